Source: an optimization exercise on an open RTL-to-GDS flow (aim: small area). Production flows keep margins and buffers that such runs may drop. At most, simulation tests tie the RTL to the original design; equivalence was not proved. Order is by start time. A run may have started before the one above it ended, and the first run may already hold edits. The series may have gaps, and a smaller design here may also do less where the tests do not look. The RTL of runs 1 and 3 to 7 was laid out without a check of its function. The clock cells of runs 19 and 20 come from the design's own scripts or RTL, not from TritonCTS. The clock input has no modelled driver; a real chip could not lean on it and would need a root buffer or a full tree. Power is estimated from default activity; no workload was simulated.

==> flow/design.v <==
`timescale 1ns / 1ps
module clockDiv(
    input clk,
    input rst,
    output out,
    output rise,
    output fall
    );
parameter scale = 5;  
reg [scale:0] r;
assign out = r[scale];
assign rise = ~r[scale] & (&r[scale-1:0]);
assign fall = &r;
always @ (posedge clk) begin
    if (rst) r <= 0;
    else     r <= r + 1;
end
endmodule
`timescale 1ns / 1ps
module counter(
    clk,
    rst,    
    en,     
    reset,  
    out,
    overflow
);
input clk, rst, en, reset;
parameter bitSize = 8;
output reg [bitSize-1:0] out;
output wire overflow;
parameter [bitSize-1:0] clearVal = {bitSize{1'b1}};
assign overflow = &out;
always @ (posedge clk) begin
    if (rst) out <= 0;
    else if (en) begin
        if (reset) out <= 0;
        else if (out == clearVal) out <= 0;
        else out <= out + 1;
    end
end
endmodule
`timescale 1ns / 1ps
module crcGenerator 
#(parameter LEN = 7)(
    input inputBit,
    input clk,
    input clear,                
    input enable,                
    input [LEN:0] generator,
    output reg [LEN - 1:0] crc
    );
wire invert;
assign invert = inputBit ^ crc[LEN - 1];
always @ (posedge clk) begin
    if (clear) begin
        crc <= 0;    
        end
    else if (enable) begin
        crc <= {crc[LEN - 2:0] ^ ({(LEN - 1){invert}} & generator[LEN - 1:1]), invert};
    end
end
endmodule
`timescale 1ns / 1ps
module crcGenMaster # (
parameter bitLength = 40,
parameter crcLength = 7
)(
    clk,             
    rst,             
    useModule,       
    instream,        
    generator,       
    crc,             
    finish,          
    state            
    );
input clk;
input rst;
input useModule;
input [bitLength - 1:0] instream;
input [crcLength:0] generator;
output wire [crcLength - 1:0] crc;
output reg finish;
output [2:0] state;
wire [crcLength - 1:0] _crc; 
reg _enable, _clear, _sync_enable; 
reg _start, _running, _waiting;
reg [9:0] _i;  
wire _datain;
assign _datain = _enable ? instream[_i] : 1'b0;
reg [1:0] _edge_useModule;
assign crc = _crc;
crcGenerator #(.LEN(crcLength)) c0 (_datain, clk, _clear, _sync_enable, generator, _crc);
always @ (posedge clk) begin
    if (rst) begin
        finish  <= 0;
        _clear  <= 1;
        _enable <= 0;
        _start  <= 0;
    end else if (_edge_useModule == 2'b01 && ~_start && ~_running && ~_waiting) begin
        finish  <= 0;
        _clear  <= 0;
        _enable <= 1;
        _start  <= 1;  
    end else if (_edge_useModule == 2'b11 && _start &&  _waiting) begin
        _start <= 0;   
        _enable <= 0;
    end else if (_edge_useModule == 2'b11 && ~_start && _waiting) begin
        finish <= 1;
    end else if (_edge_useModule == 2'b10)  begin
        finish  <= 0;
        _clear  <= 1;
        _enable <= 0;
    end
end
always @ (posedge clk) begin 
    if (rst) begin
        _running <= 0;
        _waiting <= 0;
        _i       <= 0;
    end else if (_start && ~_running && ~_waiting) begin
        _running <= 1;
        _i <= bitLength - 2;         
    end else if (_start && _running & ~_waiting) begin
        _i <= _i - 1;
        if (_i == 2) begin           
            _running <= 0;
            _waiting <= 1;
        end
    end else if (_start && _waiting) begin
    end else begin
        _running <= 0;
        _waiting <= 0;
    end
end
assign state = {_start, _running, _waiting};
always @ (posedge clk) begin
    if (rst) begin
        _sync_enable    <= 0;
        _edge_useModule <= 2'b00;
    end else begin
        _sync_enable <= _enable;
        _edge_useModule[1] <= _edge_useModule[0];
        _edge_useModule[0] <= useModule;
    end
end
endmodule
`timescale 1ns / 1ps
module spiRead(
    clk,
    rst,
    spiEn,
    start,
    bitIn,
    finish,
    byteOut, 
    waitForBitIn
);
parameter outByteSize = 1;
input clk;
input rst;
input spiEn;
input start;
input bitIn;
output [(outByteSize * 8) - 1:0] byteOut;
output reg finish;
input waitForBitIn;
wire _start;
assign _start = start;
reg _running, _waiting;
reg [(outByteSize * 8) - 1:0] inputBuffer;
reg [outByteSize + 3:0] _i;
assign byteOut = inputBuffer;
always @ (posedge clk) begin
    if (rst) begin
        inputBuffer <= 0;
        finish      <= 0;
        _running    <= 0;
        _waiting    <= 0;
        _i          <= 0;
    end else if (spiEn) begin
        if (_start && ~_running && ~_waiting) begin
            if (~waitForBitIn || ~bitIn) begin
                inputBuffer <= {{(outByteSize * 8 - 1){1'b0}}, bitIn};
                finish   <= 0;
                _running <= 1;
                _i <= (outByteSize * 8) - 1;                                     
            end
        end else if (_start && _running && ~_waiting) begin
            _i <= _i - 1;
            inputBuffer <= {inputBuffer[(outByteSize * 8) - 2:0], bitIn};
            if (_i == 1) begin
                finish   <= 1;
                _running <= 0;
                _waiting <= 1;
            end
        end else if (_start && _waiting) begin
        end else if (~_start) begin
            finish   <= 0;
            _waiting <= 0;
        end
    end
end
endmodule
`timescale 1ns / 1ps
module spiSend(
    clk,
    rst,
    spiEn,
    start,
    cmd,
    bitout,
    finish
);
parameter byteSize = 6;
input clk;
input rst;
input spiEn;
input start;
input [(byteSize * 8) - 1:0] cmd;
output bitout;
output reg finish;
wire _start;
assign _start = start;
reg _running, _waiting;
reg [(byteSize * 8) - 1:0] _cmdBuffer;
reg [byteSize - 1:0]       _i;
assign bitout = _running ? _cmdBuffer[47] : 1'b1;    
always @ (posedge clk) begin
    if (rst) begin
        finish     <= 0;
        _running   <= 0;
        _waiting   <= 0;
        _cmdBuffer <= 0;
        _i         <= 0;
    end else if (spiEn) begin
        if (_start && ~_running && ~_waiting) begin
            finish   <= 0;
            _cmdBuffer <= cmd;  
            _running <= 1;
            _i <= 47;  
        end else if (_start && _running && ~_waiting) begin
            _i <= _i - 1;
            _cmdBuffer <= _cmdBuffer << 1;
            if (_i == 1) begin
                _running <= 0;
                _waiting <= 1;
            end
        end else if (_start && _waiting) begin
            finish   <= 1;
        end else if (~_start) begin
            finish   <= 0;
            _waiting <= 0;
        end
    end
end
endmodule
`timescale 1ns / 1ps
module spiCommMaster(
    input cpuClock,              
    input enable,                
    input reset,                 
    input spiClockEn,            
    input spiClockBS,            
    output errorInterrupt,       
    output [3:0] errorType,      
    output [3:0] errorState,     
    input cmdTransmitBit,        
    input [5:0] cmdIndex,        
    input [31:0] cmdArgument,    
    input [1:0] readMode,        
    output [39:0] readResponse,  
    input commStart,             
    output commFinish,           
    input SD_MISO,               
    input SD_CD,                 
    input SD_WP,                 
    output SD_SCLK,              
    output SD_MOSI,              
    output SD_CS                 
);
localparam ST_IDLE       = 4'b0000;   
localparam ST_GEN_CRC    = 4'b0010;   
localparam ST_SEND       = 4'b0100;   
localparam ST_READ       = 4'b0110;   
localparam ST_INPUT      = 4'b1000;   
localparam ST_COOLDOWN   = 4'b1010;   
localparam ST_FINISH     = 4'b1100;   
localparam ST_ERROR      = 4'b1111;   
localparam ER_UNKN       = 4'b0000;   
localparam ER_IVST       = 4'b0001;   
localparam ER_TMOT       = 4'b0010;   
localparam ER_RESP       = 4'b0100;   
localparam ER_UDEV       = 4'b0110;   
reg [3:0] CST;             
reg EINT;                  
reg [3:0] EST;             
reg [3:0] ETYPE;           
assign errorInterrupt = EINT;
assign errorType = ETYPE;
assign errorState = EST;
wire [39:0] readData;                                         
assign readResponse = readData;
wire MOSI;                                                    
reg MOSI_EN;                                                  
assign SD_MOSI = MOSI_EN ? MOSI : 1'b1;
reg CS;                                                       
assign SD_CS = CS;
assign commFinish = (CST == 4'b1100);
wire _spiClock;                                
wire SPI_RISE, SPI_FALL;                       
clockDiv #(8) SPICLKM (cpuClock, reset, _spiClock, SPI_RISE, SPI_FALL);        
wire byte_sync;
wire spiGate;                                  
assign spiGate = spiClockEn && enable && byte_sync;
assign SD_SCLK = (spiClockEn ? byte_sync & _spiClock : 1);
localparam TMTO_bitSize = 16;
reg TMTO_RST;
wire [TMTO_bitSize-1 :0] TMTO_OUT;
wire TMTO_OV;
wire [TMTO_bitSize-1 :0] TMTO_VAL;    
wire TMTO_TOI;                        
assign TMTO_TOI = (TMTO_OUT >= TMTO_VAL);
counter #(TMTO_bitSize) TMTOM (cpuClock, reset, SPI_RISE, TMTO_RST, TMTO_OUT, TMTO_OV);
localparam TMWC_bitSize = 4;
reg TMWC_RST;
wire [TMWC_bitSize-1 :0] TMWC_OUT;
wire TMWC_OV;           
wire TMWC_MSB;          
assign TMWC_MSB = TMWC_OUT[TMWC_bitSize - 1];
counter #(TMWC_bitSize) TMWCM (cpuClock, reset, SPI_RISE, TMWC_RST, TMWC_OUT, TMWC_OV);
localparam TMBS_bitSize = 4;
reg TMBS_RST;
wire [TMBS_bitSize-1 :0] TMBS_OUT;
wire TMBS_OV;           
counter #(TMBS_bitSize, 8) TMBSM (cpuClock, reset, SPI_RISE, TMBS_RST, TMBS_OUT, TMBS_OV);
wire TMBS_TOGGLE;
assign TMBS_TOGGLE = TMBS_OUT[3];
assign byte_sync = spiClockBS ? ~TMBS_TOGGLE : 1'b1;
reg [1:0] spiClockBS_BUFF;
wire [5:0] CMD_INDEX;       
wire [31:0] CMD_ARG;        
wire [6:0] CMD_CRC;         
wire CMD_TRANSMIT;          
wire [47:0] CMD;            
assign CMD_INDEX = cmdIndex;
assign CMD_ARG = cmdArgument;
assign CMD_TRANSMIT = cmdTransmitBit;
assign CMD = {1'b0, CMD_TRANSMIT, CMD_INDEX, CMD_ARG, CMD_CRC, 1'b1};
reg SPS_STA;
reg [47:0] SPS_BUFF;
wire SPS_FIN;
spiSend SPSM (cpuClock, reset, SPI_FALL & spiGate, SPS_STA, SPS_BUFF, MOSI, SPS_FIN);
reg SPRS_STA;                             
wire [7:0] SPRS_OUT;                      
wire SPRS_FIN;                            
spiRead SPRSM (cpuClock, reset, SPI_RISE & spiGate, SPRS_STA, SD_MISO, SPRS_FIN, SPRS_OUT, 1'b1);
reg SPRD_STA;   
wire [15:0] SPRD_OUT;         
wire SPRD_FIN;
spiRead #(2) SPRDM (cpuClock, reset, SPI_RISE & spiGate, SPRD_STA, SD_MISO, SPRD_FIN, SPRD_OUT, 1'b1);
reg SPRW_STA;
wire [39:0] SPRW_OUT;
wire SPRW_FIN;
spiRead #(5) SPRWM (cpuClock, reset, SPI_RISE & spiGate, SPRW_STA, SD_MISO, SPRW_FIN, SPRW_OUT, 1'b1);
wire SPR_FIN;
assign SPR_FIN = (readMode == 2'b00 ? SPRS_FIN : (readMode == 2'b01 ?  SPRD_FIN : SPRW_FIN));
reg [39:0] SPR_BUFF;
assign readData = SPR_BUFF;
assign TMTO_VAL = (readMode == 2'b00 ? 100 : (readMode == 2'b01 ? 200 : 500));
wire [39:0] CRCR_IN;
reg CRCR_EN;
wire CRCR_FIN;
wire [6:0] CRCR_OUT;
wire [2:0] CRCR_ST;
crcGenMaster CRCRM (cpuClock, reset, CRCR_EN, CRCR_IN, 8'b10001001, CRCR_OUT, CRCR_FIN, CRCR_ST);
assign CRCR_IN = {1'b0, CMD_TRANSMIT, CMD_INDEX, CMD_ARG};
assign CMD_CRC = CRCR_OUT;
always @ (posedge cpuClock) begin
    if (reset) begin
        CST <= ST_IDLE;      
        EINT <= 0;           
        ETYPE <= 0;          
        EST <= 0;            
        MOSI_EN <= 0;        
        CS <= 1;             
        TMTO_RST <= 1;       
        TMWC_RST <= 1;       
        SPS_STA  <= 0;       
        SPS_BUFF <= 0;       
        SPRS_STA <= 0;       
        SPRD_STA <= 0;       
        SPRW_STA <= 0;       
        SPR_BUFF <= 0;       
        CRCR_EN  <= 0;       
        TMBS_RST <= 1;       
        spiClockBS_BUFF <= 0;
    end else begin
        if (SPI_FALL) begin  
            if ({spiClockBS_BUFF, spiClockBS} == 2'b01) begin  
                TMBS_RST <= 0;
            end else if ({spiClockBS_BUFF, spiClockBS} == 2'b10) begin  
                TMBS_RST <= 1;
            end
            spiClockBS_BUFF <= {spiClockBS_BUFF[0], spiClockBS};
        end
        case (CST)
            ST_IDLE: begin
                if (commStart) begin
                    CST <= ST_GEN_CRC;
                end
            end
            ST_GEN_CRC: begin  
                if (!TMWC_OV) begin
                    CS       <= 1;        
                    TMWC_RST <= 0;        
                    CRCR_EN  <= 1;        
                    CST      <= ST_SEND;  
                end
            end
            ST_SEND: begin   
                if (CRCR_FIN && TMWC_OV) begin
                    TMWC_RST <= 1;        
                    CS       <= 0;        
                    SPS_STA  <= 1;        
                    SPS_BUFF <= CMD;      
                    MOSI_EN  <= 1;        
                    CRCR_EN  <= 0;        
                    CST      <= ST_READ;  
                end else begin
                    CS <= ~TMWC_MSB;      
                end
            end
            ST_READ: begin   
                if (SPS_FIN) begin
                    SPS_STA   <= 0;      
                    MOSI_EN   <= 0;      
                    TMTO_RST  <= 0;      
                    case (readMode)      
                        2'b00:   SPRS_STA <= 1;
                        2'b01:   SPRD_STA <= 1;
                        default: SPRW_STA <= 1;
                    endcase
                    CST <= ST_INPUT;
                end
            end
            ST_INPUT: begin  
                if (TMTO_TOI) begin
                    CST <= ST_ERROR;
                    ETYPE <= ER_TMOT;     
                    EINT  <= 1;           
                    EST   <= CST;         
                end else if (SPR_FIN) begin
                    TMTO_RST <= 1;        
                    TMWC_RST <= 0;        
                    case (readMode)       
                        2'b00:   SPR_BUFF <= {32'b0, SPRS_OUT};
                        2'b01:   SPR_BUFF <= {24'b0, SPRD_OUT};
                        default: SPR_BUFF <= SPRW_OUT;
                    endcase
                    case (readMode)       
                        2'b00:   SPRS_STA <= 0;
                        2'b01:   SPRD_STA <= 0;
                        default: SPRW_STA <= 0;
                    endcase
                    CST <= ST_COOLDOWN;   
                end
            end
            ST_COOLDOWN: begin
                if (TMWC_OV) begin
                    TMWC_RST <= 1;       
                    CS <= 1;             
                    CST <= ST_FINISH;    
                end else begin
                    CS <= TMWC_MSB;      
                end
            end
            ST_FINISH: begin     
                if (!commStart) begin
                    CST <= ST_IDLE;
                end
            end
            ST_ERROR: begin      
            end
            default: begin
                CST   <= ST_ERROR;
                ETYPE <= ER_IVST;
                EST   <= 0;
            end
        endcase
    end
end  
endmodule
==> flow/run.sh <==
#!/bin/bash
# synth_recipe.tcl (not shown) runs the flow's synth.tcl, then flattens the netlist and writes it again
# the make line also repeats each setting of config.mk as NAME=value (left out here)
make -C /OpenROAD-flow-scripts/flow DESIGN_CONFIG=/design/flow/config.mk WORK_HOME=/design/flow/orfs CLKGATE_MAP_FILE= SYNTH_SCRIPT=/design/flow/synth_recipe.tcl finish
==> flow/config.mk <==
export PLATFORM = sky130hd
export DESIGN_NAME = spiCommMaster
export DESIGN_NICKNAME = spiCommMaster
export VERILOG_FILES = /design/flow/design.v
export SDC_FILE = /design/flow/constraint.sdc
export NUM_CORES = 4
export LEC_CHECK = 0
export CAP_MARGIN = 20
export CORE_MARGIN = 2
export CORE_UTILIZATION = 40
export SLEW_MARGIN = 20
==> flow/constraint.sdc <==
create_clock -name core_clock -period 10.0 [get_ports {cpuClock}]
set_input_delay 2.0000 -clock core_clock [delete_from_list [all_inputs] [get_ports {cpuClock}]]
set_output_delay 2.0000 -clock core_clock [all_outputs]
set_load 0.01 [all_outputs]
==> results of run 1 <==
final cells by class:
class                   instances  area (um^2)  area share [%]
repair buffers                115         1110            6.97
multi-input cells            1125         6620            41.5
well taps                     448          561            3.51
clock inverters                13          134           0.839
flip-flops and latches        318         6370            39.9
clock buffers                  50         1030            6.49
inverters                      35          131           0.823
power by group:
group	internal [uW]	switching, uW
Clock	777	526
Combinational	91.2	117
Sequential	1290	45.3
Total	2160	688
how the worst min path moves through the flow:
| stage | from | end | slack (ns) | cells after the start |
|---|---|---|---|---|
| floorplan | SPICLKM.r[0] | SPICLKM.r[0] | 0.41 | 1 |
| global placement | EST[0] | EST[0] | 0.42 | 2 |
| detailed placement | EST[1] | EST[1] | 0.42 | 2 |
| CTS | EST[1] | EST[1] | 0.43 | 2 |
| global route | EST[1] | EST[1] | 0.45 | 2 |
| finish | EST[1] | EST[1] | 0.42 | 2 |
registers in the layout, indices dropped and copies added, names as in the netlist, 10 cells and up:
name / flops
CRCRM._i: 10
SPRDM.inputBuffer: 16
SPRWM.inputBuffer: 40
SPR_BUFF: 40
SPSM._cmdBuffer: 48
SPS_BUFF: 47
TMTOM.out: 16
worst max-delay path, stage by stage:
cell             delay [ns]
clkdlybuf4s50_1        0.45
buf_4                  0.37
inv_2                  0.32
nand2_1                0.26
ha_1                   0.26
a21bo_1                0.19
a21o_1                 0.17
a21o_1                 0.20
a2111oi_4              0.56
o211ai_4               0.09
buf_4                  0.31
a211oi_1               0.36
nor3_1                 0.10
through the flow:
stage,setup WS [ns],total power [uW],instance area (um^2),std cells
floorplan,5.50,1500,13600,1592
global placement,4.14,1560,14800,2041
detailed placement,4.12,1570,14800,2041
CTS,4.65,2880,16000,2104
global route,4.39,2970,16000,2104
finish,4.66,2840,16000,2104
cell families (layout without fill, tap and decap cells):
group | after synthesis | in the layout | synth area share (%)
simple gates | 627 | 627 | 20.7
compound gates | 334 | 334 | 15.4
flops | 318 | 318 | 46.9
buf+inv | 149 | 213 | 4.52
mux | 91 | 91 | 7.19
xor+xnor | 47 | 47 | 3.03
fa+ha+maj | 24 | 24 | 2.21
other cells | 1 | 2 | 0.0276
cells in the mapped netlist, types with 8 or more instances:
cell type and n:
a211oi_1 61, nor2_1 179, and3_1 18, xnor2_1 26, o21ai_0 18, o211ai_1 9
a22oi_1 27, a21oi_1 175, dfxtp_1 318, nor4_1 15, nor3_1 43, clkbuf_1 88
mux2i_1 84, nand2_1 224, ha_1 24, buf_2 10, buf_1 8, xor2_1 21
inv_1 33, nand3_1 82, nor2b_1 11, nand4_1 9
routing by layer:
metal / global-route usage, % / share of wire, % / up-vias
met1: 23.6 / 48 / 5200
met4: 4.45 / 1.4 / 0
met5: 0 / 0 / -
met2: 28.7 / 46 / 171
li1: - / - / 5614
met3: 3.80 / 4.6 / 34
==> qor.yml, run 1 <==
run_status:
  status: "no timing/DRC/antenna violations"
sta:
  skew_ns: 0.0256
  post-route-period-util_pct: 53.4
  timing.slew.headroom_pct: 36.0
  setup_violations: 0
  finalHoldViolCount: 0
  slew_viol_final: 0
  min_period_ns: 5.34
  setup_tns_ns: 0
  worstMarginPinSlew_ns: 0.960
  holdWs_ns: 0.424
  max_freq_mhz: 187
  rsz0062_at_grt: "no"
critical_path:
  r2r_end: "SPRSM.inputBuffer[7]"
  critPathCaptureType: "flop"
  crit_type: "primary input to flop"
  rr_worst_depth: 9
  startpoint_type: "primary input"
  worstReg2RegStart: "SPICLKM.r[0]"
  crit_path_end: "SPR_BUFF[9]"
  critPathLaunch: "readMode[1]"
  cp_max_fo: 43
  worstPathArrival_ns: 5.69
  critPathRequiredTime_ns: 10.36
  regToRegSetupSlack_ns: 6.05
detailed_routing:
  ant_nets: 0
  vias_per_cell: 5.24
  wire_per_inst_um: 14.8
  first_pass_iters: 5
  drt_iter0_markers: 617
  drt-total-wl_um: 31100
  drc: 0
  vias: 11019
final_layout:
  fin_util_pct: 47.7
  final_cell_mix: "dfxtp_1, nand2_1, nor2_1"
  drive_gt1_share_pct: 5.92
  nFillCells: 3233
  syn_to_final_growth_pct: 17.6
  final_common_cell: "dfxtp_1"
  fin_nets: 1705
  num_antenna_cells: 0
placed_design:
  dp_hpwl_um: 19000
  io_buffers: 98
  gp_congestion: 0.782
global_routing:
  grt_usage_pct: 17.6
  grt_max_degree: 114
  grt_pass1_vias: 10542
  grt_pass1_wl_um: 52500
  antenna_found_initial: 0
  grt_overflow: 0
synthesis:
  ys.flop_type: "dfxtp_1"
  netlist_instances: 1591
  netlist_area_mm2: 0.0136
  yosysWarnings: 11
  yosysSeqAreaShare_pct: 46.9
  avgSynthCellArea_um2: 8.53
  synth_largest_area_cell: "dfxtp_1"
  synth-edff-count: 0
  yosys-top-cells-area: "dfxtp_1, a21oi_1, mux2i_1"
  async_reset_ff_share_pct: 0
  ys_types: 67
  synth-seq-cells: 318
  synth.top_cell.area_share_pct: 46.9
floorplan:
  die_height_um: 188
  core_area_mm2: 0.0334
  start_util_pct: 40.6
  die-area_mm2: 0.0354
  fp-row-count: 67
  die_x_um: 188
  pin_count: 103
hold_path:
  hold_path.class: "flop to flop"
power:
  power_density_mw_per_mm2: 178
  vdd_drop_max_uv: 146
  p_leak_uw: 0.00525
clock_tree:
  cts_tree: "built"
  root_buffer: "clkbuf_16"
  clockBufferDepth: 3
  clkSinkCount: 318
  holdBufCountCts: 0
  clock_latency_ns: 0.53
  post_cts_buffers: 0
  htreeDepth: 2
  clk_pin_slew_worst_paths_ns: 0.06
  cts_resized: 0
  cts_buffers: 36
run:
  cap_violations: 0
==> run 2: changes to the inputs <==
==> flow/design.v (replaced) <==
`timescale 1ns / 1ps
module spiCommMaster(
    input cpuClock,
    input enable,
    input reset,
    input spiClockEn,
    input spiClockBS,
    output errorInterrupt,
    output [3:0] errorType,
    output [3:0] errorState,
    input cmdTransmitBit,
    input [5:0] cmdIndex,
    input [31:0] cmdArgument,
    input [1:0] readMode,
    output [39:0] readResponse,
    input commStart,
    output commFinish,
    input SD_MISO,
    input SD_CD,
    input SD_WP,
    output SD_SCLK,
    output SD_MOSI,
    output SD_CS
);
localparam ST_IDLE  = 3'b000;
localparam ST_GEN   = 3'b001;   
localparam ST_SEND  = 3'b010;   
localparam ST_READ  = 3'b101;   
localparam ST_INPUT = 3'b011;   
localparam ST_COOL  = 3'b110;   
localparam ST_FIN   = 3'b100;
localparam ST_ERR   = 3'b111;
reg [2:0] st;
wire isErr  = (st == ST_ERR);
wire isRead = (st == ST_READ);
wire rdAct  = (st == ST_INPUT) | isErr;      
wire wcAct  = (st == ST_SEND) | (st == ST_COOL);
assign errorInterrupt = isErr;
assign errorType  = {2'b00, isErr, 1'b0};
assign errorState = {isErr, 3'b000};
assign commFinish = (st == ST_FIN);
reg [8:0] div;
wire spiRise = ~div[8] & (&div[7:0]);
wire spiFall = &div;
reg [3:0] bsCnt;
reg       bsStop;
reg [1:0] bsBuf;
wire byteSync = spiClockBS ? ~bsCnt[3] : 1'b1;
wire spiGate  = spiClockEn & enable & byteSync;
wire gFall    = spiFall & spiGate;
wire gRise    = spiRise & spiGate;
assign SD_SCLK = spiClockEn ? (byteSync & div[8]) : 1'b1;
reg [3:0] wc;           
reg [8:0] to;           
wire wcOv = &wc;
wire [8:0] toVal = (readMode == 2'b00) ? 9'd100 : (readMode == 2'b01) ? 9'd200 : 9'd500;
wire toI = (to >= toVal);
reg [5:0]  idx;         
reg        run;         
reg        sDone;       
reg [1:0]  rDone;       
reg [6:0]  crc;
reg [38:0] sh;          
reg [38:0] resp;
reg        cs;
assign readResponse = {1'b0, resp};
assign SD_CS = cs;
wire [1:0] sel = {readMode[1] | readMode[0], readMode[1] | ~readMode[0]};
wire rFin = (rDone == sel);
wire [5:0] rLen = readMode[1] ? 6'd39 : readMode[0] ? 6'd15 : 6'd7;
wire [47:0] cmd = {1'b0, cmdTransmitBit, cmdIndex, cmdArgument, 8'b0};
wire idxHi = |idx[5:3];
wire sBit  = idxHi ? cmd[idx] : crc[6];
wire sRun  = isRead & run & (|idx);
assign SD_MOSI = sRun ? sBit : 1'b1;
wire crcIn  = (idx == 6'd8) ? 1'b0 : sBit;    
wire crcInv = crcIn ^ crc[6];
always @(posedge cpuClock) begin
    if (reset) div <= 0;
    else       div <= div + 1'b1;
end
always @(posedge cpuClock) begin
    if (reset) begin
        bsStop <= 1'b1;
        bsBuf  <= 2'b00;
        bsCnt  <= 4'd0;
    end else begin
        if (spiFall) begin
            if ({bsBuf, spiClockBS} == 3'b001)      bsStop <= 1'b0;
            else if ({bsBuf, spiClockBS} == 3'b010) bsStop <= 1'b1;
            bsBuf <= {bsBuf[0], spiClockBS};
        end
        if (spiRise) begin
            if (bsStop | bsCnt[3]) bsCnt <= 4'd0;
            else                   bsCnt <= bsCnt + 1'b1;
        end
    end
end
always @(posedge cpuClock) begin
    if (reset) begin
        wc <= 4'd0;
        to <= 9'd0;
    end else if (spiRise) begin
        wc <= wcAct ? wc + 1'b1 : 4'd0;
        to <= rdAct ? to + 1'b1 : 9'd0;
    end
end
always @(posedge cpuClock) begin
    if (gFall & isRead) begin
        if (~run & ~sDone) begin
            idx <= 6'd47;
            crc <= 7'd0;
        end else if (sRun) begin
            idx <= idx - 1'b1;
            crc <= {crc[5:3], crc[2] ^ crcInv, crc[1:0], crcInv};
        end
    end else if (gRise & rdAct & ~rFin) begin
        if (~run) idx <= rLen;
        else      idx <= idx - 1'b1;
    end
end
always @(posedge cpuClock) begin
    if (gRise & rdAct & ~rFin & (run | ~SD_MISO))
        sh <= {sh[37:0], SD_MISO};
end
always @(posedge cpuClock) begin
    if (reset) begin
        run   <= 1'b0;
        sDone <= 1'b0;
        rDone <= 2'd0;
    end else begin
        if (gFall) begin
            if (isRead) begin
                if (~run & ~sDone)             run <= 1'b1;
                else if (run & ~(|idx)) begin  run <= 1'b0; sDone <= 1'b1; end
            end else begin
                sDone <= 1'b0;
            end
        end
        if (gRise) begin
            if (rdAct & ~rFin) begin
                if (~run) begin
                    rDone <= 2'd0;
                    if (~SD_MISO) run <= 1'b1;
                end else if (idx == 6'd1) begin
                    run   <= 1'b0;
                    rDone <= sel;
                end
            end else if (~rdAct) begin
                rDone <= 2'd0;
            end
        end
    end
end
always @(posedge cpuClock) begin
    if (reset) begin
        st   <= ST_IDLE;
        cs   <= 1'b1;
        resp <= 39'd0;
    end else begin
        case (st)
            ST_IDLE:  if (commStart) st <= ST_GEN;
            ST_GEN:   if (~wcOv) st <= ST_SEND;
            ST_SEND:  if (wcOv) begin
                          cs <= 1'b0;
                          st <= ST_READ;
                      end else cs <= ~wc[3];
            ST_READ:  if (sDone) st <= ST_INPUT;
            ST_INPUT: if (toI) st <= ST_ERR;
                      else if (rFin) begin
                          resp <= {sh[38:15] & {24{readMode[1]}},
                                   sh[14:8] & {7{readMode[1] | readMode[0]}},
                                   sh[7:0]};
                          st <= ST_COOL;
                      end
            ST_COOL:  if (wcOv) begin
                          cs <= 1'b1;
                          st <= ST_FIN;
                      end else cs <= wc[3];
            ST_FIN:   if (~commStart) st <= ST_IDLE;
            default:  ;
        endcase
    end
end
endmodule
==> run 2 against run 1 <==
  * Maximum frequency is 19% lower
  * Largest cell class is now registers
  * Clock skew fell by 0.015 ns
  * Cell count down 61%
  * Sequential share of layout area rose by 0.66 points
  * Clock power shrank about 50%
==> qor.yml, run 2 <==
final_layout:
  multi_input_area_mm2: 0.00266  # -60%
  final_common_cell: "clkdlybuf4s50_1"
  nFillCells: 1247  # -61%
  final_cell_mix: "clkdlybuf4s50_1, dfxtp_1, nand2b_1, edfxtp_1, mux2i_1"
  final_cell_count_no_fill: 821  # -61%
  regArea_mm2: 0.00308  # -52%
  fin_nets: 689  # -60%
  drive_gt1_share_pct: 6.28  # +0.36 points
  num_antenna_cells: 0  # unchanged
  syn_to_final_growth_pct: 27.0
  reg_top3: "resp (39), sh (39)"
synthesis:
  netlist_instances: 544  # -66%
  synthAdderAreaFrac_pct: 3.30  # +1.1 points
  ys_types: 53  # -21%
  synth-simple-area-share_pct: 19.9  # -0.80 points
  synth_largest_area_cell: "edfxtp_1"
  synthTopCellsByCount: "dfxtp_1, edfxtp_1, nand2b_1"
  synth-xor-area-share_pct: 2.78  # -0.25 points
  yosysWarnings: 1  # -10
  async_reset_ff_share_pct: 0  # unchanged
  synth_compound_area_share_pct: 6.02  # -9.4 points
  yosysSeqAreaShare_pct: 51.5  # +4.6 points
  ys.flop_type: "dfxtp_1"
  synth-edff-count: 52  # +52
  synth-seq-cells: 128  # -60%
  synth_most_common_cell: "dfxtp_1"
  netlist_area_mm2: 0.00598  # -56%
  yosys-mux-area-fraction_pct: 11.7  # +4.5 points
  synth.top_cell.area_share_pct: 26.1  # -21 points
  avgSynthCellArea_um2: 11.0  # +29%
  synth_top_family_by_area: "simple AND/OR/NAND/NOR gates"
  yosys-top-cells-area: "edfxtp_1, dfxtp_1, mux2i_1"
detailed_routing:
  drc: 0  # unchanged
  vias_per_cell: 5.09  # -2.8%
  drt_iter0_markers: 290  # -53%
  vias: 4180  # -62%
  wire_per_inst_um: 14.0  # -5.1%
  first_pass_iters: 4  # -1
  ant_nets: 0  # unchanged
  drt-total-wl_um: 11500  # -63%
placed_design:
  io_buffers: 93  # -5.1%
  gp_congestion: 0.809  # +3.4%
  dp_slack_ns: 3.43  # -0.691 ns
  dp_hpwl_um: 7630  # -60%
  place_inst: 789  # -61%
clock_tree:
  clockBufferDepth: 2  # -1
  root_buffer: "clkbuf_16"
  holdBufCountCts: 0  # unchanged
  cts_resized: 0  # unchanged
  clk_pin_slew_worst_paths_ns: 0.06  # about the same
  htreeDepth: 4  # +2
  clock_latency_ns: 0.41  # -0.12 ns
  cts_tree: "built"
  cts_buffers: 17  # -53%
  post_cts_buffers: 0  # unchanged
  clkSinkCount: 128  # -60%
power:
  p_leak_uw: 0.00258  # -51%
  combPwrFrac_pct: 4.5  # -2.8 points
  switching_share_pct: 20.5  # -3.7 points
  power.share.sequential_pct: 43.9  # -3.0 points
  power.internal_uw: 993  # -54%
  power_density_mw_per_mm2: 164  # -7.7%
  pwr-share-clk_pct: 51.5  # +5.7 points
  vdd_drop_max_uv: 123  # -16%
  power_switching_uw: 257  # -63%
critical_path:
  crit_chain: "clkdlybuf4s50_1, mux4_1, mux2i_1, a2111oi_0, and4bb_1, or4b_1, clkdlybuf4s50_1"
  cp_slowest_stage_delay_ns: 0.52  # -0.04 ns
  critPathCaptureType: "output port"
  worstPathArrival_ns: 4.58  # -1.11 ns
  rr_worst_depth: 9  # unchanged
  critPathRequiredTime_ns: 8.00  # -2.36 ns
  regToRegSetupSlack_ns: 6.70  # +0.65 ns
  critPathBufInv: 2  # -2
  critPathLaunch: "cmdArgument[4]"
  cp_max_fo: 5  # -88%
  crit_type: "primary input to output port"
  critical_path.top_delay_family: "buffers and inverters"
  cp_common_cell: "clkdlybuf4s50_1"
  r2r_end: "sh[33]"
  crit_slowest_cell: "clkdlybuf4s50_1"
  worstReg2RegStart: "div[0]"
  startpoint_type: "primary input"
floorplan:
  fp-row-count: 44  # -34%
  die_x_um: 126  # -33%
  core_area_mm2: 0.0146  # -56%
  die_height_um: 126  # -33%
  die-area_mm2: 0.0159  # -55%
  start_util_pct: 41.0  # +0.43 points
  pin_count: 103  # unchanged
global_routing:
  antenna_found_initial: 0  # unchanged
  grt_max_degree: 108  # -5.3%
  grt_pass1_vias: 4000  # -62%
  grt_overflow: 0  # unchanged
  grt_pass1_wl_um: 19500  # -63%
  grt_usage_pct: 15.1  # -2.5 points
sta:
  rsz0062_at_grt: "no"
  max_freq_mhz: 152  # -19%
  worstMarginPinSlew_ns: 0.839  # -0.122 ns
  setup_tns_ns: 0  # unchanged
  min_period_ns: 6.58  # +1.24 ns
  skew_ns: 0.0103  # -0.0153 ns
  finalHoldViolCount: 0  # unchanged
  post-route-period-util_pct: 65.8  # +12 points
  holdWs_ns: 0.446  # +0.0220 ns
  setup_ws_ns: 3.42  # -1.24 ns
  timing.slew.headroom_pct: 44.1  # +8.1 points
  slew_viol_final: 0  # unchanged
  setup_violations: 0  # unchanged
hold_path:
  holdCritStartpoint: "div[0]"
  hold_end: "div[0]"
  hold_path.class: "flop to flop"
  worstHoldPathCells: 1  # -1
run:
  cap_violations: 0  # unchanged
run_status:
  status: "no timing/DRC/antenna violations"
## run 2: cell types whose count changed after synthesis, moves of 68 or more
cell / delta
dfxtp_1: -242
nand3_1: -72
a21oi_1: -157
nand2_1: -201
nor2_1: -134
clkbuf_1: -68
## run 2: metal layers
layer	part of all wire [%]	vias up	track usage, %
met5	0	-	0
met4	0.42	0	3.49
met3	4.9	8	5.15
met2	46	92	23.9
met1	49	2003	20.2
li1	-	2077	-
## run 2: worst max path at each step
stage	end	slack (ns)	cells past startpoint
2_1_floorplan	SD_MOSI	4.49	5
3_3_place_gp	SD_MOSI	3.43	7
3_5_place_dp	SD_MOSI	3.43	7
4_1_cts	SD_MOSI	3.40	7
5_1_grt	SD_MOSI	3.29	7
6_report	SD_MOSI	3.42	7
## run 2: stage by stage
step | util, % | instance area [um^2] | power, uW
floorplan | - | 6000 | 592
global placement | 47.9 | 6990 | 616
detailed placement | 47.9 | 6980 | 617
CTS | 52.1 | 7600 | 1270
global route | 52.1 | 7600 | 1290
finish | 52.1 | 7600 | 1250
## run 2: area by class of cell
cell class / instances / area share (%)
multi-input combinational: 364 / 35.0
sequential: 128 / 40.6
clock buffer: 19 / 5.70
tap: 184 / 3.03
timing repair buffer: 96 / 12.4
clock inverter: 13 / 2.44
inverter: 17 / 0.840
## run 2: logic make-up after synthesis
kind of cell / after synthesis
xor gates and xnor gates: 19
other: 1
adders and majority gates: 16
buffers and inverters: 58
and+or+nand+nor: 210
muxes: 56
DFF: 128
AOI/OAI and AO/OA: 56
## run 2: worst reg2reg max path: stages (launching register included)
cell and delay (ns):
dfxtp_1 0.35, ha_1 0.21, nand2_1 0.08, nor2_1 0.16, and3_1 0.22, ha_1 0.67, nand4_1 0.36, nand2b_1 0.32
a21oi_4 0.12, buf_4 0.44
## run 2: power groups by stage
stage	combinational (uW)	sequential [uW]	clock, uW
2_1_floorplan	36.1	556	0
3_3_place_gp	56.5	560	0
3_5_place_dp	57.2	560	0
4_1_cts	57.3	549	660
5_1_grt	62.3	550	681
6_report	56.6	549	644
==> run 3: changes to the inputs <==
--- a/flow/design.v
+++ b/flow/design.v
@@ -40,8 +40,9 @@
 assign errorState = {isErr, 3'b000};
 assign commFinish = (st == ST_FIN);
 reg [8:0] div;
-wire spiRise = ~div[8] & (&div[7:0]);
-wire spiFall = &div;
+wire divWrap = (div[7:0] == 8'h80);
+wire spiRise = ~div[8] & divWrap;
+wire spiFall =  div[8] & divWrap;
 reg [3:0] bsCnt;
 reg       bsStop;
 reg [1:0] bsBuf;
@@ -53,8 +54,8 @@
 reg [3:0] wc;           
 reg [8:0] to;           
 wire wcOv = &wc;
-wire [8:0] toVal = (readMode == 2'b00) ? 9'd100 : (readMode == 2'b01) ? 9'd200 : 9'd500;
-wire toI = (to >= toVal);
+wire [8:0] toVal = (readMode == 2'b00) ? 9'h16f : (readMode == 2'b01) ? 9'h07d : 9'h0c4;
+wire toI = (to == toVal);
 reg [5:0]  idx;         
 reg        run;         
 reg        sDone;       
@@ -63,6 +64,7 @@
 reg [38:0] sh;          
 reg [38:0] resp;
 reg        cs;
+reg        fresh;       
 assign readResponse = {1'b0, resp};
 assign SD_CS = cs;
 wire [1:0] sel = {readMode[1] | readMode[0], readMode[1] | ~readMode[0]};
@@ -77,7 +79,8 @@
 wire crcInv = crcIn ^ crc[6];
 always @(posedge cpuClock) begin
     if (reset) div <= 0;
-    else       div <= div + 1'b1;
+    else       div <= {div[8] ^ divWrap, div[6:0],
+                       div[7] ^ div[5] ^ div[4] ^ div[3] ^ (div[6:0] == 7'd0)};
 end
 always @(posedge cpuClock) begin
     if (reset) begin
@@ -99,10 +102,10 @@
 always @(posedge cpuClock) begin
     if (reset) begin
         wc <= 4'd0;
-        to <= 9'd0;
+        to <= 9'd1;
     end else if (spiRise) begin
         wc <= wcAct ? wc + 1'b1 : 4'd0;
-        to <= rdAct ? to + 1'b1 : 9'd0;
+        to <= rdAct ? {to[7:0], to[8] ^ to[4]} : 9'd1;
     end
 end
 always @(posedge cpuClock) begin
@@ -120,15 +123,17 @@
     end
 end
 always @(posedge cpuClock) begin
-    if (gRise & rdAct & ~rFin & (run | ~SD_MISO))
-        sh <= {sh[37:0], SD_MISO};
+    if (~rdAct | (gRise & ~rFin & (run | ~SD_MISO)))
+        sh <= {sh[37:0], rdAct & SD_MISO};
 end
 always @(posedge cpuClock) begin
     if (reset) begin
         run   <= 1'b0;
         sDone <= 1'b0;
         rDone <= 2'd0;
+        fresh <= 1'b0;
     end else begin
+        fresh <= (st == ST_INPUT) & (fresh | (gRise & ~rFin & run & (idx == 6'd1)));
         if (gFall) begin
             if (isRead) begin
                 if (~run & ~sDone)             run <= 1'b1;
@@ -168,9 +173,7 @@
             ST_READ:  if (sDone) st <= ST_INPUT;
             ST_INPUT: if (toI) st <= ST_ERR;
                       else if (rFin) begin
-                          resp <= {sh[38:15] & {24{readMode[1]}},
-                                   sh[14:8] & {7{readMode[1] | readMode[0]}},
-                                   sh[7:0]};
+                          if (fresh) resp <= sh;
                           st <= ST_COOL;
                       end
             ST_COOL:  if (wcOv) begin
==> flow/flow/run.sh (new file) <==
#!/bin/bash
# Standard ORFS layout, with the port buffers made from the smallest buffer
# cell and a clock tree of small buffers without dummy loads.
set -euo pipefail
export BUFFER_PORTS_ARGS="-buffer_cell sky130_fd_sc_hd__buf_1"
export CTS_ARGS="-sink_clustering_enable -repair_clock_nets -dont_use_dummy_load -buf_list sky130_fd_sc_hd__clkbuf_8 -root_buf sky130_fd_sc_hd__clkbuf_8 -sink_clustering_size 24"
bash standard.sh "BUFFER_PORTS_ARGS=$BUFFER_PORTS_ARGS" "CTS_ARGS=$CTS_ARGS" finish > flow.log 2>&1
==> flow/standard.sh (new file) <==
#!/bin/bash
# synth_recipe.tcl (not shown) runs the flow's synth.tcl, then flattens the netlist and writes it again
# the make line also repeats each setting of config.mk as NAME=value (left out here)
make -C /OpenROAD-flow-scripts/flow DESIGN_CONFIG=/design/flow/config.mk WORK_HOME=/design/flow/orfs CLKGATE_MAP_FILE= SYNTH_SCRIPT=/design/flow/synth_recipe.tcl "${@:-finish}"
--- a/flow/config.mk
+++ b/flow/config.mk
@@ -5,7 +5,8 @@
 export SDC_FILE = /design/flow/constraint.sdc
 export NUM_CORES = 4
 export LEC_CHECK = 0
+export ABC_AREA = 1
 export CAP_MARGIN = 20
 export CORE_MARGIN = 2
-export CORE_UTILIZATION = 40
+export CORE_UTILIZATION = 70
 export SLEW_MARGIN = 20
removed: flow/run.sh
==> run 3 against run 2 <==
  * Register-to-register slack worse by 0.35 ns
  * Maximum frequency grew 31%
  * Combinational power up 58%
  * First-iteration DRC count fell by 15%
  * Area after synthesis fell by 6.9%
  * Die area fell by 46%
==> qor.yml, run 3 <==
hold_path:
  holdCritStartpoint: "sh[11]"
  hold_path.class: "flop to flop"
placed_design:
  place_inst: 828  # +4.9%
  dp_hpwl_um: 7370  # -3.4%
  gp_congestion: 0.859  # +6.3%
  io_buffers: 93  # unchanged
floorplan:
  die-area_mm2: 0.00869  # -46%
  die_x_um: 93.2  # -26%
  pin_count: 103  # unchanged
  die_height_um: 93.2  # -26%
  start_util_pct: 72.1  # +31 points
  core_area_mm2: 0.00773  # -47%
  fp-row-count: 32  # -27%
clock_tree:
  clockBufferDepth: 2  # unchanged
  clock_latency_ns: 0.43  # +0.02 ns
  clk_pin_slew_worst_paths_ns: 0.08  # +0.02 ns
  htreeDepth: 4  # unchanged
  holdBufCountCts: 0  # unchanged
  cts_buffers: 17  # unchanged
  cts_resized: 0  # unchanged
  post_cts_buffers: 0  # unchanged
  clkSinkCount: 129  # +0.78%
  root_buffer: "clkbuf_8"
  cts_tree: "built"
synthesis:
  async_reset_ff_share_pct: 0  # unchanged
  synthTopCellsByCount: "nor2_1, nand2_1, dfxtp_1"
  ys.flop_type: "dfxtp_1"
  yosysSeqAreaShare_pct: 55.7  # +4.2 points
  synth_top_family_by_area: "simple AND/OR/NAND/NOR gates"
  yosysWarnings: 1  # unchanged
  netlist_instances: 658  # +21%
  synth.top_cell.area_share_pct: 28.0  # +1.9 points
  avgSynthCellArea_um2: 8.47  # -23%
  synth_compound_area_share_pct: 9.19  # +3.2 points
  synth-xor-area-share_pct: 1.86  # -0.92 points
  synth_most_common_cell: "nor2_1"
  ys_types: 38  # -28%
  synth-simple-area-share_pct: 23.1  # +3.3 points
  synth-edff-count: 52  # unchanged
  synth_largest_area_cell: "edfxtp_1"
  synth-seq-cells: 129  # +0.78%
  synthAdderAreaFrac_pct: 1.57  # -1.7 points
  netlist_area_mm2: 0.00557  # -6.9%
  yosys-top-cells-area: "edfxtp_1, dfxtp_1, nor2_1"
  yosys-mux-area-fraction_pct: 0  # -12 points
detailed_routing:
  first_pass_iters: 5  # +1
  drc: 0  # unchanged
  wl_met3_um: 511  # -10%
  drt_iter0_markers: 247  # -15%
  highest_layer: "met4"
  wire_per_inst_um: 12.6  # -9.9%
  vias: 4476  # +7.1%
  vias_per_cell: 5.30  # +4.0%
  drt-total-wl_um: 10700  # -7.2%
  wl_met1_um: 4800  # -14%
  routed-wl-met2_um: 5200  # -2.0%
  ant_nets: 0  # unchanged
critical_path:
  cp_slowest_stage_delay_ns: 0.17  # -0.35 ns
  regToRegSetupSlack_ns: 6.35  # -0.35 ns
  crit_slowest_cell: "a21oi_1"
  cp_common_cell: "nand2_1"
  worstReg2RegStart: "div[0]"
  startpoint_type: "primary input"
  cp_max_fo: 3  # -2
  critPathRequiredTime_ns: 8.00  # about the same
  critPathCaptureType: "output port"
  critPathLaunch: "cmdArgument[15]"
  worstPathArrival_ns: 3.01  # -1.57 ns
  crit_chain: "buf_1, nand2_1, nand3_1, nand2_1, nand2_1, a21oi_1, nand2_1, a21oi_1, nand3_1, buf_1"
  crit_type: "primary input to output port"
power:
  finalPower_uw: 1110  # -11%
  power_density_mw_per_mm2: 181  # +9.7%
  p_leak_uw: 0.00250  # -2.9%
  vdd_drop_max_uv: 98.0  # -20%
sta:
  slew_viol_final: 0  # unchanged
  setup_tns_ns: 0  # unchanged
  worstMarginPinSlew_ns: 0.817  # -0.0217 ns
  post-route-period-util_pct: 50.1  # -16 points
  timing.slew.headroom_pct: 45.5  # +1.4 points
  rsz0062_at_grt: "no"
  finalHoldViolCount: 0  # unchanged
  min_period_ns: 5.01  # -1.56 ns
  max_freq_mhz: 199  # +31%
  skew_ns: 0.0303  # +0.0199 ns
  setup_violations: 0  # unchanged
global_routing:
  grt_usage_pct: 26.5  # +11 points
  grt_max_degree: 41  # -62%
  antenna_found_initial: 0  # unchanged
  grt_pass1_wl_um: 18100  # -7.3%
  grt_pass1_vias: 4188  # +4.7%
  grt_overflow: 0  # unchanged
final_layout:
  num_antenna_cells: 0  # unchanged
  final_common_cell: "nor2_1"
  final_cell_count_no_fill: 845  # +2.9%
  final_cell_mix: "nor2_1, nand2_1, buf_1"
  reg_top3: "resp (39), sh (39)"
  nFillCells: 552  # -56%
  drive_gt1_share_pct: 4.58  # -1.7 points
  syn_to_final_growth_pct: 10.0
  fin_nets: 802  # +16%
run_status:
  status: "no timing/DRC/antenna violations"
run:
  cap_violations: 0  # unchanged
run 3: changes by cell type after synthesis, sizes merged, moves of 9 or more:
cell	previous run	this run
nand3b	34	0
o21ai	12	59
mux4	9	0
inv	17	71
nor2	45	137
nand3	10	37
nor2b	9	0
nand2	23	109
nand2b	52	0
mux2i	47	0
run 3: cell type report:
cell class              count  area (um^2)  area share (%)
flip-flops and latches    129         3100            50.6
clock buffers              17          234            3.82
inverters                  72          270            4.41
well taps                 102          128            2.08
repair buffers             96          372            6.06
multi-input cells         429         2020            33.0
run 3: metrics by stage:
step / setup slack (ns) / area, um^2 / hold slack (ns) / utilization (%)
after floorplan: 4.88 / 5590 / 0.403 / -
after global placement: 5.00 / 5900 / 0.416 / 76.3
after detailed placement: 4.97 / 5900 / 0.424 / 76.3
after CTS: 4.97 / 6130 / 0.422 / 79.3
after global routing: 4.79 / 6130 / 0.430 / 79.3
final: 4.99 / 6130 / 0.417 / 79.3
run 3: routing by layer:
layer  vias up  GRT usage, %
li1       2291             -
met2       135          44.8
met1      2028          33.1
met4         0          10.2
met5         -             0
met3        22          6.12
run 3: kinds of logic (layout without fill, tap and decap cells):
kind of cell / Yosys count / in the layout
xor+xnor: 11 / 11
buf+inv: 106 / 185
compound gates: 96 / 96
other cells: 1 / 7
simple gates: 308 / 308
flops: 129 / 129
fa+ha+maj: 7 / 7
run 3: worst paths after layout:
path         depth (start not counted)      end
min                                  0   sh[12]
min reg2reg                          0   sh[12]
max                                 10  SD_MOSI
max reg2reg                         11    sh[5]
run 3: worst max-delay path: cells and delay by family:
kind | cells | cell delay, ns
compound gates | 2 | 0.32
simple gates | 6 | 0.47
buf+inv | 2 | 0.22
run 3: power by group:
group	switching (uW)	internal, uW
registers	48.8	661
clock network	158	149
logic	59.6	30.1
total	266	840
==> run 4: changes to the inputs <==
==> flow/flow/run.sh (replaced) <==
#!/bin/bash
# Standard ORFS layout, with the port buffers made from the smallest buffer
# cell and a clock tree of small buffers without dummy loads.
set -euo pipefail
export BUFFER_PORTS_ARGS="-buffer_cell sky130_fd_sc_hd__buf_1"
export CTS_ARGS="-sink_clustering_enable -repair_clock_nets -dont_use_dummy_load -buf_list sky130_fd_sc_hd__clkbuf_4 -root_buf sky130_fd_sc_hd__clkbuf_8"
bash standard.sh "BUFFER_PORTS_ARGS=$BUFFER_PORTS_ARGS" "CTS_ARGS=$CTS_ARGS" finish > flow.log 2>&1
--- a/flow/config.mk
+++ b/flow/config.mk
@@ -8,5 +8,5 @@
 export ABC_AREA = 1
 export CAP_MARGIN = 20
 export CORE_MARGIN = 2
-export CORE_UTILIZATION = 70
+export CORE_UTILIZATION = 60
 export SLEW_MARGIN = 20
==> run 4 against run 3 <==
  * Non-clock buffer count rose by 1
  * Cell count rose by 1.2%
  * Cell area decreased by 1.3%
  * Critical endpoint unchanged
  * Critical path type unchanged
  * Largest power group unchanged
==> qor.yml, run 4 <==
power:
  switching_share_pct: 24.7  # +0.65 points
  power.internal_uw: 774  # -7.9%
  combPwrFrac_pct: 8.7  # +0.6 points
  power_density_mw_per_mm2: 170  # -5.9%
  pwr-share-clk_pct: 22.5  # -5.2 points
  vdd_drop_max_uv: 80.8  # -17%
  power.share.sequential_pct: 68.9  # +4.7 points
  p_leak_uw: 0.00246  # -1.5%
  power_switching_uw: 254  # -4.6%
clock_tree:
  cts_buffers: 17  # unchanged
  post_cts_buffers: 0  # unchanged
  clockBufferDepth: 2  # unchanged
  htreeDepth: 4  # unchanged
  root_buffer: "clkbuf_8"
  clk_pin_slew_worst_paths_ns: 0.08  # about the same
  cts_resized: 0  # unchanged
  cts_tree: "built"
  clkSinkCount: 129  # unchanged
  holdBufCountCts: 0  # unchanged
  clock_latency_ns: 0.40  # -0.03 ns
global_routing:
  grt_max_degree: 56  # +37%
  grt_usage_pct: 21.9  # -4.6 points
  grt_overflow: 0  # unchanged
  grt_pass1_wl_um: 17500  # -3.5%
  antenna_found_initial: 0  # unchanged
  use_met1_pct: 27.4  # -5.7 points
  top_usage_layer: "met2"
  grt_pass1_vias: 3990  # -4.7%
  met3_usage_pct: 5.08  # -1.0 points
  gr-usage-met2_pct: 36.9  # -7.9 points
synthesis:
  ys_types: 38  # unchanged
  synth_most_common_cell: "nor2_1"
  async_reset_ff_share_pct: 0  # unchanged
  synth.top_cell.area_share_pct: 28.0  # unchanged
  synth_largest_area_cell: "edfxtp_1"
  synth-edff-count: 52  # unchanged
  netlist_area_mm2: 0.00557  # unchanged
  synth-seq-cells: 129  # unchanged
  yosysSeqAreaShare_pct: 55.7  # unchanged
  yosysWarnings: 1  # unchanged
  synthTopCellsByCount: "nor2_1, nand2_1, dfxtp_1"
  ys.flop_type: "dfxtp_1"
  netlist_instances: 658  # unchanged
  yosys-top-cells-area: "edfxtp_1, dfxtp_1, nor2_1"
  avgSynthCellArea_um2: 8.47  # unchanged
critical_path:
  crit_chain: "buf_1, nand2_1, nand3_1, nand2_1, nand2_1, a21oi_1, nand2_1, a21oi_1, nand3_1, buf_1"
  critical_path.top_delay_family: "simple AND/OR/NAND/NOR gates"
  crit_slowest_cell: "a21oi_1"
  critPathBufInv: 2  # unchanged
  cp_slowest_stage_delay_ns: 0.16  # about the same
  rr_worst_depth: 11  # unchanged
  cp_common_cell: "nand2_1"
  worstPathArrival_ns: 3.02  # about the same
  cp.depth: 10  # unchanged
  critPathCaptureType: "output port"
  critPathRequiredTime_ns: 8.00  # about the same
  regToRegSetupSlack_ns: 6.62  # +0.27 ns
  crit_type: "primary input to output port"
  cp_max_fo: 3  # unchanged
  startpoint_type: "primary input"
placed_design:
  gp_congestion: 0.856  # -0.40%
  dp_hpwl_um: 7150  # -2.9%
  place_inst: 838  # +1.2%
  io_buffers: 93  # unchanged
final_layout:
  multi_input_area_mm2: 0.00202  # unchanged
  final_common_cell: "nor2_1"
  nFillCells: 825  # +49%
  fin_nets: 803  # +0.12%
  reg_top3: "resp (39), sh (39)"
  syn_to_final_growth_pct: 8.58
  final_cell_mix: "nor2_1, nand2_1, buf_1"
  drive_gt1_share_pct: 4.70  # +0.13 points
  regArea_mm2: 0.00310  # unchanged
  num_antenna_cells: 0  # unchanged
  final_cell_count_no_fill: 855  # +1.2%
detailed_routing:
  drc: 0  # unchanged
  drt_iter0_markers: 219  # -11%
  vias_per_cell: 5.13  # -3.2%
  vias: 4384  # -2.1%
  ant_nets: 0  # unchanged
  first_pass_iters: 4  # -1
  drt-total-wl_um: 10400  # -2.3%
  wire_per_inst_um: 12.2  # -3.4%
sta:
  max_freq_mhz: 199  # -0.14%
  skew_ns: 0.0427  # +0.0125 ns
  slew_viol_final: 0  # unchanged
  post-route-period-util_pct: 50.2  # +0.068 points
  finalHoldViolCount: 0  # unchanged
  setup_tns_ns: 0  # unchanged
  rsz0062_at_grt: "no"
  setup_violations: 0  # unchanged
  min_period_ns: 5.02  # +0.00684 ns
  worstMarginPinSlew_ns: 0.827  # +0.0102 ns
  timing.slew.headroom_pct: 44.8  # -0.68 points
floorplan:
  pin_count: 103  # unchanged
  fp-row-count: 35  # +9.4%
  die_x_um: 100  # +7.7%
  core_area_mm2: 0.00911  # +18%
  die-area_mm2: 0.0101  # +16%
  die_height_um: 100  # +7.7%
  start_util_pct: 61.2  # -11 points
run_status:
  status: "no timing/DRC/antenna violations"
hold_path:
  hold_path.class: "flop to flop"
  worstHoldPathCells: 2  # +2
run:
  cap_violations: 0  # unchanged
## run 4: changes by cell type in the layout (fill, tap and decap cells not counted)
| cell | delta |
|---|---|
| clkbuf_8 | -16 |
| buf_4 | +1 |
| clkbuf_4 | +16 |
## run 4: worst reg2reg max path, delay by kind of cell, from the launching register on
family,cells,cell delay (ns)
fa+ha+maj,1,0.72
flops,1,0.33
buf+inv,4,0.85
simple gates,5,0.96
compound gates,1,0.12
## run 4: path summary, 6_finish.rpt
path,from,to
worst max-delay path,cmdArgument[13],SD_MOSI
worst min-delay path,div[2],div[3]
worst max register to register,div[0],sh[8]
worst min register to register,div[2],div[3]
## run 4: cells by family after synthesis
kind of cell | share of synthesized area (%)
AOI/OAI and AO/OA | 9.19
xor gates and xnor gates | 1.86
adders and majority gates | 1.57
buffers and inverters | 8.47
DFF | 55.7
other | 0.0673
and+or+nand+nor | 23.1
## run 4: power by group through the flow
| stage | Combinational, uW | Sequential [uW] | Clock (uW) |
|---|---|---|---|
| detailed placement | 89.5 | 716 | 0 |
| floorplan | 66.2 | 701 | 0 |
| global route | 103 | 718 | 260 |
| CTS | 89.6 | 706 | 240 |
| finish | 88.9 | 708 | 231 |
| global placement | 87.0 | 715 | 0 |
## run 4: area by class of cell
class / count / area share [%]
clock buffer: 17 / 2.21
tap: 111 / 2.30
inverter: 72 / 4.47
timing repair buffer: 97 / 6.27
sequential: 129 / 51.3
multi-input combinational: 429 / 33.5
## run 4: metal layers
| layer | up-vias | part of all wire (%) |
|---|---|---|
| li1 | 2283 | - |
| met1 | 2014 | 48 |
| met2 | 82 | 48 |
| met3 | 5 | 3.6 |
| met4 | 0 | 0.69 |
| met5 | - | 0 |
## run 4: metrics by stage
step | hold slack [ns] | util [%] | setup WS, ns | cell area, um^2 | power [uW]
after detailed placement | 0.417 | 64.9 | 4.98 | 5910 | 805
after global placement | 0.413 | 64.9 | 4.99 | 5910 | 802
after global routing | 0.442 | 66.4 | 4.81 | 6050 | 1080
after floorplan | 0.403 | - | 4.88 | 5590 | 767
final | 0.426 | 66.4 | 4.98 | 6050 | 1030
after CTS | 0.431 | 66.4 | 4.98 | 6050 | 1040
==> run 5: changes to the inputs <==
==> flow/flow/run.sh (replaced) <==
#!/bin/bash
# The standard ORFS layout (standard.sh), with three changes:
#  - ABC maps the logic with an area-oriented script (flow/area.abc); the rest of
#    the standard synthesis, and so every register, is unchanged;
#  - the port buffers are the smallest buffer cell (buf_1);
#  - the clock tree uses clkbuf_8 at the root and clkbuf_4 at the leaves, with
#    no dummy loads.
set -euo pipefail
W=$PWD
{
  echo "proc abc {args} {"
  echo "  foreach opt {-script -constr -D} {"
  echo "    set i [lsearch -exact \$args \$opt]"
  echo "    if {\$i >= 0} { set args [lreplace \$args \$i [expr {\$i + 1}]] }"
  echo "  }"
  echo "  yosys abc -script $W/flow/area.abc {*}\$args"
  echo "}"
  cat "$W/synth_recipe.tcl"
} > "$W/flow_synth.tcl"
BUF="-buffer_cell sky130_fd_sc_hd__buf_1"
CTS="-sink_clustering_enable -repair_clock_nets -dont_use_dummy_load -buf_list \"sky130_fd_sc_hd__clkbuf_4 sky130_fd_sc_hd__clkbuf_8\" -root_buf sky130_fd_sc_hd__clkbuf_16"
export BUFFER_PORTS_ARGS="$BUF" CTS_ARGS="$CTS"
bash standard.sh "SYNTH_SCRIPT=$W/flow_synth.tcl" "BUFFER_PORTS_ARGS=$BUF" "CTS_ARGS=$CTS" finish > "$W/flow.log" 2>&1
==> flow/flow/area.abc (new file) <==
strash
ifraig
scorr
dc2
strash
dch -f
amap
==> run 5 against run 4 <==
  * Synthesized cell count shrank 30%
  * Area after synthesis shrank 7.9%
  * The flow now stops in clock tree synthesis
==> qor.yml, run 5 <==
synthesis:
  async_reset_ff_share_pct: 0  # unchanged
  yosysWarnings: 1  # unchanged
  synthAdderAreaFrac_pct: 1.71  # +0.13 points
  synth_largest_area_cell: "edfxtp_1"
  avgSynthCellArea_um2: 11.2  # +32%
  yosys-mux-area-fraction_pct: 0  # unchanged
  synth-xor-area-share_pct: 0  # -1.9 points
  synth_top_family_by_area: "compound AO/OA/AOI/OAI gates"
  synth.top_cell.area_share_pct: 30.4  # +2.4 points
  synth-simple-area-share_pct: 11.5  # -12 points
  synth_compound_area_share_pct: 21.7  # +13 points
  synth_most_common_cell: "dfxtp_1"
  netlist_instances: 460  # -30%
  ys_types: 34  # -11%
  yosys-top-cells-area: "edfxtp_1, dfxtp_1, o221a_1"
  synth-edff-count: 52  # unchanged
  netlist_area_mm2: 0.00513  # -7.9%
  yosysSeqAreaShare_pct: 60.5  # +4.8 points
  synth-seq-cells: 129  # unchanged
  ys.flop_type: "dfxtp_1"
  synthTopCellsByCount: "dfxtp_1, nor2_1, edfxtp_1"
floorplan:
  die_x_um: 96.5  # -3.9%
  pin_count: 103  # unchanged
  die_height_um: 96.5  # -3.9%
  fp-row-count: 33  # -5.7%
  start_util_pct: 62.2  # +1.0 points
run_status:
  status: "stopped before the end"
  tool.error: "[ERROR STA-0564] clock_tree_synthesis positional arguments not supported."
  haltStage: "clock tree synthesis"
placed_design:
  gp_congestion: 0.827  # -3.4%
  dp_hpwl_um: 7070  # -1.2%
  io_buffers: 93  # unchanged
[run 5: cell types whose count changed after synthesis, moves of 33 or more]
cell	previous run	this run
clkinv_1	1	44
nand3_1	37	4
nand2_1	106	23
o221a_1	0	40
nor2_1	134	60
inv_1	69	0
[run 5: through the flow]
stage | cell area, um^2 | setup slack, ns | std cells
floorplan | 5150 | 3.07 | 466
global placement | 5610 | 4.69 | 659
detailed placement | 5640 | 4.68 | 660
[run 5: cell families after synthesis]
family	count (synthesis)
compound gates	138
fa+ha+maj	7
buf+inv	53
flops	129
other cells	1
simple gates	132
[run 5: worst max path at each step]
stage	from	to	cells past startpoint
3_5_place_dp	cmdIndex[5]	SD_MOSI	9
3_3_place_gp	readMode[1]	resp[36]	11
2_1_floorplan	readMode[1]	resp[0]	8
[run 5: power groups by stage]
stage | combinational (uW) | sequential, uW | clock [uW]
after floorplan | 82.9 | 713 | 0
after global placement | 115 | 725 | 0
after detailed placement | 116 | 729 | 0
==> run 6: changes to the inputs <==
--- a/flow/flow/run.sh
+++ b/flow/flow/run.sh
@@ -18,6 +18,6 @@
   cat "$W/synth_recipe.tcl"
 } > "$W/flow_synth.tcl"
 BUF="-buffer_cell sky130_fd_sc_hd__buf_1"
-CTS="-sink_clustering_enable -repair_clock_nets -dont_use_dummy_load -buf_list \"sky130_fd_sc_hd__clkbuf_4 sky130_fd_sc_hd__clkbuf_8\" -root_buf sky130_fd_sc_hd__clkbuf_16"
+CTS="-sink_clustering_enable -repair_clock_nets -dont_use_dummy_load -buf_list {sky130_fd_sc_hd__clkbuf_4 sky130_fd_sc_hd__clkbuf_8} -root_buf sky130_fd_sc_hd__clkbuf_16"
 export BUFFER_PORTS_ARGS="$BUF" CTS_ARGS="$CTS"
 bash standard.sh "SYNTH_SCRIPT=$W/flow_synth.tcl" "BUFFER_PORTS_ARGS=$BUF" "CTS_ARGS=$CTS" finish > "$W/flow.log" 2>&1
==> run 6 against run 5 <==
  * The run now finishes clean
  * Synthesized cell count stayed put
  * Area after synthesis stayed put
==> qor.yml, run 6 <==
synthesis:
  yosysSeqAreaShare_pct: 60.5  # unchanged
  synth-edff-count: 52  # unchanged
  synth.top_cell.area_share_pct: 30.4  # unchanged
  synth_most_common_cell: "dfxtp_1"
  yosysWarnings: 1  # unchanged
  netlist_area_mm2: 0.00513  # unchanged
  synthTopCellsByCount: "dfxtp_1, nor2_1, edfxtp_1"
  ys.flop_type: "dfxtp_1"
  yosys-top-cells-area: "edfxtp_1, dfxtp_1, o221a_1"
  avgSynthCellArea_um2: 11.2  # unchanged
  synth_largest_area_cell: "edfxtp_1"
  netlist_instances: 460  # unchanged
  synth-seq-cells: 129  # unchanged
  async_reset_ff_share_pct: 0  # unchanged
  ys_types: 34  # unchanged
final_layout:
  final_cell_mix: "buf_1, dfxtp_1, nor2_1"
  reg_top3: "resp (39), sh (39)"
  drive_gt1_share_pct: 4.20
  final_common_cell: "buf_1"
  num_antenna_cells: 0
  nFillCells: 646
  fin_nets: 631
  syn_to_final_growth_pct: 14.6
sta:
  timing.slew.headroom_pct: 42.7
  post-route-period-util_pct: 53.2
  min_period_ns: 5.32
  finalHoldViolCount: 0
  setup_ws_ns: 4.68
  max_freq_mhz: 188
  skew_ns: 0.0469
  rsz0062_at_grt: "no"
  setup_tns_ns: 0
  worstMarginPinSlew_ns: 0.857
  slew_viol_final: 0
  setup_violations: 0
critical_path:
  startpoint_type: "primary input"
  cp_max_fo: 2
  r2r_end: "resp[1]"
  crit_chain: "buf_1, o221a_1, a31oi_1, nor3_1, o41ai_1, a31oi_1, nor2_1, nand2_1, buf_1"
  critPathCaptureType: "output port"
  cp_slowest_stage_delay_ns: 0.34
  regToRegSetupSlack_ns: 6.17
  crit_path_end: "SD_MOSI"
  crit_slowest_cell: "o41ai_1"
  cp.depth: 9
  rr_worst_depth: 10
  critPathBufInv: 2
  worstReg2RegStart: "st[0]"
  critPathRequiredTime_ns: 8.00
  critical_path.top_delay_family: "compound AO/OA/AOI/OAI gates"
  critPathLaunch: "cmdIndex[5]"
  worstPathArrival_ns: 3.32
  crit_type: "primary input to output port"
power:
  power.share.sequential_pct: 62.3
  p_leak_uw: 0.00201
  combPwrFrac_pct: 10.0
  switching_share_pct: 25.2
  power_switching_uw: 291
  power.internal_uw: 867
  finalPower_uw: 1160
  power_density_mw_per_mm2: 197
  vdd_drop_max_uv: 115
  pwr-share-clk_pct: 27.6
floorplan:
  die-area_mm2: 0.00931
  pin_count: 103  # unchanged
  die_height_um: 96.5  # unchanged
  start_util_pct: 62.2  # unchanged
  core_area_mm2: 0.00826
  fp-row-count: 33  # unchanged
  die_x_um: 96.5  # unchanged
detailed_routing:
  drt-total-wl_um: 10400
  vias: 3951
  drt_iter0_markers: 177
  vias_per_cell: 5.84
  first_pass_iters: 5
  wire_per_inst_um: 15.4
  drc: 0
  ant_nets: 0
clock_tree:
  clkSinkCount: 129
  cts_buffers: 17
  clock_latency_ns: 0.36
  cts_resized: 0
  root_buffer: "clkbuf_16"
  clockBufferDepth: 2
  htreeDepth: 4
  clk_pin_slew_worst_paths_ns: 0.07
  cts_tree: "built"
  holdBufCountCts: 0
  post_cts_buffers: 0
global_routing:
  grt_overflow: 0
  grt_max_degree: 41
  grt_pass1_wl_um: 16400
  antenna_found_initial: 0
  grt_pass1_vias: 3624
  grt_usage_pct: 23.0
placed_design:
  dp_slack_ns: 4.68  # unchanged
  dp_hpwl_um: 7070  # unchanged
  gp_congestion: 0.827  # unchanged
  io_buffers: 93  # unchanged
hold_path:
  hold_path.class: "flop to flop"
run:
  cap_violations: 0
run_status:
  status: "no timing/DRC/antenna violations"
-- run 6: cell counts after synthesis --
Identical to the previous run, type by type.
-- run 6: power groups by stage --
stage	logic (uW)	clock network (uW)	registers, uW
finish	116	320	722
CTS	116	329	721
global placement	115	0	725
detailed placement	116	0	729
global route	134	349	730
floorplan	82.9	0	713
-- run 6: per-stage QoR --
stage	hold WS, ns	instances	util, %	area (um^2)
final	0.429	677	71.2	5880
after global placement	0.414	659	67.9	5610
after CTS	0.427	677	71.2	5880
after detailed placement	0.416	660	68.2	5640
after floorplan	0.400	466	-	5150
after global routing	0.444	677	71.2	5880
-- run 6: cells by family after synthesis --
logic type / count (synthesis) / synth area share [%]
other: 1 / 0.0731
buffers and inverters: 53 / 4.53
AO/OA/AOI/OAI: 138 / 21.7
flip-flops: 129 / 60.5
adder cells (fa/ha/maj): 7 / 1.71
AND/OR/NAND/NOR: 132 / 11.5
-- run 6: cell type report --
type | instances | area (um^2) | share of cell area (%)
Multi-Input combinational cell | 284 | 1830 | 31.1
Tap cell | 105 | 131 | 2.23
Inverter | 44 | 165 | 2.81
Clock buffer | 17 | 245 | 4.17
Timing Repair Buffer | 98 | 407 | 6.91
Sequential cell | 129 | 3100 | 52.8
-- run 6: worst min path at each step --
stage | slack [ns] | startpoint | depth (start not counted) | to
after floorplan | 0.40 | div[2] | 2 | div[3]
after global placement | 0.41 | div[6] | 2 | div[7]
after detailed placement | 0.42 | div[6] | 2 | div[7]
after CTS | 0.43 | div[6] | 2 | div[7]
after global routing | 0.44 | sh[0] | 0 | sh[1]
final | 0.43 | div[6] | 2 | div[7]
-- run 6: per-layer routing --
layer / wire length, um / up-vias / GRT usage, %
li1: - / 1960 / -
met1: 4880 / 1886 / 29.8
met2: 4910 / 94 / 37.2
met3: 491 / 11 / 5.66
met4: 131 / 0 / 9.15
met5: 0 / - / 0
-- run 6: worst min-delay path, cell delays in order (launching register included) --
cell and delay (ns):
dfxtp_1 0.30, clkinv_1 0.05, nor2_1 0.04
==> run 7: changes to the inputs <==
--- a/flow/flow/run.sh
+++ b/flow/flow/run.sh
@@ -4,7 +4,8 @@
 #    the standard synthesis, and so every register, is unchanged;
 #  - the port buffers are the smallest buffer cell (buf_1);
 #  - the clock tree uses clkbuf_8 at the root and clkbuf_4 at the leaves, with
-#    no dummy loads.
+#    no dummy loads; after CTS, flow/clkfix.tcl sizes each leaf buffer to the
+#    smallest clkbuf whose estimated slew at the flip-flops is under 115 ps.
 set -euo pipefail
 W=$PWD
 {
@@ -18,6 +19,10 @@
   cat "$W/synth_recipe.tcl"
 } > "$W/flow_synth.tcl"
 BUF="-buffer_cell sky130_fd_sc_hd__buf_1"
-CTS="-sink_clustering_enable -repair_clock_nets -dont_use_dummy_load -buf_list {sky130_fd_sc_hd__clkbuf_4 sky130_fd_sc_hd__clkbuf_8} -root_buf sky130_fd_sc_hd__clkbuf_16"
+CTS="-sink_clustering_enable -repair_clock_nets -dont_use_dummy_load -buf_list sky130_fd_sc_hd__clkbuf_4 -root_buf sky130_fd_sc_hd__clkbuf_8"
 export BUFFER_PORTS_ARGS="$BUF" CTS_ARGS="$CTS"
-bash standard.sh "SYNTH_SCRIPT=$W/flow_synth.tcl" "BUFFER_PORTS_ARGS=$BUF" "CTS_ARGS=$CTS" finish > "$W/flow.log" 2>&1
+ARGS=("SYNTH_SCRIPT=$W/flow_synth.tcl" "BUFFER_PORTS_ARGS=$BUF" "CTS_ARGS=$CTS")
+bash standard.sh "${ARGS[@]}" cts > "$W/flow_to_cts.log" 2>&1
+RES="$W/orfs/results/$FLOW_PLATFORM/spiCommMaster/base" CLK_SLEW_TARGET=0.115 \
+  openroad -no_init -exit "$W/flow/clkfix.tcl" > "$W/clkfix.log" 2>&1
+bash standard.sh "${ARGS[@]}" finish > "$W/flow.log" 2>&1
==> flow/flow/clkfix.tcl (new file) <==
# Size each clock-tree buffer that drives flip-flops to the smallest clkbuf
# whose estimated output slew is under the target, then re-legalize.
set lib $::env(FLOW_HOME)/platforms/sky130hd/lib/sky130_fd_sc_hd__tt_025C_1v80.lib
set R $::env(RES)
read_liberty $lib
read_db $R/4_cts.odb
read_sdc $R/4_cts.sdc
source $::env(FLOW_HOME)/platforms/sky130hd/setRC.tcl
set_propagated_clock [all_clocks]
estimate_parasitics -placement
set target $::env(CLK_SLEW_TARGET)
proc outslew {inst} {
  set out [get_pins -of_objects $inst -filter "direction == output"]
  return [get_property $out slew_max_rise]
}
foreach inst [get_cells -filter "ref_name =~ sky130_fd_sc_hd__clkbuf_*"] {
  set out [get_pins -of_objects $inst -filter "direction == output"]
  set loads [get_pins -of_objects [get_nets -of_objects $out] -filter "direction == input"]
  set ff 0
  foreach l $loads { if {[get_property $l is_clock]} { incr ff } }
  if {$ff == 0} { continue }
  set name [get_full_name $inst]
  set orig [get_property $inst ref_name]
  set s0 [outslew $inst]
  foreach size {1 2 4 8 16} {
    replace_cell $inst sky130_fd_sc_hd__clkbuf_$size
    estimate_parasitics -placement
    set s [outslew $inst]
    if {$s <= $target} { break }
  }
  puts "clkfix: $name $orig -> sky130_fd_sc_hd__clkbuf_$size fanout $ff slew [format %.1f [expr $s * 1e3]] ps (was [format %.1f [expr $s0 * 1e3]])"
}
# second pass: the later changes move the earlier estimates a little
foreach inst [get_cells -filter "ref_name =~ sky130_fd_sc_hd__clkbuf_*"] {
  set out [get_pins -of_objects $inst -filter "direction == output"]
  set ff 0
  foreach l [get_pins -of_objects [get_nets -of_objects $out] -filter "direction == input"] {
    if {[get_property $l is_clock]} { incr ff }
  }
  if {$ff == 0} { continue }
  regexp {clkbuf_([0-9]+)$} [get_property $inst ref_name] -> size
  while {[outslew $inst] > $target && $size < 16} {
    set size [expr {$size * 2}]
    replace_cell $inst sky130_fd_sc_hd__clkbuf_$size
    estimate_parasitics -placement
    puts "clkfix: second pass [get_full_name $inst] -> sky130_fd_sc_hd__clkbuf_$size"
  }
}
detailed_placement
check_placement -verbose
estimate_parasitics -placement
write_db $R/4_cts.odb
==> run 7 against run 6 <==
  * Highest routed layer unchanged
  * Largest cell class unchanged
  * Worst setup slack worse by 0.040 ns
  * Non-clock buffer count did not move
  * Register-to-register slack better by 0.04 ns
==> qor.yml, run 7 <==
synthesis:
  ys_types: 34  # unchanged
  yosys-top-cells-area: "edfxtp_1, dfxtp_1, o221a_1"
  synthTopCellsByCount: "dfxtp_1, nor2_1, edfxtp_1"
  synth-seq-cells: 129  # unchanged
  async_reset_ff_share_pct: 0  # unchanged
  yosysWarnings: 1  # unchanged
  avgSynthCellArea_um2: 11.2  # unchanged
  netlist_instances: 460  # unchanged
  synth-edff-count: 52  # unchanged
  netlist_area_mm2: 0.00513  # unchanged
  synth_largest_area_cell: "edfxtp_1"
  yosysSeqAreaShare_pct: 60.5  # unchanged
  ys.flop_type: "dfxtp_1"
  synth.top_cell.area_share_pct: 30.4  # unchanged
  synth_most_common_cell: "dfxtp_1"
sta:
  post-route-period-util_pct: 53.6  # +0.40 points
  worstMarginPinSlew_ns: 0.848  # -0.00850 ns
  skew_ns: 0.0621  # +0.0152 ns
  setup_ws_ns: 4.64  # -0.0403 ns
  setup_tns_ns: 0  # unchanged
  finalHoldViolCount: 0  # unchanged
  timing.slew.headroom_pct: 43.3  # +0.57 points
  min_period_ns: 5.36  # +0.0403 ns
  slew_viol_final: 0  # unchanged
  setup_violations: 0  # unchanged
  max_freq_mhz: 186  # -0.75%
  rsz0062_at_grt: "no"
  holdWs_ns: 0.428  # -0.00143 ns
critical_path:
  cp_max_fo: 23  # +21
  worstReg2RegStart: "st[0]"
  startpoint_type: "flop"
  critPathLaunch: "idx[0]"
  worstPathArrival_ns: 3.36  # +0.04 ns
  critPathRequiredTime_ns: 8.00  # about the same
  critPathCaptureType: "output port"
  crit_type: "flop to output port"
detailed_routing:
  drt_iter0_markers: 222  # +25%
  drt-total-wl_um: 10300  # -1.2%
  vias: 4010  # +1.5%
  drc: 0  # unchanged
  first_pass_iters: 5  # unchanged
  wl_met1_um: 4830  # -1.0%
  vias_per_cell: 5.92  # +1.5%
  wl_met3_um: 453  # -7.7%
  routed-wl-met2_um: 4840  # -1.4%
  highest_layer: "met4"
  wire_per_inst_um: 15.2  # -1.2%
  ant_nets: 0  # unchanged
clock_tree:
  root_buffer: "clkbuf_8"
  clk_pin_slew_worst_paths_ns: 0.09  # +0.02 ns
  clockBufferDepth: 2  # unchanged
  post_cts_buffers: 0  # unchanged
  cts_resized: 0  # unchanged
  clkSinkCount: 129  # unchanged
  cts_buffers: 17  # unchanged
  cts_tree: "built"
  htreeDepth: 4  # unchanged
  clock_latency_ns: 0.39  # +0.03 ns
  holdBufCountCts: 0  # unchanged
floorplan:
  pin_count: 103  # unchanged
  core_area_mm2: 0.00826  # unchanged
  die_x_um: 96.5  # unchanged
  fp-row-count: 33  # unchanged
  die_height_um: 96.5  # unchanged
  die-area_mm2: 0.00931  # unchanged
  start_util_pct: 62.2  # unchanged
global_routing:
  antenna_found_initial: 0  # unchanged
  grt_pass1_vias: 3652  # +0.77%
  grt_max_degree: 41  # unchanged
  grt_usage_pct: 22.7  # -0.27 points
  grt_pass1_wl_um: 16300  # -0.92%
  grt_overflow: 0  # unchanged
final_layout:
  final_cell_count_no_fill: 677  # unchanged
  syn_to_final_growth_pct: 12.3
  drive_gt1_share_pct: 4.20  # unchanged
  final_cell_mix: "buf_1, dfxtp_1, nor2_1"
  final_common_cell: "buf_1"
  fin_nets: 631  # unchanged
  num_antenna_cells: 0  # unchanged
  reg_top3: "resp (39), sh (39)"
  design_area_mm2: 0.00577  # -2.0%
placed_design:
  place_inst: 660  # unchanged
  dp_hpwl_um: 7070  # unchanged
  dp_slack_ns: 4.68  # unchanged
  placed_area_mm2: 0.00564  # unchanged
  io_buffers: 93  # unchanged
  gp_congestion: 0.827  # unchanged
power:
  power_density_mw_per_mm2: 185  # -6.0%
  p_leak_uw: 0.00197  # -2.3%
  vdd_drop_max_uv: 91.8  # -20%
run:
  cap_violations: 0  # unchanged
run_status:
  status: "no timing/DRC/antenna violations"
hold_path:
  holdCritStartpoint: "sh[0]"
  hold_path.class: "flop to flop"
-- run 7: cell counts after synthesis --
Identical to the previous run, type by type.
-- run 7: layout make-up --
class	count	area, um^2
Sequential cell	129	3100
Timing Repair Buffer	98	407
Inverter	44	165
Fill cell	656	2490
Multi-Input combinational cell	284	1830
Clock buffer	17	130
Tap cell	105	131
-- run 7: path summary, 6_finish.rpt --
kind	endpoint	slack, ns	cells after the start
max reg2reg	resp[1]	6.21	10
min reg2reg	sh[1]	0.43	0
max	SD_MOSI	4.64	9
min	sh[1]	0.43	0
-- run 7: cells by family (layout without fill, tap and decap cells) --
logic type	count (synthesis)	after routing	synth area share, %
AO/OA/AOI/OAI	138	138	21.7
adder cells (fa/ha/maj)	7	7	1.71
buffers and inverters	53	159	4.53
flip-flops	129	129	60.5
other	1	7	0.0731
AND/OR/NAND/NOR	132	132	11.5
-- run 7: routing by layer --
| layer | up-vias | GRT usage (%) |
|---|---|---|
| li1 | 1964 | - |
| met1 | 1929 | 29.6 |
| met2 | 102 | 36.9 |
| met3 | 15 | 5.59 |
| met4 | 0 | 8.45 |
| met5 | - | 0 |
-- run 7: metrics by stage --
stage	power, uW	utilization (%)
after floorplan	796	-
after global placement	840	67.9
after detailed placement	845	68.2
after CTS	1080	69.9
after global routing	1120	69.8
final	1070	69.8
-- run 7: where the power goes --
| group | leakage [uW] | internal, uW | switching [uW] | total [uW] |
|---|---|---|---|---|
| sequential | 0.00118 | 669 | 50.7 | 720 |
| clock | 0.0000816 | 79.9 | 151 | 231 |
| combinational | 0.000711 | 36.7 | 79.4 | 116 |
| total | 0.00197 | 786 | 281 | 1070 |
-- run 7: critical path, cell delays in order (launching register included) --
cell and delay, ns:
edfxtp_1 0.82, clkinv_1 0.68, o221a_1 0.45, a31oi_1 0.14, nor3_1 0.06, o41ai_1 0.35, a31oi_1 0.16, nor2_1 0.11
nand2_1 0.06, buf_1 0.14
==> run 8: changes to the inputs <==
--- a/flow/design.v
+++ b/flow/design.v
@@ -100,27 +100,23 @@
     end
 end
 always @(posedge cpuClock) begin
-    if (reset) begin
-        wc <= 4'd0;
-        to <= 9'd1;
-    end else if (spiRise) begin
-        wc <= wcAct ? wc + 1'b1 : 4'd0;
-        to <= rdAct ? {to[7:0], to[8] ^ to[4]} : 9'd1;
-    end
+    if (~rdAct)       to <= 9'd1;
+    else if (spiRise) to <= {to[7:0], to[8] ^ to[4]};
 end
 always @(posedge cpuClock) begin
-    if (gFall & isRead) begin
-        if (~run & ~sDone) begin
-            idx <= 6'd47;
-            crc <= 7'd0;
-        end else if (sRun) begin
-            idx <= idx - 1'b1;
-            crc <= {crc[5:3], crc[2] ^ crcInv, crc[1:0], crcInv};
-        end
-    end else if (gRise & rdAct & ~rFin) begin
-        if (~run) idx <= rLen;
-        else      idx <= idx - 1'b1;
-    end
+    if (reset)        wc <= 4'd0;
+    else if (wcAct)   wc <= wc + spiRise;
+    else if (spiRise) wc <= 4'd0;
+end
+wire sLoad = gFall & isRead & ~run & ~sDone;     
+wire sStep = gFall & sRun;                       
+wire rAct  = gRise & rdAct & ~rFin;              
+always @(posedge cpuClock) begin
+    idx <= sLoad ? 6'd47 : (rAct & ~run) ? rLen : idx - ((sStep | rAct) & run);
+end
+always @(posedge cpuClock) begin
+    if (sLoad)      crc <= 7'd0;
+    else if (sStep) crc <= {crc[5:3], crc[2] ^ crcInv, crc[1:0], crcInv};
 end
 always @(posedge cpuClock) begin
     if (~rdAct | (gRise & ~rFin & (run | ~SD_MISO)))
==> run 8 against run 7 <==
  * Largest cell class unchanged
  * Worst setup slack worse by 0.30 ns
  * Cell area decreased by 2.8%
  * Critical path depth fell by 1
  * Largest power group unchanged
  * Critical path type is now primary input to output port
==> qor.yml, run 8 <==
final_layout:
  multi_input_area_mm2: 0.00184  # +0.62%
  final_cell_count_no_fill: 658  # -2.8%
  final_common_cell: "buf_1"
  fin_nets: 612  # -3.0%
  regArea_mm2: 0.00297  # -4.2%
  final_cell_mix: "buf_1, dfxtp_1, o221a_1"
  reg_top3: "resp (39), sh (39)"
  drive_gt1_share_pct: 4.34  # +0.14 points
  design_area_mm2: 0.00561  # -2.8%
  nFillCells: 659  # +0.46%
  syn_to_final_growth_pct: 12.2
  num_antenna_cells: 0  # unchanged
clock_tree:
  root_buffer: "clkbuf_8"
  post_cts_buffers: 0  # unchanged
  clkSinkCount: 129  # unchanged
  htreeDepth: 4  # unchanged
  clockBufferDepth: 2  # unchanged
  cts_tree: "built"
  cts_buffers: 17  # unchanged
  clock_latency_ns: 0.39  # about the same
  clk_pin_slew_worst_paths_ns: 0.11  # +0.02 ns
  holdBufCountCts: 0  # unchanged
  cts_resized: 0  # unchanged
floorplan:
  start_util_pct: 61.5  # -0.70 points
  die_x_um: 95.3  # -1.3%
  die_height_um: 95.3  # -1.3%
  die-area_mm2: 0.00908  # -2.5%
  core_area_mm2: 0.00813  # -1.5%
  pin_count: 103  # unchanged
  fp-row-count: 33  # unchanged
critical_path:
  cp_slowest_stage_delay_ns: 0.38  # -0.44 ns
  crit_slowest_cell: "a2111oi_0"
  crit_type: "primary input to output port"
  startpoint_type: "primary input"
  critPathRequiredTime_ns: 8.00  # about the same
  crit_chain: "buf_1, o221a_1, a2111oi_0, o32ai_1, a221oi_1, o32ai_1, or2_0, buf_1"
  worstPathArrival_ns: 3.66  # +0.30 ns
  critPathCaptureType: "output port"
  cp_max_fo: 2  # -91%
global_routing:
  grt_overflow: 0  # unchanged
  grt_max_degree: 42  # +2.4%
  antenna_found_initial: 0  # unchanged
  grt_pass1_vias: 3467  # -5.1%
  grt_pass1_wl_um: 16000  # -1.9%
  grt_usage_pct: 22.5  # -0.18 points
synthesis:
  synth-edff-count: 39  # -25%
  synthTopCellsByCount: "dfxtp_1, o221a_1, nor2_1"
  synth-seq-cells: 129  # unchanged
  ys.flop_type: "dfxtp_1"
  synth_largest_area_cell: "dfxtp_1"
  yosysSeqAreaShare_pct: 59.5  # -0.98 points
  yosys-top-cells-area: "dfxtp_1, edfxtp_1, o221a_1"
  yosysWarnings: 1  # unchanged
  netlist_instances: 441  # -4.1%
  async_reset_ff_share_pct: 0  # unchanged
  ys_types: 37  # +8.8%
  netlist_area_mm2: 0.00500  # -2.6%
  synth_most_common_cell: "dfxtp_1"
  avgSynthCellArea_um2: 11.3  # +1.6%
  synth.top_cell.area_share_pct: 36.0  # +5.6 points
sta:
  setup_tns_ns: 0  # unchanged
  slew_viol_final: 0  # unchanged
  max_freq_mhz: 177  # -5.2%
  skew_ns: 0.0536  # -0.00853 ns
  setup_ws_ns: 4.34  # -0.296 ns
  min_period_ns: 5.66  # +0.296 ns
  setup_violations: 0  # unchanged
  post-route-period-util_pct: 56.6  # +3.0 points
  rsz0062_at_grt: "no"
  timing.slew.headroom_pct: 40.0  # -3.3 points
  worstMarginPinSlew_ns: 0.897  # +0.0489 ns
  holdWs_ns: 0.414  # -0.0135 ns
  finalHoldViolCount: 0  # unchanged
detailed_routing:
  vias: 3873  # -3.4%
  drc: 0  # unchanged
  first_pass_iters: 4  # -1
  wl_met1_um: 4670  # -3.3%
  wl_met3_um: 454  # +0.22%
  wire_per_inst_um: 15.1  # -0.82%
  drt_iter0_markers: 206  # -7.2%
  routed-wl-met2_um: 4680  # -3.2%
  highest_layer: "met4"
  ant_nets: 0  # unchanged
  drt-total-wl_um: 9910  # -3.6%
  vias_per_cell: 5.89  # -0.63%
placed_design:
  dp_hpwl_um: 6500  # -8.0%
  place_inst: 641  # -2.9%
  placed_area_mm2: 0.00548  # -2.7%
  io_buffers: 93  # unchanged
  gp_congestion: 0.839  # +1.5%
  dp_slack_ns: 4.34  # -0.335 ns
power:
  p_leak_uw: 0.00194  # -1.6%
  vdd_drop_max_uv: 79.8  # -13%
  power_density_mw_per_mm2: 183  # -1.3%
hold_path:
  hold_path.class: "flop to flop"
run:
  cap_violations: 0  # unchanged
run_status:
  status: "no timing/DRC/antenna violations"
## run 8: cell types whose count changed after synthesis, moves of 8 or more
cell      before  now
dfxtp_1       77   90
edfxtp_1      52   39
nor2b_1       15    7
o221a_1       40   57
o22a_1         9    1
o22ai_1       13    5
## run 8: power breakdown
group | total (uW) | leakage [uW] | internal [uW] | switching, uW
clock network | 225 | 0.0000807 | 76.0 | 149
logic | 88.1 | 0.000703 | 29.2 | 58.9
registers | 710 | 0.00115 | 659 | 51.3
## run 8: cells by family after synthesis
family,synth area share [%]
xor+xnor,0.175
buf+inv,4.36
fa+ha+maj,1.75
other cells,0.0750
flops,59.5
compound gates,24.0
simple gates,10.2
## run 8: worst paths after layout
kind                         from  endpoint  slack (ns)  cells after the start
setup / recovery  cmdArgument[18]   SD_MOSI        4.34                      8
hold / removal             sh[16]    sh[17]        0.41                      0
setup reg to reg           div[5]    idx[4]        5.93                     17
hold reg to reg            sh[16]    sh[17]        0.41                      0
## run 8: worst max-delay path: cells and delay by family
kind	cells	cell delay, ns
AO/OA/AOI/OAI	5	1.20
buffers and inverters	2	0.21
AND/OR/NAND/NOR	1	0.24
## run 8: per-stage QoR
step	utilization, %	total power (uW)
after global routing	68.9	1080
after floorplan	-	767
after CTS	69.0	1040
after global placement	67.4	806
final	68.9	1020
after detailed placement	67.4	808
## run 8: layer usage
layer,global-route usage [%],up-vias
met1,31.3,1831
met5,0,-
met4,6.04,0
met3,6.32,10
li1,-,1924
met2,34.9,108
## run 8: layout make-up
| type | instances | area share [%] |
|---|---|---|
| clock buffer | 17 | 2.23 |
| multi-input combinational | 269 | 32.8 |
| inverter | 40 | 2.68 |
| timing repair buffer | 98 | 6.90 |
| tap | 105 | 2.34 |
| sequential | 129 | 53.0 |
==> run 9: changes to the inputs <==
--- a/flow/design.v
+++ b/flow/design.v
@@ -51,16 +51,17 @@
 wire gFall    = spiFall & spiGate;
 wire gRise    = spiRise & spiGate;
 assign SD_SCLK = spiClockEn ? (byteSync & div[8]) : 1'b1;
-reg [3:0] wc;           
-reg [8:0] to;           
-wire wcOv = &wc;
-wire [8:0] toVal = (readMode == 2'b00) ? 9'h16f : (readMode == 2'b01) ? 9'h07d : 9'h0c4;
-wire toI = (to == toVal);
-reg [5:0]  idx;         
+reg [1:0] toHi;
+wire [8:0] to = {toHi, crc};
+wire [8:0] toInit = {1'b0, readMode[1], 2'b00, readMode[1] | ~readMode[0],
+                     readMode[1] | readMode[0], 2'b00, 1'b1};
+wire toI = (to == 9'h193);
+reg [6:0]  crc;
+reg [5:0]  idx;
+wire wcOv = (idx == 6'd15);
 reg        run;         
 reg        sDone;       
 reg [1:0]  rDone;       
-reg [6:0]  crc;
 reg [38:0] sh;          
 reg [38:0] resp;
 reg        cs;
@@ -69,13 +70,21 @@
 assign SD_CS = cs;
 wire [1:0] sel = {readMode[1] | readMode[0], readMode[1] | ~readMode[0]};
 wire rFin = (rDone == sel);
-wire [5:0] rLen = readMode[1] ? 6'd39 : readMode[0] ? 6'd15 : 6'd7;
+wire [5:0] rLoad = readMode[1] ? 6'd25 : readMode[0] ? 6'd49 : 6'd57;
 wire [47:0] cmd = {1'b0, cmdTransmitBit, cmdIndex, cmdArgument, 8'b0};
-wire idxHi = |idx[5:3];
-wire sBit  = idxHi ? cmd[idx] : crc[6];
+wire [63:0] cmdU;       
+genvar gi;
+generate
+    for (gi = 0; gi < 64; gi = gi + 1) begin : g_cmd
+        if (gi >= 17 && gi <= 56) assign cmdU[gi] = cmd[64 - gi];
+        else                      assign cmdU[gi] = 1'b0;
+    end
+endgenerate
+wire crcPh = (&idx[5:3]) & (|idx[2:0]);       
+wire sBit  = crcPh ? crc[6] : cmdU[idx];
 wire sRun  = isRead & run & (|idx);
 assign SD_MOSI = sRun ? sBit : 1'b1;
-wire crcIn  = (idx == 6'd8) ? 1'b0 : sBit;    
+wire crcIn  = (idx == 6'd56) ? 1'b0 : sBit;   
 wire crcInv = crcIn ^ crc[6];
 always @(posedge cpuClock) begin
     if (reset) div <= 0;
@@ -99,24 +108,22 @@
         end
     end
 end
-always @(posedge cpuClock) begin
-    if (~rdAct)       to <= 9'd1;
-    else if (spiRise) to <= {to[7:0], to[8] ^ to[4]};
-end
-always @(posedge cpuClock) begin
-    if (reset)        wc <= 4'd0;
-    else if (wcAct)   wc <= wc + spiRise;
-    else if (spiRise) wc <= 4'd0;
-end
 wire sLoad = gFall & isRead & ~run & ~sDone;     
 wire sStep = gFall & sRun;                       
 wire rAct  = gRise & rdAct & ~rFin;              
 always @(posedge cpuClock) begin
-    idx <= sLoad ? 6'd47 : (rAct & ~run) ? rLen : idx - ((sStep | rAct) & run);
+    if (reset)                       idx <= 6'd0;
+    else if (sLoad)                  idx <= 6'd17;
+    else if (rAct & ~run)            idx <= rLoad;
+    else if (spiRise & ~wcAct & ~run) idx <= 6'd0;
+    else idx <= idx + (sStep | (rAct & run) | (spiRise & wcAct));
 end
 always @(posedge cpuClock) begin
-    if (sLoad)      crc <= 7'd0;
-    else if (sStep) crc <= {crc[5:3], crc[2] ^ crcInv, crc[1:0], crcInv};
+    if (isRead & sDone)       {toHi, crc} <= toInit;
+    else if (rdAct) begin
+        if (spiRise)          {toHi, crc} <= {to[7:0], to[8] ^ to[4]};
+    end else if (sLoad)       crc <= 7'd0;
+    else if (sStep)           crc <= {crc[5:3], crc[2] ^ crcInv, crc[1:0], crcInv};
 end
 always @(posedge cpuClock) begin
     if (~rdAct | (gRise & ~rFin & (run | ~SD_MISO)))
@@ -129,7 +136,7 @@
         rDone <= 2'd0;
         fresh <= 1'b0;
     end else begin
-        fresh <= (st == ST_INPUT) & (fresh | (gRise & ~rFin & run & (idx == 6'd1)));
+        fresh <= (st == ST_INPUT) & (fresh | (gRise & ~rFin & run & (&idx)));
         if (gFall) begin
             if (isRead) begin
                 if (~run & ~sDone)             run <= 1'b1;
@@ -143,7 +150,7 @@
                 if (~run) begin
                     rDone <= 2'd0;
                     if (~SD_MISO) run <= 1'b1;
-                end else if (idx == 6'd1) begin
+                end else if (&idx) begin
                     run   <= 1'b0;
                     rDone <= sel;
                 end
@@ -165,7 +172,7 @@
             ST_SEND:  if (wcOv) begin
                           cs <= 1'b0;
                           st <= ST_READ;
-                      end else cs <= ~wc[3];
+                      end else cs <= ~idx[3];
             ST_READ:  if (sDone) st <= ST_INPUT;
             ST_INPUT: if (toI) st <= ST_ERR;
                       else if (rFin) begin
@@ -175,7 +182,7 @@
             ST_COOL:  if (wcOv) begin
                           cs <= 1'b1;
                           st <= ST_FIN;
-                      end else cs <= wc[3];
+                      end else cs <= idx[3];
             ST_FIN:   if (~commStart) st <= ST_IDLE;
             default:  ;
         endcase
==> run 9 against run 8 <==
  * Worst setup slack better by 0.040 ns
  * Critical endpoint unchanged
  * Clock power is 5% lower
  * Worst hold slack worse by 0.0079 ns
  * Highest routed layer unchanged
  * Combinational power is about 70% higher
  * Clock skew is 0.00072 ns lower
  * Largest cell class unchanged
  * Power is 3.3% higher
  * Critical path depth is 1 higher
  * Global-route usage is 2.3 points higher
  * Clock-buffer cell count stayed put
  * Die area is 5.8% lower
  * Still clean on timing, DRC and antenna
  * Register-to-register slack better by 0.17 ns
  * Sequential cell count is 11 lower
  * Critical path type unchanged
==> qor.yml, run 9 <==
synthesis:
  ys.flop_type: "dfxtp_1"
  yosys-mux-area-fraction_pct: 0  # unchanged
  synth_most_common_cell: "dfxtp_1"
  avgSynthCellArea_um2: 10.9  # -3.8%
  synthTopCellsByCount: "dfxtp_1, nor2_1, clkinv_1"
  synth_top_family_by_area: "compound AO/OA/AOI/OAI gates"
  synthAdderAreaFrac_pct: 1.33  # -0.42 points
  yosysWarnings: 1  # unchanged
  synth-xor-area-share_pct: 0.186  # +0.011 points
  synth-seq-cells: 118  # -8.5%
  yosysSeqAreaShare_pct: 59.2  # -0.25 points
  yosys-top-cells-area: "dfxtp_1, edfxtp_1, o221a_1"
  synth_compound_area_share_pct: 22.7  # -1.3 points
  synth-edff-count: 42  # +7.7%
  synth.top_cell.area_share_pct: 32.4  # -3.7 points
  netlist_area_mm2: 0.00470  # -6.0%
  async_reset_ff_share_pct: 0  # unchanged
  synth_largest_area_cell: "dfxtp_1"
  netlist_instances: 431  # -2.3%
  ys_types: 36  # -2.7%
  synth-simple-area-share_pct: 11.3  # +1.1 points
sta:
  setup_tns_ns: 0  # unchanged
  rsz0062_at_grt: "no"
  max_freq_mhz: 178  # +0.72%
  post-route-period-util_pct: 56.2  # -0.40 points
  min_period_ns: 5.62  # -0.0404 ns
  slew_viol_final: 0  # unchanged
  finalHoldViolCount: 0  # unchanged
  timing.slew.headroom_pct: 32.5  # -7.5 points
  skew_ns: 0.0529  # -0.000719 ns
  worstMarginPinSlew_ns: 1.01  # +0.116 ns
  setup_violations: 0  # unchanged
floorplan:
  die_height_um: 92.5  # -2.9%
  core_area_mm2: 0.00765  # -6.0%
  die_x_um: 92.5  # -2.9%
  pin_count: 103  # unchanged
  fp-row-count: 32  # -3.0%
  die-area_mm2: 0.00855  # -5.8%
  start_util_pct: 61.4  # about the same
final_layout:
  drive_gt1_share_pct: 4.43  # +0.088 points
  regArea_mm2: 0.00278  # -6.4%
  nFillCells: 636  # -3.5%
  fin_util_pct: 69.5  # +0.59 points
  design_area_mm2: 0.00532  # -5.2%
  fin_nets: 599  # -2.1%
  final_common_cell: "buf_1"
  reg_top3: "resp (39), sh (39), div (9)"
  final_cell_mix: "buf_1, dfxtp_1, nor2_1"
  syn_to_final_growth_pct: 13.2
  num_antenna_cells: 0  # unchanged
  multi_input_area_mm2: 0.00172  # -6.7%
clock_tree:
  clockBufferDepth: 2  # unchanged
  cts_buffers: 17  # unchanged
  clkSinkCount: 118  # -8.5%
  cts_tree: "built"
  root_buffer: "clkbuf_8"
  htreeDepth: 4  # unchanged
  cts_resized: 0  # unchanged
  holdBufCountCts: 0  # unchanged
  clock_latency_ns: 0.40  # about the same
  post_cts_buffers: 0  # unchanged
  clk_pin_slew_worst_paths_ns: 0.10  # about the same
global_routing:
  grt_pass1_wl_um: 16800  # +4.8%
  grt_usage_pct: 24.8  # +2.3 points
  grt_overflow: 0  # unchanged
  grt_max_degree: 41  # -2.4%
  grt_pass1_vias: 3651  # +5.3%
  antenna_found_initial: 0  # unchanged
critical_path:
  worstPathArrival_ns: 3.62  # -0.04 ns
  rr_worst_depth: 10  # -7
  critical_path.top_delay_family: "compound AO/OA/AOI/OAI gates"
  cp_common_cell: "buf_1"
  critPathBufInv: 3  # +1
  startpoint_type: "primary input"
  crit_type: "primary input to output port"
  cp_max_fo: 2  # unchanged
  r2r_end: "resp[5]"
  worstReg2RegStart: "st[0]"
  crit_slowest_cell: "a221oi_1"
  cp.depth: 9  # +1
  crit_chain: "buf_1, a22o_1, a222oi_1, clkinv_1, a221oi_1, or3_1, o2111ai_1, or2_0, buf_1"
  regToRegSetupSlack_ns: 6.10  # +0.17 ns
  critPathCaptureType: "output port"
  critPathRequiredTime_ns: 8.00  # about the same
  cp_slowest_stage_delay_ns: 0.29  # -0.09 ns
detailed_routing:
  vias_per_cell: 5.87  # -0.31%
  wire_per_inst_um: 15.5  # +3.2%
  ant_nets: 0  # unchanged
  first_pass_iters: 5  # +1
  drt_iter0_markers: 190  # -7.8%
  vias: 3779  # -2.4%
  drc: 0  # unchanged
  drt-total-wl_um: 10000  # +0.97%
hold_path:
  holdCritStartpoint: "div[5]"
  hold_end: "div[6]"
  worstHoldPathCells: 2  # +2
  hold_path.class: "flop to flop"
placed_design:
  io_buffers: 93  # unchanged
  dp_hpwl_um: 6870  # +5.8%
  placed_area_mm2: 0.00518  # -5.4%
  gp_congestion: 0.895  # +6.7%
run_status:
  status: "no timing/DRC/antenna violations"
run:
  cap_violations: 0  # unchanged
power:
  finalPower_uw: 1060  # +3.3%
  vdd_drop_max_uv: 112  # +40%
  p_leak_uw: 0.00186  # -4.2%
  power_density_mw_per_mm2: 199  # +9.0%
-- run 9: report_power, final --
part | switching, uW | total [uW] | internal [uW]
combinational | 101 | 150 | 49.7
sequential | 58.1 | 693 | 635
clock | 138 | 214 | 75.8
-- run 9: metal layers --
metal,global-route usage [%],up-vias,part of all wire [%]
met3,5.45,13,5.2
met4,9.20,0,1.0
met1,31.8,1787,45
li1,-,1858,-
met2,41.4,121,49
met5,0,-,0
-- run 9: cell type report --
| class | count | share of cell area, % |
|---|---|---|
| sequential | 118 | 52.3 |
| multi-input combinational | 263 | 32.3 |
| timing repair buffer | 97 | 7.27 |
| inverter | 47 | 3.32 |
| tap | 102 | 2.40 |
| clock buffer | 17 | 2.35 |
-- run 9: stage by stage --
step,hold slack (ns),worst slack [ns],cells
final,0.407,4.38,644
after global routing,0.412,4.28,644
after CTS,0.404,4.43,644
after detailed placement,0.420,4.44,627
after global placement,0.418,4.43,626
after floorplan,0.400,3.11,437
-- run 9: worst min-delay path: cells and delay by family (launching register included) --
family | cells | cell delay (ns)
AND/OR/NAND/NOR | 1 | 0.04
buffers and inverters | 1 | 0.06
flip-flops | 1 | 0.31
-- run 9: how the worst max path moves through the flow --
stage	end	slack [ns]	from
after floorplan	resp[0]	3.11	readMode[0]
after global placement	SD_MOSI	4.43	cmdArgument[31]
after detailed placement	SD_MOSI	4.44	cmdArgument[31]
after CTS	SD_MOSI	4.43	cmdArgument[31]
after global routing	SD_MOSI	4.28	cmdArgument[20]
final	SD_MOSI	4.38	cmdArgument[31]
-- run 9: kinds of logic after synthesis --
logic type               count (synthesis)
buffers and inverters                   56
AND/OR/NAND/NOR                        120
XOR/XNOR                                 1
other                                    1
AO/OA/AOI/OAI                          130
flip-flops                             118
adder cells (fa/ha/maj)                  5
==> run 10: changes to the inputs <==
--- a/flow/flow/run.sh
+++ b/flow/flow/run.sh
@@ -21,7 +21,7 @@
 BUF="-buffer_cell sky130_fd_sc_hd__buf_1"
 CTS="-sink_clustering_enable -repair_clock_nets -dont_use_dummy_load -buf_list sky130_fd_sc_hd__clkbuf_4 -root_buf sky130_fd_sc_hd__clkbuf_8"
 export BUFFER_PORTS_ARGS="$BUF" CTS_ARGS="$CTS"
-ARGS=("SYNTH_SCRIPT=$W/flow_synth.tcl" "BUFFER_PORTS_ARGS=$BUF" "CTS_ARGS=$CTS")
+ARGS=("SKIP_REPAIR_TIE_FANOUT=1" "SYNTH_SCRIPT=$W/flow_synth.tcl" "BUFFER_PORTS_ARGS=$BUF" "CTS_ARGS=$CTS")
 bash standard.sh "${ARGS[@]}" cts > "$W/flow_to_cts.log" 2>&1
 RES="$W/orfs/results/$FLOW_PLATFORM/spiCommMaster/base" CLK_SLEW_TARGET=0.115 \
   openroad -no_init -exit "$W/flow/clkfix.tcl" > "$W/clkfix.log" 2>&1
--- a/flow/config.mk
+++ b/flow/config.mk
@@ -6,7 +6,7 @@
 export NUM_CORES = 4
 export LEC_CHECK = 0
 export ABC_AREA = 1
-export CAP_MARGIN = 20
+export CAP_MARGIN = 10
 export CORE_MARGIN = 2
 export CORE_UTILIZATION = 60
-export SLEW_MARGIN = 20
+export SLEW_MARGIN = 10
==> run 10 against run 9 <==
  * Still clean
  * Cell area fell by 0.87%
  * Clock-buffer cell count did not move
  * Sequential cell count did not move
  * Critical path depth did not move
  * Sequential share of layout area rose by 0.46 points
  * Global-route usage fell by 0.43 points
  * Core utilization fell by 0.61 points
  * First-iteration DRC count rose by 61%
  * Clock power fell by 5%
  * Synthesized cell count did not move
  * Register-to-register slack improved by 0.35 ns
  * Power fell by 1.4%
  * Critical path type unchanged
  * Critical endpoint unchanged
  * Largest power group unchanged
==> qor.yml, run 10 <==
floorplan:
  die_x_um: 92.5  # unchanged
  start_util_pct: 61.4  # unchanged
  die-area_mm2: 0.00855  # unchanged
  pin_count: 103  # unchanged
  core_area_mm2: 0.00765  # unchanged
  fp-row-count: 32  # unchanged
  die_height_um: 92.5  # unchanged
sta:
  finalHoldViolCount: 0  # unchanged
  skew_ns: 0.0541  # +0.00121 ns
  setup_violations: 0  # unchanged
  setup_tns_ns: 0  # unchanged
  timing.slew.headroom_pct: 23.3  # -9.2 points
  worstMarginPinSlew_ns: 1.15  # +0.135 ns
  slew_viol_final: 0  # unchanged
  max_freq_mhz: 179  # +0.69%
  rsz0062_at_grt: "no"
  post-route-period-util_pct: 55.8  # -0.38 points
  min_period_ns: 5.58  # -0.0382 ns
global_routing:
  grt_overflow: 0  # unchanged
  antenna_found_initial: 0  # unchanged
  grt_max_degree: 48  # +17%
  grt_usage_pct: 24.4  # -0.43 points
  grt_pass1_vias: 3555  # -2.6%
  grt_pass1_wl_um: 16500  # -1.4%
synthesis:
  ys.flop_type: "dfxtp_1"
  yosysSeqAreaShare_pct: 59.2  # unchanged
  avgSynthCellArea_um2: 10.9  # unchanged
  netlist_area_mm2: 0.00470  # unchanged
  yosysWarnings: 1  # unchanged
  netlist_instances: 431  # unchanged
  async_reset_ff_share_pct: 0  # unchanged
  synthTopCellsByCount: "dfxtp_1, nor2_1, clkinv_1"
  synth-seq-cells: 118  # unchanged
  synth.top_cell.area_share_pct: 32.4  # unchanged
  synth_largest_area_cell: "dfxtp_1"
  synth-edff-count: 42  # unchanged
  synth_most_common_cell: "dfxtp_1"
  yosys-top-cells-area: "dfxtp_1, edfxtp_1, o221a_1"
  ys_types: 36  # unchanged
clock_tree:
  clock_latency_ns: 0.38  # -0.02 ns
  clkSinkCount: 118  # unchanged
  clockBufferDepth: 2  # unchanged
  post_cts_buffers: 0  # unchanged
  holdBufCountCts: 0  # unchanged
  cts_tree: "built"
  clk_pin_slew_worst_paths_ns: 0.10  # about the same
  root_buffer: "clkbuf_8"
  cts_buffers: 17  # unchanged
  cts_resized: 0  # unchanged
  htreeDepth: 4  # unchanged
detailed_routing:
  vias_per_cell: 5.92  # +0.94%
  drc: 0  # unchanged
  drt-total-wl_um: 9830  # -1.8%
  vias: 3779  # unchanged
  ant_nets: 0  # unchanged
  wire_per_inst_um: 15.4  # -0.87%
  drt_iter0_markers: 305  # +61%
  first_pass_iters: 4  # -1
final_layout:
  nFillCells: 634  # -0.31%
  regArea_mm2: 0.00278  # unchanged
  drive_gt1_share_pct: 4.29  # -0.14 points
  fin_nets: 593  # -1.0%
  reg_top3: "resp (39), sh (39), div (9)"
  num_antenna_cells: 0  # unchanged
  multi_input_area_mm2: 0.00169  # -1.7%
  syn_to_final_growth_pct: 12.2
  final_cell_mix: "buf_1, dfxtp_1, nor2_1"
  final_common_cell: "buf_1"
  final_cell_count_no_fill: 638  # -0.93%
placed_design:
  gp_congestion: 0.925  # +3.4%
  io_buffers: 93  # unchanged
  dp_hpwl_um: 6690  # -2.6%
  place_inst: 621  # -0.96%
critical_path:
  critPathLaunch: "cmdArgument[31]"
  r2r_end: "crc[2]"
  crit_type: "primary input to output port"
  rr_worst_depth: 14  # +4
  startpoint_type: "primary input"
  critPathCaptureType: "output port"
  cp_max_fo: 2  # unchanged
  crit_path_end: "SD_MOSI"
  worstReg2RegStart: "div[5]"
  critPathRequiredTime_ns: 8.00  # about the same
  regToRegSetupSlack_ns: 6.45  # +0.35 ns
  worstPathArrival_ns: 3.58  # -0.04 ns
power:
  p_leak_uw: 0.00183  # -1.5%
  vdd_drop_max_uv: 93.3  # -17%
  pwr-share-clk_pct: 19.5  # -0.8 points
  switching_share_pct: 27.8  # -0.36 points
  power_switching_uw: 289  # -2.6%
  power.internal_uw: 753  # -0.91%
  power.share.sequential_pct: 66.3  # +0.8 points
  combPwrFrac_pct: 14.2  # about the same
  power_density_mw_per_mm2: 198  # -0.53%
run:
  cap_violations: 0  # unchanged
run_status:
  status: "no timing/DRC/antenna violations"
hold_path:
  hold_path.class: "flop to flop"
==> run 10: layout make-up <==
| class | count | area share [%] |
|---|---|---|
| Clock buffer | 17 | 2.21 |
| Inverter | 47 | 3.35 |
| Multi-Input combinational cell | 257 | 32.0 |
| Sequential cell | 118 | 52.8 |
| Tap cell | 102 | 2.42 |
| Timing Repair Buffer | 97 | 7.19 |
==> run 10: routing by layer <==
layer  GRT usage [%]  part of all wire (%)  vias to the layer above  routed length, um
li1                -                     -                     1847                  -
met1            33.0                    45                     1794               4380
met2            39.4                    48                      122               4750
met3            6.18                   6.1                       16                595
met4            6.47                   1.1                        0                108
met5               0                     0                        -                  0
==> run 10: how the worst min path moves through the flow <==
stage	from	endpoint	slack [ns]	cells past startpoint
2_1_floorplan	div[2]	div[3]	0.40	2
3_3_place_gp	div[6]	div[7]	0.41	2
3_5_place_dp	div[6]	div[7]	0.41	2
4_1_cts	sh[29]	sh[30]	0.42	0
5_1_grt	sh[0]	sh[1]	0.45	0
6_report	sh[29]	sh[30]	0.42	0
==> run 10: power by group through the flow <==
stage / combinational (uW) / sequential [uW] / clock, uW
2_1_floorplan: 109 / 683 / 0
3_3_place_gp: 144 / 698 / 0
3_5_place_dp: 149 / 699 / 0
4_1_cts: 149 / 691 / 227
5_1_grt: 170 / 703 / 233
6_report: 148 / 692 / 203
==> run 10: cell families after synthesis <==
kind of cell / Yosys count / synth area share (%)
flops: 118 / 59.2
compound gates: 130 / 22.7
fa+ha+maj: 5 / 1.33
xor+xnor: 1 / 0.186
simple gates: 120 / 11.3
buf+inv: 56 / 5.19
other cells: 1 / 0.0798
==> run 10: worst max-delay path, stage by stage <==
cell	delay (ns)
buf_1	0.07
a22o_1	0.21
a222oi_1	0.27
clkinv_1	0.11
a221oi_1	0.29
or3_1	0.14
o2111ai_1	0.10
or2_0	0.24
buf_1	0.14
==> run 10: per-stage QoR <==
step / total power [uW] / hold slack [ns] / area (um^2) / utilization, % / setup WS [ns]
floorplan: 791 / 0.400 / 4700 / - / 3.11
global placement: 842 / 0.414 / 5150 / 67.4 / 4.42
detailed placement: 848 / 0.414 / 5150 / 67.4 / 4.45
CTS: 1070 / 0.419 / 5290 / 69.1 / 4.44
global route: 1110 / 0.448 / 5270 / 68.9 / 4.20
finish: 1040 / 0.425 / 5270 / 68.9 / 4.42
==> run 11: changes to the inputs <==
--- a/flow/design.v
+++ b/flow/design.v
@@ -59,13 +59,13 @@
 reg [6:0]  crc;
 reg [5:0]  idx;
 wire wcOv = (idx == 6'd15);
-reg        run;         
+wire run  = idx[5] | idx[4];    
 reg        sDone;       
 reg [1:0]  rDone;       
 reg [38:0] sh;          
 reg [38:0] resp;
 reg        cs;
-reg        fresh;       
+wire afterRise = (div == 9'h100);
 assign readResponse = {1'b0, resp};
 assign SD_CS = cs;
 wire [1:0] sel = {readMode[1] | readMode[0], readMode[1] | ~readMode[0]};
@@ -76,15 +76,15 @@
 genvar gi;
 generate
     for (gi = 0; gi < 64; gi = gi + 1) begin : g_cmd
-        if (gi >= 17 && gi <= 56) assign cmdU[gi] = cmd[64 - gi];
+        if (gi >= 16 && gi <= 55) assign cmdU[gi] = cmd[63 - gi];
         else                      assign cmdU[gi] = 1'b0;
     end
 endgenerate
-wire crcPh = (&idx[5:3]) & (|idx[2:0]);       
+wire crcPh = &idx[5:3];                       
 wire sBit  = crcPh ? crc[6] : cmdU[idx];
-wire sRun  = isRead & run & (|idx);
+wire sRun  = isRead & run & ~(&idx);
 assign SD_MOSI = sRun ? sBit : 1'b1;
-wire crcIn  = (idx == 6'd56) ? 1'b0 : sBit;   
+wire crcIn  = (idx == 6'd55) ? 1'b0 : sBit;   
 wire crcInv = crcIn ^ crc[6];
 always @(posedge cpuClock) begin
     if (reset) div <= 0;
@@ -108,15 +108,16 @@
         end
     end
 end
-wire sLoad = gFall & isRead & ~run & ~sDone;     
+wire sAct  = gFall & isRead & ~sDone;            
+wire sLoad = sAct & ~run;                        
 wire sStep = gFall & sRun;                       
 wire rAct  = gRise & rdAct & ~rFin;              
 always @(posedge cpuClock) begin
-    if (reset)                       idx <= 6'd0;
-    else if (sLoad)                  idx <= 6'd17;
-    else if (rAct & ~run)            idx <= rLoad;
-    else if (spiRise & ~wcAct & ~run) idx <= 6'd0;
-    else idx <= idx + (sStep | (rAct & run) | (spiRise & wcAct));
+    if (reset)                          idx <= 6'd0;
+    else if (sLoad)                     idx <= 6'd16;
+    else if (rAct & ~run & ~SD_MISO)    idx <= rLoad;
+    else if (spiRise & ~wcAct & ~run)   idx <= 6'd0;
+    else idx <= idx + (((sAct | rAct) & run) | (spiRise & wcAct));
 end
 always @(posedge cpuClock) begin
     if (isRead & sDone)       {toHi, crc} <= toInit;
@@ -126,34 +127,25 @@
     else if (sStep)           crc <= {crc[5:3], crc[2] ^ crcInv, crc[1:0], crcInv};
 end
 always @(posedge cpuClock) begin
-    if (~rdAct | (gRise & ~rFin & (run | ~SD_MISO)))
+    if (~rdAct | (rAct & (run | ~SD_MISO)))
         sh <= {sh[37:0], rdAct & SD_MISO};
 end
 always @(posedge cpuClock) begin
     if (reset) begin
-        run   <= 1'b0;
         sDone <= 1'b0;
         rDone <= 2'd0;
-        fresh <= 1'b0;
     end else begin
-        fresh <= (st == ST_INPUT) & (fresh | (gRise & ~rFin & run & (&idx)));
         if (gFall) begin
             if (isRead) begin
-                if (~run & ~sDone)             run <= 1'b1;
-                else if (run & ~(|idx)) begin  run <= 1'b0; sDone <= 1'b1; end
+                if (&idx) sDone <= 1'b1;
             end else begin
                 sDone <= 1'b0;
             end
         end
         if (gRise) begin
             if (rdAct & ~rFin) begin
-                if (~run) begin
-                    rDone <= 2'd0;
-                    if (~SD_MISO) run <= 1'b1;
-                end else if (&idx) begin
-                    run   <= 1'b0;
-                    rDone <= sel;
-                end
+                if (~run)       rDone <= 2'd0;
+                else if (&idx)  rDone <= sel;
             end else if (~rdAct) begin
                 rDone <= 2'd0;
             end
@@ -176,7 +168,7 @@
             ST_READ:  if (sDone) st <= ST_INPUT;
             ST_INPUT: if (toI) st <= ST_ERR;
                       else if (rFin) begin
-                          if (fresh) resp <= sh;
+                          if (afterRise) resp <= sh;
                           st <= ST_COOL;
                       end
             ST_COOL:  if (wcOv) begin
--- a/flow/config.mk
+++ b/flow/config.mk
@@ -9,4 +9,5 @@
 export CAP_MARGIN = 10
 export CORE_MARGIN = 2
 export CORE_UTILIZATION = 60
+export GPL_TIMING_DRIVEN = 0
 export SLEW_MARGIN = 10
==> run 11 against run 10 <==
  * Still clean on timing, DRC and antenna
  * Global-route usage increased by 0.17 points
  * Die area shrank 1.6%
  * Sequential share of layout area is 1.3 points lower
  * Cell area grew 0.97%
  * Synthesized cell count decreased by 1.6%
  * First-iteration DRC count shrank 40%
  * Routed wire length is essentially flat
  * Clock-buffer cell count stayed put
  * Core utilization grew 1.0 points
  * Critical path type unchanged
  * Critical endpoint unchanged
  * Largest cell class unchanged
  * Highest routed layer unchanged
==> qor.yml, run 11 <==
run_status:
  status: "no timing/DRC/antenna violations"
clock_tree:
  cts_resized: 0  # unchanged
  clockBufferDepth: 2  # unchanged
  post_cts_buffers: 0  # unchanged
  cts_tree: "built"
  clk_pin_slew_worst_paths_ns: 0.10  # about the same
  cts_buffers: 17  # unchanged
  holdBufCountCts: 0  # unchanged
  root_buffer: "clkbuf_8"
  clkSinkCount: 116  # -1.7%
  clock_latency_ns: 0.40  # +0.02 ns
  htreeDepth: 4  # unchanged
synthesis:
  ys.flop_type: "dfxtp_1"
  avgSynthCellArea_um2: 10.9  # about the same
  yosysSeqAreaShare_pct: 59.3  # +0.11 points
  synth_largest_area_cell: "dfxtp_1"
  synth.top_cell.area_share_pct: 32.1  # -0.33 points
  ys_types: 39  # +8.3%
  yosysWarnings: 1  # unchanged
  yosys-top-cells-area: "dfxtp_1, edfxtp_1, o221a_1"
  synth-edff-count: 42  # unchanged
  netlist_instances: 424  # -1.6%
  synthTopCellsByCount: "dfxtp_1, clkinv_1, nor2_1"
  synth_most_common_cell: "dfxtp_1"
  netlist_area_mm2: 0.00462  # -1.6%
  async_reset_ff_share_pct: 0  # unchanged
  synth-seq-cells: 116  # -1.7%
critical_path:
  startpoint_type: "primary input"
  cp_slowest_stage_delay_ns: 0.43  # +0.14 ns
  worstPathArrival_ns: 3.74  # +0.16 ns
  cp_common_cell: "a31oi_1"
  cp_max_fo: 2  # unchanged
  crit_slowest_cell: "or4_1"
  critPathRequiredTime_ns: 8.00  # about the same
  critPathCaptureType: "output port"
  crit_type: "primary input to output port"
  crit_chain: "buf_1, a221oi_1, a31oi_1, or4_1, a31oi_1, a31oi_1, a31o_1, or3_1, buf_1"
power:
  power_density_mw_per_mm2: 198  # +0.17%
  finalPower_uw: 1050  # +1.1%
  power_switching_uw: 298  # +2.9%
  p_leak_uw: 0.00192  # +5.2%
  vdd_drop_max_uv: 104  # +11%
  power.internal_uw: 757  # +0.47%
  combPwrFrac_pct: 14.9  # +0.7 points
  switching_share_pct: 28.2  # +0.48 points
  power.share.sequential_pct: 64.8  # -1.5 points
  pwr-share-clk_pct: 20.2  # +0.7 points
final_layout:
  reg_top3: "resp (39), sh (39), div (9)"
  fin_nets: 599  # +1.0%
  num_antenna_cells: 0  # unchanged
  final_cell_mix: "buf_1, dfxtp_1, clkinv_1, nor2_1"
  final_common_cell: "buf_1"
  drive_gt1_share_pct: 6.83  # +2.5 points
  syn_to_final_growth_pct: 15.1
sta:
  rsz0062_at_grt: "no"
  finalHoldViolCount: 0  # unchanged
  worstMarginPinSlew_ns: 1.12  # -0.0244 ns
  slew_viol_final: 0  # unchanged
  min_period_ns: 5.74  # +0.156 ns
  skew_ns: 0.0495  # -0.00458 ns
  max_freq_mhz: 174  # -2.7%
  post-route-period-util_pct: 57.4  # +1.6 points
  setup_violations: 0  # unchanged
  timing.slew.headroom_pct: 24.9  # +1.6 points
  setup_ws_ns: 4.26  # -0.156 ns
floorplan:
  die_height_um: 91.8  # -0.78%
  die-area_mm2: 0.00842  # -1.6%
  pin_count: 103  # unchanged
  core_area_mm2: 0.00761  # -0.52%
  start_util_pct: 60.8  # -0.68 points
  fp-row-count: 32  # unchanged
  die_x_um: 91.8  # -0.78%
hold_path:
  hold_path.class: "flop to flop"
run:
  cap_violations: 0  # unchanged
global_routing:
  grt_usage_pct: 24.5  # +0.17 points
  grt_max_degree: 43  # -10%
  grt_pass1_vias: 3547  # -0.23%
  grt_overflow: 0  # unchanged
  antenna_found_initial: 0  # unchanged
  grt_pass1_wl_um: 16400  # -0.62%
placed_design:
  io_buffers: 93  # unchanged
  dp_hpwl_um: 6800  # +1.6%
  gp_congestion: 0.901  # -2.6%
  dp_slack_ns: 4.26  # -0.183 ns
detailed_routing:
  vias: 3782  # +0.079%
  first_pass_iters: 5  # +1
  wire_per_inst_um: 15.3  # -0.95%
  drt_iter0_markers: 184  # -40%
  drt-total-wl_um: 9830  # about the same
  ant_nets: 0  # unchanged
  drc: 0  # unchanged
  vias_per_cell: 5.87  # -0.85%
## run 11: cell count changes in the layout (fill, tap and decap cells not counted), moves of 3 or more
cell      change
a21oi_1       -3
buf_4         +9
a22o_1        +3
nor2_1        -5
a221oi_1      -4
nand2_1       +6
or2_0         -4
o221ai_1      -4
## run 11: cell families after synthesis
group / synth area share (%)
fa+ha+maj: 1.35
other cells: 0.0811
simple gates: 10.8
xor+xnor: 0.190
compound gates: 22.8
flops: 59.3
buf+inv: 5.44
## run 11: worst paths after layout
check                   start       to  slack, ns  depth (start not counted)
setup / recovery  cmdIndex[5]  SD_MOSI       4.26                          9
hold / removal         div[2]   div[3]       0.41                          2
setup reg to reg       div[3]   sh[14]       6.27                         13
hold reg to reg        div[2]   div[3]       0.41                          2
## run 11: metrics by stage
| step | cell area, um^2 | cells | util, % | hold slack [ns] | TNS, ns |
|---|---|---|---|---|---|
| final | 5320 | 644 | 70.0 | 0.409 | 0 |
| after global routing | 5320 | 644 | 70.0 | 0.442 | 0 |
| after CTS | 5310 | 643 | 69.7 | 0.406 | 0 |
| after detailed placement | 5170 | 626 | 68.0 | 0.423 | 0 |
| after global placement | 5100 | 619 | 67.0 | 0.417 | -59.02 |
| after floorplan | 4620 | 424 | - | 0.400 | 0 |
## run 11: worst max-delay path, delay by kind of cell
kind	cells	cell delay, ns
AO/OA/AOI/OAI	5	0.78
AND/OR/NAND/NOR	2	0.75
buffers and inverters	2	0.21
## run 11: power groups by stage
stage / Clock (uW) / Combinational, uW / Sequential, uW
6_report: 213 / 158 / 684
5_1_grt: 241 / 180 / 697
4_1_cts: 230 / 157 / 683
3_5_place_dp: 0 / 155 / 691
3_3_place_gp: 0 / 143 / 695
2_1_floorplan: 0 / 109 / 675
## run 11: layout make-up
type | count | area [um^2]
buffer | 9 | 67.6
clock buffer | 17 | 123
fill | 628 | 2290
inverter | 49 | 184
multi-input combinational | 250 | 1640
sequential | 116 | 2740
tap | 102 | 128
timing repair buffer | 101 | 438
## run 11: per-layer routing
metal / track usage [%] / part of all wire, % / vias up
met2: 37.7 / 47 / 130
met1: 33.2 / 45 / 1788
met3: 7.07 / 6.0 / 17
met5: 0 / 0 / -
li1: - / - / 1847
met4: 9.33 / 1.6 / 0
==> run 12: changes to the inputs <==
--- a/flow/config.mk
+++ b/flow/config.mk
@@ -9,5 +9,4 @@
 export CAP_MARGIN = 10
 export CORE_MARGIN = 2
 export CORE_UTILIZATION = 60
-export GPL_TIMING_DRIVEN = 0
 export SLEW_MARGIN = 10
==> run 12 against run 11 <==
  * Still clean on timing, DRC and antenna
  * First-iteration DRC count grew 3.3%
  * Maximum frequency shrank 0.22%
  * Combinational power shrank 6%
  * Global-route usage grew 0.080 points
  * Cell count shrank 1.9%
  * Clock power is essentially flat
  * Sequential power is essentially flat
  * Cell area shrank 2.2%
  * Critical path depth is the same
  * Highest routed layer unchanged
==> qor.yml, run 12 <==
run_status:
  status: "no timing/DRC/antenna violations"
power:
  power.share.sequential_pct: 65.3  # +0.5 points
  switching_share_pct: 28.2  # about the same
  power.internal_uw: 753  # -0.53%
  power_density_mw_per_mm2: 202  # +1.7%
  power_switching_uw: 296  # -0.55%
  p_leak_uw: 0.00184  # -4.3%
  pwr-share-clk_pct: 20.6  # +0.4 points
  vdd_drop_max_uv: 122  # +18%
  combPwrFrac_pct: 14.1  # -0.8 points
detailed_routing:
  ant_nets: 0  # unchanged
  drt-total-wl_um: 9830  # about the same
  vias_per_cell: 5.86  # -0.23%
  first_pass_iters: 7  # +2
  drt_iter0_markers: 190  # +3.3%
  drc: 0  # unchanged
  wire_per_inst_um: 15.6  # +1.9%
  vias: 3703  # -2.1%
clock_tree:
  htreeDepth: 4  # unchanged
  cts_tree: "built"
  cts_resized: 0  # unchanged
  clockBufferDepth: 2  # unchanged
  holdBufCountCts: 0  # unchanged
  clock_latency_ns: 0.40  # about the same
  clk_pin_slew_worst_paths_ns: 0.07  # -0.03 ns
  post_cts_buffers: 0  # unchanged
  cts_buffers: 17  # unchanged
  root_buffer: "clkbuf_8"
  clkSinkCount: 116  # unchanged
synthesis:
  yosysWarnings: 1  # unchanged
  yosysSeqAreaShare_pct: 59.3  # unchanged
  synth_most_common_cell: "dfxtp_1"
  synth-seq-cells: 116  # unchanged
  yosys-top-cells-area: "dfxtp_1, edfxtp_1, o221a_1"
  avgSynthCellArea_um2: 10.9  # unchanged
  synth_largest_area_cell: "dfxtp_1"
  ys_types: 39  # unchanged
  netlist_instances: 424  # unchanged
  synthTopCellsByCount: "dfxtp_1, clkinv_1, nor2_1"
  netlist_area_mm2: 0.00462  # unchanged
  ys.flop_type: "dfxtp_1"
  synth-edff-count: 42  # unchanged
  async_reset_ff_share_pct: 0  # unchanged
  synth.top_cell.area_share_pct: 32.1  # unchanged
sta:
  timing.slew.headroom_pct: 26.4  # +1.5 points
  post-route-period-util_pct: 57.5  # +0.13 points
  rsz0062_at_grt: "no"
  max_freq_mhz: 174  # -0.22%
  finalHoldViolCount: 0  # unchanged
  setup_violations: 0  # unchanged
  min_period_ns: 5.75  # +0.0126 ns
  setup_tns_ns: 0  # unchanged
  slew_viol_final: 0  # unchanged
  worstMarginPinSlew_ns: 1.10  # -0.0227 ns
  skew_ns: 0.0548  # +0.00530 ns
final_layout:
  final_cell_mix: "buf_1, dfxtp_1, clkinv_1"
  fin_nets: 587  # -2.0%
  num_antenna_cells: 0  # unchanged
  drive_gt1_share_pct: 4.53  # -2.3 points
  final_common_cell: "buf_1"
  fin_util_pct: 68.4  # -1.5 points
  reg_top3: "resp (39), sh (39), div (9)"
  syn_to_final_growth_pct: 12.6
critical_path:
  rr_worst_depth: 12  # -1
  cp_max_fo: 2  # unchanged
  worstPathArrival_ns: 3.75  # about the same
  critPathCaptureType: "output port"
  critPathRequiredTime_ns: 8.00  # about the same
  crit_type: "primary input to output port"
  startpoint_type: "primary input"
placed_design:
  gp_congestion: 0.860  # -4.6%
  dp_hpwl_um: 6600  # -3.0%
  io_buffers: 93  # unchanged
global_routing:
  grt_max_degree: 41  # -4.7%
  grt_pass1_wl_um: 16500  # +0.76%
  antenna_found_initial: 0  # unchanged
  grt_pass1_vias: 3645  # +2.8%
  grt_overflow: 0  # unchanged
  grt_usage_pct: 24.6  # +0.080 points
floorplan:
  die_height_um: 91.8  # unchanged
  die_x_um: 91.8  # unchanged
  start_util_pct: 60.8  # unchanged
  fp-row-count: 32  # unchanged
  die-area_mm2: 0.00842  # unchanged
  core_area_mm2: 0.00761  # unchanged
  pin_count: 103  # unchanged
run:
  cap_violations: 0  # unchanged
hold_path:
  worstHoldPathCells: 2  # unchanged
  hold_path.class: "flop to flop"
==> run 12: cell counts after synthesis <==
No cell type changed its count.
==> run 12: through the flow <==
stage	instances	area, um^2	setup slack, ns	total power [uW]	hold slack, ns
detailed placement	615	5080	4.26	839	0.421
finish	632	5200	4.25	1050	0.435
CTS	632	5210	4.24	1060	0.426
global placement	615	5080	4.29	834	0.414
global route	632	5200	4.16	1110	0.434
floorplan	424	4620	1.85	784	0.400
==> run 12: kinds of logic (layout without fill, tap and decap cells) <==
group,Yosys count,after routing,share of synthesized area (%)
AOI/OAI and AO/OA,128,128,22.8
xor gates and xnor gates,1,1,0.190
adders and majority gates,5,5,1.35
buffers and inverters,58,164,5.44
DFF,116,116,59.3
other,1,1,0.0811
and+or+nand+nor,115,115,10.8
==> run 12: per-layer routing <==
metal,global-route usage [%],wire [um]
met1,32.4,4620
met4,9.45,68
met2,39.5,4640
met5,0,0
met3,6.08,501
==> run 12: critical path: stages <==
cell      delay (ns)
buf_1           0.07
a221oi_1        0.28
a31oi_1         0.07
or4_1           0.42
a31oi_1         0.17
a31oi_1         0.07
a31o_1          0.21
or3_1           0.31
buf_1           0.13
==> run 12: layout make-up <==
cell class / count / area (um^2)
flip-flops and latches: 116 / 2740
fillers: 626 / 2400
multi-input cells: 250 / 1640
repair buffers: 98 / 387
inverters: 49 / 184
well taps: 102 / 128
clock buffers: 17 / 125
==> run 12: power groups by stage <==
stage	registers (uW)	clock network, uW	logic, uW
floorplan	675	0	109
global placement	691	0	144
detailed placement	691	0	148
CTS	685	231	148
global route	697	240	172
finish	685	216	148
==> run 12: final timing paths <==
path	slack, ns	end	from
max	4.25	SD_MOSI	cmdIndex[5]
min	0.43	div[4]	div[3]
max reg2reg	6.37	crc[3]	idx[0]
min reg2reg	0.43	div[4]	div[3]
==> run 13: changes to the inputs <==
--- a/flow/config.mk
+++ b/flow/config.mk
@@ -8,5 +8,5 @@
 export ABC_AREA = 1
 export CAP_MARGIN = 10
 export CORE_MARGIN = 2
-export CORE_UTILIZATION = 60
+export CORE_UTILIZATION = 70
 export SLEW_MARGIN = 10
==> run 13 against run 12 <==
  * Still clean
  * Sequential share of layout area grew 0.46 points
  * Global-route usage grew 4.1 points
  * Cell count shrank 4.1%
  * Cell area shrank 0.87%
  * Clock skew shrank 0.0016 ns
  * Clock power shrank 3%
  * Critical path depth is the same
  * Non-clock buffer count shrank 1
  * Via count grew 3.2%
  * Critical endpoint unchanged
  * Largest power group unchanged
  * Highest routed layer unchanged
==> qor.yml, run 13 <==
clock_tree:
  cts_tree: "built"
  clockBufferDepth: 2  # unchanged
  clock_latency_ns: 0.40  # about the same
  clk_pin_slew_worst_paths_ns: 0.09  # +0.02 ns
  holdBufCountCts: 0  # unchanged
  cts_resized: 0  # unchanged
  root_buffer: "clkbuf_8"
  cts_buffers: 17  # unchanged
  htreeDepth: 4  # unchanged
  post_cts_buffers: 0  # unchanged
  clkSinkCount: 116  # unchanged
global_routing:
  grt_max_degree: 41  # unchanged
  grt_pass1_wl_um: 16300  # -1.7%
  grt_pass1_vias: 3481  # -4.5%
  antenna_found_initial: 0  # unchanged
  grt_usage_pct: 28.7  # +4.1 points
  grt_overflow: 0  # unchanged
floorplan:
  pin_count: 103  # unchanged
  fp-row-count: 29  # -9.4%
  die-area_mm2: 0.00727  # -14%
  core_area_mm2: 0.00635  # -17%
  die_x_um: 85.3  # -7.1%
  start_util_pct: 72.8  # +12 points
  die_height_um: 85.3  # -7.1%
final_layout:
  fin_nets: 586  # -0.17%
  design_area_mm2: 0.00516  # -0.87%
  drive_gt1_share_pct: 4.35  # -0.18 points
  final_common_cell: "buf_1"
  reg_top3: "resp (39), sh (39), div (9)"
  final_cell_count_no_fill: 606  # -4.1%
  final_cell_mix: "buf_1, dfxtp_1, clkinv_1"
  syn_to_final_growth_pct: 11.6
  num_antenna_cells: 0  # unchanged
synthesis:
  netlist_instances: 424  # unchanged
  yosysSeqAreaShare_pct: 59.3  # unchanged
  avgSynthCellArea_um2: 10.9  # unchanged
  async_reset_ff_share_pct: 0  # unchanged
  ys_types: 39  # unchanged
  synthTopCellsByCount: "dfxtp_1, clkinv_1, nor2_1"
  netlist_area_mm2: 0.00462  # unchanged
  synth_most_common_cell: "dfxtp_1"
  synth.top_cell.area_share_pct: 32.1  # unchanged
  synth-seq-cells: 116  # unchanged
  yosysWarnings: 1  # unchanged
  synth-edff-count: 42  # unchanged
  yosys-top-cells-area: "dfxtp_1, edfxtp_1, o221a_1"
  synth_largest_area_cell: "dfxtp_1"
  ys.flop_type: "dfxtp_1"
critical_path:
  crit_type: "primary input to output port"
  worstPathArrival_ns: 3.75  # about the same
  startpoint_type: "primary input"
  regToRegSetupSlack_ns: 5.81  # -0.56 ns
  critPathCaptureType: "output port"
  cp_max_fo: 2  # unchanged
  critPathRequiredTime_ns: 8.00  # about the same
detailed_routing:
  ant_nets: 0  # unchanged
  wire_per_inst_um: 16.7  # +7.7%
  first_pass_iters: 5  # -2
  drc: 0  # unchanged
  drt-total-wl_um: 10100  # +3.2%
  vias: 3820  # +3.2%
  vias_per_cell: 6.30  # +7.6%
  drt_iter0_markers: 225  # +18%
sta:
  min_period_ns: 5.75  # +0.00644 ns
  skew_ns: 0.0532  # -0.00162 ns
  rsz0062_at_grt: "no"
  worstMarginPinSlew_ns: 1.13  # +0.0310 ns
  max_freq_mhz: 174  # -0.11%
  setup_tns_ns: 0  # unchanged
  setup_ws_ns: 4.25  # -0.00644 ns
  timing.slew.headroom_pct: 24.3  # -2.1 points
  setup_violations: 0  # unchanged
  slew_viol_final: 0  # unchanged
  post-route-period-util_pct: 57.5  # +0.064 points
  finalHoldViolCount: 0  # unchanged
placed_design:
  gp_congestion: 0.966  # +12%
  place_inst: 589  # -4.2%
  dp_slack_ns: 4.25  # -0.00618 ns
  dp_hpwl_um: 6920  # +4.8%
  io_buffers: 93  # unchanged
  placed_area_mm2: 0.00504  # -0.76%
power:
  vdd_drop_max_uv: 176  # +45%
  finalPower_uw: 1050  # +0.26%
  p_leak_uw: 0.00183  # -0.37%
  power_density_mw_per_mm2: 204  # +1.1%
run:
  cap_violations: 0  # unchanged
hold_path:
  hold_path.class: "flop to flop"
run_status:
  status: "no timing/DRC/antenna violations"
-- run 13: per-stage QoR --
stage	utilization (%)	hold slack, ns
after floorplan	-	0.400
after global placement	79.4	0.411
after detailed placement	79.4	0.424
after CTS	81.5	0.421
after global routing	81.3	0.442
final	81.3	0.430
-- run 13: kinds of logic (layout without fill, tap and decap cells) --
kind of cell               count (synthesis)  in the layout  share of synthesized area [%]
AOI/OAI and AO/OA                        128            128                           22.8
xor gates and xnor gates                   1              1                          0.190
adders and majority gates                  5              5                           1.35
buffers and inverters                     58            163                           5.44
DFF                                      116            116                           59.3
other                                      1              1                         0.0811
and+or+nand+nor                          115            115                           10.8
-- run 13: where the power goes --
part           leakage [uW]  switching, uW  total, uW  internal, uW
Sequential          0.00105           62.9        690           627
Combinational      0.000706            101        151          50.3
Clock             0.0000781            139        210          71.6
Total               0.00183            303       1050           749
-- run 13: layer usage --
layer | global-route usage [%] | share of wire [%] | up-vias
met5 | 0 | 0 | -
met4 | 14.6 | 2.4 | 0
met3 | 7.00 | 6.8 | 25
met2 | 44.2 | 48 | 171
met1 | 38.1 | 43 | 1804
li1 | - | - | 1820
-- run 13: final cells by class --
cell class / count / area, um^2
inverters: 49 / 184
fillers: 426 / 1190
clock buffers: 17 / 119
multi-input cells: 250 / 1640
well taps: 77 / 96.3
flip-flops and latches: 116 / 2740
repair buffers: 97 / 379
-- run 13: path summary, 6_finish.rpt --
check,startpoint,depth (start not counted),to
max reg2reg,st[0],9,resp[18]
max,cmdIndex[5],9,SD_MOSI
min reg2reg,div[6],2,div[7]
min,div[6],2,div[7]
-- run 13: worst max-delay path, stage by stage --
cell	delay [ns]
buf_1	0.07
a221oi_1	0.25
a31oi_1	0.07
or4_1	0.43
a31oi_1	0.18
a31oi_1	0.07
a31o_1	0.21
or3_1	0.33
buf_1	0.14
==> run 14: changes to the inputs <==
==> flow/flow/area.abc (replaced) <==
strash
ifraig
scorr
dc2
balance
rewrite
refactor
balance
rewrite
rewrite -z
balance
refactor -z
rewrite -z
balance
dch -f
amap -F 3 -A 8
strash
dch -f
amap -F 3 -A 8
==> run 14 against run 13 <==
  * Sequential cell count is the same
  * Synthesized cell count grew 1.9%
  * Via count shrank 1.9%
  * Largest cell class unchanged
  * First-iteration DRC count grew 59%
  * Still clean
  * Routed wire length shrank 5.7%
  * Worst setup slack gained 0.26 ns
  * Area after synthesis shrank 3.2%
  * Clock power grew 2%
  * Combinational power shrank 44%
  * Global-route usage shrank 0.71 points
  * Critical path depth is the same
  * Largest power group unchanged
  * Worst hold slack lost 0.015 ns
==> qor.yml, run 14 <==
placed_design:
  dp_hpwl_um: 6510  # -5.9%
  place_inst: 596  # +1.2%
  gp_congestion: 0.894  # -7.4%
  dp_slack_ns: 4.51  # +0.260 ns
  io_buffers: 93  # unchanged
clock_tree:
  clk_pin_slew_worst_paths_ns: 0.10  # about the same
  clkSinkCount: 116  # unchanged
  root_buffer: "clkbuf_8"
  clockBufferDepth: 2  # unchanged
  cts_tree: "built"
  clock_latency_ns: 0.40  # about the same
  cts_buffers: 17  # unchanged
  cts_resized: 0  # unchanged
  post_cts_buffers: 0  # unchanged
  htreeDepth: 4  # unchanged
  holdBufCountCts: 0  # unchanged
sta:
  worstMarginPinSlew_ns: 1.12  # -0.0109 ns
  rsz0062_at_grt: "no"
  finalHoldViolCount: 0  # unchanged
  max_freq_mhz: 182  # +4.8%
  setup_ws_ns: 4.51  # +0.262 ns
  min_period_ns: 5.49  # -0.262 ns
  slew_viol_final: 0  # unchanged
  setup_violations: 0  # unchanged
  post-route-period-util_pct: 54.9  # -2.6 points
  skew_ns: 0.0450  # -0.00821 ns
  setup_tns_ns: 0  # unchanged
  timing.slew.headroom_pct: 24.3  # about the same
synthesis:
  yosysSeqAreaShare_pct: 61.3  # +2.0 points
  async_reset_ff_share_pct: 0  # unchanged
  synth.top_cell.area_share_pct: 33.1  # +1.1 points
  synth_largest_area_cell: "dfxtp_1"
  yosysWarnings: 1  # unchanged
  synth_most_common_cell: "nor2_1"
  netlist_instances: 432  # +1.9%
  synth-seq-cells: 116  # unchanged
  yosys-top-cells-area: "dfxtp_1, edfxtp_1, o22ai_1"
  synth-edff-count: 42  # unchanged
  synthTopCellsByCount: "nor2_1, dfxtp_1, o22ai_1"
  avgSynthCellArea_um2: 10.4  # -5.0%
  ys.flop_type: "dfxtp_1"
  ys_types: 36  # -7.7%
  netlist_area_mm2: 0.00447  # -3.2%
final_layout:
  final_cell_mix: "buf_1, nor2_1, dfxtp_1"
  fin_nets: 593  # +1.2%
  final_common_cell: "buf_1"
  num_antenna_cells: 0  # unchanged
  fin_util_pct: 79.8  # -1.4 points
  drive_gt1_share_pct: 4.29  # -0.057 points
  syn_to_final_growth_pct: 12.0
  reg_top3: "resp (39), sh (39), div (9)"
  final_cell_count_no_fill: 613  # +1.2%
run:
  cap_violations: 0  # unchanged
global_routing:
  grt_usage_pct: 28.0  # -0.71 points
  grt_pass1_wl_um: 15800  # -3.1%
  grt_max_degree: 65  # +59%
  grt_overflow: 0  # unchanged
  grt_pass1_vias: 3457  # -0.69%
  antenna_found_initial: 0  # unchanged
floorplan:
  die-area_mm2: 0.00705  # -3.1%
  fp-row-count: 29  # unchanged
  start_util_pct: 71.3  # -1.5 points
  die_x_um: 83.9  # -1.5%
  core_area_mm2: 0.00628  # -1.1%
  pin_count: 103  # unchanged
  die_height_um: 83.9  # -1.5%
power:
  power_density_mw_per_mm2: 191  # -6.1%
  p_leak_uw: 0.00173  # -5.7%
  vdd_drop_max_uv: 143  # -19%
detailed_routing:
  first_pass_iters: 5  # unchanged
  drc: 0  # unchanged
  drt-total-wl_um: 9570  # -5.7%
  wire_per_inst_um: 15.6  # -6.8%
  ant_nets: 0  # unchanged
  vias_per_cell: 6.11  # -3.0%
  drt_iter0_markers: 357  # +59%
  vias: 3748  # -1.9%
critical_path:
  worstPathArrival_ns: 3.49  # -0.26 ns
  startpoint_type: "primary input"
  cp_max_fo: 2  # unchanged
  crit_type: "primary input to output port"
  critPathCaptureType: "output port"
  critPathRequiredTime_ns: 8.00  # about the same
run_status:
  status: "no timing/DRC/antenna violations"
hold_path:
  hold_path.class: "flop to flop"
run 14: cell types whose count changed in the layout (fill, tap and decap cells not counted), sizes merged, moves of 4 or more:
cell	delta
a21oi	-8
a22o	-6
a22oi	+8
clkinv	-6
nand2	-21
nand3	-4
nor2	+32
o221a	-40
o22ai	+46
run 14: area by class of cell:
type | count | area [um^2]
repair buffers | 96 | 373
clock buffers | 17 | 125
well taps | 77 | 96.3
fillers | 436 | 1270
multi-input cells | 264 | 1510
inverters | 43 | 161
flip-flops and latches | 116 | 2740
run 14: logic make-up (layout without fill, tap and decap cells):
group	Yosys count	count (layout)	synth area share (%)
flops	116	116	61.3
fa+ha+maj	5	5	1.40
simple gates	127	127	12.3
buf+inv	52	156	5.12
compound gates	130	130	19.6
other cells	1	1	0.0838
xor+xnor	1	1	0.196
run 14: path summary, 6_finish.rpt:
kind                                 startpoint  endpoint  slack, ns  cells past startpoint
worst min-delay path                     div[1]    div[2]       0.41                      2
worst max-delay path            cmdArgument[18]   SD_MOSI       4.51                      9
worst max register to register           div[5]    crc[4]       6.20                     11
worst min register to register           div[1]    div[2]       0.41                      2
run 14: stage by stage:
stage / instance area [um^2] / hold WS, ns / total power, uW
after global placement: 4890 / 0.409 / 745
after detailed placement: 4890 / 0.424 / 750
final: 5010 / 0.415 / 959
after CTS: 5020 / 0.409 / 968
after floorplan: 4470 / 0.401 / 708
after global routing: 5010 / 0.426 / 996
run 14: where the power goes:
| group | switching [uW] | internal [uW] |
|---|---|---|
| clock network | 139 | 75.8 |
| logic | 54.9 | 30.1 |
| registers | 51.6 | 608 |
| total | 245 | 714 |
run 14: metal layers:
layer  up-vias  share of wire, %  GRT usage, %
li1       1835                 -             -
met2       166                49          46.0
met3        18               6.8          7.22
met1      1729                43          36.6
met5         -                 0             0
met4         0               1.5          9.09
run 14: worst max-delay path, stage by stage:
cell and delay [ns]:
buf_1 0.07, a222oi_1 0.35, a32oi_1 0.15, nor2_1 0.12, nor4_1 0.05, a41oi_1 0.15, o21ai_0 0.13, or3_1 0.33
buf_1 0.14
==> run 15: changes to the inputs <==
--- a/flow/config.mk
+++ b/flow/config.mk
@@ -8,5 +8,5 @@
 export ABC_AREA = 1
 export CAP_MARGIN = 10
 export CORE_MARGIN = 2
-export CORE_UTILIZATION = 70
+export CORE_UTILIZATION = 80
 export SLEW_MARGIN = 10
==> run 15 against run 14 <==
  * Clock power is 2% higher
  * Via count rose by 11%
  * Largest cell class unchanged
  * Clock-buffer cell count did not move
  * Critical path type unchanged
  * Worst hold slack better by 0.027 ns
==> qor.yml, run 15 <==
synthesis:
  netlist_instances: 432  # unchanged
  ys.flop_type: "dfxtp_1"
  synth-edff-count: 42  # unchanged
  avgSynthCellArea_um2: 10.4  # unchanged
  synth_most_common_cell: "nor2_1"
  yosysWarnings: 1  # unchanged
  async_reset_ff_share_pct: 0  # unchanged
  synth.top_cell.area_share_pct: 33.1  # unchanged
  synth_largest_area_cell: "dfxtp_1"
  yosysSeqAreaShare_pct: 61.3  # unchanged
  ys_types: 36  # unchanged
  yosys-top-cells-area: "dfxtp_1, edfxtp_1, o22ai_1"
  synthTopCellsByCount: "nor2_1, dfxtp_1, o22ai_1"
  synth-seq-cells: 116  # unchanged
  netlist_area_mm2: 0.00447  # unchanged
detailed_routing:
  vias: 4155  # +11%
  drc: 0  # unchanged
  wire_per_inst_um: 19.9  # +28%
  first_pass_iters: 9  # +4
  vias_per_cell: 6.83  # +12%
  ant_nets: 0  # unchanged
  drt_iter0_markers: 465  # +30%
  drt-total-wl_um: 12100  # +27%
critical_path:
  critPathBufInv: 2  # unchanged
  critPathCaptureType: "output port"
  critical_path.top_delay_family: "compound AO/OA/AOI/OAI gates"
  cp_max_fo: 2  # unchanged
  critPathRequiredTime_ns: 8.00  # about the same
  worstPathArrival_ns: 3.54  # +0.05 ns
  cp_slowest_stage_delay_ns: 0.35  # about the same
  cp.depth: 9  # unchanged
  startpoint_type: "primary input"
  crit_chain: "buf_1, a222oi_1, a32oi_1, nor2_1, nor4_1, a41oi_1, o21ai_0, or3_1, buf_1"
  cp_common_cell: "buf_1"
  crit_slowest_cell: "or3_1"
  rr_worst_depth: 14  # +3
  crit_type: "primary input to output port"
placed_design:
  placed_area_mm2: 0.00488  # -0.13%
  place_inst: 591  # -0.84%
  dp_hpwl_um: 7580  # +16%
  gp_congestion: 0.908  # +1.6%
  io_buffers: 93  # unchanged
hold_path:
  worstHoldPathCells: 2  # unchanged
  hold_path.class: "flop to flop"
sta:
  max_freq_mhz: 180  # -0.88%
  finalHoldViolCount: 0  # unchanged
  setup_tns_ns: 0  # unchanged
  min_period_ns: 5.54  # +0.0487 ns
  worstMarginPinSlew_ns: 1.09  # -0.0321 ns
  skew_ns: 0.0397  # -0.00532 ns
  setup_violations: 0  # unchanged
  timing.slew.headroom_pct: 27.0  # +2.6 points
  post-route-period-util_pct: 55.4  # +0.49 points
  rsz0062_at_grt: "no"
  slew_viol_final: 0  # unchanged
clock_tree:
  clkSinkCount: 116  # unchanged
  clock_latency_ns: 0.40  # about the same
  cts_tree: "built"
  root_buffer: "clkbuf_8"
  clk_pin_slew_worst_paths_ns: 0.11  # about the same
  holdBufCountCts: 0  # unchanged
  htreeDepth: 4  # unchanged
  cts_resized: 0  # unchanged
  clockBufferDepth: 2  # unchanged
  post_cts_buffers: 0  # unchanged
  cts_buffers: 17  # unchanged
floorplan:
  die-area_mm2: 0.00621  # -12%
  start_util_pct: 82.2  # +11 points
  fp-row-count: 27  # -6.9%
  die_x_um: 78.8  # -6.1%
  pin_count: 103  # unchanged
  die_height_um: 78.8  # -6.1%
  core_area_mm2: 0.00544  # -13%
final_layout:
  syn_to_final_growth_pct: 11.8
  regArea_mm2: 0.00274  # unchanged
  fin_nets: 593  # unchanged
  reg_top3: "resp (39), sh (39), div (9)"
  final_cell_mix: "buf_1, nor2_1, dfxtp_1"
  nFillCells: 227  # -48%
  final_common_cell: "buf_1"
  drive_gt1_share_pct: 4.29  # unchanged
  multi_input_area_mm2: 0.00151  # unchanged
  final_cell_count_no_fill: 608  # -0.82%
  num_antenna_cells: 0  # unchanged
  design_area_mm2: 0.00500  # -0.17%
power:
  power_density_mw_per_mm2: 195  # +2.1%
  vdd_drop_max_uv: 143  # -0.23%
  finalPower_uw: 977  # +1.9%
  p_leak_uw: 0.00173  # about the same
global_routing:
  grt_overflow: 0  # unchanged
  grt_pass1_wl_um: 18500  # +18%
  grt_max_degree: 65  # unchanged
  grt_usage_pct: 39.8  # +12 points
  grt_pass1_vias: 3862  # +12%
  antenna_found_initial: 0  # unchanged
run_status:
  status: "no timing/DRC/antenna violations"
run:
  cap_violations: 0  # unchanged
[run 15: cell types whose count changed in the layout (fill, tap and decap cells not counted)]
| cell | previous run | this run |
|---|---|---|
| clkbuf_2 | 7 | 8 |
| clkbuf_4 | 9 | 8 |
| o311ai_0 | 1 | 0 |
| o311ai_1 | 0 | 1 |
[run 15: cell type report]
type,instances,share of cell area (%)
clock buffers,17,2.45
inverters,43,3.23
multi-input cells,264,30.2
flip-flops and latches,116,54.8
well taps,72,1.80
repair buffers,96,7.45
[run 15: worst paths after layout]
check,from,to,slack [ns]
setup / recovery,cmdArgument[18],SD_MOSI,4.46
hold / removal,div[0],div[1],0.44
setup reg to reg,div[5],crc[5],6.06
hold reg to reg,div[0],div[1],0.44
[run 15: report_power, final]
| part | leakage, uW | switching (uW) | internal (uW) |
|---|---|---|---|
| clock | 0.0000803 | 144 | 73.8 |
| combinational | 0.000601 | 56.0 | 30.2 |
| sequential | 0.00105 | 64.0 | 609 |
[run 15: worst min-delay path: cells and delay by family (launching register included)]
| family | cells | cell delay [ns] |
|---|---|---|
| simple gates | 1 | 0.04 |
| buf+inv | 1 | 0.05 |
| flops | 1 | 0.32 |
[run 15: per-stage QoR]
stage	hold slack (ns)	setup slack [ns]	util [%]
floorplan	0.401	2.12	-
global placement	0.408	4.56	89.7
detailed placement	0.426	4.56	89.7
CTS	0.422	4.51	92.2
global route	0.451	4.29	92.0
finish	0.442	4.46	92.0
[run 15: kinds of logic after synthesis]
kind of cell / Yosys count / share of synthesized area [%]
AOI/OAI and AO/OA: 130 / 19.6
and+or+nand+nor: 127 / 12.3
DFF: 116 / 61.3
buffers and inverters: 52 / 5.12
adders and majority gates: 5 / 1.40
xor gates and xnor gates: 1 / 0.196
other: 1 / 0.0838
[run 15: routing by layer]
layer  GRT usage, %  part of all wire, %  up-vias  wire (um)
met4           19.5                  4.4        0        534
met5              0                    0        -          0
li1               -                    -     1831          -
met1           46.9                   36     1921       4360
met2           67.4                   50      329       6070
met3           11.0                  9.5       74       1150
==> run 16: changes to the inputs <==
--- a/flow/flow/run.sh
+++ b/flow/flow/run.sh
@@ -1,11 +1,12 @@
 #!/bin/bash
-# The standard ORFS layout (standard.sh), with three changes:
+# The standard ORFS layout (standard.sh), with these changes:
 #  - ABC maps the logic with an area-oriented script (flow/area.abc); the rest of
 #    the standard synthesis, and so every register, is unchanged;
 #  - the port buffers are the smallest buffer cell (buf_1);
+#  - one tie cell drives all constant outputs (SKIP_REPAIR_TIE_FANOUT);
 #  - the clock tree uses clkbuf_8 at the root and clkbuf_4 at the leaves, with
 #    no dummy loads; after CTS, flow/clkfix.tcl sizes each leaf buffer to the
-#    smallest clkbuf whose estimated slew at the flip-flops is under 115 ps.
+#    smallest clkbuf whose estimated slew at the flip-flops is under 100 ps.
 set -euo pipefail
 W=$PWD
 {
@@ -23,6 +24,6 @@
 export BUFFER_PORTS_ARGS="$BUF" CTS_ARGS="$CTS"
 ARGS=("SKIP_REPAIR_TIE_FANOUT=1" "SYNTH_SCRIPT=$W/flow_synth.tcl" "BUFFER_PORTS_ARGS=$BUF" "CTS_ARGS=$CTS")
 bash standard.sh "${ARGS[@]}" cts > "$W/flow_to_cts.log" 2>&1
-RES="$W/orfs/results/$FLOW_PLATFORM/spiCommMaster/base" CLK_SLEW_TARGET=0.115 \
+RES="$W/orfs/results/$FLOW_PLATFORM/spiCommMaster/base" CLK_SLEW_TARGET=0.100 \
   openroad -no_init -exit "$W/flow/clkfix.tcl" > "$W/clkfix.log" 2>&1
 bash standard.sh "${ARGS[@]}" finish > "$W/flow.log" 2>&1
--- a/flow/config.mk
+++ b/flow/config.mk
@@ -8,5 +8,5 @@
 export ABC_AREA = 1
 export CAP_MARGIN = 10
 export CORE_MARGIN = 2
-export CORE_UTILIZATION = 80
+export CORE_UTILIZATION = 70
 export SLEW_MARGIN = 10
==> run 16 against run 15 <==
  * Die area increased by 14%
  * Cell area increased by 0.50%
  * Worst setup slack gained 0.049 ns
  * Routed wire length down 21%
  * Cell count increased by 0.82%
  * Largest power group unchanged
==> qor.yml, run 16 <==
clock_tree:
  clock_latency_ns: 0.40  # about the same
  cts_buffers: 17  # unchanged
  root_buffer: "clkbuf_8"
  cts_resized: 0  # unchanged
  post_cts_buffers: 0  # unchanged
  clkSinkCount: 116  # unchanged
  clk_pin_slew_worst_paths_ns: 0.09  # -0.02 ns
  clockBufferDepth: 2  # unchanged
  htreeDepth: 4  # unchanged
  cts_tree: "built"
  holdBufCountCts: 0  # unchanged
placed_design:
  dp_hpwl_um: 6510  # -14%
  io_buffers: 93  # unchanged
  placed_area_mm2: 0.00489  # +0.13%
  gp_congestion: 0.894  # -1.5%
  dp_slack_ns: 4.51  # -0.0482 ns
detailed_routing:
  drc: 0  # unchanged
  first_pass_iters: 5  # -4
  drt_iter0_markers: 315  # -32%
  drt-total-wl_um: 9600  # -21%
  ant_nets: 0  # unchanged
  vias_per_cell: 6.13  # -10%
  vias: 3756  # -9.6%
  wire_per_inst_um: 15.7  # -21%
critical_path:
  rr_worst_depth: 11  # -3
  worstReg2RegStart: "div[5]"
  crit_slowest_cell: "a222oi_1"
  critPathRequiredTime_ns: 8.00  # about the same
  cp_common_cell: "buf_1"
  r2r_end: "crc[4]"
  startpoint_type: "primary input"
  regToRegSetupSlack_ns: 6.20  # +0.14 ns
  critPathCaptureType: "output port"
  critical_path.top_delay_family: "compound AO/OA/AOI/OAI gates"
  cp_max_fo: 2  # unchanged
  critPathBufInv: 2  # unchanged
  cp_slowest_stage_delay_ns: 0.35  # about the same
  crit_chain: "buf_1, a222oi_1, a32oi_1, nor2_1, nor4_1, a41oi_1, o21ai_0, or3_1, buf_1"
  worstPathArrival_ns: 3.49  # -0.05 ns
  crit_type: "primary input to output port"
power:
  vdd_drop_max_uv: 142  # -0.81%
  power_density_mw_per_mm2: 194  # -0.92%
  p_leak_uw: 0.00173  # +0.22%
final_layout:
  syn_to_final_growth_pct: 12.4
  design_area_mm2: 0.00503  # +0.50%
  nFillCells: 430  # +89%
  num_antenna_cells: 0  # unchanged
  final_cell_mix: "buf_1, nor2_1, dfxtp_1"
  fin_nets: 593  # unchanged
  reg_top3: "resp (39), sh (39), div (9)"
  final_common_cell: "buf_1"
  fin_util_pct: 80.1  # -12 points
  drive_gt1_share_pct: 4.29  # unchanged
floorplan:
  pin_count: 103  # unchanged
  die_x_um: 83.9  # +6.6%
  start_util_pct: 71.3  # -11 points
  die_height_um: 83.9  # +6.6%
  core_area_mm2: 0.00628  # +15%
  die-area_mm2: 0.00705  # +14%
  fp-row-count: 29  # +7.4%
sta:
  min_period_ns: 5.49  # -0.0493 ns
  post-route-period-util_pct: 54.9  # -0.49 points
  worstMarginPinSlew_ns: 1.12  # +0.0320 ns
  finalHoldViolCount: 0  # unchanged
  slew_viol_final: 0  # unchanged
  timing.slew.headroom_pct: 24.3  # -2.6 points
  rsz0062_at_grt: "no"
  setup_tns_ns: 0  # unchanged
  setup_violations: 0  # unchanged
  holdWs_ns: 0.408  # -0.0340 ns
  setup_ws_ns: 4.51  # +0.0493 ns
  max_freq_mhz: 182  # +0.90%
  skew_ns: 0.0354  # -0.00432 ns
synthesis:
  yosysWarnings: 1  # unchanged
  synth.top_cell.area_share_pct: 33.1  # unchanged
  ys.flop_type: "dfxtp_1"
  ys_types: 36  # unchanged
  async_reset_ff_share_pct: 0  # unchanged
  netlist_instances: 432  # unchanged
  synth-edff-count: 42  # unchanged
  yosys-top-cells-area: "dfxtp_1, edfxtp_1, o22ai_1"
  yosysSeqAreaShare_pct: 61.3  # unchanged
  synth_most_common_cell: "nor2_1"
  synthTopCellsByCount: "nor2_1, dfxtp_1, o22ai_1"
  avgSynthCellArea_um2: 10.4  # unchanged
  synth_largest_area_cell: "dfxtp_1"
  synth-seq-cells: 116  # unchanged
  netlist_area_mm2: 0.00447  # unchanged
hold_path:
  worstHoldPathCells: 2  # unchanged
  hold_end: "div[2]"
  holdCritStartpoint: "div[1]"
  hold_path.class: "flop to flop"
run:
  cap_violations: 0  # unchanged
global_routing:
  grt_pass1_wl_um: 15800  # -15%
  grt_usage_pct: 28.0  # -12 points
  antenna_found_initial: 0  # unchanged
  grt_overflow: 0  # unchanged
  grt_pass1_vias: 3461  # -10%
  grt_max_degree: 65  # unchanged
run_status:
  status: "no timing/DRC/antenna violations"
run 16: layer usage:
layer  up-vias  global-route usage (%)  wire length (um)
li1       1835                       -                 -
met1      1714                    37.1              4030
met2       185                    45.5              4700
met3        22                    7.22               682
met4         0                    9.09               182
met5         -                       0                 0
run 16: cell families (layout without fill, tap and decap cells):
logic type / Yosys count / in the layout / synth area share, %
AND/OR/NAND/NOR: 127 / 127 / 12.3
AO/OA/AOI/OAI: 130 / 130 / 19.6
adder cells (fa/ha/maj): 5 / 5 / 1.40
flip-flops: 116 / 116 / 61.3
XOR/XNOR: 1 / 1 / 0.196
other: 1 / 1 / 0.0838
buffers and inverters: 52 / 156 / 5.12
run 16: metrics by stage:
stage,instances,power (uW)
floorplan,432,708
global placement,596,745
detailed placement,596,750
CTS,613,968
global route,613,1010
finish,613,973
run 16: layout make-up:
cell class              count  area [um^2]  share of cell area [%]
clock buffers              17          141                    2.81
flip-flops and latches    116         2740                    54.6
well taps                  77         96.3                    1.92
repair buffers             96          373                    7.42
multi-input cells         264         1510                    30.1
inverters                  43          161                    3.21
run 16: report_power, final:
group / switching (uW) / internal (uW) / leakage (uW)
Clock: 141 / 87.8 / 0.0000851
Sequential: 51.6 / 608 / 0.00105
Combinational: 54.7 / 30.1 / 0.000600
run 16: worst reg2reg max path: stages (launching register included):
cell	delay (ns)
dfxtp_1	0.33
clkinv_1	0.07
nand4_1	0.07
or4_1	0.47
nor2_1	0.21
ha_1	0.25
clkinv_1	0.16
nor2_1	0.28
clkinv_1	0.13
o311ai_0	0.93
clkinv_1	0.38
nand2_1	0.22
run 16: worst max path at each step:
stage,startpoint,endpoint,slack (ns),cells past startpoint
after floorplan,readMode[1],resp[0],2.12,9
after detailed placement,cmdArgument[18],SD_MOSI,4.51,9
after global routing,cmdArgument[18],SD_MOSI,4.29,9
after CTS,cmdArgument[18],SD_MOSI,4.50,9
final,cmdArgument[18],SD_MOSI,4.51,9
after global placement,cmdArgument[18],SD_MOSI,4.51,9
==> run 17: changes to the inputs <==
==> flow/flow/area.abc (replaced) <==
strash
ifraig
scorr
dc2
balance
rewrite
refactor
balance
rewrite
rewrite -z
balance
refactor -z
rewrite -z
balance
dch -f
amap -F 3 -A 8 -E 0.01
strash
dch -f
amap -F 3 -A 8 -E 0.01
--- a/flow/config.mk
+++ b/flow/config.mk
@@ -6,7 +6,7 @@
 export NUM_CORES = 4
 export LEC_CHECK = 0
 export ABC_AREA = 1
-export CAP_MARGIN = 10
+export CAP_MARGIN = 0
 export CORE_MARGIN = 2
 export CORE_UTILIZATION = 70
-export SLEW_MARGIN = 10
+export SLEW_MARGIN = 0
==> run 17 against run 16 <==
  * Worst setup slack got worse by 0.055 ns
  * Clock-buffer cell count unchanged
  * Die area decreased by 0.48%
  * Non-clock buffer count unchanged
  * Area after synthesis decreased by 0.50%
  * Cell area decreased by 0.55%
  * Sequential power about the same
  * Critical path type unchanged
==> qor.yml, run 17 <==
critical_path:
  r2r_end: "crc[4]"
  worstReg2RegStart: "div[5]"
  crit_slowest_cell: "a222oi_1"
  critPathBufInv: 2  # unchanged
  cp_slowest_stage_delay_ns: 0.33  # -0.02 ns
  critPathLaunch: "cmdArgument[27]"
  regToRegSetupSlack_ns: 6.28  # +0.08 ns
  rr_worst_depth: 12  # +1
  critPathCaptureType: "output port"
  worstPathArrival_ns: 3.55  # +0.06 ns
  cp.depth: 9  # unchanged
  crit_chain: "buf_1, a222oi_1, a22oi_1, o22ai_1, nor2_1, a31oi_1, o221ai_1, or3_1, buf_1"
  critPathRequiredTime_ns: 8.00  # about the same
  crit_type: "primary input to output port"
  cp_common_cell: "buf_1"
  critical_path.top_delay_family: "compound AO/OA/AOI/OAI gates"
  startpoint_type: "primary input"
  cp_max_fo: 2  # unchanged
  crit_path_end: "SD_MOSI"
floorplan:
  core_area_mm2: 0.00624  # -0.58%
  die_x_um: 83.7  # -0.24%
  start_util_pct: 71.3  # about the same
  die-area_mm2: 0.00701  # -0.48%
  fp-row-count: 29  # unchanged
  die_height_um: 83.7  # -0.24%
  pin_count: 103  # unchanged
global_routing:
  grt_pass1_vias: 3276  # -5.3%
  grt_overflow: 0  # unchanged
  antenna_found_initial: 0  # unchanged
  grt_usage_pct: 27.6  # -0.39 points
  grt_pass1_wl_um: 15400  # -2.2%
  grt_max_degree: 65  # unchanged
final_layout:
  final_cell_mix: "buf_1, nor2_1, dfxtp_1"
  drive_gt1_share_pct: 4.36  # +0.073 points
  fin_util_pct: 80.1  # about the same
  syn_to_final_growth_pct: 12.3  # about the same
  reg_top3: "resp (39), sh (39), div (9)"
  nFillCells: 446  # +3.7%
  fin_nets: 584  # -1.5%
  final_common_cell: "buf_1"
  num_antenna_cells: 0  # unchanged
placed_design:
  gp_congestion: 0.865  # -3.2%
  io_buffers: 93  # unchanged
  dp_hpwl_um: 6330  # -2.7%
sta:
  max_freq_mhz: 180  # -0.99%
  setup_tns_ns: 0  # unchanged
  min_period_ns: 5.55  # +0.0547 ns
  worstMarginPinSlew_ns: 1.12  # -0.000454 ns
  slew_viol_final: 0  # unchanged
  finalHoldViolCount: 0  # unchanged
  post-route-period-util_pct: 55.5  # +0.55 points
  setup_violations: 0  # unchanged
  rsz0062_at_grt: "no"
  timing.slew.headroom_pct: 24.4  # +0.031 points
  holdWs_ns: 0.429  # +0.0207 ns
  skew_ns: 0.0420  # +0.00661 ns
synthesis:
  yosys-top-cells-area: "dfxtp_1, edfxtp_1, o22ai_1"
  netlist_area_mm2: 0.00445  # -0.50%
  synth_most_common_cell: "nor2_1"
  synthTopCellsByCount: "nor2_1, dfxtp_1, o22ai_1"
  synth-seq-cells: 116  # unchanged
  avgSynthCellArea_um2: 10.5  # +1.6%
  yosysWarnings: 1  # unchanged
  yosysSeqAreaShare_pct: 61.6  # +0.31 points
  synth.top_cell.area_share_pct: 33.3  # +0.17 points
  synth_largest_area_cell: "dfxtp_1"
  ys_types: 38  # +5.6%
  synth-edff-count: 42  # unchanged
  netlist_instances: 423  # -2.1%
  async_reset_ff_share_pct: 0  # unchanged
  ys.flop_type: "dfxtp_1"
power:
  finalPower_uw: 960  # -1.3%
  pwr-share-clk_pct: 22.8  # -0.7 points
  p_leak_uw: 0.00174  # +0.33%
  power.internal_uw: 722  # -0.60%
  vdd_drop_max_uv: 142  # -0.28%
  power_density_mw_per_mm2: 192  # -0.80%
  combPwrFrac_pct: 8.7  # about the same
  power_switching_uw: 238  # -3.5%
  switching_share_pct: 24.8  # -0.56 points
  power.share.sequential_pct: 68.6  # +0.8 points
hold_path:
  holdCritStartpoint: "div[1]"
  hold_path.class: "flop to flop"
clock_tree:
  clk_pin_slew_worst_paths_ns: 0.06  # -0.03 ns
  cts_resized: 0  # unchanged
  cts_buffers: 17  # unchanged
  holdBufCountCts: 0  # unchanged
  htreeDepth: 4  # unchanged
  clock_latency_ns: 0.39  # about the same
  cts_tree: "built"
  clockBufferDepth: 2  # unchanged
  root_buffer: "clkbuf_8"
  clkSinkCount: 116  # unchanged
  post_cts_buffers: 0  # unchanged
detailed_routing:
  drt_iter0_markers: 403  # +28%
  first_pass_iters: 5  # unchanged
  drc: 0  # unchanged
  ant_nets: 0  # unchanged
  vias_per_cell: 6.13  # about the same
  vias: 3702  # -1.4%
  wire_per_inst_um: 15.5  # -1.2%
  drt-total-wl_um: 9340  # -2.7%
run:
  cap_violations: 0  # unchanged
run_status:
  status: "no timing/DRC/antenna violations"
run 17: changes by cell type after synthesis, sizes merged, moves of 3 or more:
cell	before	now
nor3	14	8
a222oi	3	6
a22oi	12	9
a31oi	3	6
o21ai	20	11
run 17: cells by family (layout without fill, tap and decap cells):
logic type | Yosys count | in the layout | share of synthesized area (%)
AND/OR/NAND/NOR | 124 | 124 | 12.1
buffers and inverters | 51 | 155 | 5.06
flip-flops | 116 | 116 | 61.6
adder cells (fa/ha/maj) | 5 | 5 | 1.41
XOR/XNOR | 1 | 1 | 0.197
AO/OA/AOI/OAI | 125 | 125 | 19.5
other | 1 | 1 | 0.0843
run 17: cell type report:
class	instances	area [um^2]	area share, %
Clock buffer	17	136	2.73
Inverter	42	158	3.15
Multi-Input combinational cell	256	1490	29.9
Sequential cell	116	2740	54.9
Tap cell	77	96.3	1.93
Timing Repair Buffer	96	373	7.46
run 17: routing by layer:
| metal | track usage [%] | vias up | share of wire, % |
|---|---|---|---|
| met3 | 8.21 | 12 | 6.8 |
| met2 | 43.2 | 145 | 49 |
| met1 | 38.3 | 1742 | 43 |
| met4 | 7.33 | 0 | 0.99 |
| li1 | - | 1803 | - |
| met5 | 0 | - | 0 |
run 17: how the worst min path moves through the flow:
| stage | end | slack, ns | cells after the start |
|---|---|---|---|
| after global routing | sh[21] | 0.44 | 0 |
| after detailed placement | div[2] | 0.42 | 2 |
| after global placement | div[2] | 0.41 | 2 |
| after floorplan | div[1] | 0.40 | 2 |
| after CTS | sh[5] | 0.42 | 0 |
| final | div[2] | 0.43 | 2 |
run 17: through the flow:
| step | instances | setup slack (ns) | cell area, um^2 |
|---|---|---|---|
| 2_1_floorplan | 423 | 2.02 | 4450 |
| 6_report | 604 | 4.45 | 5000 |
| 4_1_cts | 604 | 4.49 | 5000 |
| 5_1_grt | 604 | 4.35 | 5000 |
| 3_5_place_dp | 587 | 4.49 | 4860 |
| 3_3_place_gp | 587 | 4.53 | 4860 |
run 17: worst min-delay path: cells and delay by family (launching register included):
kind	cells	cell delay [ns]
buf+inv	1	0.05
simple gates	1	0.04
flops	1	0.30
run 17: power by group through the flow:
stage	clock (uW)	combinational (uW)	sequential (uW)
finish	219	83.2	658
detailed placement	0	82.0	667
CTS	224	82.1	659
global placement	0	80.0	664
floorplan	0	56.3	651
global route	242	89.8	668
==> run 18: changes to the inputs <==
--- a/flow/config.mk
+++ b/flow/config.mk
@@ -6,7 +6,7 @@
 export NUM_CORES = 4
 export LEC_CHECK = 0
 export ABC_AREA = 1
-export CAP_MARGIN = 0
+export CAP_MARGIN = 10
 export CORE_MARGIN = 2
 export CORE_UTILIZATION = 70
-export SLEW_MARGIN = 0
+export SLEW_MARGIN = 10
==> run 18 against run 17 <==
  * Area after synthesis unchanged
  * Worst hold slack unchanged
  * Critical path type unchanged
  * First-iteration DRC count unchanged
  * Worst setup slack is the same
  * Synthesized cell count unchanged
  * Still clean
  * Largest power group unchanged
  * Largest cell class unchanged
  * Core utilization is the same
  * Sequential power about the same
  * Clock-buffer cell count is the same
==> qor.yml, run 18 <==
clock_tree:
  clkSinkCount: 116  # unchanged
  cts_tree: "built"
  clk_pin_slew_worst_paths_ns: 0.06  # about the same
  holdBufCountCts: 0  # unchanged
  htreeDepth: 4  # unchanged
  clock_latency_ns: 0.39  # about the same
  root_buffer: "clkbuf_8"
  cts_resized: 0  # unchanged
  post_cts_buffers: 0  # unchanged
  clockBufferDepth: 2  # unchanged
  cts_buffers: 17  # unchanged
sta:
  worstMarginPinSlew_ns: 1.12  # unchanged
  finalHoldViolCount: 0  # unchanged
  min_period_ns: 5.55  # unchanged
  max_freq_mhz: 180  # unchanged
  setup_violations: 0  # unchanged
  rsz0062_at_grt: "no"
  timing.slew.headroom_pct: 24.4  # unchanged
  setup_tns_ns: 0  # unchanged
  post-route-period-util_pct: 55.5  # unchanged
  skew_ns: 0.0420  # unchanged
  slew_viol_final: 0  # unchanged
  holdWs_ns: 0.429  # unchanged
detailed_routing:
  wl_met3_um: 631  # unchanged
  wire_per_inst_um: 15.5  # unchanged
  vias: 3702  # unchanged
  drt-total-wl_um: 9340  # unchanged
  wl_met1_um: 4030  # unchanged
  routed-wl-met2_um: 4590  # unchanged
  ant_nets: 0  # unchanged
  drt_iter0_markers: 403  # unchanged
  first_pass_iters: 5  # unchanged
  vias_per_cell: 6.13  # unchanged
  highest_layer: "met4"
  drc: 0  # unchanged
floorplan:
  die_height_um: 83.7  # unchanged
  fp-row-count: 29  # unchanged
  core_area_mm2: 0.00624  # unchanged
  die-area_mm2: 0.00701  # unchanged
  start_util_pct: 71.3  # unchanged
  pin_count: 103  # unchanged
  die_x_um: 83.7  # unchanged
global_routing:
  grt_pass1_vias: 3276  # unchanged
  antenna_found_initial: 0  # unchanged
  grt_usage_pct: 27.6  # unchanged
  grt_overflow: 0  # unchanged
  grt_pass1_wl_um: 15400  # unchanged
  grt_max_degree: 65  # unchanged
critical_path:
  critical_path.top_delay_family: "compound AO/OA/AOI/OAI gates"
  crit_chain: "buf_1, a222oi_1, a22oi_1, o22ai_1, nor2_1, a31oi_1, o221ai_1, or3_1, buf_1"
  critPathRequiredTime_ns: 8.00  # about the same
  critPathCaptureType: "output port"
  cp_slowest_stage_delay_ns: 0.33  # about the same
  crit_type: "primary input to output port"
  critPathBufInv: 2  # unchanged
  worstPathArrival_ns: 3.55  # about the same
  startpoint_type: "primary input"
  cp_max_fo: 2  # unchanged
  cp_common_cell: "buf_1"
  crit_slowest_cell: "a222oi_1"
power:
  power_density_mw_per_mm2: 192  # unchanged
  vdd_drop_max_uv: 142  # unchanged
  p_leak_uw: 0.00174  # unchanged
  finalPower_uw: 960  # unchanged
synthesis:
  synth-seq-cells: 116  # unchanged
  synth_compound_area_share_pct: 19.5  # unchanged
  synth.top_cell.area_share_pct: 33.3  # unchanged
  netlist_instances: 423  # unchanged
  async_reset_ff_share_pct: 0  # unchanged
  yosysSeqAreaShare_pct: 61.6  # unchanged
  avgSynthCellArea_um2: 10.5  # unchanged
  synth-xor-area-share_pct: 0.197  # unchanged
  ys.flop_type: "dfxtp_1"
  synthAdderAreaFrac_pct: 1.41  # unchanged
  ys_types: 38  # unchanged
  netlist_area_mm2: 0.00445  # unchanged
  synth_largest_area_cell: "dfxtp_1"
  synthTopCellsByCount: "nor2_1, dfxtp_1, o22ai_1"
  synth_top_family_by_area: "compound AO/OA/AOI/OAI gates"
  yosys-top-cells-area: "dfxtp_1, edfxtp_1, o22ai_1"
  synth-edff-count: 42  # unchanged
  synth-simple-area-share_pct: 12.1  # unchanged
  yosys-mux-area-fraction_pct: 0  # unchanged
  synth_most_common_cell: "nor2_1"
  yosysWarnings: 1  # unchanged
placed_design:
  gp_congestion: 0.865  # unchanged
  dp_hpwl_um: 6330  # unchanged
  place_inst: 587  # unchanged
  io_buffers: 93  # unchanged
final_layout:
  reg_top3: "resp (39), sh (39), div (9)"
  nFillCells: 446  # unchanged
  syn_to_final_growth_pct: 12.3  # unchanged
  final_cell_count_no_fill: 604  # unchanged
  fin_nets: 584  # unchanged
  final_cell_mix: "buf_1, nor2_1, dfxtp_1"
  drive_gt1_share_pct: 4.36  # unchanged
  final_common_cell: "buf_1"
  num_antenna_cells: 0  # unchanged
run_status:
  status: "no timing/DRC/antenna violations"
run:
  cap_violations: 0  # unchanged
hold_path:
  hold_path.class: "flop to flop"
-- run 18: cell counts in the layout (fill, tap and decap cells not counted) --
Identical to the previous run, type by type.
-- run 18: final timing paths --
| kind | startpoint | end | slack, ns | cells after the start |
|---|---|---|---|---|
| hold / removal | div[1] | div[2] | 0.43 | 2 |
| setup / recovery | cmdArgument[27] | SD_MOSI | 4.45 | 9 |
| setup reg to reg | div[5] | crc[4] | 6.28 | 12 |
| hold reg to reg | div[1] | div[2] | 0.43 | 2 |
-- run 18: cell type report --
type,count,area [um^2],area share (%)
flip-flops and latches,116,2740,54.9
multi-input cells,256,1490,29.9
repair buffers,96,373,7.46
inverters,42,158,3.15
clock buffers,17,136,2.73
well taps,77,96.3,1.93
-- run 18: routing by layer --
| layer | global-route usage, % | up-vias |
|---|---|---|
| met5 | 0 | - |
| met4 | 7.33 | 0 |
| met3 | 8.21 | 12 |
| met2 | 43.2 | 145 |
| met1 | 38.3 | 1742 |
| li1 | - | 1803 |
-- run 18: tightest hold or removal path, delay by kind of cell, from the launching register on --
kind                   cells  cell delay, ns
flip-flops                 1            0.30
AND/OR/NAND/NOR            1            0.04
buffers and inverters      1            0.05
-- run 18: cells by family after synthesis --
family | count (synthesis)
AOI/OAI and AO/OA | 125
and+or+nand+nor | 124
DFF | 116
buffers and inverters | 51
adders and majority gates | 5
xor gates and xnor gates | 1
other | 1
-- run 18: power breakdown --
part           internal [uW]  switching (uW)
clock network           83.8             135
registers                608            50.3
logic                   30.0            53.2
-- run 18: metrics by stage --
step                worst slack (ns)  area, um^2  util [%]
global route                    4.35        5000      80.1
CTS                             4.49        5000      80.1
global placement                4.53        4860      77.9
finish                          4.45        5000      80.1
floorplan                       2.02        4450         -
detailed placement              4.49        4860      77.9
==> run 19: changes to the inputs <==
--- a/flow/flow/run.sh
+++ b/flow/flow/run.sh
@@ -4,9 +4,11 @@
 #    the standard synthesis, and so every register, is unchanged;
 #  - the port buffers are the smallest buffer cell (buf_1);
 #  - one tie cell drives all constant outputs (SKIP_REPAIR_TIE_FANOUT);
-#  - the clock tree uses clkbuf_8 at the root and clkbuf_4 at the leaves, with
-#    no dummy loads; after CTS, flow/clkfix.tcl sizes each leaf buffer to the
-#    smallest clkbuf whose estimated slew at the flip-flops is under 100 ps.
+#  - after the standard CTS step, flow/mytree.tcl replaces its clock tree by
+#    four clkbuf_16 fed straight from the clock port, each driving one quarter
+#    of the flip-flops (balanced bisection of their placement), and
+#    flow/clkfix.tcl then sizes each of them to the smallest clkbuf whose
+#    estimated slew at the flip-flops is under 100 ps (else the largest).
 set -euo pipefail
 W=$PWD
 {
@@ -25,5 +27,6 @@
 ARGS=("SKIP_REPAIR_TIE_FANOUT=1" "SYNTH_SCRIPT=$W/flow_synth.tcl" "BUFFER_PORTS_ARGS=$BUF" "CTS_ARGS=$CTS")
 bash standard.sh "${ARGS[@]}" cts > "$W/flow_to_cts.log" 2>&1
 RES="$W/orfs/results/$FLOW_PLATFORM/spiCommMaster/base" CLK_SLEW_TARGET=0.100 \
+  MT_K=4 MT_LEAF=sky130_fd_sc_hd__clkbuf_16 \
   openroad -no_init -exit "$W/flow/clkfix.tcl" > "$W/clkfix.log" 2>&1
 bash standard.sh "${ARGS[@]}" finish > "$W/flow.log" 2>&1
--- a/flow/flow/clkfix.tcl
+++ b/flow/flow/clkfix.tcl
@@ -1,11 +1,15 @@
-# Size each clock-tree buffer that drives flip-flops to the smallest clkbuf
-# whose estimated output slew is under the target, then re-legalize.
+# With MT_K set, first replace the clock tree by MT_K buffers (flow/mytree.tcl).
+# Then size each clock-tree buffer that drives flip-flops to the smallest
+# clkbuf whose estimated output slew is under the target, and re-legalize.
 set lib $::env(FLOW_HOME)/platforms/sky130hd/lib/sky130_fd_sc_hd__tt_025C_1v80.lib
 set R $::env(RES)
 read_liberty $lib
 read_db $R/4_cts.odb
 read_sdc $R/4_cts.sdc
 source $::env(FLOW_HOME)/platforms/sky130hd/setRC.tcl
+if {[info exists ::env(MT_K)]} {
+  source [file join [file dirname [info script]] mytree.tcl]
+}
 set_propagated_clock [all_clocks]
 estimate_parasitics -placement
 set target $::env(CLK_SLEW_TARGET)
==> flow/flow/mytree.tcl (new file) <==
set K $::env(MT_K)
set bufcell $::env(MT_LEAF)
set port_net [get_nets cpuClock]
# all flip-flop clock pins
set sinks {}
foreach p [get_pins -hierarchical */CLK] { lappend sinks $p }
puts "mytree: [llength $sinks] clock sinks"
# old tree: every clock buffer between the port and the sinks
set old {}
foreach inst [get_cells -filter "ref_name =~ sky130_fd_sc_hd__clkbuf_*"] {
  set a [get_pins -of_objects $inst -filter "direction == input"]
  set n [get_nets -of_objects $a]
  if {[string match "*cpuClock*" [get_full_name $n]]} { lappend old $inst }
}
puts "mytree: removing [llength $old] buffers"
foreach p $sinks {
  set n [get_nets -of_objects $p]
  disconnect_pin $n $p
}
set oldnets {}
foreach inst $old {
  lappend oldnets [get_full_name [get_nets -of_objects [get_pins -of_objects $inst -filter "direction == output"]]]
}
foreach inst $old { delete_instance $inst }
foreach nn $oldnets { delete_net [get_nets $nn] }
# sink locations
set xs {}; set ys {}
foreach p $sinks {
  set inst [sta::sta_to_db_inst [get_cells -of_objects $p]]
  set bb [$inst getBBox]
  lappend xs [expr {([$bb xMin] + [$bb xMax]) / 2.0}]
  lappend ys [expr {([$bb yMin] + [$bb yMax]) / 2.0}]
}
set n [llength $sinks]
# balanced recursive bisection into K clusters, cutting the longer side
proc mt_split {idxs k} {
  upvar xs xs ys ys
  if {$k == 1} { return [list $idxs] }
  set k1 [expr {$k / 2}]
  set vx {}; set vy {}
  foreach i $idxs { lappend vx [lindex $xs $i]; lappend vy [lindex $ys $i] }
  set sx [expr {[tcl::mathfunc::max {*}$vx] - [tcl::mathfunc::min {*}$vx]}]
  set sy [expr {[tcl::mathfunc::max {*}$vy] - [tcl::mathfunc::min {*}$vy]}]
  set v [expr {$sx >= $sy ? $vx : $vy}]
  set ord [lsort -real -indices $v]
  set cut [expr {int(round([llength $idxs] * double($k1) / $k))}]
  set a {}; set b {}
  set j 0
  foreach o $ord {
    if {$j < $cut} { lappend a [lindex $idxs $o] } else { lappend b [lindex $idxs $o] }
    incr j
  }
  return [concat [mt_split $a $k1] [mt_split $b [expr {$k - $k1}]]]
}
set all {}
for {set i 0} {$i < $n} {incr i} { lappend all $i }
set groups [mt_split $all $K]
set asg [lrepeat $n 0]
set k 0
foreach grp $groups { foreach i $grp { lset asg $i $k }; incr k }
set cx {}; set cy {}
for {set k 0} {$k < $K} {incr k} {
  set sx 0; set sy 0; set c 0
  for {set i 0} {$i < $n} {incr i} {
    if {[lindex $asg $i] == $k} { set sx [expr {$sx + [lindex $xs $i]}]; set sy [expr {$sy + [lindex $ys $i]}]; incr c }
  }
  lappend cx [expr {$sx / $c}]; lappend cy [expr {$sy / $c}]
}
set feed $port_net
if {$K > 4} {
  make_instance clkbuf_my_root $::env(MT_ROOT)
  set feed [make_net clknet_my_root]
  connect_pin $port_net [get_pins clkbuf_my_root/A]
  connect_pin $feed [get_pins clkbuf_my_root/X]
  [sta::sta_to_db_net $feed] setSigType CLOCK
  set sx 0; set sy 0
  foreach x $cx y $cy { set sx [expr {$sx + $x}]; set sy [expr {$sy + $y}] }
  set rinst [sta::sta_to_db_inst [get_cells clkbuf_my_root]]
  $rinst setLocation [expr {int($sx / $K)}] [expr {int($sy / $K)}]
  $rinst setPlacementStatus PLACED
}
for {set k 0} {$k < $K} {incr k} {
  set bname "clkbuf_my_$k"
  make_instance $bname $bufcell
  set net "clknet_my_$k"
  set netobj [make_net $net]
  connect_pin $feed [get_pins $bname/A]
  connect_pin $netobj [get_pins $bname/X]
  set c 0
  for {set i 0} {$i < $n} {incr i} {
    if {[lindex $asg $i] == $k} { connect_pin $netobj [lindex $sinks $i]; incr c }
  }
  set inst [sta::sta_to_db_inst [get_cells $bname]]
  $inst setLocation [expr {int([lindex $cx $k])}] [expr {int([lindex $cy $k])}]
  $inst setPlacementStatus PLACED
  [sta::sta_to_db_net $netobj] setSigType CLOCK
  puts "mytree: $bname drives $c sinks"
}
detailed_placement
set_propagated_clock [all_clocks]
estimate_parasitics -placement
foreach inst [get_cells clkbuf_my_*] {
  set out [get_pins -of_objects $inst -filter "direction == output"]
  puts "mytree: [get_full_name $inst] slew [format %.1f [expr [get_property $out slew_max_rise] * 1e3]] ps"
}
==> run 19 against run 18 <==
  * Die area stayed put
  * Maximum frequency fell by 0.20%
  * Critical path depth unchanged
  * Routed wire length is 0.73% lower
  * Via count down 0.78%
  * Combinational power down 0.5%
  * Cell count is 2.2% lower
  * Critical path type unchanged
  * Largest cell class unchanged
==> qor.yml, run 19 <==
critical_path:
  crit_slowest_cell: "a222oi_1"
  crit_chain: "buf_1, a222oi_1, a22oi_1, o22ai_1, nor2_1, a31oi_1, o221ai_1, or3_1, buf_1"
  worstPathArrival_ns: 3.56  # about the same
  critPathCaptureType: "output port"
  crit_type: "primary input to output port"
  critPathRequiredTime_ns: 8.00  # about the same
  cp_max_fo: 2  # unchanged
  cp_slowest_stage_delay_ns: 0.33  # about the same
  cp_common_cell: "buf_1"
  startpoint_type: "primary input"
placed_design:
  io_buffers: 93  # unchanged
  dp_hpwl_um: 6330  # unchanged
  placed_area_mm2: 0.00486  # unchanged
  dp_slack_ns: 4.49  # unchanged
  gp_congestion: 0.865  # unchanged
synthesis:
  netlist_area_mm2: 0.00445  # unchanged
  async_reset_ff_share_pct: 0  # unchanged
  synth_most_common_cell: "nor2_1"
  synth-seq-cells: 116  # unchanged
  ys.flop_type: "dfxtp_1"
  avgSynthCellArea_um2: 10.5  # unchanged
  yosysSeqAreaShare_pct: 61.6  # unchanged
  yosys-top-cells-area: "dfxtp_1, edfxtp_1, o22ai_1"
  synth_largest_area_cell: "dfxtp_1"
  yosysWarnings: 1  # unchanged
  synth-edff-count: 42  # unchanged
  ys_types: 38  # unchanged
  netlist_instances: 423  # unchanged
  synth.top_cell.area_share_pct: 33.3  # unchanged
  synthTopCellsByCount: "nor2_1, dfxtp_1, o22ai_1"
hold_path:
  hold_path.class: "flop to flop"
sta:
  setup_tns_ns: 0  # unchanged
  min_period_ns: 5.56  # +0.0114 ns
  slew_viol_final: 0  # unchanged
  post-route-period-util_pct: 55.6  # +0.11 points
  max_freq_mhz: 180  # -0.20%
  rsz0062_at_grt: "no"
  timing.slew.headroom_pct: 26.0  # +1.6 points
  holdWs_ns: 0.433  # +0.00387 ns
  finalHoldViolCount: 0  # unchanged
  setup_violations: 0  # unchanged
  setup_ws_ns: 4.44  # -0.0114 ns
  worstMarginPinSlew_ns: 1.10  # -0.0239 ns
  skew_ns: 0.0101  # -0.0319 ns
final_layout:
  final_common_cell: "buf_1"
  regArea_mm2: 0.00274  # unchanged
  design_area_mm2: 0.00496  # -0.73%
  final_cell_mix: "buf_1, nor2_1, dfxtp_1"
  reg_top3: "resp (39), sh (39), div (9)"
  fin_nets: 571  # -2.2%
  drive_gt1_share_pct: 1.95  # -2.4 points
  multi_input_area_mm2: 0.00149  # unchanged
  syn_to_final_growth_pct: 11.5
  nFillCells: 443  # -0.67%
  num_antenna_cells: 0  # unchanged
detailed_routing:
  vias_per_cell: 6.21  # +1.4%
  drt_iter0_markers: 344  # -15%
  drc: 0  # unchanged
  drt-total-wl_um: 9270  # -0.73%
  first_pass_iters: 5  # unchanged
  wire_per_inst_um: 15.7  # +1.5%
  vias: 3673  # -0.78%
  ant_nets: 0  # unchanged
run_status:
  status: "no timing/DRC/antenna violations"
floorplan:
  fp-row-count: 29  # unchanged
  start_util_pct: 71.3  # unchanged
  core_area_mm2: 0.00624  # unchanged
  die_x_um: 83.7  # unchanged
  die_height_um: 83.7  # unchanged
  die-area_mm2: 0.00701  # unchanged
  pin_count: 103  # unchanged
global_routing:
  antenna_found_initial: 0  # unchanged
  grt_usage_pct: 26.5  # -1.2 points
  grt_overflow: 0  # unchanged
  grt_pass1_wl_um: 15200  # -1.3%
  grt_pass1_vias: 3252  # -0.73%
  grt_max_degree: 65  # unchanged
run:
  cap_violations: 0  # unchanged
clock_tree:
  post_cts_buffers: 0  # unchanged
  holdBufCountCts: 0  # unchanged
  clkSinkCount: 116  # unchanged
  clk_pin_slew_worst_paths_ns: 0.09  # +0.03 ns
  clock_latency_ns: 0.16  # -0.23 ns
  cts_resized: 0  # unchanged
power:
  power_density_mw_per_mm2: 186  # -3.1%
  vdd_drop_max_uv: 192  # +35%
  finalPower_uw: 923  # -3.8%
  p_leak_uw: 0.00170  # -2.0%
run 19: per-layer routing:
layer | track usage (%) | wire length [um]
met1 | 37.5 | 3960
met2 | 43.9 | 4540
met3 | 3.36 | 640
met4 | 6.74 | 127
met5 | 0 | 0
run 19: cell families (layout without fill, tap and decap cells):
logic type / after synthesis / in the layout / share of synthesized area, %
DFF: 116 / 116 / 61.6
and+or+nand+nor: 124 / 124 / 12.1
xor gates and xnor gates: 1 / 1 / 0.197
adders and majority gates: 5 / 5 / 1.41
buffers and inverters: 51 / 142 / 5.06
AOI/OAI and AO/OA: 125 / 125 / 19.5
other: 1 / 1 / 0.0843
run 19: power by group:
| group | total [uW] | switching [uW] | leakage (uW) | internal, uW |
|---|---|---|---|---|
| Sequential | 660 | 52.0 | 0.00105 | 608 |
| Clock | 181 | 107 | 0.0000493 | 73.9 |
| Combinational | 82.8 | 52.8 | 0.000605 | 30.0 |
| Total | 923 | 212 | 0.00170 | 712 |
run 19: final timing paths:
check | startpoint | endpoint | slack, ns | cells past startpoint
max | cmdArgument[27] | SD_MOSI | 4.44 | 9
max reg2reg | div[5] | crc[4] | 6.30 | 12
min | div[1] | div[2] | 0.43 | 2
min reg2reg | div[1] | div[2] | 0.43 | 2
run 19: layout make-up:
class / count / share of cell area, %
plain buffers: 4 / 2.02
inverters: 42 / 3.18
multi-input cells: 256 / 30.1
flip-flops and latches: 116 / 55.3
well taps: 77 / 1.94
repair buffers: 96 / 7.51
run 19: metrics by stage:
| stage | util, % | instances |
|---|---|---|
| finish | 79.5 | 591 |
| global route | 79.5 | 591 |
| floorplan | - | 423 |
| CTS | 80.1 | 604 |
| global placement | 77.9 | 587 |
| detailed placement | 77.9 | 587 |
run 19: critical path: cells and delay by family:
kind / cells / cell delay [ns]
AO/OA/AOI/OAI: 5 / 0.97
buffers and inverters: 2 / 0.21
AND/OR/NAND/NOR: 2 / 0.39
==> run 20: changes to the inputs <==
--- a/flow/design.v
+++ b/flow/design.v
@@ -51,12 +51,12 @@
 wire gFall    = spiFall & spiGate;
 wire gRise    = spiRise & spiGate;
 assign SD_SCLK = spiClockEn ? (byteSync & div[8]) : 1'b1;
+reg [6:0] crc;
 reg [1:0] toHi;
 wire [8:0] to = {toHi, crc};
 wire [8:0] toInit = {1'b0, readMode[1], 2'b00, readMode[1] | ~readMode[0],
                      readMode[1] | readMode[0], 2'b00, 1'b1};
 wire toI = (to == 9'h193);
-reg [6:0]  crc;
 reg [5:0]  idx;
 wire wcOv = (idx == 6'd15);
 wire run  = idx[5] | idx[4];    
==> run 20 against run 19 <==
  * Highest routed layer unchanged
  * Worst setup slack better by 0.068 ns
  * Register-to-register slack got worse by 0.11 ns
  * Largest cell class unchanged
  * Still clean on timing, DRC and antenna
  * Critical path depth did not move
  * Critical endpoint unchanged
  * Synthesized cell count is 0.47% higher
  * Cell count is 0.34% higher
  * Largest power group unchanged
==> qor.yml, run 20 <==
sta:
  worstMarginPinSlew_ns: 1.15  # +0.0563 ns
  setup_violations: 0  # unchanged
  timing.slew.headroom_pct: 22.2  # -3.8 points
  max_freq_mhz: 182  # +1.2%
  post-route-period-util_pct: 54.9  # -0.68 points
  min_period_ns: 5.49  # -0.0680 ns
  skew_ns: 0.00999  # -0.0000823 ns
  slew_viol_final: 0  # unchanged
  rsz0062_at_grt: "no"
  finalHoldViolCount: 0  # unchanged
  setup_tns_ns: 0  # unchanged
final_layout:
  final_cell_mix: "buf_1, nor2_1, dfxtp_1"
  syn_to_final_growth_pct: 11.5  # about the same
  drive_gt1_share_pct: 1.94  # -0.0075 points
  final_common_cell: "buf_1"
  reg_top3: "resp (39), sh (39), div (9)"
  fin_nets: 573  # +0.35%
  num_antenna_cells: 0  # unchanged
  final_cell_count_no_fill: 593  # +0.34%
  nFillCells: 413  # -6.8%
critical_path:
  worstPathArrival_ns: 3.49  # -0.07 ns
  critPathCaptureType: "output port"
  critPathRequiredTime_ns: 8.00  # about the same
  cp_max_fo: 2  # unchanged
  cp_slowest_stage_delay_ns: 0.36  # +0.03 ns
  crit_type: "primary input to output port"
  cp_common_cell: "buf_1"
  startpoint_type: "primary input"
  crit_chain: "buf_1, a222oi_1, a22oi_1, o22ai_1, nor2_1, a31oi_1, o221ai_1, or3_1, buf_1"
  crit_slowest_cell: "or3_1"
synthesis:
  synth-seq-cells: 116  # unchanged
  ys.flop_type: "dfxtp_1"
  synth-simple-area-share_pct: 12.4  # +0.32 points
  synth.top_cell.area_share_pct: 33.2  # -0.037 points
  synth_compound_area_share_pct: 19.3  # -0.25 points
  avgSynthCellArea_um2: 10.5  # -0.36%
  synth-edff-count: 42  # unchanged
  netlist_instances: 425  # +0.47%
  yosysSeqAreaShare_pct: 61.6  # -0.069 points
  netlist_area_mm2: 0.00446  # +0.11%
  ys_types: 38  # unchanged
  async_reset_ff_share_pct: 0  # unchanged
  synth_top_family_by_area: "compound AO/OA/AOI/OAI gates"
  synth_largest_area_cell: "dfxtp_1"
  synthTopCellsByCount: "nor2_1, dfxtp_1, o22ai_1"
  yosysWarnings: 1  # unchanged
  synthAdderAreaFrac_pct: 1.40  # -0.0016 points
  synth_most_common_cell: "nor2_1"
  yosys-mux-area-fraction_pct: 0  # unchanged
  synth-xor-area-share_pct: 0.197  # -0.00022 points
  yosys-top-cells-area: "dfxtp_1, edfxtp_1, o22ai_1"
floorplan:
  die_height_um: 83.8  # about the same
  die_x_um: 83.8  # about the same
  core_area_mm2: 0.00624  # unchanged
  fp-row-count: 29  # unchanged
  start_util_pct: 71.4  # +0.080 points
  pin_count: 103  # unchanged
  die-area_mm2: 0.00702  # +0.11%
power:
  switching_share_pct: 23.9  # +0.95 points
  power_switching_uw: 225  # +6.3%
  p_leak_uw: 0.00171  # +0.21%
  pwr-share-clk_pct: 19.6  # about the same
  vdd_drop_max_uv: 275  # +43%
  power.internal_uw: 718  # +0.83%
  power_density_mw_per_mm2: 190  # +2.0%
  combPwrFrac_pct: 9.8  # +0.8 points
  power.share.sequential_pct: 70.6  # -0.9 points
global_routing:
  antenna_found_initial: 0  # unchanged
  grt_usage_pct: 26.7  # +0.24 points
  grt_overflow: 0  # unchanged
  grt_max_degree: 65  # unchanged
  grt_pass1_wl_um: 15400  # +1.5%
  grt_pass1_vias: 3291  # +1.2%
hold_path:
  hold_path.class: "flop to flop"
run:
  cap_violations: 0  # unchanged
detailed_routing:
  first_pass_iters: 5  # unchanged
  ant_nets: 0  # unchanged
  drc: 0  # unchanged
  drt-total-wl_um: 9290  # +0.17%
  wire_per_inst_um: 15.7  # -0.17%
  drt_iter0_markers: 255  # -26%
  vias_per_cell: 6.11  # -1.7%
  vias: 3622  # -1.4%
clock_tree:
  clkSinkCount: 116  # unchanged
  post_cts_buffers: 0  # unchanged
  clock_latency_ns: 0.17  # about the same
  holdBufCountCts: 0  # unchanged
  clk_pin_slew_worst_paths_ns: 0.11  # +0.02 ns
  cts_resized: 0  # unchanged
placed_design:
  gp_congestion: 0.860  # -0.57%
  dp_hpwl_um: 6280  # -0.83%
  place_inst: 589  # +0.34%
  io_buffers: 93  # unchanged
run_status:
  status: "no timing/DRC/antenna violations"
==> run 20: cell types whose count changed after synthesis, sizes merged <==
| cell | before | now |
|---|---|---|
| a221oi | 5 | 4 |
| a31oi | 6 | 5 |
| nor3 | 8 | 10 |
| a21oi | 9 | 8 |
| nor2 | 80 | 83 |
| o21ai | 11 | 10 |
| a211oi | 2 | 3 |
| or3 | 4 | 3 |
| a22oi | 9 | 10 |
==> run 20: kinds of logic after synthesis <==
group                      count (synthesis)
xor gates and xnor gates                   1
adders and majority gates                  5
other                                      1
buffers and inverters                     51
and+or+nand+nor                          128
DFF                                      116
AOI/OAI and AO/OA                        123
==> run 20: worst paths after layout <==
path	cells past startpoint	end	slack, ns	start
max	9	SD_MOSI	4.51	cmdArgument[27]
min	2	div[2]	0.43	div[1]
max reg2reg	10	crc[4]	6.19	div[5]
min reg2reg	2	div[2]	0.43	div[1]
==> run 20: power by group through the flow <==
| stage | sequential, uW | combinational (uW) | clock [uW] |
|---|---|---|---|
| after floorplan | 657 | 62.8 | 0 |
| after global placement | 670 | 89.2 | 0 |
| after detailed placement | 672 | 91.1 | 0 |
| after CTS | 664 | 90.9 | 225 |
| after global routing | 676 | 102 | 197 |
| final | 665 | 92.7 | 184 |
==> run 20: per-stage QoR <==
stage	setup WS, ns	utilization [%]	hold slack [ns]	cell area (um^2)	power (uW)
after detailed placement	4.52	78.0	0.428	4870	763
after global placement	4.55	78.0	0.409	4870	759
final	4.51	79.6	0.434	4970	943
after global routing	4.34	79.6	0.468	4970	976
after floorplan	2.02	-	0.401	4460	719
after CTS	4.51	80.2	0.416	5000	980
==> run 20: worst max-delay path, delay by kind of cell <==
| family | cells | cell delay [ns] |
|---|---|---|
| compound gates | 5 | 0.87 |
| buf+inv | 2 | 0.21 |
| simple gates | 2 | 0.41 |
==> run 20: cell type report <==
cell class / count / area (um^2) / area share (%)
multi-input cells: 258 / 1500 / 30.2
inverters: 42 / 158 / 3.17
repair buffers: 96 / 373 / 7.50
plain buffers: 4 / 100 / 2.01
flip-flops and latches: 116 / 2740 / 55.2
well taps: 77 / 96.3 / 1.94
==> run 20: layer usage <==
metal	wire length [um]	part of all wire, %	GRT usage (%)	vias to the layer above
li1	-	-	-	1786
met1	4000	43	37.8	1686
met2	4600	49	43.5	131
met3	516	5.6	3.76	19
met4	175	1.9	7.92	0
met5	0	0	0	-

-- port drivers added, routing unchanged --
The results above use ideal ports. As a check the final layouts listed here were re-extracted and re-timed, cells and wires unchanged.
Step 1: set_driving_cell puts a clkbuf_16 on cpuClock and a buf_2 on each other input, an assumption about the parent block.
Step 2 moves the port delays by t, midway between the first and last clock arrival at a register: inputs arrive t later, outputs are due t later. That takes back most of the time a late clock gives input paths.
Three values: no drivers, after step 1, after step 2; two values: the first two.
| run | shift t [ns] | slack for setup (ns) | clock arrival spread, ns |
|---|---|---|---|
| run 1 | 0.561 | 4.663 / 4.672 / 4.128 | 0.026 / 0.026 |
| run 2 | 0.440 | 3.425 / 3.404 / 3.404 | 0.010 / 0.010 |
| run 3 | 0.447 | 4.987 / 4.964 / 4.964 | 0.031 / 0.031 |
| run 4 | 0.419 | 4.980 / 4.960 / 4.960 | 0.043 / 0.043 |
| run 6 | 0.379 | 4.678 / 4.641 / 4.658 | 0.047 / 0.047 |
| run 7 | 0.396 | 4.638 / 4.604 / 4.659 | 0.062 / 0.063 |
| run 8 | 0.394 | 4.342 / 4.319 / 4.319 | 0.054 / 0.053 |
| run 9 | 0.411 | 4.382 / 4.360 / 4.360 | 0.053 / 0.053 |
| run 10 | 0.388 | 4.420 / 4.399 / 4.399 | 0.065 / 0.065 |
| run 11 | 0.406 | 4.265 / 4.244 / 4.244 | 0.050 / 0.050 |
| run 12 | 0.406 | 4.252 / 4.231 / 4.231 | 0.055 / 0.055 |
| run 13 | 0.406 | 4.246 / 4.227 / 4.227 | 0.053 / 0.054 |
| run 14 | 0.406 | 4.507 / 4.487 / 4.487 | 0.045 / 0.046 |
| run 15 | 0.410 | 4.458 / 4.435 / 4.435 | 0.040 / 0.040 |
| run 16 | 0.410 | 4.508 / 4.488 / 4.488 | 0.035 / 0.036 |
| run 17 | 0.402 | 4.453 / 4.431 / 4.431 | 0.042 / 0.042 |
| run 18 | 0.402 | 4.453 / 4.431 / 4.431 | 0.042 / 0.042 |
| run 19 | 0.236 | 4.442 / 4.420 / 4.420 | 0.010 / 0.010 |
| run 20 | 0.242 | 4.510 / 4.489 / 4.489 | 0.010 / 0.010 |
After both steps setup and hold are still met in every run listed. The setup slack of run 1, which loses most, moves by +0.009 ns with the drivers and by -0.535 ns with both steps.
